This design comes from an exercise in tuning for small area on the open sky130 flow, not from production work.
Only simulation tests tie the RTL to the original design; equivalence was not proved.
The runs stand in the order in which they began. Some may have run side by side, so a run need not build on the results above it, and the first need not be the original design.
Not every run is shown, and edits may drop behaviour that the tests do not exercise.
No activity file was given, so power comes from the tool's default toggle rates.

**design.v**
```verilog
module endian_flip #(
	parameter B = 8 
)(
	input logic  [8*B-1:0] d_i,
	output logic [8*B-1:0] d_o
);
genvar i;
generate
	for( i=0; i < B; i++) begin
		assign d_o[8*i+7:8*i] = d_i[8*(B-i-1)+7:8*(B-i-1)];
	end
endgenerate
endmodule
module header(
	input [63:0]    data_i,
	input           h0_v_i,  
	input           h1_v_i,  
	input           h2_v_i,  
	output logic        sid_p0_v_o, 
	output logic [15:0] sid_p0_o,
	output logic        sid_p1_v_o,	 
	output logic [63:0] sid_p1_o,
	output logic        seq_p0_v_o,
	output logic [15:0] seq_p0_o,
	output logic        seq_p1_v_o,
	output logic [47:0] seq_p1_o,
	output logic        msg_cnt_v_o,
	output logic [15:0] msg_cnt_o 
);
assign sid_p0_v_o = h1_v_i;
endian_flip #(.B(2)) m_ef_sid_p0( 
	.d_i(data_i[15:0]),
	.d_o(sid_p0_o)
);
assign sid_p1_v_o = h0_v_i;
endian_flip #(.B(8)) m_ef_sid_p1( 
	.d_i(data_i),
	.d_o(sid_p1_o)
);
assign seq_p0_v_o = h2_v_i;
endian_flip #(.B(2)) m_ef_seq_p0(
	.d_i(data_i[15:0]),
	.d_o(seq_p0_o)
);
assign seq_p1_v_o = h1_v_i;
endian_flip #(.B(6)) m_ef_seq_p1(
	.d_i(data_i[63:16]),
	.d_o(seq_p1_o)
);
assign msg_cnt_v_o = h2_v_i;
endian_flip #(.B(2)) m_ef_msg_cnt(
	.d_i(data_i[31:16]),
	.d_o(msg_cnt_o)
);
endmodule
module countdown #(
	parameter CNT_W = 14,  
	parameter CNT_B = 14'b10011100010000  
)(
	input clk,
	input nreset,
	input        start_v_i,  
	output logic finished_o
);
reg   [CNT_W-1:0] cnt_q;
logic [CNT_W-1:0] cnt_next;
logic             zero;
assign zero     = ~|cnt_q; 
assign cnt_next = start_v_i ? CNT_B :
					zero ? '0 : cnt_q - {{CNT_W-1{1'b0}}, 1'd1};
always @(posedge clk)
begin
	if (~nreset ) begin
		cnt_q <= CNT_B;
	end else begin
		cnt_q <= cnt_next;
	end
end
assign finished_o = zero;
endmodule
module miss_msg_det #(
	parameter SEQ_NUM_W = 64,
	parameter SID_W     = 80,
	parameter ML_W      = 16,
	parameter SID_GAP_MAX_IDX = SEQ_NUM_W-1	
)(
	input clk,
	input nreset,
	input                 v_i,
	input [SID_W-1:0]     sid_i,
	input [SEQ_NUM_W-1:0] seq_num_i,
	input [ML_W-1:0]      msg_cnt_i,
	input                 eos_i,  
	output logic                 miss_seq_num_v_o,
	output logic [SID_W-1:0]     miss_seq_num_sid_o,
	output logic [SEQ_NUM_W-1:0] miss_seq_num_start_o,	
	output logic [SEQ_NUM_W-1:0] miss_seq_num_cnt_o,
	output logic                 miss_sid_v_o,
	output logic [SID_W-1:0]     miss_sid_start_o,
	output logic [SEQ_NUM_W-1:0] miss_sid_seq_num_start_o,
	output logic [SID_W-1:0]     miss_sid_cnt_o,
	output logic [SEQ_NUM_W-1:0] miss_sid_seq_num_end_o
);
reg   [SID_W-1:0] sid_q;
logic [SID_W-1:0] sid_next;
logic [SID_W-1:0] sid_add;
logic             sid_add_v;
logic             sid_add_overflow;
logic             sid_loop;
logic             sid_lt;
logic             sid_gap_v;
logic [SID_W-1:0] sid_gap;
logic             sid_match;
reg   [SEQ_NUM_W-1:0] seq_q;
logic [SEQ_NUM_W-1:0] seq_next;
logic [SEQ_NUM_W-1:0] seq_add;
logic                 seq_add_overflow;
logic                 seq_add_v;
logic                 seq_gap_v;
logic [SEQ_NUM_W-1:0] seq_gap;
logic [SEQ_NUM_W-1:0] seq_gap_add;
logic                 seq_gap_add_overflow;
logic                 seq_lt;  
logic [ML_W:0] msg_cnt_add_one;
assign { sid_add_overflow, sid_add } = sid_q + { {SID_W-1{1'b0}}, 1'b1};
assign sid_add_v = eos_i;
assign sid_gap   = sid_i - sid_q;
assign sid_gap_v = ~(|sid_gap[SID_W-1:SID_GAP_MAX_IDX]);  
assign sid_lt    = sid_gap_v & ( sid_q < sid_i );
assign sid_next  = sid_add_v ? sid_add : 
				   sid_lt ? sid_i : sid_q;
always @(posedge clk) begin
	if ( ~nreset ) begin
		sid_q <= {SID_W{1'b0}};
	end else if ( v_i ) begin
		sid_q <= sid_next;
	end
end
assign miss_sid_v_o     = sid_lt & v_i;
assign miss_sid_start_o = sid_q;
assign miss_sid_cnt_o   = sid_gap;
assign miss_sid_seq_num_start_o = seq_q;
assign miss_sid_seq_num_end_o   = seq_num_i;
assign msg_cnt_add_one = msg_cnt_i + {{ML_W-1{1'b0}}, 1'b1}; 
assign { seq_add_overflow,     seq_add     } = seq_q     + { {SEQ_NUM_W-ML_W-1{1'b0}}, msg_cnt_add_one };
assign { seq_gap_add_overflow, seq_gap_add } = seq_num_i + { {SEQ_NUM_W-ML_W-1{1'b0}}, msg_cnt_add_one }; 
assign sid_match = sid_q == sid_i;
assign seq_gap   = seq_num_i - seq_q;
assign seq_lt    = seq_q < seq_num_i;
assign seq_gap_v = seq_lt & v_i;  
assign seq_next = eos_i ? '0 : seq_gap_v ? seq_gap_add : seq_add;
always @(posedge clk) begin
	if ( ~nreset ) begin
		seq_q <= '0;
	end else if( v_i ) begin
		seq_q <= seq_next;
	end
end
assign miss_seq_num_v_o     = seq_gap_v & sid_match;
assign miss_seq_num_sid_o   = sid_q;
assign miss_seq_num_start_o = seq_q;
assign miss_seq_num_cnt_o   = seq_gap; 
endmodule
module dispatch #(
	parameter AXI_DATA_W = 64,
	parameter AXI_KEEP_W = (AXI_DATA_W/8),
	parameter KEEP_LW    = 3, 
	parameter LEN_W      = 16, 
	parameter OV_DATA_W  = 64-LEN_W, 
	parameter OV_KEEP_W  = (OV_DATA_W/8), 
	parameter OV_KEEP_LW = 3, 
	parameter HEADER_DATA_OFF = 6
)(
	input clk,
	input nreset,
	input                  valid_i,
	input [AXI_DATA_W-1:0] data_i,
	input [AXI_KEEP_W-1:0] keep_i,
	input                  init_v_i,
	input                  last_i,
	output                 msg_end_v_o,
	output                  valid_o,
	output                  start_o,
	output [AXI_DATA_W-1:0] data_o,
	output [KEEP_LW-1:0]    len_o,
	output                  ov_valid_o,
	output [OV_DATA_W-1:0]  ov_data_o,
	output [OV_KEEP_LW-1:0] ov_len_o
);
localparam SEL_DATA_SHIFT_MAX = LEN_W/8;
localparam HEADER_DATA_LEN    = AXI_KEEP_W - HEADER_DATA_OFF; 
logic fsm_invalid_next;
logic fsm_msg_next;
logic fsm_len_align_next;
logic fsm_len_split_next;
reg   fsm_invalid_q;
reg   fsm_msg_q;
reg   fsm_len_align_q;
reg   fsm_len_split_q;
logic               sel_msg_end;
logic [LEN_W-1:0]   sel_msg_len_q;
logic [LEN_W-1:0]   sel_msg_len_dec;
logic [LEN_W-1:0]   sel_msg_len_next;
logic [KEEP_LW-1:0] data_len;
assign data_len = sel_msg_end ? sel_msg_len_q : 
				( valid_i & init_v_i )? HEADER_DATA_LEN :  AXI_KEEP_W; 
assign sel_msg_end = ~|sel_msg_len_q[LEN_W-1:KEEP_LW] & ( sel_msg_len_q[KEEP_LW-1:0] <= AXI_KEEP_W ) & ~init_v_i;
assign sel_msg_len_dec = sel_msg_len_q - data_len;
logic               pload_overlap_v;
logic [KEEP_LW-1:0] pload_overlap_len;
logic [KEEP_LW-1:0] msg_overlap_len;
logic [KEEP_LW-1:0] sel_len_inc2;
logic               sel_len_inc2_overflow;
logic               msg_len_split;
logic               msg_len_align;
logic               msg_len_align_end;
logic               msg_len_inner;
assign pload_overlap_v   = valid_i & msg_len_inner & sel_msg_end & ~fsm_len_align_q & ~(msg_len_split|fsm_len_split_q);
assign pload_overlap_len = data_len - sel_msg_len_q[KEEP_LW-1:0];
assign { sel_len_inc2_overflow , sel_len_inc2 } = sel_msg_len_q[KEEP_LW-1:0] + 'd2;
assign msg_overlap_len   = AXI_KEEP_W - sel_len_inc2;
assign msg_len_split = sel_msg_len_q == 'd7;  
assign msg_len_align = sel_msg_len_q == 'd8;  
assign msg_len_inner =( AXI_KEEP_W > sel_msg_len_q[KEEP_LW-1:0] ) & ~msg_len_align_end;  
assign msg_len_align_end = ( AXI_KEEP_W == sel_len_inc2 ) & ~sel_len_inc2_overflow;  
logic               init_len_v;
logic [LEN_W-1:0]   init_len;
logic [LEN_W-1:0]   init_overlap_len;
logic [LEN_W-1:0]   header_msg_len;
logic [7:0]         init_len_p1;
logic [7:0]         init_len_split_half_next;
logic [7:0]         init_len_split_half_q;
logic [7:0]         init_len_p0;
assign init_len_v = valid_i & ( sel_msg_end | init_v_i | fsm_len_split_q );
assign init_len   = {LEN_W{init_v_i}}  & ( { data_i[39:32] , data_i[47:40] } - 'd2 )
				  | {LEN_W{fsm_msg_q & msg_len_align_end}} & { data_i[55:48], data_i[63:56] }
				  | {LEN_W{fsm_msg_q & pload_overlap_v  }} & init_overlap_len
				  | {LEN_W{fsm_len_align_q }} & ({ data_i[7:0], data_i[15:8] } -'d6)
				  | {LEN_W{fsm_len_split_q }} & ({ init_len_split_half_q, data_i[7:0]} - 'd7);
assign init_overlap_len = { init_len_p1, init_len_p0 } -{ {LEN_W-KEEP_LW{1'b0}} , {KEEP_LW{pload_overlap_v}} &  msg_overlap_len };
assign sel_msg_len_next = init_len_v ? init_len : 
						 sel_msg_end ? 'd0 : ( sel_msg_len_q - 'd8 );
always @(posedge clk) begin
	if ( ~nreset ) begin
		sel_msg_len_q <= '0;
	end else begin
		sel_msg_len_q <= sel_msg_len_next;
	end
end
logic [KEEP_LW-1:0] len_shift;
logic [LEN_W-1:0]  len_shifted_arr[AXI_KEEP_W-2:1];
logic [LEN_W-1:0]  len_shifted;
assign len_shift = sel_msg_len_q[KEEP_LW-1:0];
genvar s;
generate
for ( s = 1; s < AXI_KEEP_W-1; s++ ) begin
	assign len_shifted_arr[s] = data_i[s*8 + LEN_W-1: s*8];
end
endgenerate
always_comb begin
	len_shifted = '0;
	for(int i=1; i< AXI_KEEP_W-1; i++) begin
		if( len_shift == i ) len_shifted = len_shifted_arr[i]; 
	end
end
assign init_len_p0 = len_shifted[15:8];
assign init_len_p1 = len_shifted[7:0];
assign init_len_split_half_next = data_i[AXI_DATA_W-1:AXI_DATA_W-8];
always @(posedge clk) begin
	init_len_split_half_q <= init_len_split_half_next;
end
logic [KEEP_LW-1:0]    sel_data_len;
logic [KEEP_LW-1:0]    sel_data_len_start;
logic [KEEP_LW-1:0]    ov_data_len;
assign sel_data_len_start = {KEEP_LW{fsm_len_split_q}} & 'd7
					      | {KEEP_LW{fsm_len_align_q}} & 'd6
					      | {KEEP_LW{fsm_msg_q}} & AXI_KEEP_W
					      | {KEEP_LW{valid_i & init_v_i}} & 'd2;  
assign sel_data_len = ( fsm_msg_q & sel_msg_end) ? sel_msg_len_q : sel_data_len_start;
assign ov_data_len = msg_overlap_len;
logic [KEEP_LW-1:0]    sel_data_shift;
logic [KEEP_LW-1:0]    ov_data_shift;
logic [AXI_DATA_W-1:0] sel_data_shifted; 
logic [AXI_DATA_W-1:0] ov_data_shifted; 
logic [AXI_DATA_W-1:0] data_shifted_arr[AXI_KEEP_W-1:0]; 
assign sel_data_shift = {KEEP_LW{fsm_len_split_q}} & 'd1
					  | {KEEP_LW{fsm_len_align_q}} & 'd2
					  | {KEEP_LW{valid_i & init_v_i}} & HEADER_DATA_OFF; 
assign ov_data_shift = sel_len_inc2;
generate
for ( s = 0; s < AXI_KEEP_W; s++ ) begin
	assign data_shifted_arr[s] = data_i >> (8*s);
end
endgenerate
always_comb begin
	sel_data_shifted = '0;
	ov_data_shifted  = '0;
	for(int i=0; i<=SEL_DATA_SHIFT_MAX ; i++) begin
		if( sel_data_shift == i ) sel_data_shifted = data_shifted_arr[i];
	end 
	if ( sel_data_shift == HEADER_DATA_OFF ) sel_data_shifted = data_shifted_arr[HEADER_DATA_OFF];
	for(int i=0; i< AXI_KEEP_W; i++) begin
		if( ov_data_shift == i ) ov_data_shifted = data_shifted_arr[i]; 
	end
end
logic sel_valid;
logic ov_valid;
assign sel_valid = ( ~fsm_invalid_q | init_v_i ) & valid_i; 
assign ov_valid = ~fsm_invalid_q & pload_overlap_v & valid_i & ~last_i;
logic sel_data_start;
reg   msg_len_align_end_q;
logic msg_len_align_end_next;
assign msg_len_align_end_next = msg_len_align_end & sel_msg_end & fsm_msg_q;
always @(posedge clk) begin
	msg_len_align_end_q	 <= msg_len_align_end_next;
end
assign sel_data_start = (fsm_len_split_q | fsm_len_align_q | msg_len_align_end_q | init_v_i) & ~last_i;
assign valid_o    = sel_valid;
assign ov_valid_o = ov_valid;
assign start_o    = sel_data_start;
assign data_o     = sel_data_shifted;
assign ov_data_o  = ov_data_shifted;
assign len_o      = sel_data_len;
assign ov_len_o   = ov_data_len;
assign msg_end_v_o = ( sel_msg_end & ~(fsm_len_split_q|fsm_len_align_q) ) & valid_i;
assign fsm_invalid_next = fsm_invalid_q & ~(valid_i& init_v_i) 
						| valid_i & last_i;
assign fsm_msg_next = (( valid_i & init_v_i )  
				    | fsm_len_align_q 
					| fsm_len_split_q
					| fsm_msg_q & ~( fsm_len_split_next | fsm_len_align_next | last_i)
					) & ~( valid_i & last_i );
assign fsm_len_align_next = fsm_msg_q & sel_msg_end & msg_len_align; 
assign fsm_len_split_next = fsm_msg_q & sel_msg_end & msg_len_split; 
always @(posedge clk) begin
	if ( ~nreset ) begin
		fsm_invalid_q   <= 1'b1;
		fsm_msg_q       <= 1'b0;
		fsm_len_align_q <= 1'b0;
		fsm_len_split_q <= 1'b0;
	end else begin
		fsm_invalid_q   <= fsm_invalid_next;
		fsm_msg_q       <= fsm_msg_next;
		fsm_len_align_q <= fsm_len_align_next;
		fsm_len_split_q <= fsm_len_split_next;
	end
end
endmodule
module moldudp64 #(
	parameter AXI_DATA_W  = 64,
	parameter AXI_KEEP_W  = 8,
	parameter SID_W       = 80,
	parameter SEQ_NUM_W   = 64,
	parameter ML_W        = 16,  
	parameter EOS_MSG_CNT = {ML_W{1'b1}}, 
	parameter OV_DATA_W  = 64-ML_W, 
	parameter OV_KEEP_W  = (OV_DATA_W/8), 
	parameter OV_KEEP_LW = 3  
)(
	input clk,
	input nreset,
	input                  udp_axis_tvalid_i,
	input [AXI_KEEP_W-1:0] udp_axis_tkeep_i,
	input [AXI_DATA_W-1:0] udp_axis_tdata_i,
	input                  udp_axis_tlast_i,
	input                  udp_axis_tuser_i,
	output                 udp_axis_tready_o,
	output logic                 miss_seq_num_v_o,
	output logic [SID_W-1:0]     miss_seq_num_sid_o,
	output logic [SEQ_NUM_W-1:0] miss_seq_num_start_o,	
	output logic [SEQ_NUM_W-1:0] miss_seq_num_cnt_o,
	output logic                 miss_sid_v_o,
	output logic [SID_W-1:0]     miss_sid_start_o,
	output logic [SEQ_NUM_W-1:0] miss_sid_seq_num_start_o,
	output logic [SID_W-1:0]     miss_sid_cnt_o,
	output logic [SEQ_NUM_W-1:0] miss_sid_seq_num_end_o,	
	output logic            flatlined_v_o,
	output [SID_W-1:0]      mold_msg_sid_o,
	output [SEQ_NUM_W-1:0]  mold_msg_seq_num_o,
	output                   mold_msg_v_o,
	output                   mold_msg_start_o,  
	output [AXI_KEEP_LW-1:0] mold_msg_len_o,
	output [AXI_DATA_W-1:0]  mold_msg_data_o, 
	output                   mold_msg_ov_v_o,
	output [OV_KEEP_LW-1:0]  mold_msg_ov_len_o,
	output [OV_DATA_W-1:0]   mold_msg_ov_data_o
);
localparam AXI_MSG_L   = $clog2( AXI_DATA_W / 8 );
localparam AXI_KEEP_LW = $clog2( AXI_KEEP_W ) + 1;
localparam DFF_DATA_W  = AXI_DATA_W - 8;  
localparam DFF_DATA_LW = $clog2( DFF_DATA_W );  
localparam DATA_DIF_W  = AXI_DATA_W - DFF_DATA_W;  
reg   [SID_W-1:0]     sid_q;
logic [SID_W-1:0]     sid_next;
reg   [SEQ_NUM_W-1:0] seq;
reg   [SEQ_NUM_W-1:0] seq_q;
logic [SEQ_NUM_W-1:0] seq_next;
logic [SEQ_NUM_W-1:0] seq_add;
logic                 seq_add_overflow;
logic                 seq_msb_en;
logic                 seq_lsb_en;
logic                 seq_en;
logic        init_sid_p0_v; 
logic [15:0] init_sid_p0;
logic        init_sid_p1_v;
logic [63:0] init_sid_p1;
logic        init_seq_num_p0_v;
logic [15:0] init_seq_num_p0;
logic        init_seq_num_p1_v;
logic [47:0] init_seq_num_p1;
logic            msg_end_v;
logic            pkt_end_v;
reg   [ML_W-1:0] msg_cnt_q;
logic [ML_W-1:0] msg_cnt_next;
logic            msg_cnt_dec_v;
logic [ML_W-1:0] msg_cnt_dec;
logic            init_msg_cnt_v;
logic [ML_W-1:0] init_msg_cnt;
logic            init_eos; 
logic            cnt_en;
logic            cnt_end;
logic            cnt_end_next;
reg   fsm_invalid_q;
logic fsm_invalid_next;
logic h0_v;
reg   fsm_h1_q;
reg   fsm_h2_q;
logic fsm_h1_next;
logic fsm_h2_next;
reg   fsm_msg_q;
logic fsm_msg_next;
header m_header(
	.data_i(udp_axis_tdata_i),
	.h0_v_i(h0_v),
	.h1_v_i(fsm_h1_q),
	.h2_v_i(fsm_h2_q),
	.sid_p0_v_o(init_sid_p0_v), 
	.sid_p0_o  (init_sid_p0),
	.sid_p1_v_o(init_sid_p1_v),
	.sid_p1_o  (init_sid_p1),
	.seq_p0_v_o(init_seq_num_p0_v),
	.seq_p0_o  (init_seq_num_p0),
	.seq_p1_v_o(init_seq_num_p1_v),
	.seq_p1_o  (init_seq_num_p1),
	.msg_cnt_v_o(init_msg_cnt_v),
	.msg_cnt_o  (init_msg_cnt)
);
always @(posedge clk) begin
	if( init_sid_p0_v )
		sid_q[15:0] <= init_sid_p0;
	if( init_sid_p1_v ) 
		sid_q[79:16] <= init_sid_p1;
end
assign { seq_add_overflow, seq_add } = seq_q + {{SEQ_NUM_W-1{1'b0}}, 1'b1};
assign seq_next[15:0]  = init_seq_num_p0_v ? init_seq_num_p0 : seq_add[15:0];
assign seq_next[63:16] = init_seq_num_p1_v ? init_seq_num_p1 : seq_add[63:16];
assign seq = { seq_q[63:16] , init_seq_num_p0_v? init_seq_num_p0 : seq_q[15:0] }; 
assign seq_en     = msg_end_v;
assign seq_msb_en = seq_en | init_seq_num_p1_v;
assign seq_lsb_en = seq_en | init_seq_num_p0_v;
always @(posedge clk) begin
	if( seq_lsb_en )
		seq_q[15:0] <= seq_next[15:0];
	if( seq_msb_en ) 
		seq_q[63:16] <= seq_next[63:16];
end
assign msg_cnt_dec   = msg_cnt_q - { {ML_W-1{1'b0}}, 1'b1 };
assign msg_cnt_dec_v = msg_end_v & ~cnt_end;
assign msg_cnt_next = init_msg_cnt_v ? init_msg_cnt :
					  msg_cnt_dec_v  ? msg_cnt_dec : msg_cnt_q;
assign cnt_end_next = ~|msg_cnt_next;
assign cnt_end = ~|msg_cnt_q;
assign cnt_en = init_msg_cnt_v | msg_end_v;
always @(posedge clk) begin
	if ( ~nreset ) begin
		msg_cnt_q <= '0;
	end else if ( cnt_en ) begin
		msg_cnt_q <= msg_cnt_next;	
	end
end
assign init_eos = init_msg_cnt == EOS_MSG_CNT;
miss_msg_det #(
	.SEQ_NUM_W(SEQ_NUM_W),
	.SID_W(SID_W),
	.ML_W(ML_W)
) m_miss_det(
	.clk(clk),
	.nreset(nreset),
	.v_i      (fsm_h2_q                      ),
	.sid_i    (sid_q                         ),
	.seq_num_i({seq_q[63:16], init_seq_num_p0}),
	.msg_cnt_i(init_msg_cnt                  ),
	.eos_i    (init_eos                      ),  
	.miss_seq_num_v_o    (miss_seq_num_v_o    ),
	.miss_seq_num_sid_o  (miss_seq_num_sid_o  ),
	.miss_seq_num_start_o(miss_seq_num_start_o),	
	.miss_seq_num_cnt_o  (miss_seq_num_cnt_o  ),
	.miss_sid_v_o            (miss_sid_v_o            ),
	.miss_sid_start_o        (miss_sid_start_o        ),
	.miss_sid_seq_num_start_o(miss_sid_seq_num_start_o),
	.miss_sid_cnt_o          (miss_sid_cnt_o          ),
	.miss_sid_seq_num_end_o  (miss_sid_seq_num_end_o  )
);
	countdown #() m_cntdwn(
		.clk(clk),
		.nreset(nreset),
		.start_v_i (h0_v     ),
		.finished_o(flatlined_v_o)
	);
dispatch #(
	.AXI_DATA_W(AXI_DATA_W),
	.AXI_KEEP_W(AXI_KEEP_W),
	.KEEP_LW(AXI_KEEP_LW),
	.LEN_W(ML_W),
	.OV_DATA_W(OV_DATA_W), 
	.OV_KEEP_W(OV_KEEP_W),
	.OV_KEEP_LW(OV_KEEP_LW),
	.HEADER_DATA_OFF(6)
) m_mold_data_dispatch(
	.clk(clk),
	.nreset(nreset),
	.valid_i(udp_axis_tvalid_i),
	.data_i(udp_axis_tdata_i),
	.keep_i(udp_axis_tkeep_i),
	.init_v_i(fsm_h2_q),
	.last_i(udp_axis_tlast_i),
	.msg_end_v_o(msg_end_v),
	.valid_o(mold_msg_v_o),
	.start_o(mold_msg_start_o),
	.data_o(mold_msg_data_o),
	.len_o(mold_msg_len_o),
	.ov_valid_o(mold_msg_ov_v_o),
	.ov_data_o (mold_msg_ov_data_o),
	.ov_len_o  (mold_msg_ov_len_o)
);
logic tlast_q;
always @(posedge clk) begin
	if ( ~nreset ) begin
		tlast_q <= 1'b0;
	end else begin
		tlast_q <= udp_axis_tlast_i;
	end
end
assign fsm_invalid_next = udp_axis_tvalid_i
						& ( udp_axis_tlast_i | ( cnt_end & ~(h0_v | fsm_h1_q | fsm_h2_q) ))
						| ( fsm_invalid_q & ~udp_axis_tvalid_i);
assign h0_v            = udp_axis_tvalid_i & ( fsm_invalid_q | tlast_q ) ;
assign fsm_h1_next  = h0_v;
assign fsm_h2_next  = fsm_h1_q & udp_axis_tvalid_i;
assign fsm_msg_next = fsm_h2_q 
                    | fsm_msg_q & ~(cnt_end | udp_axis_tlast_i); 
always @(posedge clk) begin
	if ( ~nreset ) begin
		fsm_invalid_q <= 1'b1;
		fsm_h1_q      <= 1'b0;
		fsm_h2_q      <= 1'b0;
		fsm_msg_q     <= 1'b0;
	end else begin
		fsm_invalid_q <=fsm_invalid_next;
		fsm_h1_q      <=fsm_h1_next;
		fsm_h2_q      <=fsm_h2_next;
		fsm_msg_q     <=fsm_msg_next;
	end
end
assign udp_axis_tready_o  = 1'b1;  
assign mold_msg_sid_o     = sid_q;
assign mold_msg_seq_num_o = seq;
endmodule
```
**run.sh**
```bash
#!/bin/bash
# synth_recipe.tcl (not shown) runs the flow's synth.tcl, then flattens the netlist and writes it again
# the make line also repeats each setting of config.mk as NAME=value (left out here)
make -C /OpenROAD-flow-scripts/flow DESIGN_CONFIG=/design/flow/config.mk WORK_HOME=/design/flow/orfs CLKGATE_MAP_FILE= SYNTH_SCRIPT=/design/flow/synth_recipe.tcl finish
```
**config.mk**
```make
export PLATFORM = sky130hd
export DESIGN_NAME = moldudp64
export DESIGN_NICKNAME = moldudp64
export VERILOG_FILES = /design/flow/design.v
export SDC_FILE = /design/flow/constraint.sdc
export NUM_CORES = 4
export LEC_CHECK = 0
export CAP_MARGIN = 20
export CORE_MARGIN = 2
export CORE_UTILIZATION = 40
export SLEW_MARGIN = 20
```
**constraint.sdc**
```tcl
create_clock -name core_clock -period 8.0 [get_ports {clk}]
set_input_delay 1.6000 -clock core_clock [delete_from_list [all_inputs] [get_ports {clk}]]
set_output_delay 1.6000 -clock core_clock [all_outputs]
set_load 0.01 [all_outputs]
```
==> flow_metrics.env, run 1 <==
export IMPL_status="no timing/DRC/antenna violations"
export IMPL_min_path_type="flop to flop"
export IMPL_fin_crit_sh_pct=96.47
export IMPL_pin_count=843
export IMPL_core_sq_mm=0.09347
export IMPL_crit_type="input port to output pin"
export IMPL_numPortBuffers=832
export IMPL_fp_dieH_um=311.2
export IMPL_arrival_ns=6.12
export IMPL_synth_area_leaders="edfxtp_1 11%, dfxtp_1 11%, ha_1 6.0%"
export IMPL_drt_total_wl_um=201400
export IMPL_ys_ff_latch=351
export IMPL_synth_warnings=7
export IMPL_row_count=112
export IMPL_switchingPower_mw=3.801
export IMPL_finalCriticalPeriod_ns=7.718
export IMPL_area_growth_syn_to_layout_pct=26.65
export IMPL_rr_worst_depth=31
export IMPL_netlist_instances=5204
export IMPL_cts_root_buf="clkbuf_16"
export IMPL_post_synth_mux_area_share_pct=1.074
export IMPL_synth_xor_area_share_pct=7.496
export IMPL_ir_worst_vdd_v=0.0001779
export IMPL_fin_nets=5957
export IMPL_seqPwrFrac_pct=25.2
export IMPL_swShare_pct=40.59
export IMPL_first_iter_violations=4845
export IMPL_drcViolationCount=0
export IMPL_via_per_inst=6.353
export IMPL_worstPathRequired_ns=6.40
export IMPL_dp_hpwl_um=152500
export IMPL_start_util_pct=40.37
export IMPL_grt_pass1_vias=41120
export IMPL_synth_simple_area_share_pct=23.51
export IMPL_numCtsBuffers=46
export IMPL_h_tree_depth=2
export IMPL_p_int_mw=5.562
export IMPL_critPathCapture="miss_seq_num_cnt_o[57]"
export IMPL_start_kind="input port"
export IMPL_rr_endpoint="m_miss_det.seq_q[58]"
export IMPL_power_mw=9.363
export IMPL_vias=44410
export IMPL_grt_antenna_before_repair=11
export IMPL_crit_path_end_kind="output pin"
export IMPL_grt_max_degree=97
export IMPL_insertion_delay_ns=0.62
export IMPL_drtPass1Iterations=11
export IMPL_ys_types=96
export IMPL_crit_path_max_fanout=6
export IMPL_r2r_slack_ns=1.19
export IMPL_layout_commonest_cell="clkdlybuf4s50_1"
export IMPL_synth_avg_cell_area_sq_um=7.252
export IMPL_synth_seq_area_share_pct=22.44
export IMPL_p_per_area_mw_per_mm2=195.9
export IMPL_gr_total_overflow=0
export IMPL_r2r_start="m_miss_det.seq_q[0]"
export IMPL_wire_per_inst_um=28.81
export IMPL_ant_nets=0
export IMPL_grt_pass1_wl_um=288400
export IMPL_max_freq_mhz=129.6
export IMPL_final_core_util_pct=51.13
export IMPL_setup_tns_ns=0
export IMPL_tightestPinTransition_ns=1.135
export IMPL_p_clk_share_pct=24.4
export IMPL_drv_slew=0
export IMPL_synth_adder_area_share_pct=6.246
export IMPL_clock_sinks=351
export IMPL_drive_above_1_share_pct=7.294
export IMPL_synth_edff_count=144
export IMPL_slew_headroom_pct=23.73
export IMPL_synth_top_cell_by_area="edfxtp_1"
export IMPL_grt_use_total_pct=39.47
export IMPL_synth_top_family_by_area="compound AO/OA/AOI/OAI gates"
export IMPL_crit_start="udp_axis_tdata_i[0]"
export IMPL_die_area_sq_mm=0.09682
export IMPL_fp_dieW_um=311.2
export IMPL_async_flop_share_pct=0
export IMPL_combPwrFrac_pct=50.4
export IMPL_layout_common_cells="827 x clkdlybuf4s50_1, 539 x nand2_1, 419 x a21oi_1"
export IMPL_setup_viol=0
export IMPL_drv_cap=0
export IMPL_syn_cell_area_sq_mm=0.03774
export IMPL_p_leak_nw=16.72
export IMPL_clk_path_buf_depth=3
export IMPL_synth_compound_area_share_pct=27.92
export IMPL_cts_clk_slew_worst_paths_ns=0.06
export IMPL_synth_top_area_share_pct=11.46
export IMPL_synthFlopType="dfxtp_1"
export IMPL_finalHoldViolations=0
export IMPL_clock_skew_ns=0.03043
export IMPL_place_congestion=1.037
export IMPL_cts_tree="built"
-- flip-flops by register name, summed over array words and instances (netlist names), 8 cells and up, named ones only --
| name | flops |
|---|---|
| m_cntdwn.cnt_q | 14 |
| m_miss_det.seq_q | 64 |
| m_miss_det.sid_q | 80 |
| m_mold_data_dispatch.init_len_split_half_q | 8 |
| m_mold_data_dispatch.sel_msg_len_q | 16 |
| msg_cnt_q | 16 |
| seq_q | 64 |
| sid_q | 80 |
-- cell families after synthesis --
group | Yosys count
buffers and inverters | 864
XOR/XNOR | 323
other | 1
adder cells (fa/ha/maj) | 186
AND/OR/NAND/NOR | 1826
flip-flops | 351
multiplexers | 40
AO/OA/AOI/OAI | 1613
-- power groups by stage --
stage               Clock, mW  Sequential [mW]  Combinational (mW)
finish                   2.29             2.36                4.72
global route             2.37             2.37                5.02
CTS                      2.30             2.35                4.66
detailed placement          0             2.38                4.62
global placement            0             2.38                4.62
floorplan                   0             2.32                2.61
-- worst min path at each step --
| stage | startpoint | to | slack, ns | depth (start not counted) |
|---|---|---|---|---|
| final | m_cntdwn.cnt_q[0] | m_cntdwn.cnt_q[0] | 0.46 | 1 |
| after global routing | m_cntdwn.cnt_q[0] | m_cntdwn.cnt_q[0] | 0.48 | 1 |
| after CTS | m_cntdwn.cnt_q[0] | m_cntdwn.cnt_q[0] | 0.46 | 1 |
| after detailed placement | m_cntdwn.cnt_q[0] | m_cntdwn.cnt_q[0] | 0.45 | 1 |
| after global placement | m_cntdwn.cnt_q[0] | m_cntdwn.cnt_q[0] | 0.44 | 1 |
| after floorplan | flop | flop | 0.43 | 2 |
-- metrics by stage --
| step | setup WS, ns | hold slack, ns | instances | instance area (sq um) |
|---|---|---|---|---|
| floorplan | 0.02911 | 0.4263 | 5204 | 37740 |
| finish | 0.2824 | 0.4625 | 6990 | 47790 |
| global route | -0.04851 | 0.4772 | 6985 | 47780 |
| global placement | -0.3589 | 0.4435 | 6897 | 46120 |
| detailed placement | -0.3842 | 0.4536 | 6898 | 46140 |
| CTS | 0.002014 | 0.4648 | 6983 | 47730 |
-- synthesized netlist by cell type, types with 48 or more instances --
library cell / count
o211ai_1: 59
nor2b_1: 54
a21o_1: 80
clkbuf_1: 302
nand4_1: 126
nand3_1: 196
buf_4: 261
a31oi_1: 48
inv_1: 237
o21ai_0: 389
a211oi_1: 91
dfxtp_1: 207
nor4_1: 59
xor2_1: 140
xnor2_1: 183
a221oi_1: 50
nor3_1: 161
and3_1: 66
edfxtp_1: 144
a21oi_1: 422
o22ai_1: 52
ha_1: 182
nand2_1: 540
a22oi_1: 49
nor2_1: 379
-- per-layer routing --
layer | vias up | wire (um) | global-route usage, %
met1 | 21280 | 78620 | 49.94
met3 | 584 | 20740 | 8.358
met4 | 8 | 11940 | 20.30
li1 | 19810 | - | -
met5 | - | 48 | 0
met2 | 2727 | 90010 | 63.20
-- critical path: stages --
cell and delay [ns]:
clkdlybuf4s50_1 0.46, buf_4 0.21, ha_1 0.34, a211oi_1 0.29, nor2_1 0.10, nor4_1 0.35
o31ai_1 0.13, a21oi_1 0.28, o22ai_2 0.20, a211oi_1 0.38, o31ai_1 0.18, o21ai_0 0.21
buf_4 0.16, a21oi_1 0.13, or4_1 0.43, nand4_1 0.10, clkdlybuf4s50_1 0.54
-- area by class of cell --
type | count | area [sq um]
fillers | 9306 | 45680
inverters | 238 | 894.6
clock buffers | 58 | 1247
multi-input cells | 3989 | 25110
well taps | 1254 | 1569
repair buffers | 1068 | 10130
clock inverters | 27 | 350.3
diodes | 5 | 12.51
flip-flops and latches | 351 | 8481
-- timing repair --
| action | 4_1_cts | 5_1_grt |
|---|---|---|
| setup endpoints to repair | 0 | 33 |
| gates resized for setup | 0 | 10 |
| hold buffers | 0 | 0 |
| setup buffers | 0 | 2 |
==> inputs of run 2 (changes only) <==
--- a/design.v
+++ b/design.v
@@ -12,4 +12,62 @@
 endgenerate
 endmodule
+module pfx_carry #(
+	parameter W = 8
+)(
+	input  [W-1:0] p,
+	input  [W-1:0] g,
+	input          ci,
+	output [W-1:0] co
+);
+integer i, j;
+reg [W-1:0] pp, gg;
+always @(*) begin
+	pp = p;
+	gg = g;
+	gg[0] = g[0] | (p[0] & ci);
+	for (i = 1; i <= $clog2(W); i = i+1) begin
+		for (j = 2**i - 1; j < W; j = j + 2**i) begin
+			gg[j] = gg[j] | pp[j] & gg[j - 2**(i-1)];
+			pp[j] = pp[j] & pp[j - 2**(i-1)];
+		end
+	end
+	for (i = $clog2(W); i > 0; i = i-1) begin
+		for (j = 2**i + 2**(i-1) - 1; j < W; j = j + 2**i) begin
+			gg[j] = gg[j] | pp[j] & gg[j - 2**(i-1)];
+			pp[j] = pp[j] & pp[j - 2**(i-1)];
+		end
+	end
+end
+assign co = gg;
+endmodule
+module add_bk #(
+	parameter W = 8
+)(
+	input  [W-1:0] a,
+	input  [W-1:0] b,
+	input          ci,
+	output [W-1:0] s,
+	output         co
+);
+wire [W-1:0] p, g, c;
+assign p = a ^ b;
+assign g = a & b;
+pfx_carry #(.W(W)) m_pfx(.p(p), .g(g), .ci(ci), .co(c));
+assign s  = p ^ {c[W-2:0], ci};
+assign co = c[W-1];
+endmodule
+module inc_bk #(
+	parameter W = 8
+)(
+	input  [W-1:0] a,
+	input          ci,
+	output [W-1:0] s,
+	output         co
+);
+wire [W-1:0] c;
+pfx_carry #(.W(W)) m_pfx(.p(a), .g({W{1'b0}}), .ci(ci), .co(c));
+assign s  = a ^ {c[W-2:0], ci};
+assign co = c[W-1];
+endmodule
 module header(
 	input [63:0]    data_i,
@@ -67,6 +125,8 @@
 logic             zero;
 assign zero     = ~|cnt_q; 
+logic [CNT_W-1:0] cnt_dec_n;
+inc_bk #(.W(CNT_W)) m_dec(.a(~cnt_q), .ci(1'b1), .s(cnt_dec_n), .co());
 assign cnt_next = start_v_i ? CNT_B :
-					zero ? '0 : cnt_q - {{CNT_W-1{1'b0}}, 1'd1};
+					zero ? '0 : ~cnt_dec_n;
 always @(posedge clk)
 begin
@@ -102,37 +162,22 @@
 	output logic [SEQ_NUM_W-1:0] miss_sid_seq_num_end_o
 );
-reg   [SID_W-1:0] sid_q;
-logic [SID_W-1:0] sid_next;
-logic [SID_W-1:0] sid_add;
-logic             sid_add_v;
-logic             sid_add_overflow;
-logic             sid_loop;
-logic             sid_lt;
-logic             sid_gap_v;
+reg   [SID_W-1:0]     sid_q;
+reg   [SEQ_NUM_W-1:0] seq_q;
 logic [SID_W-1:0] sid_gap;
+logic             sid_ge;
 logic             sid_match;
-reg   [SEQ_NUM_W-1:0] seq_q;
-logic [SEQ_NUM_W-1:0] seq_next;
-logic [SEQ_NUM_W-1:0] seq_add;
-logic                 seq_add_overflow;
-logic                 seq_add_v;
-logic                 seq_gap_v;
-logic [SEQ_NUM_W-1:0] seq_gap;
-logic [SEQ_NUM_W-1:0] seq_gap_add;
-logic                 seq_gap_add_overflow;
-logic                 seq_lt;  
-logic [ML_W:0] msg_cnt_add_one;
-assign { sid_add_overflow, sid_add } = sid_q + { {SID_W-1{1'b0}}, 1'b1};
-assign sid_add_v = eos_i;
-assign sid_gap   = sid_i - sid_q;
-assign sid_gap_v = ~(|sid_gap[SID_W-1:SID_GAP_MAX_IDX]);  
-assign sid_lt    = sid_gap_v & ( sid_q < sid_i );
-assign sid_next  = sid_add_v ? sid_add : 
-				   sid_lt ? sid_i : sid_q;
+logic             sid_lt;
+logic [SID_W-1:0] sid_add;
+add_bk #(.W(SID_W)) m_sid_sub(.a(sid_i), .b(~sid_q), .ci(1'b1), .s(sid_gap), .co(sid_ge));
+assign sid_match = sid_i == sid_q;
+assign sid_lt    = sid_ge & ~sid_match & ~(|sid_gap[SID_W-1:SID_GAP_MAX_IDX]);
+inc_bk #(.W(SID_W)) m_sid_inc(.a(sid_q), .ci(1'b1), .s(sid_add), .co());
 always @(posedge clk) begin
 	if ( ~nreset ) begin
 		sid_q <= {SID_W{1'b0}};
-	end else if ( v_i ) begin
-		sid_q <= sid_next;
+	end else if ( v_i & eos_i ) begin
+		sid_q <= sid_add;
+	end else if ( v_i & sid_lt ) begin
+		sid_q <= sid_i;
 	end
 end
@@ -142,23 +187,28 @@
 assign miss_sid_seq_num_start_o = seq_q;
 assign miss_sid_seq_num_end_o   = seq_num_i;
-assign msg_cnt_add_one = msg_cnt_i + {{ML_W-1{1'b0}}, 1'b1}; 
-assign { seq_add_overflow,     seq_add     } = seq_q     + { {SEQ_NUM_W-ML_W-1{1'b0}}, msg_cnt_add_one };
-assign { seq_gap_add_overflow, seq_gap_add } = seq_num_i + { {SEQ_NUM_W-ML_W-1{1'b0}}, msg_cnt_add_one }; 
-assign sid_match = sid_q == sid_i;
-assign seq_gap   = seq_num_i - seq_q;
-assign seq_lt    = seq_q < seq_num_i;
-assign seq_gap_v = seq_lt & v_i;  
-assign seq_next = eos_i ? '0 : seq_gap_v ? seq_gap_add : seq_add;
+logic [SEQ_NUM_W-1:0] seq_gap;
+logic                 seq_ge;
+logic                 seq_lt;
+logic [SEQ_NUM_W-1:0] seq_base;
+logic [SEQ_NUM_W-1:0] seq_next;
+logic                 seq_lo_co;
+add_bk #(.W(SEQ_NUM_W)) m_seq_sub(.a(seq_num_i), .b(~seq_q), .ci(1'b1), .s(seq_gap), .co(seq_ge));
+assign seq_lt   = seq_ge & ~(seq_num_i == seq_q);
+assign seq_base = seq_lt ? seq_num_i : seq_q;
+add_bk #(.W(ML_W)) m_seq_add_lo(.a(seq_base[ML_W-1:0]), .b(msg_cnt_i), .ci(1'b1),
+	.s(seq_next[ML_W-1:0]), .co(seq_lo_co));
+inc_bk #(.W(SEQ_NUM_W-ML_W)) m_seq_add_hi(.a(seq_base[SEQ_NUM_W-1:ML_W]), .ci(seq_lo_co),
+	.s(seq_next[SEQ_NUM_W-1:ML_W]), .co());
 always @(posedge clk) begin
 	if ( ~nreset ) begin
 		seq_q <= '0;
 	end else if( v_i ) begin
-		seq_q <= seq_next;
+		seq_q <= eos_i ? '0 : seq_next;
 	end
 end
-assign miss_seq_num_v_o     = seq_gap_v & sid_match;
+assign miss_seq_num_v_o     = seq_lt & v_i & sid_match;
 assign miss_seq_num_sid_o   = sid_q;
 assign miss_seq_num_start_o = seq_q;
-assign miss_seq_num_cnt_o   = seq_gap; 
+assign miss_seq_num_cnt_o   = seq_gap;
 endmodule
 module dispatch #(
@@ -188,6 +238,11 @@
 	output [OV_KEEP_LW-1:0] ov_len_o
 );
-localparam SEL_DATA_SHIFT_MAX = LEN_W/8;
-localparam HEADER_DATA_LEN    = AXI_KEEP_W - HEADER_DATA_OFF; 
+logic [7:0] b [0:7];
+genvar s;
+generate
+for ( s = 0; s < 8; s++ ) begin : g_b
+	assign b[s] = data_i[8*s+7:8*s];
+end
+endgenerate
 logic fsm_invalid_next;
 logic fsm_msg_next;
@@ -198,47 +253,64 @@
 reg   fsm_len_align_q;
 reg   fsm_len_split_q;
-logic               sel_msg_end;
-logic [LEN_W-1:0]   sel_msg_len_q;
-logic [LEN_W-1:0]   sel_msg_len_dec;
-logic [LEN_W-1:0]   sel_msg_len_next;
-logic [KEEP_LW-1:0] data_len;
-assign data_len = sel_msg_end ? sel_msg_len_q : 
-				( valid_i & init_v_i )? HEADER_DATA_LEN :  AXI_KEEP_W; 
-assign sel_msg_end = ~|sel_msg_len_q[LEN_W-1:KEEP_LW] & ( sel_msg_len_q[KEEP_LW-1:0] <= AXI_KEEP_W ) & ~init_v_i;
-assign sel_msg_len_dec = sel_msg_len_q - data_len;
-logic               pload_overlap_v;
-logic [KEEP_LW-1:0] pload_overlap_len;
-logic [KEEP_LW-1:0] msg_overlap_len;
-logic [KEEP_LW-1:0] sel_len_inc2;
-logic               sel_len_inc2_overflow;
-logic               msg_len_split;
-logic               msg_len_align;
-logic               msg_len_align_end;
-logic               msg_len_inner;
+logic [LEN_W-1:0] sel_msg_len_q;
+logic [LEN_W-1:0] sel_msg_len_next;
+logic [3:0]       l4;
+logic             len_hi_zero;
+logic             sel_msg_end;
+logic             msg_len_split;
+logic             msg_len_align;
+logic             msg_len_align_end;
+logic             msg_len_inner;
+logic             pload_overlap_v;
+assign l4                = sel_msg_len_q[3:0];
+assign len_hi_zero       = ~|sel_msg_len_q[LEN_W-1:4];
+assign sel_msg_end       = len_hi_zero & ( ~l4[3] | ~|l4[2:0] ) & ~init_v_i;
+assign msg_len_split     = len_hi_zero & ( l4 == 4'd7 );
+assign msg_len_align     = len_hi_zero & ( l4 == 4'd8 );
+assign msg_len_align_end = l4 == 4'd6;
+assign msg_len_inner     = ~l4[3] & ~msg_len_align_end;
 assign pload_overlap_v   = valid_i & msg_len_inner & sel_msg_end & ~fsm_len_align_q & ~(msg_len_split|fsm_len_split_q);
-assign pload_overlap_len = data_len - sel_msg_len_q[KEEP_LW-1:0];
-assign { sel_len_inc2_overflow , sel_len_inc2 } = sel_msg_len_q[KEEP_LW-1:0] + 'd2;
-assign msg_overlap_len   = AXI_KEEP_W - sel_len_inc2;
-assign msg_len_split = sel_msg_len_q == 'd7;  
-assign msg_len_align = sel_msg_len_q == 'd8;  
-assign msg_len_inner =( AXI_KEEP_W > sel_msg_len_q[KEEP_LW-1:0] ) & ~msg_len_align_end;  
-assign msg_len_align_end = ( AXI_KEEP_W == sel_len_inc2 ) & ~sel_len_inc2_overflow;  
-logic               init_len_v;
-logic [LEN_W-1:0]   init_len;
-logic [LEN_W-1:0]   init_overlap_len;
-logic [LEN_W-1:0]   header_msg_len;
-logic [7:0]         init_len_p1;
-logic [7:0]         init_len_split_half_next;
-logic [7:0]         init_len_split_half_q;
-logic [7:0]         init_len_p0;
+logic [7:0] sh1 [0:7];
+logic [7:0] sh2 [0:7];
+logic [7:0] sh4 [0:7];
+generate
+for ( s = 0; s < 8; s++ ) begin : g_sh
+	assign sh1[s] = ( l4[0] & s < 7 ) ? b[s+1 < 8 ? s+1 : 7] : b[s];
+	assign sh2[s] = ( l4[1] & s < 6 ) ? sh1[s+2 < 8 ? s+2 : 7] : sh1[s];
+	assign sh4[s] = ( l4[2] & s < 4 ) ? sh2[s+4 < 8 ? s+4 : 7] : sh2[s];
+end
+endgenerate
+logic             init_len_v;
+logic [LEN_W-1:0] init_hdr_len;
+logic [LEN_W-2:0] init_hdr_len_n;
+logic [7:0]       init_len_split_half_q;
+logic             c_align_end, c_overlap, c_align, c_split, c_cont;
+logic [LEN_W-1:0] len_y;
+logic [3:0]       len_k;
+logic [3:0]       len_lo;
+logic             len_lo_co;
+logic [LEN_W-5:0] len_hi_n;
+logic [LEN_W-1:0] len_sub;
 assign init_len_v = valid_i & ( sel_msg_end | init_v_i | fsm_len_split_q );
-assign init_len   = {LEN_W{init_v_i}}  & ( { data_i[39:32] , data_i[47:40] } - 'd2 )
-				  | {LEN_W{fsm_msg_q & msg_len_align_end}} & { data_i[55:48], data_i[63:56] }
-				  | {LEN_W{fsm_msg_q & pload_overlap_v  }} & init_overlap_len
-				  | {LEN_W{fsm_len_align_q }} & ({ data_i[7:0], data_i[15:8] } -'d6)
-				  | {LEN_W{fsm_len_split_q }} & ({ init_len_split_half_q, data_i[7:0]} - 'd7);
-assign init_overlap_len = { init_len_p1, init_len_p0 } -{ {LEN_W-KEEP_LW{1'b0}} , {KEEP_LW{pload_overlap_v}} &  msg_overlap_len };
-assign sel_msg_len_next = init_len_v ? init_len : 
-						 sel_msg_end ? 'd0 : ( sel_msg_len_q - 'd8 );
+inc_bk #(.W(LEN_W-1)) m_hdr_dec(.a(~{b[4], b[5][7:1]}), .ci(1'b1), .s(init_hdr_len_n), .co());
+assign init_hdr_len = { ~init_hdr_len_n, b[5][0] };
+assign c_align_end = init_len_v & fsm_msg_q & msg_len_align_end;
+assign c_overlap   = init_len_v & fsm_msg_q & pload_overlap_v;
+assign c_align     = init_len_v & fsm_len_align_q;
+assign c_split     = init_len_v & fsm_len_split_q;
+assign c_cont      = ~init_len_v & ~sel_msg_end;
+assign len_y = {LEN_W{c_align_end}} & { b[6], b[7] }
+             | {LEN_W{c_overlap & |l4}} & { sh4[0], sh4[1] }
+             | {LEN_W{c_align}} & { b[0], b[1] }
+             | {LEN_W{c_split}} & { init_len_split_half_q, b[0] }
+             | {LEN_W{c_cont}} & sel_msg_len_q;
+assign len_k = {4{c_overlap}} & ( 4'd6 - l4 )
+             | {4{c_align}} & 4'd6
+             | {4{c_split}} & 4'd7
+             | {4{c_cont}} & 4'd8;
+add_bk #(.W(4)) m_len_lo(.a(len_y[3:0]), .b(~len_k), .ci(1'b1), .s(len_lo), .co(len_lo_co));
+inc_bk #(.W(LEN_W-4)) m_len_hi(.a(~len_y[LEN_W-1:4]), .ci(~len_lo_co), .s(len_hi_n), .co());
+assign len_sub = { ~len_hi_n, len_lo };
+assign sel_msg_len_next = ( {LEN_W{init_len_v & init_v_i}} & init_hdr_len ) | len_sub;
 always @(posedge clk) begin
 	if ( ~nreset ) begin
@@ -248,60 +320,28 @@
 	end
 end
-logic [KEEP_LW-1:0] len_shift;
-logic [LEN_W-1:0]  len_shifted_arr[AXI_KEEP_W-2:1];
-logic [LEN_W-1:0]  len_shifted;
-assign len_shift = sel_msg_len_q[KEEP_LW-1:0];
-genvar s;
-generate
-for ( s = 1; s < AXI_KEEP_W-1; s++ ) begin
-	assign len_shifted_arr[s] = data_i[s*8 + LEN_W-1: s*8];
-end
-endgenerate
-always_comb begin
-	len_shifted = '0;
-	for(int i=1; i< AXI_KEEP_W-1; i++) begin
-		if( len_shift == i ) len_shifted = len_shifted_arr[i]; 
-	end
-end
-assign init_len_p0 = len_shifted[15:8];
-assign init_len_p1 = len_shifted[7:0];
-assign init_len_split_half_next = data_i[AXI_DATA_W-1:AXI_DATA_W-8];
 always @(posedge clk) begin
-	init_len_split_half_q <= init_len_split_half_next;
+	init_len_split_half_q <= b[7];
 end
-logic [KEEP_LW-1:0]    sel_data_len;
-logic [KEEP_LW-1:0]    sel_data_len_start;
-logic [KEEP_LW-1:0]    ov_data_len;
+logic [KEEP_LW-1:0] sel_data_len_start;
+logic [KEEP_LW-1:0] sel_data_len;
 assign sel_data_len_start = {KEEP_LW{fsm_len_split_q}} & 'd7
 					      | {KEEP_LW{fsm_len_align_q}} & 'd6
 					      | {KEEP_LW{fsm_msg_q}} & AXI_KEEP_W
 					      | {KEEP_LW{valid_i & init_v_i}} & 'd2;  
-assign sel_data_len = ( fsm_msg_q & sel_msg_end) ? sel_msg_len_q : sel_data_len_start;
-assign ov_data_len = msg_overlap_len;
-logic [KEEP_LW-1:0]    sel_data_shift;
-logic [KEEP_LW-1:0]    ov_data_shift;
-logic [AXI_DATA_W-1:0] sel_data_shifted; 
-logic [AXI_DATA_W-1:0] ov_data_shifted; 
-logic [AXI_DATA_W-1:0] data_shifted_arr[AXI_KEEP_W-1:0]; 
-assign sel_data_shift = {KEEP_LW{fsm_len_split_q}} & 'd1
-					  | {KEEP_LW{fsm_len_align_q}} & 'd2
-					  | {KEEP_LW{valid_i & init_v_i}} & HEADER_DATA_OFF; 
-assign ov_data_shift = sel_len_inc2;
+assign sel_data_len = ( fsm_msg_q & sel_msg_end) ? sel_msg_len_q[KEEP_LW-1:0] : sel_data_len_start;
+logic init_sel;
+logic [7:0] d [0:7];
+assign init_sel = valid_i & init_v_i;
+assign d[0] = init_sel ? ( fsm_len_split_q ? 8'd0 : b[6] ) :
+              fsm_len_split_q ? b[1] : fsm_len_align_q ? b[2] : b[0];
+assign d[1] = init_sel ? ( fsm_len_split_q ? 8'd0 : b[7] ) :
+              fsm_len_split_q ? b[2] : fsm_len_align_q ? b[3] : b[1];
 generate
-for ( s = 0; s < AXI_KEEP_W; s++ ) begin
-	assign data_shifted_arr[s] = data_i >> (8*s);
+for ( s = 2; s < 6; s++ ) begin : g_d
+	assign d[s] = {8{~init_sel}} & ( fsm_len_split_q ? b[s+1] : fsm_len_align_q ? b[s+2] : b[s] );
 end
 endgenerate
-always_comb begin
-	sel_data_shifted = '0;
-	ov_data_shifted  = '0;
-	for(int i=0; i<=SEL_DATA_SHIFT_MAX ; i++) begin
-		if( sel_data_shift == i ) sel_data_shifted = data_shifted_arr[i];
-	end 
-	if ( sel_data_shift == HEADER_DATA_OFF ) sel_data_shifted = data_shifted_arr[HEADER_DATA_OFF];
-	for(int i=0; i< AXI_KEEP_W; i++) begin
-		if( ov_data_shift == i ) ov_data_shifted = data_shifted_arr[i]; 
-	end
-end
+assign d[6] = {8{~init_sel}} & ( fsm_len_split_q ? b[7] : b[6] );
+assign d[7] = {8{~init_sel}} & b[7];
 logic sel_valid;
 logic ov_valid;
@@ -319,8 +359,8 @@
 assign ov_valid_o = ov_valid;
 assign start_o    = sel_data_start;
-assign data_o     = sel_data_shifted;
-assign ov_data_o  = ov_data_shifted;
+assign data_o     = { d[7], d[6], d[5], d[4], d[3], d[2], d[1], d[0] };
+assign ov_data_o  = { sh4[7], sh4[6], sh4[5], sh4[4], sh4[3], sh4[2] };
 assign len_o      = sel_data_len;
-assign ov_len_o   = ov_data_len;
+assign ov_len_o   = 3'd6 - l4[2:0];
 assign msg_end_v_o = ( sel_msg_end & ~(fsm_len_split_q|fsm_len_align_q) ) & valid_i;
 assign fsm_invalid_next = fsm_invalid_q & ~(valid_i& init_v_i) 
@@ -452,5 +492,5 @@
 		sid_q[79:16] <= init_sid_p1;
 end
-assign { seq_add_overflow, seq_add } = seq_q + {{SEQ_NUM_W-1{1'b0}}, 1'b1};
+inc_bk #(.W(SEQ_NUM_W)) m_seq_inc(.a(seq_q), .ci(1'b1), .s(seq_add), .co(seq_add_overflow));
 assign seq_next[15:0]  = init_seq_num_p0_v ? init_seq_num_p0 : seq_add[15:0];
 assign seq_next[63:16] = init_seq_num_p1_v ? init_seq_num_p1 : seq_add[63:16];
@@ -465,5 +505,7 @@
 		seq_q[63:16] <= seq_next[63:16];
 end
-assign msg_cnt_dec   = msg_cnt_q - { {ML_W-1{1'b0}}, 1'b1 };
+logic [ML_W-1:0] msg_cnt_dec_n;
+inc_bk #(.W(ML_W)) m_msg_cnt_dec(.a(~msg_cnt_q), .ci(1'b1), .s(msg_cnt_dec_n), .co());
+assign msg_cnt_dec   = ~msg_cnt_dec_n;
 assign msg_cnt_dec_v = msg_end_v & ~cnt_end;
 assign msg_cnt_next = init_msg_cnt_v ? init_msg_cnt :
--- a/config.mk
+++ b/config.mk
@@ -6,6 +6,8 @@
 export NUM_CORES = 4
 export LEC_CHECK = 0
+export ABC_AREA = 1
 export CAP_MARGIN = 20
 export CORE_MARGIN = 2
-export CORE_UTILIZATION = 40
+export CORE_UTILIZATION = 55
+export CTS_BUF_LIST = sky130_fd_sc_hd__clkbuf_2 sky130_fd_sc_hd__clkbuf_4
 export SLEW_MARGIN = 20
==> run 2 against run 1 <==
Net effect:
- largest power group unchanged
- core utilization is 19 points higher
- count of clock-buffer cells in the layout grew 87
- flip-flop and latch count unchanged
- maximum frequency is 0.18% lower
- via count shrank 28%
==> flow_metrics.env, run 2 <==
export IMPL_area_growth_syn_to_layout_pct=27.23
export IMPL_fp_dieH_um=241.6
export IMPL_cts_hold_buf=0
export IMPL_synth_top_area_share_pct=13.92
export IMPL_fin_nets=5286
export IMPL_cpMostUsedCell="nand2_1"
export IMPL_critPathCapture="miss_sid_v_o"
export IMPL_start_util_pct=55.41
export IMPL_clock_sinks=351
export IMPL_start_kind="flop"
export IMPL_drtPass1Iterations=10
export IMPL_max_freq_mhz=129.3
export IMPL_drive_above_1_share_pct=6.378
export IMPL_synth_simple_area_share_pct=20.25
export IMPL_via_per_inst=5.647
export IMPL_numPortBuffers=832
export IMPL_critPathSlowestCell="clkdlybuf4s50_1"
export IMPL_max_stage_delay_ns=0.55
export IMPL_setup_viol=0
export IMPL_min_path_type="flop to flop"
export IMPL_h_tree_depth=3
export IMPL_finalHoldViolations=0
export IMPL_async_flop_share_pct=0
export IMPL_synth_adder_area_share_pct=17.05
export IMPL_cts_tree="built"
export IMPL_r2r_slack_ns=1.09
export IMPL_synth_edff_count=144
export IMPL_ys_top_cells_by_count="871 x nand2_1, 570 x inv_1, 403 x o21ai_0"
export IMPL_drv_slew=0
export IMPL_ys_types=60
export IMPL_synth_area_leaders="edfxtp_1 14%, dfxtp_1 13%, ha_1 12%"
export IMPL_syn_cell_area_sq_mm=0.03106
export IMPL_drv_cap=0
export IMPL_die_area_sq_mm=0.05839
export IMPL_tightestPinTransition_ns=1.052
export IMPL_grt_use_total_pct=43.41
export IMPL_layout_commonest_cell="nand2_1"
export IMPL_row_count=87
export IMPL_setup_slack_ns=0.2688
export IMPL_yosysMostFrequentCell="nand2_1"
export IMPL_gr_total_overflow=0
export IMPL_synth_avg_cell_area_sq_um=7.267
export IMPL_drt_total_wl_um=131800
export IMPL_first_iter_violations=3982
export IMPL_cts_clk_slew_worst_paths_ns=0.07
export IMPL_wire_per_inst_um=23.14
export IMPL_setup_tns_ns=0
export IMPL_synthFlopType="dfxtp_1"
export IMPL_fin_crit_sh_pct=96.64
export IMPL_crit_type="flop to output pin"
export IMPL_place_congestion=1.048
export IMPL_crit_path_end_kind="output pin"
export IMPL_ir_worst_vdd_v=0.0001319
export IMPL_cp_cell_sequence="ha_1, fa_1, nand3b_1, nand2_1, inv_1, o211ai_1, buf_4, nand2_1, nand2_1, nand2_1, nand2_1, inv_1, o21bai_1, a21o_1, nand2_1, nand2_1, a21oi_1, fa_1, xnor2_1, nor4_1, o2111a_1, nand2_1, inv_1, clkdlybuf4s50_1"
export IMPL_vias=32170
export IMPL_netlist_instances=4274
export IMPL_grt_pass1_wl_um=190700
export IMPL_rr_endpoint="m_miss_det.seq_q[63]"
export IMPL_grt_pass1_vias=29700
export IMPL_synth_top_family_by_area="simple AND/OR/NAND/NOR gates"
export IMPL_grt_max_degree=109
export IMPL_p_leak_nw=17.06
export IMPL_ys_ff_latch=351
export IMPL_synth_xor_area_share_pct=4.483
export IMPL_p_per_area_mw_per_mm2=184.4
export IMPL_slew_headroom_pct=29.84
export IMPL_clk_path_buf_depth=3
export IMPL_numCtsBuffers=100
export IMPL_fp_dieW_um=241.6
export IMPL_arrival_ns=6.13
export IMPL_core_sq_mm=0.05606
export IMPL_insertion_delay_ns=0.93
export IMPL_rr_worst_depth=40
export IMPL_cts_root_buf="clkbuf_4"
export IMPL_worstPathRequired_ns=6.40
export IMPL_ant_nets=0
export IMPL_status="no timing/DRC/antenna violations"
export IMPL_place_ws_ns=-0.05339
export IMPL_finalCriticalPeriod_ns=7.731
export IMPL_r2r_start="seq_q[29]"
export IMPL_dp_hpwl_um=100800
export IMPL_grt_antenna_before_repair=11
export IMPL_crit_path_max_fanout=6
export IMPL_crit_start="m_miss_det.sid_q[0]"
export IMPL_top_regs="m_miss_det.sid_q: 80 flops, sid_q: 80 flops"
export IMPL_drcViolationCount=0
export IMPL_clock_skew_ns=0.05729
export IMPL_layout_common_cells="870 x nand2_1, 831 x clkdlybuf4s50_1, 568 x inv_1"
export IMPL_pin_count=843
export IMPL_synth_compound_area_share_pct=15.25
export IMPL_synth_seq_area_share_pct=27.26
export IMPL_synth_warnings=18
export IMPL_synth_top_cell_by_area="edfxtp_1"
export IMPL_post_synth_mux_area_share_pct=0
-- run 2: report_power, final --
group | switching (mW) | leakage, nW | total, mW | internal (mW)
clock network | 0.895 | 0.768 | 1.77 | 0.873
registers | 0.211 | 3.05 | 2.28 | 2.07
logic | 1.82 | 13.2 | 3.23 | 1.42
-- run 2: kinds of logic after synthesis --
group           Yosys count
xor+xnor                159
buf+inv                1017
fa+ha+maj               374
compound gates          860
other cells               1
flops                   351
simple gates           1512
-- run 2: repair_timing --
action	CTS	global route
gates resized for setup	0	1
hold endpoints to repair	0	0
setup endpoints to repair	0	1
buffers inserted	0	2
-- run 2: critical path, delay by kind of cell, from the launching register on --
kind,cells,cell delay [ns]
AND/OR/NAND/NOR,10,1.41
XOR/XNOR,1,0.22
flip-flops,1,0.37
buffers and inverters,5,1.08
AO/OA/AOI/OAI,5,1.11
adder cells (fa/ha/maj),3,1.03
-- run 2: layout make-up --
cell class                      count  area, sq um
Multi-Input combinational cell   2906        17750
Timing Repair Buffer              897         8811
Sequential cell                   351         8477
Clock buffer                      145         1089
Antenna cell                       17        42.54
Inverter                          579         2177
Tap cell                          756        945.9
Clock inverter                     45        222.7
Fill cell                        4848        16540
-- run 2: how the worst min path moves through the flow --
stage	from	to	slack, ns	cells past startpoint
after detailed placement	m_cntdwn.cnt_q[0]	m_cntdwn.cnt_q[0]	0.43	1
after global routing	m_cntdwn.cnt_q[0]	m_cntdwn.cnt_q[0]	0.46	1
after CTS	m_cntdwn.cnt_q[0]	m_cntdwn.cnt_q[0]	0.44	1
final	m_cntdwn.cnt_q[0]	m_cntdwn.cnt_q[0]	0.44	1
after global placement	m_cntdwn.cnt_q[0]	m_cntdwn.cnt_q[0]	0.40	1
after floorplan	m_cntdwn.cnt_q[0]	m_cntdwn.cnt_q[0]	0.39	1
-- run 2: layer usage --
metal / vias to the layer above / wire length [um] / global-route usage (%) / share of wire (%)
met5: - / 25 / 0 / 0.019
met3: 485 / 16490 / 13.93 / 13
met1: 14810 / 47680 / 51.67 / 36
li1: 14850 / - / - / -
met4: 4 / 9700 / 28.11 / 7.4
met2: 2014 / 57880 / 67.51 / 44
-- run 2: through the flow --
| stage | power (mW) | util (%) | cells | hold WS [ns] | cell area [sq um] |
|---|---|---|---|---|---|
| 6_report | 7.286 | 70.49 | 5696 | 0.4402 | 39520 |
| 5_1_grt | 7.668 | 70.47 | 5691 | 0.4568 | 39510 |
| 3_3_place_gp | 5.424 | 68.03 | 5487 | 0.4027 | 38140 |
| 4_1_cts | 7.230 | 70.38 | 5677 | 0.4404 | 39460 |
| 2_1_floorplan | 4.195 | - | 4274 | 0.3925 | 31060 |
| 3_5_place_dp | 5.473 | 68.05 | 5487 | 0.4313 | 38150 |
==> inputs of run 3 (changes only) <==
--- a/design.v
+++ b/design.v
@@ -48,7 +48,9 @@
 	input          ci,
 	output [W-1:0] s,
-	output         co
+	output         co,
+	output         eq
 );
 wire [W-1:0] p, g, c;
+assign eq = &p;
 assign p = a ^ b;
 assign g = a & b;
@@ -70,4 +72,75 @@
 assign co = c[W-1];
 endmodule
+module inc_blk #(
+	parameter W = 8,
+	parameter K = 8
+)(
+	input  [W-1:0] a,
+	input          ci,
+	output [W-1:0] s,
+	output         co
+);
+localparam NB = (W+K-1)/K;
+wire [NB:0] bc;
+wire [W:0]  c;
+assign bc[0] = ci;
+genvar i, j;
+generate
+for (i = 0; i < NB; i = i+1) begin : g_blk
+	localparam LO = i*K;
+	localparam HI = (i*K+K > W) ? W : i*K+K;
+	assign c[LO] = bc[i];
+	for (j = LO+1; j < HI; j = j+1) begin : g_bt
+		assign c[j] = c[j-1] & a[j-1];
+	end
+	assign bc[i+1] = bc[i] & (&a[HI-1:LO]);
+end
+endgenerate
+assign s  = a ^ c[W-1:0];
+assign co = bc[NB];
+endmodule
+module add_ci #(
+	parameter W = 8,
+	parameter K = 8
+)(
+	input  [W-1:0] a,
+	input  [W-1:0] b,
+	input          ci,
+	output [W-1:0] s,
+	output         co,
+	output         eq,   
+	output [(W+K-1)/K-1:0] bco  
+);
+localparam NB = (W+K-1)/K;
+wire [W-1:0]  s0;
+wire [W:0]    t;
+wire [NB-1:0] bg, bp, bc;
+genvar i, j;
+generate
+for (i = 0; i < NB; i = i+1) begin : g_blk
+	localparam LO = i*K;
+	localparam HI = (i*K+K > W) ? W : i*K+K;
+	wire [HI-LO:0] cc;
+	assign cc[0] = 1'b0;
+	for (j = LO; j < HI; j = j+1) begin : g_bt
+		assign s0[j]      = a[j] ^ b[j] ^ cc[j-LO];
+		assign cc[j-LO+1] = a[j] & b[j] | cc[j-LO] & (a[j] ^ b[j]);
+	end
+	assign bg[i] = cc[HI-LO];
+	assign bp[i] = &s0[HI-1:LO];
+	assign t[LO] = (i == 0) ? ci : bc[i-1];
+	for (j = LO; j < HI; j = j+1) begin : g_inc
+		assign s[j]   = s0[j] ^ t[j];
+		if (j+1 < HI) begin : g_t
+			assign t[j+1] = s0[j] & t[j];
+		end
+	end
+end
+endgenerate
+pfx_carry #(.W(NB)) m_pfx(.p(bp), .g(bg), .ci(ci), .co(bc));
+assign co  = bc[NB-1];
+assign eq  = &bp;
+assign bco = bc;
+endmodule
 module header(
 	input [63:0]    data_i,
@@ -126,5 +199,5 @@
 assign zero     = ~|cnt_q; 
 logic [CNT_W-1:0] cnt_dec_n;
-inc_bk #(.W(CNT_W)) m_dec(.a(~cnt_q), .ci(1'b1), .s(cnt_dec_n), .co());
+inc_blk #(.W(CNT_W),.K(7)) m_dec(.a(~cnt_q), .ci(1'b1), .s(cnt_dec_n), .co());
 assign cnt_next = start_v_i ? CNT_B :
 					zero ? '0 : ~cnt_dec_n;
@@ -164,13 +237,23 @@
 reg   [SID_W-1:0]     sid_q;
 reg   [SEQ_NUM_W-1:0] seq_q;
-logic [SID_W-1:0] sid_gap;
-logic             sid_ge;
-logic             sid_match;
-logic             sid_lt;
-logic [SID_W-1:0] sid_add;
-add_bk #(.W(SID_W)) m_sid_sub(.a(sid_i), .b(~sid_q), .ci(1'b1), .s(sid_gap), .co(sid_ge));
-assign sid_match = sid_i == sid_q;
-assign sid_lt    = sid_ge & ~sid_match & ~(|sid_gap[SID_W-1:SID_GAP_MAX_IDX]);
-inc_bk #(.W(SID_W)) m_sid_inc(.a(sid_q), .ci(1'b1), .s(sid_add), .co());
+localparam SID_K  = 7;
+localparam SID_NB = (SID_W+SID_K-1)/SID_K;
+logic [SID_W-1:0]  sid_gap;
+logic              sid_ge;
+logic              sid_match;
+logic              sid_lt;
+logic [SID_W-1:0]  sid_add;
+logic [SID_NB-1:0] sid_bco;
+add_ci #(.W(SID_W), .K(SID_K)) m_sid_sub(.a(sid_i), .b(~sid_q), .ci(1'b1), .s(sid_gap), .co(sid_ge),
+	.eq(sid_match), .bco(sid_bco));
+localparam HZ_W = SID_W - SID_GAP_MAX_IDX;
+logic [HZ_W-1:0] hz_x, hz_y, hz_c;
+logic            sid_hi_zero;
+assign hz_x = sid_i[SID_W-1:SID_GAP_MAX_IDX];
+assign hz_y = ~sid_q[SID_W-1:SID_GAP_MAX_IDX];
+assign hz_c = { hz_x[HZ_W-2:0] | hz_y[HZ_W-2:0], sid_bco[SID_GAP_MAX_IDX/SID_K-1] };
+assign sid_hi_zero = &( ~( hz_x ^ hz_y ^ hz_c ) );
+assign sid_lt    = sid_ge & ~sid_match & sid_hi_zero;
+inc_blk #(.W(SID_W)) m_sid_inc(.a(sid_q), .ci(1'b1), .s(sid_add), .co());
 always @(posedge clk) begin
 	if ( ~nreset ) begin
@@ -193,9 +276,10 @@
 logic [SEQ_NUM_W-1:0] seq_next;
 logic                 seq_lo_co;
-add_bk #(.W(SEQ_NUM_W)) m_seq_sub(.a(seq_num_i), .b(~seq_q), .ci(1'b1), .s(seq_gap), .co(seq_ge));
-assign seq_lt   = seq_ge & ~(seq_num_i == seq_q);
+logic                 seq_eq;
+add_bk #(.W(SEQ_NUM_W)) m_seq_sub(.a(seq_num_i), .b(~seq_q), .ci(1'b1), .s(seq_gap), .co(seq_ge), .eq(seq_eq));
+assign seq_lt   = seq_ge & ~seq_eq;
 assign seq_base = seq_lt ? seq_num_i : seq_q;
 add_bk #(.W(ML_W)) m_seq_add_lo(.a(seq_base[ML_W-1:0]), .b(msg_cnt_i), .ci(1'b1),
-	.s(seq_next[ML_W-1:0]), .co(seq_lo_co));
+	.s(seq_next[ML_W-1:0]), .co(seq_lo_co), .eq());
 inc_bk #(.W(SEQ_NUM_W-ML_W)) m_seq_add_hi(.a(seq_base[SEQ_NUM_W-1:ML_W]), .ci(seq_lo_co),
 	.s(seq_next[SEQ_NUM_W-1:ML_W]), .co());
@@ -271,12 +355,22 @@
 assign msg_len_inner     = ~l4[3] & ~msg_len_align_end;
 assign pload_overlap_v   = valid_i & msg_len_inner & sel_msg_end & ~fsm_len_align_q & ~(msg_len_split|fsm_len_split_q);
-logic [7:0] sh1 [0:7];
-logic [7:0] sh2 [0:7];
 logic [7:0] sh4 [0:7];
+logic [6:0] l4_dec;
+genvar m;
 generate
+for ( m = 0; m < 7; m++ ) begin : g_dec
+	assign l4_dec[m] = l4[2:0] == m;
+end
 for ( s = 0; s < 8; s++ ) begin : g_sh
-	assign sh1[s] = ( l4[0] & s < 7 ) ? b[s+1 < 8 ? s+1 : 7] : b[s];
-	assign sh2[s] = ( l4[1] & s < 6 ) ? sh1[s+2 < 8 ? s+2 : 7] : sh1[s];
-	assign sh4[s] = ( l4[2] & s < 4 ) ? sh2[s+4 < 8 ? s+4 : 7] : sh2[s];
+	logic [7:0] sh_or [0:7];
+	assign sh_or[0] = {8{l4_dec[0]}} & b[s];
+	for ( m = 1; m < 8; m++ ) begin : g_m
+		if ( s + m < 8 && m < 7 && ( s < 2 || s + m < 8 ) ) begin : g_t
+			assign sh_or[m] = sh_or[m-1] | {8{l4_dec[m]}} & b[s+m];
+		end else begin : g_n
+			assign sh_or[m] = sh_or[m-1];
+		end
+	end
+	assign sh4[s] = sh_or[7];
 end
 endgenerate
@@ -295,4 +389,5 @@
 inc_bk #(.W(LEN_W-1)) m_hdr_dec(.a(~{b[4], b[5][7:1]}), .ci(1'b1), .s(init_hdr_len_n), .co());
 assign init_hdr_len = { ~init_hdr_len_n, b[5][0] };
+logic c_field;
 assign c_align_end = init_len_v & fsm_msg_q & msg_len_align_end;
 assign c_overlap   = init_len_v & fsm_msg_q & pload_overlap_v;
@@ -300,14 +395,12 @@
 assign c_split     = init_len_v & fsm_len_split_q;
 assign c_cont      = ~init_len_v & ~sel_msg_end;
-assign len_y = {LEN_W{c_align_end}} & { b[6], b[7] }
-             | {LEN_W{c_overlap & |l4}} & { sh4[0], sh4[1] }
-             | {LEN_W{c_align}} & { b[0], b[1] }
+assign c_field     = c_align_end | c_overlap & |l4 | c_align;
+assign len_y = {LEN_W{c_field}} & { sh4[0], sh4[1] }
              | {LEN_W{c_split}} & { init_len_split_half_q, b[0] }
              | {LEN_W{c_cont}} & sel_msg_len_q;
-assign len_k = {4{c_overlap}} & ( 4'd6 - l4 )
-             | {4{c_align}} & 4'd6
+assign len_k = {4{c_align_end | c_overlap | c_align}} & ( 4'd6 - l4 )
              | {4{c_split}} & 4'd7
              | {4{c_cont}} & 4'd8;
-add_bk #(.W(4)) m_len_lo(.a(len_y[3:0]), .b(~len_k), .ci(1'b1), .s(len_lo), .co(len_lo_co));
+add_bk #(.W(4)) m_len_lo(.a(len_y[3:0]), .b(~len_k), .ci(1'b1), .s(len_lo), .co(len_lo_co), .eq());
 inc_bk #(.W(LEN_W-4)) m_len_hi(.a(~len_y[LEN_W-1:4]), .ci(~len_lo_co), .s(len_hi_n), .co());
 assign len_sub = { ~len_hi_n, len_lo };
@@ -333,14 +426,17 @@
 logic [7:0] d [0:7];
 assign init_sel = valid_i & init_v_i;
-assign d[0] = init_sel ? ( fsm_len_split_q ? 8'd0 : b[6] ) :
-              fsm_len_split_q ? b[1] : fsm_len_align_q ? b[2] : b[0];
-assign d[1] = init_sel ? ( fsm_len_split_q ? 8'd0 : b[7] ) :
-              fsm_len_split_q ? b[2] : fsm_len_align_q ? b[3] : b[1];
+logic d_hdr, d_split, d_align, d_msg;
+assign d_hdr   = init_sel & ~fsm_len_split_q;
+assign d_split = ~init_sel & fsm_len_split_q;
+assign d_align = ~init_sel & ~fsm_len_split_q & fsm_len_align_q;
+assign d_msg   = ~init_sel & ~fsm_len_split_q & ~fsm_len_align_q;
+assign d[0] = {8{d_hdr}} & b[6] | {8{d_split}} & b[1] | {8{d_align}} & b[2] | {8{d_msg}} & b[0];
+assign d[1] = {8{d_hdr}} & b[7] | {8{d_split}} & b[2] | {8{d_align}} & b[3] | {8{d_msg}} & b[1];
 generate
 for ( s = 2; s < 6; s++ ) begin : g_d
-	assign d[s] = {8{~init_sel}} & ( fsm_len_split_q ? b[s+1] : fsm_len_align_q ? b[s+2] : b[s] );
+	assign d[s] = {8{d_split}} & b[s+1] | {8{d_align}} & b[s+2] | {8{d_msg}} & b[s];
 end
 endgenerate
-assign d[6] = {8{~init_sel}} & ( fsm_len_split_q ? b[7] : b[6] );
+assign d[6] = {8{d_split}} & b[7] | {8{d_msg}} & b[6];
 assign d[7] = {8{~init_sel}} & b[7];
 logic sel_valid;
@@ -492,5 +588,5 @@
 		sid_q[79:16] <= init_sid_p1;
 end
-inc_bk #(.W(SEQ_NUM_W)) m_seq_inc(.a(seq_q), .ci(1'b1), .s(seq_add), .co(seq_add_overflow));
+inc_blk #(.W(SEQ_NUM_W)) m_seq_inc(.a(seq_q), .ci(1'b1), .s(seq_add), .co(seq_add_overflow));
 assign seq_next[15:0]  = init_seq_num_p0_v ? init_seq_num_p0 : seq_add[15:0];
 assign seq_next[63:16] = init_seq_num_p1_v ? init_seq_num_p1 : seq_add[63:16];
@@ -506,5 +602,5 @@
 end
 logic [ML_W-1:0] msg_cnt_dec_n;
-inc_bk #(.W(ML_W)) m_msg_cnt_dec(.a(~msg_cnt_q), .ci(1'b1), .s(msg_cnt_dec_n), .co());
+inc_blk #(.W(ML_W)) m_msg_cnt_dec(.a(~msg_cnt_q), .ci(1'b1), .s(msg_cnt_dec_n), .co());
 assign msg_cnt_dec   = ~msg_cnt_dec_n;
 assign msg_cnt_dec_v = msg_end_v & ~cnt_end;
==> flow/run.sh (new file) <==
#!/bin/bash
set -euo pipefail
export BUFFER_PORTS_ARGS="-buffer_cell sky130_fd_sc_hd__buf_1"
bash standard.sh > standard.log 2>&1
==> standard.sh (new file) <==
#!/bin/bash
# synth_recipe.tcl (not shown) runs the flow's synth.tcl, then flattens the netlist and writes it again
# the make line also repeats each setting of config.mk as NAME=value (left out here)
make -C /OpenROAD-flow-scripts/flow DESIGN_CONFIG=/design/flow/config.mk WORK_HOME=/design/flow/orfs CLKGATE_MAP_FILE= SYNTH_SCRIPT=/design/flow/synth_recipe.tcl "${@:-finish}"
--- a/config.mk
+++ b/config.mk
@@ -9,5 +9,7 @@
 export CAP_MARGIN = 20
 export CORE_MARGIN = 2
-export CORE_UTILIZATION = 55
-export CTS_BUF_LIST = sky130_fd_sc_hd__clkbuf_2 sky130_fd_sc_hd__clkbuf_4
+export CORE_UTILIZATION = 40
+export CTS_BUF_LIST = sky130_fd_sc_hd__clkbuf_8
+export CTS_CLUSTER_DIAMETER = 60
+export CTS_CLUSTER_SIZE = 16
 export SLEW_MARGIN = 20
removed: run.sh
==> run 3 against run 2 <==
Net effect:
- synthesized area shrank 2.9%
- global-route usage shrank 11 points
- power shrank 12%
- synthesized cell count shrank 11%
- clock power shrank 15%
- maximum frequency shrank 2.1%
- critical path type unchanged
- critical endpoint is now miss_sid_cnt_o[76]
==> flow_metrics.env, run 3 <==
export IMPL_row_count=100
export IMPL_numPortBuffers=832
export IMPL_first_iter_violations=3053
export IMPL_synth_top_family_by_area="adder cells"
export IMPL_insertion_delay_ns=0.68
export IMPL_drtPass1Iterations=8
export IMPL_yosysMostFrequentCell="nand2_1"
export IMPL_synth_area_leaders="ha_1 16%, edfxtp_1 14%, dfxtp_1 14%"
export IMPL_finalHoldViolations=0
export IMPL_crit_path_end_kind="output pin"
export IMPL_via_per_inst=5.517
export IMPL_cts_hold_buf=0
export IMPL_synth_adder_area_share_pct=23.19
export IMPL_finalCriticalPeriod_ns=7.899
export IMPL_start_util_pct=40.44
export IMPL_layout_common_cells="830 x buf_1, 735 x nand2_1, 438 x inv_1"
export IMPL_clock_skew_ns=0.06120
export IMPL_synthFlopType="dfxtp_1"
export IMPL_crit_path_max_fanout=3
export IMPL_ys_ff_latch=351
export IMPL_power_mw=6.432
export IMPL_clk_path_buf_depth=3
export IMPL_h_tree_depth=2
export IMPL_core_sq_mm=0.07457
export IMPL_fp_dieH_um=278.6
export IMPL_synth_compound_area_share_pct=13.56
export IMPL_crit_type="flop to output pin"
export IMPL_post_synth_mux_area_share_pct=0
export IMPL_wire_per_inst_um=24.71
export IMPL_synth_simple_area_share_pct=18.61
export IMPL_drv_cap=0
export IMPL_synth_top_area_share_pct=15.89
export IMPL_grt_pass1_wl_um=186900
export IMPL_drv_slew=0
export IMPL_grt_max_degree=91
export IMPL_synth_xor_area_share_pct=2.294
export IMPL_numCtsBuffers=41
export IMPL_grt_use_total_pct=32.78
export IMPL_area_growth_syn_to_layout_pct=12.26
export IMPL_dp_hpwl_um=101500
export IMPL_top_regs="m_miss_det.sid_q: 80 flops, sid_q: 80 flops"
export IMPL_fin_nets=4935
export IMPL_place_congestion=0.9671
export IMPL_fin_crit_sh_pct=98.74
export IMPL_start_kind="flop"
export IMPL_gr_total_overflow=0
export IMPL_ant_nets=0
export IMPL_pin_count=843
export IMPL_die_area_sq_mm=0.07761
export IMPL_ys_top_cells_by_count="745 x nand2_1, 438 x inv_1, 383 x ha_1"
export IMPL_synth_edff_count=144
export IMPL_netlist_instances=3796
export IMPL_p_leak_nw=14.32
export IMPL_vias=29630
export IMPL_slew_headroom_pct=19.47
export IMPL_drt_total_wl_um=132700
export IMPL_worstPathRequired_ns=6.40
export IMPL_fillers=7616
export IMPL_setup_viol=0
export IMPL_cts_tree="built"
export IMPL_setup_tns_ns=0
export IMPL_grt_antenna_before_repair=5
export IMPL_drcViolationCount=0
export IMPL_synth_seq_area_share_pct=28.08
export IMPL_p_per_area_mw_per_mm2=190.0
export IMPL_grt_pass1_vias=26830
export IMPL_layout_commonest_cell="buf_1"
export IMPL_clock_sinks=351
export IMPL_r2r_slack_ns=0.81
export IMPL_synth_top_cell_by_area="ha_1"
export IMPL_min_path_type="flop to flop"
export IMPL_syn_cell_area_sq_mm=0.03016
export IMPL_ys_types=54
export IMPL_async_flop_share_pct=0
export IMPL_arrival_ns=6.30
export IMPL_synth_avg_cell_area_sq_um=7.945
export IMPL_ir_worst_vdd_v=0.00009937
export IMPL_cts_root_buf="clkbuf_8"
export IMPL_cts_clk_slew_worst_paths_ns=0.10
export IMPL_tightestPinTransition_ns=1.197
export IMPL_synth_warnings=22
export IMPL_max_freq_mhz=126.6
export IMPL_fp_dieW_um=278.6
export IMPL_drive_above_1_share_pct=7.071
export IMPL_status="no timing/DRC/antenna violations"
## run 3: cell count changes after synthesis, sizes merged, moves of 28 or more
cell	delta
fa	+28
clkbuf	-30
ha	+91
a21oi	-52
o221ai	+65
o22ai	+48
nor2	-95
xnor2	-88
o21ai	-184
nand2	-122
nand3	-47
inv	-133
## run 3: final timing paths
check,end,from,cells past startpoint
min reg2reg,m_cntdwn.cnt_q[0],m_cntdwn.cnt_q[0],1
max reg2reg,m_miss_det.sid_q[18],m_miss_det.sid_q[7],34
max,miss_sid_cnt_o[76],sid_q[56],19
min,m_cntdwn.cnt_q[0],m_cntdwn.cnt_q[0],1
## run 3: timing repair
item,CTS,global route
setup buffers,18,2
pin swaps,8,13
setup endpoints to repair,8,12
gates resized for setup,17,25
## run 3: critical path, cell delays in order (launching register included)
cell and delay [ns]:
edfxtp_1 0.56, ha_1 0.27, fa_1 0.39, fa_1 0.39, fa_1 0.39, fa_1 0.39, fa_1 0.36, inv_1 0.08
fa_1 0.44, or3_1 0.49, or2_2 0.35, o21ai_4 0.21, ha_2 0.20, ha_1 0.14, ha_1 0.14, ha_1 0.14
ha_1 0.15, ha_2 0.20, xnor2_2 0.15, buf_2 0.18
## run 3: stage by stage
stage	cells	instance area, sq um	hold slack (ns)	util [%]	setup slack (ns)
floorplan	3796	30160	0.3925	-	0.9884
finish	5371	33860	0.4133	45.40	0.1007
global placement	5270	32590	0.4026	43.71	0.3462
CTS	5364	33720	0.4143	45.22	0.004875
global route	5370	33860	0.4203	45.40	-0.03325
detailed placement	5270	32590	0.4013	43.71	0.2633
## run 3: cell type report
cell class | count | area (sq um) | share of cell area (%)
clock buffer | 44 | 605.6 | 1.789
clock inverter | 32 | 341.6 | 1.009
antenna | 4 | 10.01 | 0.02956
sequential | 351 | 8479 | 25.04
tap | 969 | 1212 | 3.581
inverter | 461 | 1734 | 5.122
timing repair buffer | 934 | 3924 | 11.59
multi-input combinational | 2576 | 17550 | 51.84
## run 3: per-layer routing
metal  GRT usage (%)  part of all wire, %
met1           42.68                   41
met2           51.85                   45
met3           6.573                  8.8
met4           16.14                  5.6
met5               0                    0
## run 3: kinds of logic (layout without fill, tap and decap cells)
logic type / count (synthesis) / count (layout)
AOI/OAI and AO/OA: 686 / 686
xor gates and xnor gates: 79 / 79
adders and majority gates: 493 / 493
buffers and inverters: 869 / 1471
DFF: 351 / 351
other: 1 / 5
and+or+nand+nor: 1317 / 1317
## run 3: power breakdown
part | internal [mW] | leakage [nW] | total [mW] | switching, mW
combinational | 0.944 | 10.8 | 2.63 | 1.68
clock | 0.631 | 0.480 | 1.50 | 0.871
sequential | 2.07 | 3.05 | 2.30 | 0.233
total | 3.64 | 14.3 | 6.43 | 2.79
==> inputs of run 4 (changes only) <==
--- a/config.mk
+++ b/config.mk
@@ -10,6 +10,4 @@
 export CORE_MARGIN = 2
 export CORE_UTILIZATION = 40
-export CTS_BUF_LIST = sky130_fd_sc_hd__clkbuf_8
-export CTS_CLUSTER_DIAMETER = 60
-export CTS_CLUSTER_SIZE = 16
+export CTS_BUF_LIST = sky130_fd_sc_hd__clkbuf_4 sky130_fd_sc_hd__clkbuf_8
 export SLEW_MARGIN = 20
==> run 4 against run 3 <==
Net effect:
- still clean on timing, DRC and antenna
- worst setup slack better by 0.032 ns
- sequential share of layout area shrank 0.37 points
- critical path depth stayed put
- combinational power barely moved
- sequential power about the same
- highest routed layer unchanged
==> flow_metrics.env, run 4 <==
export IMPL_gr_total_overflow=0
export IMPL_synthFlopType="dfxtp_1"
export IMPL_finalHoldViolations=0
export IMPL_synth_edff_count=144
export IMPL_area_growth_syn_to_layout_pct=13.92
export IMPL_grt_pass1_vias=27030
export IMPL_core_sq_mm=0.07457
export IMPL_fin_nets=4956
export IMPL_synth_avg_cell_area_sq_um=7.945
export IMPL_synth_top_cell_by_area="ha_1"
export IMPL_place_congestion=0.9671
export IMPL_status="no timing/DRC/antenna violations"
export IMPL_worstPathRequired_ns=6.40
export IMPL_first_iter_violations=3183
export IMPL_min_path_type="flop to flop"
export IMPL_place_area_sq_mm=0.03259
export IMPL_slew_headroom_pct=23.89
export IMPL_clock_skew_ns=0.05688
export IMPL_layout_commonest_cell="buf_1"
export IMPL_synth_warnings=22
export IMPL_rr_worst_depth=34
export IMPL_rr_endpoint="m_miss_det.sid_q[9]"
export IMPL_met2_usage_pct=52.12
export IMPL_async_flop_share_pct=0
export IMPL_yosysMostFrequentCell="nand2_1"
export IMPL_crit_type="flop to output pin"
export IMPL_ir_worst_vdd_v=0.00009996
export IMPL_drtPass1Iterations=7
export IMPL_drv_cap=0
export IMPL_tightestPinTransition_ns=1.138
export IMPL_r2r_slack_ns=1.26
export IMPL_arrival_ns=6.27
export IMPL_synth_top_area_share_pct=15.89
export IMPL_p_leak_nw=14.60
export IMPL_cts_clk_slew_worst_paths_ns=0.06
export IMPL_setup_viol=0
export IMPL_drv_slew=0
export IMPL_clk_path_buf_depth=3
export IMPL_crit_path_max_fanout=3
export IMPL_ys_types=54
export IMPL_insertion_delay_ns=0.69
export IMPL_start_util_pct=40.44
export IMPL_grt_use_total_pct=32.92
export IMPL_ys_top_cells_by_count="745 x nand2_1, 438 x inv_1, 383 x ha_1"
export IMPL_finish_instance_area_sq_mm=0.03436
export IMPL_r2r_start="m_miss_det.sid_q[7]"
export IMPL_layout_common_cells="830 x buf_1, 735 x nand2_1, 434 x inv_1"
export IMPL_synth_area_leaders="ha_1 16%, edfxtp_1 14%, dfxtp_1 14%"
export IMPL_p_per_area_mw_per_mm2=202.8
export IMPL_max_freq_mhz=127.1
export IMPL_netlist_instances=3796
export IMPL_power_mw=6.968
export IMPL_h_tree_depth=3
export IMPL_die_area_sq_mm=0.07761
export IMPL_drcViolationCount=0
export IMPL_grt_pass1_wl_um=187300
export IMPL_synth_seq_area_share_pct=28.08
export IMPL_grt_util_met3_pct=7.438
export IMPL_critPathCapture="miss_sid_cnt_o[76]"
export IMPL_drive_above_1_share_pct=7.992
export IMPL_ant_nets=0
export IMPL_grt_max_degree=91
export IMPL_numCtsBuffers=72
export IMPL_ys_ff_latch=351
export IMPL_crit_path_end_kind="output pin"
export IMPL_numPortBuffers=832
export IMPL_top_regs="m_miss_det.sid_q: 80 flops, sid_q: 80 flops"
export IMPL_grt_antenna_before_repair=8
export IMPL_grtUsageMet1_pct=42.32
export IMPL_syn_cell_area_sq_mm=0.03016
export IMPL_via_per_inst=5.490
export IMPL_fp_dieW_um=278.6
export IMPL_pin_count=843
export IMPL_dp_hpwl_um=101500
export IMPL_drt_total_wl_um=133000
export IMPL_vias=29730
export IMPL_row_count=100
export IMPL_fillers=7611
export IMPL_fin_crit_sh_pct=98.35
export IMPL_busiest_layer="met2"
export IMPL_cts_tree="built"
export IMPL_wire_per_inst_um=24.55
export IMPL_finalCriticalPeriod_ns=7.868
export IMPL_crit_start="sid_q[56]"
export IMPL_cts_root_buf="clkbuf_8"
export IMPL_start_kind="flop"
export IMPL_clock_sinks=351
export IMPL_cts_hold_buf=0
export IMPL_fp_dieH_um=278.6
[run 4: cell count changes in the layout (fill, tap and decap cells not counted), moves of 5 or more]
cell and change:
buf_4 -10, clkbuf_4 +26, clkbuf_8 +40, clkinv_2 +8
clkinv_4 -5, clkinv_8 -5, inv_6 -6
[run 4: kinds of logic (layout without fill, tap and decap cells)]
logic type               after synthesis  after routing  share of synthesized area, %
XOR/XNOR                              79             79                         2.294
AND/OR/NAND/NOR                     1317           1317                         18.61
flip-flops                           351            351                         28.08
AO/OA/AOI/OAI                        686            686                         13.56
adder cells (fa/ha/maj)              493            493                         23.19
buffers and inverters                869           1515                         14.25
other                                  1              6                       0.01243
[run 4: through the flow]
stage | utilization [%] | TNS (ns) | hold slack [ns] | instances | worst slack, ns
2_1_floorplan | - | 0 | 0.3925 | 3796 | 0.9884
6_report | 46.08 | 0 | 0.4084 | 5416 | 0.1324
3_3_place_gp | 43.71 | 0 | 0.4026 | 5270 | 0.3462
3_5_place_dp | 43.71 | 0 | 0.4013 | 5270 | 0.2633
4_1_cts | 45.84 | 0 | 0.4092 | 5405 | 0.0006199
5_1_grt | 46.07 | -0.04043 | 0.4149 | 5415 | -0.04043
[run 4: what timing repair did]
action / 4_1_cts / 5_1_grt
endpoints found under the setup margin: 8 / 12
gates resized for setup: 12 / 29
pin swaps: 4 / 16
setup buffers: 5 / 5
[run 4: report_power, final]
| group | switching (mW) | internal, mW |
|---|---|---|
| clock network | 0.889 | 1.15 |
| logic | 1.68 | 0.943 |
| registers | 0.233 | 2.07 |
| total | 2.80 | 4.16 |
[run 4: per-layer routing]
metal,routed length [um],share of wire (%),vias up
met5,0,0,-
met4,7360,5.5,0
met3,12550,9.4,347
met2,59600,45,1692
met1,53440,40,14040
li1,-,-,13650
[run 4: worst max-delay path, stage by stage, from the launching register on]
cell and delay (ns):
edfxtp_1 0.54, ha_1 0.26, fa_1 0.39, fa_1 0.39
fa_1 0.39, fa_1 0.39, fa_1 0.36, inv_1 0.08
fa_1 0.44, or3_1 0.49, or2_2 0.35, o21ai_4 0.21
ha_2 0.20, ha_1 0.14, ha_1 0.14, ha_1 0.14
ha_1 0.15, ha_2 0.20, xnor2_2 0.15, buf_2 0.18
[run 4: area by class of cell]
| class | count | area (sq um) | area share (%) |
|---|---|---|---|
| Sequential cell | 351 | 8478 | 24.67 |
| Antenna cell | 5 | 12.51 | 0.03642 |
| Timing Repair Buffer | 924 | 3849 | 11.20 |
| Multi-Input combinational cell | 2576 | 17550 | 51.09 |
| Inverter | 461 | 1734 | 5.047 |
| Clock inverter | 20 | 168.9 | 0.4916 |
| Clock buffer | 110 | 1351 | 3.933 |
| Tap cell | 969 | 1212 | 3.529 |
[run 4: worst min path at each step]
stage | to | start | cells after the start | slack (ns)
after global routing | m_cntdwn.cnt_q[0] | m_cntdwn.cnt_q[0] | 1 | 0.41
after floorplan | m_cntdwn.cnt_q[0] | m_cntdwn.cnt_q[0] | 1 | 0.39
after CTS | m_cntdwn.cnt_q[0] | m_cntdwn.cnt_q[0] | 1 | 0.41
after detailed placement | m_cntdwn.cnt_q[0] | m_cntdwn.cnt_q[0] | 1 | 0.40
final | m_cntdwn.cnt_q[0] | m_cntdwn.cnt_q[0] | 1 | 0.41
after global placement | m_cntdwn.cnt_q[0] | m_cntdwn.cnt_q[0] | 1 | 0.40
==> inputs of run 5 (changes only) <==
--- a/design.v
+++ b/design.v
@@ -223,4 +223,6 @@
 	input [SID_W-1:0]     sid_i,
 	input [SEQ_NUM_W-1:0] seq_num_i,
+	input [SEQ_NUM_W-1:0] cur_seq_i,
+	output [SEQ_NUM_W-1:0] cur_seq_inc_o,
 	input [ML_W-1:0]      msg_cnt_i,
 	input                 eos_i,  
@@ -279,6 +281,8 @@
 add_bk #(.W(SEQ_NUM_W)) m_seq_sub(.a(seq_num_i), .b(~seq_q), .ci(1'b1), .s(seq_gap), .co(seq_ge), .eq(seq_eq));
 assign seq_lt   = seq_ge & ~seq_eq;
-assign seq_base = seq_lt ? seq_num_i : seq_q;
-add_bk #(.W(ML_W)) m_seq_add_lo(.a(seq_base[ML_W-1:0]), .b(msg_cnt_i), .ci(1'b1),
+assign seq_base[SEQ_NUM_W-1:ML_W] = ( v_i & ~seq_lt ) ? seq_q[SEQ_NUM_W-1:ML_W] : cur_seq_i[SEQ_NUM_W-1:ML_W];
+assign seq_base[ML_W-1:0] = ~v_i ? cur_seq_i[ML_W-1:0] :
+                            seq_lt ? seq_num_i[ML_W-1:0] : seq_q[ML_W-1:0];
+add_bk #(.W(ML_W)) m_seq_add_lo(.a(seq_base[ML_W-1:0]), .b(msg_cnt_i & {ML_W{v_i}}), .ci(1'b1),
 	.s(seq_next[ML_W-1:0]), .co(seq_lo_co), .eq());
 inc_bk #(.W(SEQ_NUM_W-ML_W)) m_seq_add_hi(.a(seq_base[SEQ_NUM_W-1:ML_W]), .ci(seq_lo_co),
@@ -291,4 +295,5 @@
 	end
 end
+assign cur_seq_inc_o = seq_next;
 assign miss_seq_num_v_o     = seq_lt & v_i & sid_match;
 assign miss_seq_num_sid_o   = sid_q;
@@ -588,5 +593,4 @@
 		sid_q[79:16] <= init_sid_p1;
 end
-inc_blk #(.W(SEQ_NUM_W)) m_seq_inc(.a(seq_q), .ci(1'b1), .s(seq_add), .co(seq_add_overflow));
 assign seq_next[15:0]  = init_seq_num_p0_v ? init_seq_num_p0 : seq_add[15:0];
 assign seq_next[63:16] = init_seq_num_p1_v ? init_seq_num_p1 : seq_add[63:16];
@@ -628,4 +632,6 @@
 	.sid_i    (sid_q                         ),
 	.seq_num_i({seq_q[63:16], init_seq_num_p0}),
+	.cur_seq_i(seq_q                         ),
+	.cur_seq_inc_o(seq_add                   ),
 	.msg_cnt_i(init_msg_cnt                  ),
 	.eos_i    (init_eos                      ),  
--- a/config.mk
+++ b/config.mk
@@ -10,4 +10,6 @@
 export CORE_MARGIN = 2
 export CORE_UTILIZATION = 40
-export CTS_BUF_LIST = sky130_fd_sc_hd__clkbuf_4 sky130_fd_sc_hd__clkbuf_8
+export CTS_BUF_LIST = sky130_fd_sc_hd__clkbuf_8
+export CTS_CLUSTER_DIAMETER = 60
+export CTS_CLUSTER_SIZE = 16
 export SLEW_MARGIN = 20
==> run 5 against run 4 <==
Net effect:
- synthesized cell count up 0.53%
- critical path depth up 7
- sequential power about the same
- flip-flop and latch count unchanged
- clock power down 26%
- worst setup slack better by 0.019 ns
- final cell count down 0.30%
- clock skew down 0.018 ns
- global-route usage up 2.1 points
- non-clock buffer count up 25
- routed wire length up 5.0%
- combinational power up 6%
- largest cell class unchanged
- highest routed layer is now met5
==> flow_metrics.env, run 5 <==
export IMPL_p_per_area_mw_per_mm2=196.5
export IMPL_yosysMostFrequentCell="nand2_1"
export IMPL_grt_max_degree=84
export IMPL_grt_pass1_vias=27560
export IMPL_netlist_instances=3816
export IMPL_cts_root_buf="clkbuf_8"
export IMPL_place_congestion=0.9784
export IMPL_layout_commonest_cell="nand2_1"
export IMPL_cts_clk_slew_worst_paths_ns=0.10
export IMPL_drv_cap=0
export IMPL_clock_sinks=351
export IMPL_fin_crit_sh_pct=98.11
export IMPL_drive_above_1_share_pct=7.101
export IMPL_synthFlopType="dfxtp_1"
export IMPL_p_int_mw=3.684
export IMPL_swShare_pct=44.15
export IMPL_cts_hold_buf=0
export IMPL_grt_pass1_wl_um=197100
export IMPL_synth_top_area_share_pct=14.56
export IMPL_seqCellArea_sq_mm=0.008489
export IMPL_clock_skew_ns=0.03863
export IMPL_combPwrFrac_pct=42.2
export IMPL_clk_path_buf_depth=3
export IMPL_cpMostUsedCell="fa_1"
export IMPL_drtPass1Iterations=6
export IMPL_ys_types=60
export IMPL_switchingPower_mw=2.912
export IMPL_synth_top_cell_by_area="edfxtp_1"
export IMPL_place_area_sq_mm=0.03219
export IMPL_synth_avg_cell_area_sq_um=7.780
export IMPL_fin_nets=4917
export IMPL_rsz0062_at_grt="true"
export IMPL_vias=30050
export IMPL_p_leak_nw=14.41
export IMPL_die_area_sq_mm=0.07642
export IMPL_multiInputGateArea_sq_mm=0.01698
export IMPL_insertion_delay_ns=0.67
export IMPL_fillers=7595
export IMPL_pin_count=843
export IMPL_crit_buf_inv=5
export IMPL_h_tree_depth=2
export IMPL_via_per_inst=5.565
export IMPL_layout_common_cells="840 x nand2_1, 828 x buf_1, 469 x inv_1"
export IMPL_synth_area_leaders="edfxtp_1 15%, dfxtp_1 14%, ha_1 14%"
export IMPL_finalHoldViolations=0
export IMPL_status="no timing/DRC/antenna violations"
export IMPL_area_growth_syn_to_layout_pct=13.05
export IMPL_async_flop_share_pct=0
export IMPL_slew_headroom_pct=23.14
export IMPL_tightestPinTransition_ns=1.145
export IMPL_ir_worst_vdd_v=0.0001056
export IMPL_synth_warnings=22
export IMPL_finalCriticalPeriod_ns=7.849
export IMPL_drv_slew=0
export IMPL_crit_type="flop to output pin"
export IMPL_row_count=99
export IMPL_drcViolationCount=0
export IMPL_grt_use_total_pct=35.00
export IMPL_fp_dieH_um=276.4
export IMPL_gr_total_overflow=0
export IMPL_max_stage_delay_ns=0.51
export IMPL_core_sq_mm=0.07321
export IMPL_min_path_type="flop to flop"
export IMPL_top_regs="m_miss_det.sid_q: 80 flops, sid_q: 80 flops"
export IMPL_drt_total_wl_um=139600
export IMPL_fp_dieW_um=276.4
export IMPL_grt_antenna_before_repair=11
export IMPL_cts_tree="built"
export IMPL_synth_edff_count=144
export IMPL_start_util_pct=40.56
export IMPL_setup_tns_ns=0
export IMPL_cp_top_family="adder cells"
export IMPL_synth_seq_area_share_pct=28.52
export IMPL_wire_per_inst_um=25.86
export IMPL_first_iter_violations=3220
export IMPL_numPortBuffers=832
export IMPL_start_kind="flop"
export IMPL_max_freq_mhz=127.4
export IMPL_dp_hpwl_um=107000
export IMPL_numCtsBuffers=43
export IMPL_p_clk_share_pct=22.8
export IMPL_seqPwrFrac_pct=35.0
export IMPL_crit_path_max_fanout=3
export IMPL_crit_path_end_kind="output pin"
export IMPL_ys_ff_latch=351
export IMPL_ys_top_cells_by_count="851 x nand2_1, 475 x inv_1, 328 x ha_1"
export IMPL_ant_nets=0
export IMPL_finish_instance_area_sq_mm=0.03356
export IMPL_worstPathRequired_ns=6.40
export IMPL_setup_viol=0
export IMPL_arrival_ns=6.25
export IMPL_critPathSlowestCell="fa_2"
export IMPL_syn_cell_area_sq_mm=0.02969
==> run 5: cell count changes after synthesis, sizes merged, moves of 9 or more <==
cell,delta
or2,-22
nand4,-13
xnor2,+14
inv,+38
ha,-55
nand2,+101
nand3,-26
nor4,+9
a21oi,-74
o21ai,+32
nor2,+14
o22ai,+10
nor3,-33
==> run 5: cell type report <==
type                    instances  area share, %
clock inverters                32         0.9096
diodes                          5        0.03728
multi-input cells            2552          50.58
flip-flops and latches        351          25.29
inverters                     505          5.663
well taps                     959          3.575
clock buffers                  47          1.927
repair buffers                949          12.01
==> run 5: metal layers <==
metal	share of wire (%)	routed length, um	track usage, %	up-vias
met1	40	55380	45.02	14370
met5	0.042	58	0	-
met4	4.9	6826	15.64	8
li1	-	-	-	13550
met2	45	63300	56.04	1784
met3	10	14070	7.926	346
==> run 5: timing repair <==
action | CTS | global route
pin swaps | 7 | 18
buffers inserted | 8 | 17
resized for setup | 20 | 56
setup endpoints to repair | 11 | 15
==> run 5: through the flow <==
step / util [%] / instances / hold WS (ns) / total power, mW / worst slack, ns
after floorplan: - / 3816 / 0.3925 / 4.145 / 0.8578
after global placement: 43.97 / 5291 / 0.4010 / 5.030 / 0.06221
after detailed placement: 43.97 / 5291 / 0.4061 / 5.069 / -0.09426
after CTS: 45.44 / 5378 / 0.4182 / 6.584 / 0.006090
after global routing: 45.83 / 5396 / 0.4323 / 7.014 / -0.06569
final: 45.85 / 5400 / 0.4134 / 6.595 / 0.1514
==> run 5: worst paths after layout <==
kind,from,end,slack [ns],depth (start not counted)
max,sid_q[14],miss_sid_cnt_o[76],0.15,26
min reg2reg,m_cntdwn.cnt_q[0],m_cntdwn.cnt_q[0],0.41,1
min,m_cntdwn.cnt_q[0],m_cntdwn.cnt_q[0],0.41,1
max reg2reg,sid_q[14],m_miss_det.sid_q[71],1.00,30
==> run 5: cells by family (layout without fill, tap and decap cells) <==
family / Yosys count / in the layout / share of synthesized area [%]
flops: 351 / 351 / 28.52
simple gates: 1343 / 1343 / 18.54
compound gates: 676 / 676 / 13.86
buf+inv: 913 / 1533 / 15.05
xor+xnor: 94 / 94 / 2.773
fa+ha+maj: 438 / 438 / 21.24
other cells: 1 / 6 / 0.01263
==> run 5: power groups by stage <==
| stage | Sequential [mW] | Combinational, mW | Clock, mW |
|---|---|---|---|
| floorplan | 2.28 | 1.87 | 0 |
| finish | 2.31 | 2.78 | 1.50 |
| global route | 2.33 | 3.08 | 1.60 |
| global placement | 2.35 | 2.68 | 0 |
| detailed placement | 2.35 | 2.72 | 0 |
| CTS | 2.31 | 2.74 | 1.53 |
==> inputs of run 6 (changes only) <==
==> flow/run.sh (replaced) <==
#!/bin/bash
set -euo pipefail
export BUFFER_PORTS_ARGS="-buffer_cell sky130_fd_sc_hd__buf_1"
export RECOVER_POWER=100
bash standard.sh > standard.log 2>&1
--- a/config.mk
+++ b/config.mk
@@ -7,5 +7,5 @@
 export LEC_CHECK = 0
 export ABC_AREA = 1
-export CAP_MARGIN = 20
+export CAP_MARGIN = 0
 export CORE_MARGIN = 2
 export CORE_UTILIZATION = 40
@@ -13,3 +13,3 @@
 export CTS_CLUSTER_DIAMETER = 60
 export CTS_CLUSTER_SIZE = 16
-export SLEW_MARGIN = 20
+export SLEW_MARGIN = 0
==> run 6 against run 5 <==
Net effect:
- the layout now fails its checks (max-capacitance violations, max-slew violations)
- routed wire length about the same
- maximum frequency down 0.17%
- sequential share of layout area up 0.14 points
- count of clock-buffer cells in the layout unchanged
- final cell count about the same
- critical endpoint unchanged
==> flow_metrics.env, run 6 <==
export IMPL_status="complete, but fails checks"
export IMPL_check_failures="max-capacitance violations, max-slew violations"
export IMPL_r2r_start="sid_q[14]"
export IMPL_clk_path_buf_depth=3
export IMPL_finalCriticalPeriod_ns=7.862
export IMPL_cts_hold_buf=0
export IMPL_synth_top_family_by_area="adder cells"
export IMPL_whs_endpoint="m_cntdwn.cnt_q[0]"
export IMPL_tightestPinTransition_ns=4.139
export IMPL_layout_commonest_cell="nand2_1"
export IMPL_drcViolationCount=0
export IMPL_synth_adder_area_share_pct=21.24
export IMPL_max_freq_mhz=127.2
export IMPL_cts_tree="built"
export IMPL_insertion_delay_ns=0.66
export IMPL_drive_above_1_share_pct=5.794
export IMPL_fin_crit_sh_pct=98.28
export IMPL_start_kind="flop"
export IMPL_start_util_pct=40.56
export IMPL_row_count=99
export IMPL_post_synth_mux_area_share_pct=0
export IMPL_drv_slew=218
export IMPL_drv_cap=4
export IMPL_layout_common_cells="840 x nand2_1, 798 x buf_1, 470 x inv_1"
export IMPL_rsz0062_at_grt="true"
export IMPL_multiInputGateArea_sq_mm=0.01698
export IMPL_rr_worst_depth=30
export IMPL_swShare_pct=44.13
export IMPL_fillers=7648
export IMPL_place_congestion=0.9784
export IMPL_seqPwrFrac_pct=35.1
export IMPL_setup_viol=0
export IMPL_clock_skew_ns=0.03301
export IMPL_syn_cell_area_sq_mm=0.02969
export IMPL_die_area_sq_mm=0.07642
export IMPL_met2_usage_pct=56.04
export IMPL_numCtsBuffers=43
export IMPL_grt_util_met3_pct=7.926
export IMPL_synth_xor_area_share_pct=2.773
export IMPL_slew_headroom_pct=-175.9
export IMPL_drtPass1Iterations=7
export IMPL_grt_pass1_wl_um=197100
export IMPL_area_growth_syn_to_layout_pct=12.37
export IMPL_pin_count=843
export IMPL_grt_pass1_vias=27560
export IMPL_crit_type="flop to output pin"
export IMPL_clock_sinks=351
export IMPL_final_cells=5401
export IMPL_p_leak_nw=14.20
export IMPL_core_sq_mm=0.07321
export IMPL_hold_start="m_cntdwn.cnt_q[0]"
export IMPL_ys_types=60
export IMPL_vias=30080
export IMPL_r2r_slack_ns=0.98
export IMPL_combPwrFrac_pct=42.1
export IMPL_wire_per_inst_um=25.86
export IMPL_fin_hold_ws_ns=0.4135
export IMPL_final_core_util_pct=45.57
export IMPL_synth_area_leaders="edfxtp_1 15%, dfxtp_1 14%, ha_1 14%"
export IMPL_synth_edff_count=144
export IMPL_numPortBuffers=832
export IMPL_gr_total_overflow=0
export IMPL_ys_ff_latch=351
export IMPL_top_regs="m_miss_det.sid_q: 80 flops, sid_q: 80 flops"
export IMPL_worstPathRequired_ns=6.40
export IMPL_synth_simple_area_share_pct=18.54
export IMPL_fp_dieH_um=276.4
export IMPL_grt_antenna_before_repair=12
export IMPL_min_path_type="flop to flop"
export IMPL_whs_path_depth=1
export IMPL_synth_seq_area_share_pct=28.52
export IMPL_yosysMostFrequentCell="nand2_1"
export IMPL_dp_hpwl_um=107000
export IMPL_placed_cells=5291
export IMPL_grtUsageMet1_pct=45.02
export IMPL_synth_compound_area_share_pct=13.86
export IMPL_netlist_instances=3816
export IMPL_grt_max_degree=84
export IMPL_synth_warnings=22
export IMPL_arrival_ns=6.26
export IMPL_ir_worst_vdd_v=0.0001054
export IMPL_crit_path_end_kind="output pin"
export IMPL_ys_top_cells_by_count="851 x nand2_1, 475 x inv_1, 328 x ha_1"
export IMPL_ant_nets=0
export IMPL_setup_tns_ns=0
export IMPL_cts_root_buf="clkbuf_8"
export IMPL_cts_clk_slew_worst_paths_ns=0.10
export IMPL_crit_path_max_fanout=3
export IMPL_rr_endpoint="m_miss_det.sid_q[71]"
export IMPL_synthFlopType="dfxtp_1"
export IMPL_fp_dieW_um=276.4
export IMPL_seqCellArea_sq_mm=0.008486
export IMPL_synth_top_cell_by_area="edfxtp_1"
export IMPL_async_flop_share_pct=0
export IMPL_synth_top_area_share_pct=14.56
export IMPL_drt_total_wl_um=139600
export IMPL_busiest_layer="met2"
export IMPL_p_per_area_mw_per_mm2=197.4
export IMPL_fin_nets=4917
export IMPL_switchingPower_mw=2.907
export IMPL_setup_slack_ns=0.1379
export IMPL_p_clk_share_pct=22.8
export IMPL_h_tree_depth=2
export IMPL_synth_avg_cell_area_sq_um=7.780
export IMPL_first_iter_violations=3373
export IMPL_finalHoldViolations=0
export IMPL_p_int_mw=3.680
export IMPL_grt_use_total_pct=35.00
export IMPL_via_per_inst=5.570
export IMPL_place_ws_ns=-0.09426
-- run 6: how the worst max path moves through the flow --
stage	endpoint	cells after the start	slack, ns	start
2_1_floorplan	miss_sid_v_o	33	0.86	m_miss_det.sid_q[7]
3_3_place_gp	seq_q[59]	44	0.06	udp_axis_tdata_i[8]
3_5_place_dp	seq_q[59]	44	-0.09	udp_axis_tdata_i[8]
4_1_cts	miss_sid_cnt_o[76]	30	0.006	sid_q[0]
5_1_grt	miss_sid_v_o	27	-0.07	sid_q[49]
6_report	miss_sid_cnt_o[76]	26	0.14	sid_q[14]
-- run 6: power groups by stage --
| stage | logic, mW | clock network, mW | registers, mW |
|---|---|---|---|
| floorplan | 1.87 | 0 | 2.28 |
| global placement | 2.68 | 0 | 2.35 |
| detailed placement | 2.72 | 0 | 2.35 |
| CTS | 2.74 | 1.53 | 2.31 |
| global route | 3.07 | 1.60 | 2.33 |
| finish | 2.77 | 1.50 | 2.32 |
-- run 6: area by class of cell --
class / instances / share of cell area (%)
multi-input cells: 2552 / 50.89
flip-flops and latches: 351 / 25.43
repair buffers: 949 / 11.49
inverters: 505 / 5.689
well taps: 959 / 3.596
clock buffers: 47 / 1.939
clock inverters: 32 / 0.9151
diodes: 6 / 0.04500
-- run 6: critical path, cell delays in order (launching register included) --
cell and delay (ns):
edfxtp_1 0.42, ha_1 0.21, fa_1 0.38, fa_1 0.41, fa_1 0.42, fa_2 0.37, fa_1 0.38, inv_1 0.09
fa_2 0.51, nor4_4 0.24, nand2_2 0.12, nand2_4 0.11, nand2_4 0.07, nand2_4 0.09, inv_2 0.04, o21ai_4 0.19
buf_6 0.12, buf_4 0.12, a21o_1 0.13, ha_2 0.16, ha_1 0.13, ha_1 0.14, ha_2 0.18, ha_4 0.12
ha_2 0.16, xnor2_1 0.11, buf_2 0.16
-- run 6: layer usage --
layer / vias up / share of wire (%)
met5: - / 0.029
met4: 6 / 4.8
met3: 345 / 9.5
met2: 1741 / 45
met1: 14430 / 40
li1: 13560 / -
-- run 6: through the flow --
step	area, sq um	power, mW
final	33360	6.587
after global routing	33350	7.010
after CTS	33270	6.584
after detailed placement	32190	5.069
after global placement	32190	5.030
after floorplan	29690	4.145
-- run 6: logic make-up (layout without fill, tap and decap cells) --
family	Yosys count	in the layout
other	1	7
flip-flops	351	351
adder cells (fa/ha/maj)	438	438
XOR/XNOR	94	94
AO/OA/AOI/OAI	676	676
buffers and inverters	913	1533
AND/OR/NAND/NOR	1343	1343
-- run 6: timing repair --
item	in CTS	in global routing
resized for setup	20	56
endpoints found under the setup margin	11	15
pin swaps	7	18
buffers inserted	8	17
==> inputs of run 7 (changes only) <==
--- a/design.v
+++ b/design.v
@@ -257,11 +257,14 @@
 assign sid_hi_zero = &( ~( hz_x ^ hz_y ^ hz_c ) );
 assign sid_lt    = sid_ge & ~sid_match & sid_hi_zero;
-inc_blk #(.W(SID_W)) m_sid_inc(.a(sid_q), .ci(1'b1), .s(sid_add), .co());
+reg eos_pend_q;
+always @(posedge clk) begin
+	eos_pend_q <= nreset & v_i & eos_i;
+end
 always @(posedge clk) begin
 	if ( ~nreset ) begin
 		sid_q <= {SID_W{1'b0}};
-	end else if ( v_i & eos_i ) begin
+	end else if ( eos_pend_q ) begin
 		sid_q <= sid_add;
-	end else if ( v_i & sid_lt ) begin
+	end else if ( v_i & ~eos_i & sid_lt ) begin
 		sid_q <= sid_i;
 	end
@@ -281,6 +284,8 @@
 add_bk #(.W(SEQ_NUM_W)) m_seq_sub(.a(seq_num_i), .b(~seq_q), .ci(1'b1), .s(seq_gap), .co(seq_ge), .eq(seq_eq));
 assign seq_lt   = seq_ge & ~seq_eq;
-assign seq_base[SEQ_NUM_W-1:ML_W] = ( v_i & ~seq_lt ) ? seq_q[SEQ_NUM_W-1:ML_W] : cur_seq_i[SEQ_NUM_W-1:ML_W];
-assign seq_base[ML_W-1:0] = ~v_i ? cur_seq_i[ML_W-1:0] :
+assign seq_base[SEQ_NUM_W-1:ML_W] = eos_pend_q ? sid_q[SEQ_NUM_W-1:ML_W] :
+                                    ( v_i & ~seq_lt ) ? seq_q[SEQ_NUM_W-1:ML_W] : cur_seq_i[SEQ_NUM_W-1:ML_W];
+assign seq_base[ML_W-1:0] = eos_pend_q ? sid_q[ML_W-1:0] :
+                            ~v_i ? cur_seq_i[ML_W-1:0] :
                             seq_lt ? seq_num_i[ML_W-1:0] : seq_q[ML_W-1:0];
 add_bk #(.W(ML_W)) m_seq_add_lo(.a(seq_base[ML_W-1:0]), .b(msg_cnt_i & {ML_W{v_i}}), .ci(1'b1),
@@ -288,4 +293,7 @@
 inc_bk #(.W(SEQ_NUM_W-ML_W)) m_seq_add_hi(.a(seq_base[SEQ_NUM_W-1:ML_W]), .ci(seq_lo_co),
 	.s(seq_next[SEQ_NUM_W-1:ML_W]), .co());
+inc_blk #(.W(SID_W-SEQ_NUM_W)) m_sid_inc_hi(.a(sid_q[SID_W-1:SEQ_NUM_W]), .ci(&sid_q[SEQ_NUM_W-1:0]),
+	.s(sid_add[SID_W-1:SEQ_NUM_W]), .co());
+assign sid_add[SEQ_NUM_W-1:0] = seq_next;
 always @(posedge clk) begin
 	if ( ~nreset ) begin
==> flow/run.sh (replaced) <==
#!/bin/bash
set -euo pipefail
export BUFFER_PORTS_ARGS="-buffer_cell sky130_fd_sc_hd__buf_1"
bash standard.sh > standard.log 2>&1
--- a/config.mk
+++ b/config.mk
@@ -7,5 +7,5 @@
 export LEC_CHECK = 0
 export ABC_AREA = 1
-export CAP_MARGIN = 0
+export CAP_MARGIN = 20
 export CORE_MARGIN = 2
 export CORE_UTILIZATION = 40
@@ -13,3 +13,3 @@
 export CTS_CLUSTER_DIAMETER = 60
 export CTS_CLUSTER_SIZE = 16
-export SLEW_MARGIN = 0
+export SLEW_MARGIN = 20
==> run 7 against run 6 <==
Net effect:
- now clean on timing, DRC and antenna
- flip-flop and latch count is 1 higher
- combinational power is 6% higher
- die area fell by 1.4%
- global-route usage rose by 0.49 points
- critical path depth fell by 4
- worst setup slack lost 0.0047 ns
- critical path type unchanged
- critical endpoint unchanged
==> flow_metrics.env, run 7 <==
export IMPL_status="no timing/DRC/antenna violations"
export IMPL_clk_path_buf_depth=3
export IMPL_rr_worst_depth=40
export IMPL_drtPass1Iterations=7
export IMPL_dp_hpwl_um=107100
export IMPL_synth_area_leaders="edfxtp_1 15%, dfxtp_1 14%, ha_1 12%"
export IMPL_synth_top_cell_by_area="edfxtp_1"
export IMPL_layout_commonest_cell="buf_1"
export IMPL_max_stage_delay_ns=0.59
export IMPL_placed_cells=5246
export IMPL_drive_above_1_share_pct=8.257
export IMPL_drv_cap=0
export IMPL_fin_crit_sh_pct=98.34
export IMPL_grt_max_degree=74
export IMPL_whs_path_depth=1
export IMPL_crit_type="flop to output pin"
export IMPL_critPathSlowestCell="or4_4"
export IMPL_ys_top_cells_by_count="730 x nand2_1, 502 x inv_1, 275 x o21ai_0"
export IMPL_synth_top_area_share_pct=14.78
export IMPL_fp_dieH_um=274.5
export IMPL_finalHoldViolations=0
export IMPL_top_regs="m_miss_det.sid_q: 80 flops, sid_q: 80 flops"
export IMPL_grt_pass1_wl_um=193500
export IMPL_synth_avg_cell_area_sq_um=7.801
export IMPL_ys_ff_latch=352
export IMPL_first_iter_violations=3684
export IMPL_ys_types=55
export IMPL_start_kind="flop"
export IMPL_min_path_type="flop to flop"
export IMPL_die_area_sq_mm=0.07533
export IMPL_cp_cell_sequence="ha_1, fa_1, fa_2, fa_1, fa_2, fa_1, inv_1, fa_2, or4_4, o21ai_2, a21oi_1, nand2_4, buf_6, a21o_1, ha_2, ha_4, ha_4, ha_4, ha_4, ha_4, xnor2_2, buf_2"
export IMPL_core_sq_mm=0.07271
export IMPL_p_leak_nw=13.78
export IMPL_gr_total_overflow=0
export IMPL_p_per_area_mw_per_mm2=203.0
export IMPL_finalCriticalPeriod_ns=7.867
export IMPL_arrival_ns=6.27
export IMPL_crit_path_end_kind="output pin"
export IMPL_worstPathRequired_ns=6.40
export IMPL_grt_antenna_before_repair=15
export IMPL_row_count=99
export IMPL_numPortBuffers=832
export IMPL_via_per_inst=5.662
export IMPL_cpMostUsedCell="ha_4"
export IMPL_swShare_pct=43.23
export IMPL_grt_use_total_pct=35.48
export IMPL_synth_warnings=22
export IMPL_fp_dieW_um=274.5
export IMPL_area_growth_syn_to_layout_pct=14.45
export IMPL_start_util_pct=40.24
export IMPL_hold_start="m_cntdwn.cnt_q[0]"
export IMPL_rr_endpoint="m_miss_det.sid_q[42]"
export IMPL_p_clk_share_pct=22.8
export IMPL_slew_headroom_pct=29.44
export IMPL_place_area_sq_mm=0.03201
export IMPL_p_int_mw=3.859
export IMPL_wire_per_inst_um=26.25
export IMPL_clock_sinks=352
export IMPL_crit_buf_inv=3
export IMPL_insertion_delay_ns=0.66
export IMPL_ant_nets=0
export IMPL_max_freq_mhz=127.1
export IMPL_seqPwrFrac_pct=34.1
export IMPL_grt_pass1_vias=27490
export IMPL_pin_count=843
export IMPL_synth_seq_area_share_pct=29.01
export IMPL_crit_path_max_fanout=3
export IMPL_h_tree_depth=2
export IMPL_setup_viol=0
export IMPL_drt_total_wl_um=140100
export IMPL_synthFlopType="dfxtp_1"
export IMPL_ir_worst_vdd_v=0.0001405
export IMPL_tightestPinTransition_ns=1.055
export IMPL_r2r_start="m_miss_det.seq_q[37]"
export IMPL_layout_common_cells="826 x buf_1, 720 x nand2_1, 502 x inv_1"
export IMPL_numCtsBuffers=42
export IMPL_vias=30220
export IMPL_netlist_instances=3751
export IMPL_fin_nets=4803
export IMPL_final_cells=5338
export IMPL_syn_cell_area_sq_mm=0.02926
export IMPL_drcViolationCount=0
export IMPL_cp_top_family="adder cells"
export IMPL_drv_slew=0
export IMPL_cts_hold_buf=0
export IMPL_finish_instance_area_sq_mm=0.03349
export IMPL_fin_hold_ws_ns=0.4120
export IMPL_r2r_slack_ns=0.67
export IMPL_cts_tree="built"
export IMPL_combPwrFrac_pct=43.1
export IMPL_synth_edff_count=144
export IMPL_cts_clk_slew_worst_paths_ns=0.09
export IMPL_switchingPower_mw=2.938
export IMPL_async_flop_share_pct=0
export IMPL_whs_endpoint="m_cntdwn.cnt_q[0]"
export IMPL_cts_root_buf="clkbuf_8"
export IMPL_clock_skew_ns=0.06978
export IMPL_yosysMostFrequentCell="nand2_1"
export IMPL_place_congestion=0.9993
run 7: cell types whose count changed after synthesis, sizes merged, moves of 21 or more:
cell / before / now
o22ai: 81 / 102
ha: 328 / 273
a21oi: 149 / 191
o21ai: 263 / 296
nand3: 69 / 136
nor2: 291 / 195
inv: 481 / 513
clkbuf: 114 / 135
nand2: 866 / 748
run 7: worst max-delay path by stage:
stage                         startpoint                   end  slack, ns  depth (start not counted)
global placement     udp_axis_tdata_i[3]  m_miss_det.sid_q[46]      -0.04                         44
CTS                 m_miss_det.sid_q[49]          miss_sid_v_o      0.002                         25
floorplan            udp_axis_tdata_i[8]  m_miss_det.sid_q[46]       0.56                         50
detailed placement   udp_axis_tdata_i[8]  m_miss_det.sid_q[42]      -0.18                         49
global route                    sid_q[7]    miss_sid_cnt_o[76]      -0.07                         29
finish                         sid_q[35]    miss_sid_cnt_o[76]       0.13                         22
run 7: cell type report:
cell class              instances  area, sq um
clock inverters                30        379.1
diodes                          7        17.52
well taps                     959         1200
fillers                      7583        39220
repair buffers                974         4248
clock buffers                  43        591.8
flip-flops and latches        352         8506
inverters                     530         1998
multi-input cells            2443        16550
run 7: worst reg2reg max path, delay by kind of cell, from the launching register on:
kind	cells	cell delay, ns
flip-flops	1	0.43
AO/OA/AOI/OAI	11	1.60
adder cells (fa/ha/maj)	5	1.49
AND/OR/NAND/NOR	17	2.86
buffers and inverters	7	0.78
run 7: what timing repair did:
action | 4_1_cts | 5_1_grt
setup buffers | 7 | 5
pin swaps | 8 | 24
cloned | 0 | 0
gates resized for setup | 31 | 71
endpoints found under the setup margin | 25 | 15
run 7: power by group through the flow:
stage                     clock (mW)  sequential, mW  combinational, mW
after floorplan                    0            2.29               1.93
after global placement             0            2.35               2.80
after detailed placement           0            2.35               2.84
after CTS                       1.57            2.31               2.86
after global routing            1.63            2.34               3.24
final                           1.55            2.32               2.93
run 7: per-layer routing:
| layer | share of wire, % | track usage, % |
|---|---|---|
| met5 | 0.031 | 0 |
| met4 | 5.5 | 17.52 |
| met3 | 11 | 8.188 |
| met2 | 44 | 54.86 |
| met1 | 40 | 46.45 |
run 7: through the flow:
step / setup TNS [ns] / util [%] / setup slack, ns / power [mW]
after floorplan: 0 / - / 0.5635 / 4.218
after global placement: -0.1660 / 44.00 / -0.04291 / 5.155
after detailed placement: -3.388 / 44.02 / -0.1788 / 5.195
after CTS: 0 / 45.54 / 0.002058 / 6.743
after global routing: -0.2343 / 46.04 / -0.06753 / 7.205
final: 0 / 46.06 / 0.1332 / 6.798
run 7: logic make-up (layout without fill, tap and decap cells):
family                     after synthesis  in the layout  share of synthesized area, %
other                                    1              8                       0.01282
adders and majority gates              383            383                         19.20
and+or+nand+nor                       1185           1185                         17.24
AOI/OAI and AO/OA                      784            784                         16.03
DFF                                    352            352                         29.01
xor gates and xnor gates                90             90                         2.694
buffers and inverters                  956           1577                         15.81
==> inputs of run 8 (changes only) <==
--- a/config.mk
+++ b/config.mk
@@ -10,6 +10,6 @@
 export CORE_MARGIN = 2
 export CORE_UTILIZATION = 40
-export CTS_BUF_LIST = sky130_fd_sc_hd__clkbuf_8
-export CTS_CLUSTER_DIAMETER = 60
-export CTS_CLUSTER_SIZE = 16
+export CTS_BUF_LIST = sky130_fd_sc_hd__clkbuf_16
+export CTS_CLUSTER_DIAMETER = 80
+export CTS_CLUSTER_SIZE = 30
 export SLEW_MARGIN = 20
==> run 8 against run 7 <==
Net effect:
- combinational power is essentially flat
- critical path depth is the same
- final area shrank 0.68%
- first-iteration DRC count shrank 0.65%
- synthesized cell count is the same
- synthesized area is the same
- sequential share of layout area grew 0.20 points
- core utilization shrank 0.31 points
- highest routed layer unchanged
==> flow_metrics.env, run 8 <==
export IMPL_status="no timing/DRC/antenna violations"
export IMPL_netlist_instances=3751
export IMPL_p_leak_nw=13.79
export IMPL_fp_dieW_um=274.5
export IMPL_via_per_inst=5.677
export IMPL_grt_antenna_before_repair=13
export IMPL_die_area_sq_mm=0.07533
export IMPL_grt_pass1_vias=27370
export IMPL_synth_warnings=22
export IMPL_tightestPinTransition_ns=1.070
export IMPL_ir_worst_vdd_v=0.0001543
export IMPL_place_ws_ns=-0.1788
export IMPL_place_congestion=0.9993
export IMPL_layout_commonest_cell="buf_1"
export IMPL_max_stage_delay_ns=0.58
export IMPL_crit_type="flop to output pin"
export IMPL_drtPass1Iterations=6
export IMPL_synth_edff_count=144
export IMPL_numCtsBuffers=29
export IMPL_fin_crit_sh_pct=98.29
export IMPL_setup_viol=0
export IMPL_numPortBuffers=832
export IMPL_r2r_slack_ns=0.58
export IMPL_syn_cell_area_sq_mm=0.02926
export IMPL_drv_slew=0
export IMPL_clock_sinks=352
export IMPL_grt_max_degree=74
export IMPL_cts_tree="built"
export IMPL_synth_xor_area_share_pct=2.694
export IMPL_wire_per_inst_um=26.26
export IMPL_start_util_pct=40.24
export IMPL_gr_total_overflow=0
export IMPL_cp_top_family="adder cells"
export IMPL_cpMostUsedCell="ha_1"
export IMPL_finish_instance_area_sq_mm=0.03326
export IMPL_finalHoldViolations=0
export IMPL_yosysMostFrequentCell="nand2_1"
export IMPL_area_growth_syn_to_layout_pct=13.67
export IMPL_met2_usage_pct=54.49
export IMPL_async_flop_share_pct=0
export IMPL_grtUsageMet1_pct=46.48
export IMPL_ys_ff_latch=352
export IMPL_drv_cap=0
export IMPL_insertion_delay_ns=0.62
export IMPL_fin_hold_ws_ns=0.4132
export IMPL_cts_clk_slew_worst_paths_ns=0.09
export IMPL_grt_pass1_wl_um=193200
export IMPL_final_cells=5315
export IMPL_row_count=99
export IMPL_cp_cell_sequence="ha_2, fa_1, fa_2, fa_1, fa_2, fa_1, inv_1, fa_2, or4_4, o21ai_2, a21oi_1, nand2_2, buf_6, a21o_1, ha_1, ha_1, ha_1, ha_1, ha_1, ha_2, xnor2_2, buf_2"
export IMPL_dp_hpwl_um=107100
export IMPL_slew_headroom_pct=28.42
export IMPL_cts_root_buf="clkbuf_16"
export IMPL_ys_types=55
export IMPL_arrival_ns=6.26
export IMPL_synth_top_cell_by_area="edfxtp_1"
export IMPL_synthFlopType="dfxtp_1"
export IMPL_drive_above_1_share_pct=7.464
export IMPL_start_kind="flop"
export IMPL_placed_cells=5246
export IMPL_h_tree_depth=1
export IMPL_final_core_util_pct=45.74
export IMPL_grt_use_total_pct=35.32
export IMPL_synth_avg_cell_area_sq_um=7.801
export IMPL_drt_total_wl_um=139600
export IMPL_vias=30170
export IMPL_max_freq_mhz=127.2
export IMPL_synth_area_leaders="edfxtp_1 15%, dfxtp_1 14%, ha_1 12%"
export IMPL_busiest_layer="met2"
export IMPL_grt_util_met3_pct=8.258
export IMPL_synth_compound_area_share_pct=16.03
export IMPL_min_path_type="flop to flop"
export IMPL_synth_simple_area_share_pct=17.24
export IMPL_finalCriticalPeriod_ns=7.863
export IMPL_p_per_area_mw_per_mm2=204.7
export IMPL_top_regs="m_miss_det.sid_q: 80 flops, sid_q: 80 flops"
export IMPL_synth_top_area_share_pct=14.78
export IMPL_ant_nets=0
export IMPL_crit_path_max_fanout=3
export IMPL_place_area_sq_mm=0.03201
export IMPL_synth_top_family_by_area="adder cells"
export IMPL_fp_dieH_um=274.5
export IMPL_pin_count=843
export IMPL_post_synth_mux_area_share_pct=0
export IMPL_fin_nets=4791
export IMPL_crit_path_end_kind="output pin"
export IMPL_worstPathRequired_ns=6.40
export IMPL_rsz0062_at_grt="true"
export IMPL_crit_buf_inv=3
export IMPL_setup_slack_ns=0.1370
export IMPL_synth_seq_area_share_pct=29.01
export IMPL_synth_adder_area_share_pct=19.20
export IMPL_layout_common_cells="828 x buf_1, 722 x nand2_1, 498 x inv_1"
export IMPL_clk_path_buf_depth=3
export IMPL_critPathSlowestCell="or4_4"
export IMPL_clock_skew_ns=0.03374
export IMPL_ys_top_cells_by_count="730 x nand2_1, 502 x inv_1, 275 x o21ai_0"
export IMPL_drcViolationCount=0
export IMPL_first_iter_violations=3660
export IMPL_core_sq_mm=0.07271
==> run 8: cell count changes in the layout (fill, tap and decap cells not counted), sizes merged <==
cell | before | now
bufinv | 6 | 0
clkbuf | 44 | 31
clkinv | 25 | 26
clkinvlp | 3 | 1
diode | 7 | 2
inv | 526 | 528
==> run 8: layout make-up <==
cell class / count / area, sq um
sequential: 352 / 8513
tap: 959 / 1200
antenna: 2 / 5.005
inverter: 530 / 1998
fill: 7591 / 39450
timing repair buffer: 975 / 4245
clock inverter: 25 / 285.3
multi-input combinational: 2443 / 16290
clock buffer: 29 / 725.7
==> run 8: what timing repair did <==
| action | in CTS | in global routing |
|---|---|---|
| pin swaps | 7 | 12 |
| setup buffers | 5 | 8 |
| gates cloned | 0 | 0 |
| endpoints found under the setup margin | 21 | 15 |
| hold buffers | 0 | 0 |
| resized for setup | 29 | 24 |
==> run 8: cells by family (layout without fill, tap and decap cells) <==
kind of cell               after synthesis  in the layout
and+or+nand+nor                       1185           1185
adders and majority gates              383            383
AOI/OAI and AO/OA                      784            784
other                                    1              3
DFF                                    352            352
xor gates and xnor gates                90             90
buffers and inverters                  956           1559
==> run 8: path summary, 6_finish.rpt <==
check             depth (start not counted)                  from                    to
setup reg to reg                         39  m_miss_det.seq_q[37]  m_miss_det.sid_q[34]
hold reg to reg                           1     m_cntdwn.cnt_q[0]     m_cntdwn.cnt_q[0]
setup / recovery                         22             sid_q[35]    miss_sid_cnt_o[76]
hold / removal                            1     m_cntdwn.cnt_q[0]     m_cntdwn.cnt_q[0]
==> run 8: power by group <==
part / leakage [nW] / total, mW / switching (mW) / internal (mW)
sequential: 3.06 / 2.32 / 0.209 / 2.11
combinational: 10.2 / 2.90 / 1.90 / 1.00
clock: 0.499 / 1.59 / 0.866 / 0.726
==> run 8: stage by stage <==
step	setup TNS (ns)	total power, mW
final	0	6.809
after global placement	-0.1660	5.155
after CTS	0	6.787
after global routing	-0.05291	7.223
after detailed placement	-3.388	5.195
after floorplan	0	4.218
==> run 8: worst register-to-register path, delay by kind of cell (launching register included) <==
family,cells,cell delay (ns)
simple gates,16,2.80
fa+ha+maj,5,1.49
compound gates,11,1.63
buf+inv,7,0.95
flops,1,0.42
==> run 8: metal layers <==
layer | routed length, um | up-vias
li1 | - | 13450
met1 | 55210 | 14310
met2 | 61280 | 2015
met3 | 15190 | 395
met4 | 7825 | 6
met5 | 40 | -
==> inputs of run 9 (changes only) <==
--- a/design.v
+++ b/design.v
@@ -239,22 +239,25 @@
 reg   [SID_W-1:0]     sid_q;
 reg   [SEQ_NUM_W-1:0] seq_q;
-localparam SID_K  = 7;
-localparam SID_NB = (SID_W+SID_K-1)/SID_K;
-logic [SID_W-1:0]  sid_gap;
-logic              sid_ge;
+localparam LO_W   = SID_GAP_MAX_IDX;
+localparam HZ_W   = SID_W - SID_GAP_MAX_IDX;
+localparam SID_K  = 4;
+logic [LO_W-1:0]   sid_gap_lo;
+logic              sid_lo_ge;
+logic              sid_lo_eq;
 logic              sid_match;
 logic              sid_lt;
 logic [SID_W-1:0]  sid_add;
-logic [SID_NB-1:0] sid_bco;
-add_ci #(.W(SID_W), .K(SID_K)) m_sid_sub(.a(sid_i), .b(~sid_q), .ci(1'b1), .s(sid_gap), .co(sid_ge),
-	.eq(sid_match), .bco(sid_bco));
-localparam HZ_W = SID_W - SID_GAP_MAX_IDX;
+add_ci #(.W(LO_W), .K(SID_K)) m_sid_sub(.a(sid_i[LO_W-1:0]), .b(~sid_q[LO_W-1:0]), .ci(1'b1),
+	.s(sid_gap_lo), .co(sid_lo_ge), .eq(sid_lo_eq), .bco());
 logic [HZ_W-1:0] hz_x, hz_y, hz_c;
 logic            sid_hi_zero;
-assign hz_x = sid_i[SID_W-1:SID_GAP_MAX_IDX];
-assign hz_y = ~sid_q[SID_W-1:SID_GAP_MAX_IDX];
-assign hz_c = { hz_x[HZ_W-2:0] | hz_y[HZ_W-2:0], sid_bco[SID_GAP_MAX_IDX/SID_K-1] };
+logic            sid_hi_eq;
+assign hz_x = sid_i[SID_W-1:LO_W];
+assign hz_y = ~sid_q[SID_W-1:LO_W];
+assign hz_c = { hz_x[HZ_W-2:0] | hz_y[HZ_W-2:0], sid_lo_ge };
 assign sid_hi_zero = &( ~( hz_x ^ hz_y ^ hz_c ) );
-assign sid_lt    = sid_ge & ~sid_match & sid_hi_zero;
+assign sid_hi_eq   = hz_x == ~hz_y;
+assign sid_match   = sid_lo_eq & sid_hi_eq;
+assign sid_lt      = sid_hi_zero & ( |hz_x | |hz_y | sid_lo_ge ) & ~sid_match;
 reg eos_pend_q;
 always @(posedge clk) begin
@@ -272,5 +275,5 @@
 assign miss_sid_v_o     = sid_lt & v_i;
 assign miss_sid_start_o = sid_q;
-assign miss_sid_cnt_o   = sid_gap;
+assign miss_sid_cnt_o   = { {HZ_W{1'b0}}, sid_gap_lo };
 assign miss_sid_seq_num_start_o = seq_q;
 assign miss_sid_seq_num_end_o   = seq_num_i;
@@ -368,10 +371,14 @@
 assign msg_len_inner     = ~l4[3] & ~msg_len_align_end;
 assign pload_overlap_v   = valid_i & msg_len_inner & sel_msg_end & ~fsm_len_align_q & ~(msg_len_split|fsm_len_split_q);
+logic       init_sel;
+logic [2:0] sh_amt;
 logic [7:0] sh4 [0:7];
 logic [6:0] l4_dec;
+assign init_sel = valid_i & init_v_i;
+assign sh_amt = init_sel ? 3'd6 : fsm_len_split_q ? 3'd1 : fsm_len_align_q ? 3'd2 : l4[2:0];
 genvar m;
 generate
 for ( m = 0; m < 7; m++ ) begin : g_dec
-	assign l4_dec[m] = l4[2:0] == m;
+	assign l4_dec[m] = sh_amt == m;
 end
 for ( s = 0; s < 8; s++ ) begin : g_sh
@@ -408,6 +415,7 @@
 assign c_split     = init_len_v & fsm_len_split_q;
 assign c_cont      = ~init_len_v & ~sel_msg_end;
-assign c_field     = c_align_end | c_overlap & |l4 | c_align;
+assign c_field     = c_align_end | c_overlap & |l4;
 assign len_y = {LEN_W{c_field}} & { sh4[0], sh4[1] }
+             | {LEN_W{c_align}} & { b[0], b[1] }
              | {LEN_W{c_split}} & { init_len_split_half_q, b[0] }
              | {LEN_W{c_cont}} & sel_msg_len_q;
@@ -436,21 +444,18 @@
 					      | {KEEP_LW{valid_i & init_v_i}} & 'd2;  
 assign sel_data_len = ( fsm_msg_q & sel_msg_end) ? sel_msg_len_q[KEEP_LW-1:0] : sel_data_len_start;
-logic init_sel;
 logic [7:0] d [0:7];
-assign init_sel = valid_i & init_v_i;
-logic d_hdr, d_split, d_align, d_msg;
-assign d_hdr   = init_sel & ~fsm_len_split_q;
-assign d_split = ~init_sel & fsm_len_split_q;
-assign d_align = ~init_sel & ~fsm_len_split_q & fsm_len_align_q;
-assign d_msg   = ~init_sel & ~fsm_len_split_q & ~fsm_len_align_q;
-assign d[0] = {8{d_hdr}} & b[6] | {8{d_split}} & b[1] | {8{d_align}} & b[2] | {8{d_msg}} & b[0];
-assign d[1] = {8{d_hdr}} & b[7] | {8{d_split}} & b[2] | {8{d_align}} & b[3] | {8{d_msg}} & b[1];
+logic d_hdr, d_sh, d_msg;
+assign d_hdr = init_sel & ~fsm_len_split_q;
+assign d_sh  = ~init_sel & ( fsm_len_split_q | fsm_len_align_q );
+assign d_msg = ~init_sel & ~fsm_len_split_q & ~fsm_len_align_q;
 generate
-for ( s = 2; s < 6; s++ ) begin : g_d
-	assign d[s] = {8{d_split}} & b[s+1] | {8{d_align}} & b[s+2] | {8{d_msg}} & b[s];
+for ( s = 0; s < 8; s++ ) begin : g_d
+	if ( s < 2 ) begin : g_lo
+		assign d[s] = {8{d_hdr | d_sh}} & sh4[s] | {8{d_msg}} & b[s];
+	end else begin : g_hi
+		assign d[s] = {8{d_sh}} & sh4[s] | {8{d_msg}} & b[s];
+	end
 end
 endgenerate
-assign d[6] = {8{d_split}} & b[7] | {8{d_msg}} & b[6];
-assign d[7] = {8{~init_sel}} & b[7];
 logic sel_valid;
 logic ov_valid;
@@ -686,16 +691,8 @@
 	.ov_len_o  (mold_msg_ov_len_o)
 );
-logic tlast_q;
-always @(posedge clk) begin
-	if ( ~nreset ) begin
-		tlast_q <= 1'b0;
-	end else begin
-		tlast_q <= udp_axis_tlast_i;
-	end
-end
 assign fsm_invalid_next = udp_axis_tvalid_i
 						& ( udp_axis_tlast_i | ( cnt_end & ~(h0_v | fsm_h1_q | fsm_h2_q) ))
 						| ( fsm_invalid_q & ~udp_axis_tvalid_i);
-assign h0_v            = udp_axis_tvalid_i & ( fsm_invalid_q | tlast_q ) ;
+assign h0_v            = udp_axis_tvalid_i & fsm_invalid_q;
 assign fsm_h1_next  = h0_v;
 assign fsm_h2_next  = fsm_h1_q & udp_axis_tvalid_i;
==> run 9 against run 8 <==
Net effect:
- final cell count down 2.6%
- core utilization is 0.41 points lower
- flip-flop and latch count down 1
- critical path depth increased by 26
- first-iteration DRC count is 20% lower
- clock power rose by 4%
- non-clock buffer count decreased by 64
- synthesized cell count decreased by 2.0%
- routed wire length shrank 4.5%
- count of clock-buffer cells in the layout unchanged
- die area down 3.1%
- power is 3.5% lower
- highest routed layer unchanged
==> flow_metrics.env, run 9 <==
export IMPL_status="no timing/DRC/antenna violations"
export IMPL_cts_root_buf="clkbuf_16"
export IMPL_max_freq_mhz=132.4
export IMPL_seqPwrFrac_pct=34.5
export IMPL_numPortBuffers=815
export IMPL_drive_above_1_share_pct=6.052
export IMPL_cts_tree="built"
export IMPL_drtPass1Iterations=6
export IMPL_pin_count=843
export IMPL_rr_worst_depth=48
export IMPL_r2r_slack_ns=0.61
export IMPL_ys_types=64
export IMPL_h_tree_depth=1
export IMPL_finalCriticalPeriod_ns=7.553
export IMPL_max_stage_delay_ns=0.45
export IMPL_start_kind="input port"
export IMPL_drv_slew=0
export IMPL_first_iter_violations=2945
export IMPL_fp_dieH_um=270.2
export IMPL_whs_path_depth=1
export IMPL_numCtsBuffers=29
export IMPL_clock_skew_ns=0.02693
export IMPL_core_sq_mm=0.07003
export IMPL_grt_antenna_before_repair=13
export IMPL_p_clk_share_pct=25.1
export IMPL_insertion_delay_ns=0.63
export IMPL_combPwrFrac_pct=40.3
export IMPL_syn_cell_area_sq_mm=0.02834
export IMPL_yosysMostFrequentCell="nand2_1"
export IMPL_gr_total_overflow=0
export IMPL_synth_top_cell_by_area="edfxtp_1"
export IMPL_async_flop_share_pct=0
export IMPL_setup_viol=0
export IMPL_slew_headroom_pct=22.41
export IMPL_ir_worst_vdd_v=0.0002129
export IMPL_fin_nets=4614
export IMPL_r2r_start="m_miss_det.seq_q[33]"
export IMPL_layout_commonest_cell="nand2_1"
export IMPL_synthFlopType="dfxtp_1"
export IMPL_vias=28570
export IMPL_row_count=97
export IMPL_cts_clk_slew_worst_paths_ns=0.11
export IMPL_synth_area_leaders="edfxtp_1 15%, dfxtp_1 15%, nand2_1 11%"
export IMPL_setup_tns_ns=0
export IMPL_final_cells=5176
export IMPL_synth_top_area_share_pct=15.26
export IMPL_fp_dieW_um=270.2
export IMPL_p_leak_nw=12.83
export IMPL_dp_hpwl_um=103500
export IMPL_start_util_pct=40.47
export IMPL_grt_max_degree=105
export IMPL_swShare_pct=42.92
export IMPL_area_growth_syn_to_layout_pct=12.02
export IMPL_place_area_sq_mm=0.03064
export IMPL_via_per_inst=5.520
export IMPL_grt_pass1_vias=26310
export IMPL_ys_top_cells_by_count="827 x nand2_1, 471 x inv_1, 282 x buf_4"
export IMPL_synth_avg_cell_area_sq_um=7.707
export IMPL_critPathSlowestCell="fa_1"
export IMPL_switchingPower_mw=2.819
export IMPL_drv_cap=0
export IMPL_clock_sinks=351
export IMPL_top_regs="m_miss_det.sid_q: 80 flops, sid_q: 80 flops"
export IMPL_layout_common_cells="824 x nand2_1, 815 x buf_1, 468 x inv_1"
export IMPL_drcViolationCount=0
export IMPL_place_congestion=1.008
export IMPL_place_ws_ns=-0.2732
export IMPL_finalHoldViolations=0
export IMPL_ant_nets=0
export IMPL_finish_instance_area_sq_mm=0.03174
export IMPL_crit_path_end_kind="flop"
export IMPL_tightestPinTransition_ns=1.135
export IMPL_arrival_ns=8.00
export IMPL_crit_path_max_fanout=5
export IMPL_setup_slack_ns=0.4474
export IMPL_fin_crit_sh_pct=94.41
export IMPL_whs_endpoint="m_cntdwn.cnt_q[0]"
export IMPL_placed_cells=5114
export IMPL_rsz0062_at_grt="false"
export IMPL_min_path_type="flop to flop"
export IMPL_grt_pass1_wl_um=187100
export IMPL_clk_path_buf_depth=3
export IMPL_synth_edff_count=144
export IMPL_netlist_instances=3677
export IMPL_worstPathRequired_ns=8.45
export IMPL_hold_start="m_cntdwn.cnt_q[0]"
export IMPL_grt_use_total_pct=34.84
export IMPL_drt_total_wl_um=133300
export IMPL_synth_warnings=22
export IMPL_p_int_mw=3.749
export IMPL_die_area_sq_mm=0.07299
export IMPL_p_per_area_mw_per_mm2=206.9
export IMPL_crit_type="input port to flop"
export IMPL_ys_ff_latch=351
export IMPL_synth_seq_area_share_pct=29.88
export IMPL_rr_endpoint="seq_q[63]"
export IMPL_wire_per_inst_um=25.75
-- run 9: changes by cell type in the layout (fill, tap and decap cells not counted), sizes merged, moves of 17 or more --
cell,delta
ha,-32
conb,+17
o21ai,-58
nand3,-23
nor2,-25
buf,-62
inv,-27
o221ai,-34
nand2,+103
fa,-21
a31oi,+43
-- run 9: per-layer routing --
metal	share of wire [%]	wire, um	GRT usage (%)	up-vias
met2	46	61080	56.45	1618
li1	-	-	-	13030
met4	5.0	6728	15.83	14
met1	40	53160	44.67	13610
met3	9.2	12210	7.023	301
met5	0.069	92	0	-
-- run 9: worst max-delay path, delay by kind of cell --
family | cells | cell delay, ns
buffers and inverters | 7 | 0.80
adder cells (fa/ha/maj) | 6 | 1.58
XOR/XNOR | 1 | 0.25
AO/OA/AOI/OAI | 8 | 1.13
AND/OR/NAND/NOR | 26 | 2.64
-- run 9: how the worst max path moves through the flow --
stage | startpoint | depth (start not counted) | end | slack, ns
detailed placement | udp_axis_tdata_i[8] | 50 | seq_q[55] | -0.27
floorplan | udp_axis_tdata_i[8] | 50 | seq_q[46] | 0.85
global placement | udp_axis_tdata_i[8] | 48 | seq_q[55] | -0.14
finish | udp_axis_tdata_i[8] | 48 | seq_q[63] | 0.45
global route | udp_axis_tdata_i[8] | 48 | seq_q[63] | 0.01
CTS | udp_axis_tdata_i[8] | 50 | seq_q[55] | 0.38
-- run 9: what timing repair did --
item | 4_1_cts | 5_1_grt
buffers inserted | 0 | 2
endpoints found under the hold margin | 0 | 0
endpoints found under the setup margin | 0 | 48
hold buffers | 0 | 0
gates resized for setup | 0 | 3
-- run 9: power groups by stage --
stage / Combinational [mW] / Sequential, mW / Clock [mW]
floorplan: 1.83 / 2.24 / 0
global placement: 2.58 / 2.30 / 0
detailed placement: 2.61 / 2.31 / 0
CTS: 2.62 / 2.27 / 1.67
global route: 2.94 / 2.28 / 1.73
finish: 2.65 / 2.27 / 1.65
-- run 9: layout make-up --
cell class	instances	area (sq um)
Fill cell	7263	38280
Multi-Input combinational cell	2425	15370
Sequential cell	351	8476
Timing Repair Buffer	911	3792
Inverter	489	1847
Tap cell	940	1176
Clock buffer	29	725.7
Clock inverter	25	340.3
Antenna cell	6	15.01
-- run 9: cell families (layout without fill, tap and decap cells) --
kind of cell	after synthesis	in the layout	share of synthesized area, %
xor+xnor	94	94	2.905
other cells	2	24	0.02650
compound gates	711	711	14.91
buf+inv	917	1454	16.22
flops	351	351	29.88
simple gates	1272	1272	19.13
fa+ha+maj	330	330	16.93
-- run 9: stage by stage --
step	hold slack [ns]	power [mW]	utilization [%]
after floorplan	0.3925	4.076	-
after global placement	0.4015	4.883	43.72
after detailed placement	0.4069	4.914	43.75
after CTS	0.4222	6.555	45.27
after global routing	0.4629	6.952	45.33
final	0.4210	6.569	45.33
==> inputs of run 10 (changes only) <==
--- a/config.mk
+++ b/config.mk
@@ -13,3 +13,4 @@
 export CTS_CLUSTER_DIAMETER = 80
 export CTS_CLUSTER_SIZE = 30
+export SETUP_SLACK_MARGIN = 0.1
 export SLEW_MARGIN = 20
==> run 10 against run 9 <==
Net effect:
- still clean on timing, DRC and antenna
- sequential power barely moved
- largest cell class unchanged
- routed wire length about the same
- clock power is essentially flat
- largest power group unchanged
==> flow_metrics.env, run 10 <==
export IMPL_status="no timing/DRC/antenna violations"
export IMPL_synth_top_cell_by_area="edfxtp_1"
export IMPL_numCtsBuffers=29
export IMPL_rr_worst_depth=48
export IMPL_synth_xor_area_share_pct=2.905
export IMPL_synthFlopType="dfxtp_1"
export IMPL_start_kind="input port"
export IMPL_synth_seq_area_share_pct=29.88
export IMPL_slew_headroom_pct=20.09
export IMPL_drt_total_wl_um=133300
export IMPL_start_util_pct=40.47
export IMPL_die_area_sq_mm=0.07299
export IMPL_cts_root_buf="clkbuf_16"
export IMPL_synth_avg_cell_area_sq_um=7.707
export IMPL_synth_adder_area_share_pct=16.93
export IMPL_clock_sinks=351
export IMPL_tightestPinTransition_ns=1.168
export IMPL_synth_edff_count=144
export IMPL_grt_pass1_wl_um=187100
export IMPL_drv_slew=0
export IMPL_setup_viol=0
export IMPL_whs_path_depth=1
export IMPL_worstPathRequired_ns=8.34
export IMPL_yosysMostFrequentCell="nand2_1"
export IMPL_crit_path_max_fanout=5
export IMPL_rsz0062_at_grt="false"
export IMPL_place_congestion=1.008
export IMPL_critPathSlowestCell="fa_1"
export IMPL_grt_pass1_vias=26310
export IMPL_row_count=97
export IMPL_pin_count=843
export IMPL_vias=28660
export IMPL_fp_dieW_um=270.2
export IMPL_cts_clk_slew_worst_paths_ns=0.10
export IMPL_cp_top_family="simple AND/OR/NAND/NOR gates"
export IMPL_ys_ff_latch=351
export IMPL_finalCriticalPeriod_ns=7.418
export IMPL_finalHoldViolations=0
export IMPL_seqCellArea_sq_mm=0.008476
export IMPL_synth_compound_area_share_pct=14.91
export IMPL_critical_path_depth=48
export IMPL_p_leak_nw=12.83
export IMPL_area_growth_syn_to_layout_pct=12.07
export IMPL_grt_use_total_pct=34.84
export IMPL_placed_cells=5114
export IMPL_numPortBuffers=815
export IMPL_async_flop_share_pct=0
export IMPL_insertion_delay_ns=0.63
export IMPL_drtPass1Iterations=7
export IMPL_synth_simple_area_share_pct=19.13
export IMPL_clock_skew_ns=0.02760
export IMPL_fin_nets=4614
export IMPL_drcViolationCount=0
export IMPL_h_tree_depth=1
export IMPL_cts_tree="built"
export IMPL_arrival_ns=7.76
export IMPL_r2r_slack_ns=0.75
export IMPL_wire_per_inst_um=25.75
export IMPL_netlist_instances=3677
export IMPL_clk_path_buf_depth=3
export IMPL_p_per_area_mw_per_mm2=206.8
export IMPL_max_freq_mhz=134.8
export IMPL_max_stage_delay_ns=0.45
export IMPL_synth_top_area_share_pct=15.26
export IMPL_synth_area_leaders="edfxtp_1 15%, dfxtp_1 15%, nand2_1 11%"
export IMPL_crit_type="input port to flop"
export IMPL_fillers=7262
export IMPL_ant_nets=0
export IMPL_ys_types=64
export IMPL_crit_buf_inv=7
export IMPL_grt_antenna_before_repair=13
export IMPL_drv_cap=0
export IMPL_fin_crit_sh_pct=92.72
export IMPL_setup_tns_ns=0
export IMPL_ys_top_cells_by_count="827 x nand2_1, 471 x inv_1, 282 x buf_4"
export IMPL_synth_warnings=22
export IMPL_cts_hold_buf=0
export IMPL_top_regs="m_miss_det.sid_q: 80 flops, sid_q: 80 flops"
export IMPL_via_per_inst=5.538
export IMPL_grt_max_degree=105
export IMPL_final_cells=5175
export IMPL_first_iter_violations=2852
export IMPL_dp_hpwl_um=103500
export IMPL_ir_worst_vdd_v=0.0002123
export IMPL_layout_common_cells="824 x nand2_1, 815 x buf_1, 468 x inv_1"
export IMPL_layout_commonest_cell="nand2_1"
export IMPL_crit_path_end_kind="flop"
export IMPL_core_sq_mm=0.07003
export IMPL_min_path_type="flop to flop"
export IMPL_multiInputGateArea_sq_mm=0.01539
export IMPL_fp_dieH_um=270.2
export IMPL_final_core_util_pct=45.35
export IMPL_gr_total_overflow=0
export IMPL_syn_cell_area_sq_mm=0.02834
export IMPL_synth_top_family_by_area="simple AND/OR/NAND/NOR gates"
export IMPL_post_synth_mux_area_share_pct=0
export IMPL_drive_above_1_share_pct=6.099
==> run 10: cell count changes in the layout (fill, tap and decap cells not counted) <==
| cell | delta |
|---|---|
| o21ai_0 | -1 |
| o21ai_1 | +1 |
| xor2_2 | +2 |
| xor2_1 | -2 |
| diode_2 | -1 |
==> run 10: per-stage QoR <==
stage,setup slack [ns],power [mW],instance area (sq um),hold WS (ns)
3_5_place_dp,-0.2732,4.914,30640,0.4069
2_1_floorplan,0.8509,4.076,28400,0.3925
4_1_cts,0.3769,6.555,31700,0.4222
5_1_grt,0.1251,6.954,31760,0.4629
3_3_place_gp,-0.1446,4.883,30620,0.4015
6_report,0.5823,6.567,31760,0.4203
==> run 10: repair_timing <==
action | CTS | global route
setup endpoints to repair | 0 | 79
buffers inserted | 0 | 2
gates resized for setup | 0 | 6
==> run 10: kinds of logic (layout without fill, tap and decap cells) <==
family | after synthesis | in the layout
XOR/XNOR | 94 | 94
buffers and inverters | 917 | 1454
flip-flops | 351 | 351
AND/OR/NAND/NOR | 1272 | 1272
adder cells (fa/ha/maj) | 330 | 330
AO/OA/AOI/OAI | 711 | 711
other | 2 | 23
==> run 10: worst register-to-register path: cells and delay by family, from the launching register on <==
family | cells | cell delay (ns)
simple gates | 26 | 2.79
fa+ha+maj | 6 | 1.55
compound gates | 10 | 1.54
flops | 1 | 0.49
buf+inv | 5 | 0.48
xor+xnor | 1 | 0.10
==> run 10: final timing paths <==
| kind | from | end |
|---|---|---|
| min | m_cntdwn.cnt_q[0] | m_cntdwn.cnt_q[0] |
| max | udp_axis_tdata_i[8] | seq_q[63] |
| min reg2reg | m_cntdwn.cnt_q[0] | m_cntdwn.cnt_q[0] |
| max reg2reg | m_miss_det.seq_q[33] | seq_q[63] |
==> run 10: where the power goes <==
part / total [mW] / switching, mW / internal (mW)
Clock: 1.65 / 0.903 / 0.749
Sequential: 2.27 / 0.187 / 2.08
Combinational: 2.65 / 1.73 / 0.919
Total: 6.57 / 2.82 / 3.75
==> run 10: area by class of cell <==
type                    count  area share (%)
flip-flops and latches    351           26.69
inverters                 489           5.815
repair buffers            911           11.94
clock inverters            25           1.072
clock buffers              29           2.285
multi-input cells        2425           48.45
diodes                      5         0.03940
well taps                 940           3.704
==> run 10: per-layer routing <==
layer	wire length [um]	up-vias	track usage, %
met3	12130	321	7.023
met5	83	-	0
met1	52980	13700	44.67
met4	7012	12	15.83
li1	-	13020	-
met2	61050	1609	56.45
==> inputs of run 11 (changes only) <==
--- a/config.mk
+++ b/config.mk
@@ -9,5 +9,5 @@
 export CAP_MARGIN = 20
 export CORE_MARGIN = 2
-export CORE_UTILIZATION = 40
+export CORE_UTILIZATION = 55
 export CTS_BUF_LIST = sky130_fd_sc_hd__clkbuf_16
 export CTS_CLUSTER_DIAMETER = 80
==> run 11 against run 10 <==
Net effect:
- the flow now stops in 3_2_place_iop
- synthesized cell count stayed put
- synthesized area stayed put
==> flow_metrics.env, run 11 <==
export IMPL_status="aborted with a tool error"
export IMPL_stop_stage="3_2_place_iop"
export IMPL_tool_error="[ERROR PPL-0024] Number of IO pins (843) exceeds maximum number of available positions (830). Increase the die perimeter from 923.94um to 1146.48um."
export IMPL_synth_edff_count=144
export IMPL_synth_warnings=22
export IMPL_fp_dieW_um=231.0
export IMPL_synth_avg_cell_area_sq_um=7.707
export IMPL_row_count=83
export IMPL_start_util_pct=55.46
export IMPL_ys_top_cells_by_count="827 x nand2_1, 471 x inv_1, 282 x buf_4"
export IMPL_synth_seq_area_share_pct=29.88
export IMPL_fp_dieH_um=231.0
export IMPL_netlist_instances=3677
export IMPL_yosysMostFrequentCell="nand2_1"
export IMPL_synth_top_cell_by_area="edfxtp_1"
export IMPL_synth_top_area_share_pct=15.26
export IMPL_syn_cell_area_sq_mm=0.02834
export IMPL_async_flop_share_pct=0
export IMPL_ys_types=64
export IMPL_ys_ff_latch=351
export IMPL_synth_area_leaders="edfxtp_1 15%, dfxtp_1 15%, nand2_1 11%"
export IMPL_synthFlopType="dfxtp_1"
[run 11: logic make-up after synthesis]
family,after synthesis,synth area share [%]
AO/OA/AOI/OAI,711,14.91
other,2,0.02650
flip-flops,351,29.88
adder cells (fa/ha/maj),330,16.93
AND/OR/NAND/NOR,1272,19.13
buffers and inverters,917,16.22
XOR/XNOR,94,2.905
==> inputs of run 12 (changes only) <==
--- a/design.v
+++ b/design.v
@@ -194,16 +194,19 @@
 	output logic finished_o
 );
+localparam [CNT_W-1:0] LFSR_MASK  = 14'h2015;
+localparam [CNT_W-1:0] LFSR_START = 14'h0001;
+localparam [CNT_W-1:0] LFSR_END   = 14'h2a11;
 reg   [CNT_W-1:0] cnt_q;
 logic [CNT_W-1:0] cnt_next;
+logic [CNT_W-1:0] cnt_step;
 logic             zero;
-assign zero     = ~|cnt_q; 
-logic [CNT_W-1:0] cnt_dec_n;
-inc_blk #(.W(CNT_W),.K(7)) m_dec(.a(~cnt_q), .ci(1'b1), .s(cnt_dec_n), .co());
-assign cnt_next = start_v_i ? CNT_B :
-					zero ? '0 : ~cnt_dec_n;
+assign zero     = cnt_q == LFSR_END;
+assign cnt_step = { 1'b0, cnt_q[CNT_W-1:1] } ^ ( LFSR_MASK & {CNT_W{cnt_q[0]}} );
+assign cnt_next = start_v_i ? LFSR_START :
+					zero ? cnt_q : cnt_step;
 always @(posedge clk)
 begin
 	if (~nreset ) begin
-		cnt_q <= CNT_B;
+		cnt_q <= LFSR_START;
 	end else begin
 		cnt_q <= cnt_next;
@@ -384,5 +387,5 @@
 for ( s = 0; s < 8; s++ ) begin : g_sh
 	logic [7:0] sh_or [0:7];
-	assign sh_or[0] = {8{l4_dec[0]}} & b[s];
+	assign sh_or[0] = {8{l4_dec[0] & ( s >= 2 )}} & b[s];
 	for ( m = 1; m < 8; m++ ) begin : g_m
 		if ( s + m < 8 && m < 7 && ( s < 2 || s + m < 8 ) ) begin : g_t
--- a/config.mk
+++ b/config.mk
@@ -9,5 +9,5 @@
 export CAP_MARGIN = 20
 export CORE_MARGIN = 2
-export CORE_UTILIZATION = 55
+export CORE_UTILIZATION = 40
 export CTS_BUF_LIST = sky130_fd_sc_hd__clkbuf_16
 export CTS_CLUSTER_DIAMETER = 80
==> run 12 against run 11 <==
Net effect:
- the run now finishes clean
- synthesized cell count up 2.7%
- synthesized area is 1.1% higher
==> flow_metrics.env, run 12 <==
export IMPL_status="no timing/DRC/antenna violations"
export IMPL_ys_top_cells_by_count="801 x nand2_1, 522 x inv_1, 279 x buf_4, 279 x o21ai_0, 231 x ha_1"
export IMPL_layout_commonest_cell="buf_1"
export IMPL_pin_count=843
export IMPL_synth_area_leaders="edfxtp_1 15%, dfxtp_1 14%, nand2_1 10%"
export IMPL_cts_tree="built"
export IMPL_crit_path_max_fanout=6
export IMPL_layout_common_cells="814 x buf_1, 798 x nand2_1, 516 x inv_1"
export IMPL_synthFlopType="dfxtp_1"
export IMPL_drcViolationCount=0
export IMPL_synth_seq_area_share_pct=29.57
export IMPL_ys_ff_latch=351
export IMPL_grt_max_degree=92
export IMPL_wl_met1_um=57750
export IMPL_first_iter_violations=3539
export IMPL_crit_type="input port to flop"
export IMPL_finalHoldViolations=0
export IMPL_grt_antenna_before_repair=14
export IMPL_clock_skew_ns=0.03220
export IMPL_max_stage_delay_ns=0.38
export IMPL_clk_path_buf_depth=3
export IMPL_via_per_inst=5.592
export IMPL_p_per_area_mw_per_mm2=206.5
export IMPL_cts_hold_buf=0
export IMPL_setup_viol=0
export IMPL_fp_dieH_um=271.6
export IMPL_setup_tns_ns=0
export IMPL_drtPass1Iterations=9
export IMPL_cts_clk_slew_worst_paths_ns=0.11
export IMPL_grt_pass1_wl_um=196400
export IMPL_clock_sinks=351
export IMPL_cts_root_buf="clkbuf_16"
export IMPL_rsz0062_at_grt="false"
export IMPL_synth_top_area_share_pct=15.10
export IMPL_fin_nets=4712
export IMPL_synth_edff_count=144
export IMPL_p_leak_nw=13.49
export IMPL_syn_cell_area_sq_mm=0.02863
export IMPL_tightestPinTransition_ns=1.184
export IMPL_start_util_pct=40.19
export IMPL_arrival_ns=8.19
export IMPL_async_flop_share_pct=0
export IMPL_worstPathRequired_ns=8.60
export IMPL_wl_met3_um=15150
export IMPL_drt_total_wl_um=141500
export IMPL_place_area_sq_mm=0.03106
export IMPL_yosysMostFrequentCell="nand2_1"
export IMPL_synth_warnings=22
export IMPL_place_congestion=0.9889
export IMPL_seqCellArea_sq_mm=0.008479
export IMPL_ant_nets=0
export IMPL_maxUsedRoutingLayer="met5"
export IMPL_slew_headroom_pct=21.08
export IMPL_min_path_type="flop to flop"
export IMPL_multiInputGateArea_sq_mm=0.01545
export IMPL_synth_top_cell_by_area="edfxtp_1"
export IMPL_start_kind="input port"
export IMPL_numPortBuffers=815
export IMPL_ir_worst_vdd_v=0.0001442
export IMPL_dp_hpwl_um=109300
export IMPL_finalCriticalPeriod_ns=7.592
export IMPL_wire_per_inst_um=26.74
export IMPL_area_growth_syn_to_layout_pct=12.48
export IMPL_finish_instance_area_sq_mm=0.03221
export IMPL_fillers=7494
export IMPL_wl_met2_um=60900
export IMPL_max_freq_mhz=131.7
export IMPL_die_area_sq_mm=0.07374
export IMPL_cts_setup_buffers=0
export IMPL_row_count=98
export IMPL_drive_above_1_share_pct=6.178
export IMPL_power_mw=6.650
export IMPL_netlist_instances=3777
export IMPL_numCtsBuffers=29
export IMPL_fin_crit_sh_pct=94.90
export IMPL_h_tree_depth=1
export IMPL_top_regs="m_miss_det.sid_q: 80 flops, sid_q: 80 flops"
export IMPL_grt_use_total_pct=36.63
export IMPL_core_sq_mm=0.07124
export IMPL_place_ws_ns=-0.1511
export IMPL_vias=29610
export IMPL_insertion_delay_ns=0.65
export IMPL_synth_avg_cell_area_sq_um=7.581
export IMPL_gr_total_overflow=0
export IMPL_drv_cap=0
export IMPL_drv_slew=0
export IMPL_fp_dieW_um=271.6
export IMPL_grt_pass1_vias=26690
export IMPL_final_core_util_pct=45.21
export IMPL_setup_slack_ns=0.4078
export IMPL_crit_path_end_kind="flop"
export IMPL_critPathSlowestCell="fa_1"
export IMPL_ys_types=63
export IMPL_cts_resized=0
## run 12: changes by cell type after synthesis, moves of 21 or more
| cell | before | now |
|---|---|---|
| nor2_1 | 155 | 198 |
| nand4_1 | 38 | 66 |
| a31oi_1 | 63 | 37 |
| nand3_1 | 109 | 137 |
| inv_1 | 471 | 522 |
| o21ai_0 | 220 | 279 |
| clkbuf_1 | 90 | 111 |
| nand2_1 | 827 | 801 |
## run 12: cell families after synthesis
family / Yosys count / synth area share, %
flops: 351 / 29.57
xor+xnor: 94 / 2.875
fa+ha+maj: 320 / 16.32
simple gates: 1324 / 19.79
other cells: 2 / 0.02623
buf+inv: 977 / 16.85
compound gates: 709 / 14.56
## run 12: path summary, 6_finish.rpt
kind                              from              endpoint  slack (ns)  cells after the start
setup / recovery   udp_axis_tdata_i[8]  m_miss_det.sid_q[45]        0.41                     52
hold / removal       m_cntdwn.cnt_q[6]     m_cntdwn.cnt_q[5]        0.43                      2
setup reg to reg  m_miss_det.seq_q[33]  m_miss_det.sid_q[45]        0.71                     50
hold reg to reg      m_cntdwn.cnt_q[6]     m_cntdwn.cnt_q[5]        0.43                      2
## run 12: routing by layer
metal | global-route usage, % | vias up
li1 | - | 13280
met1 | 50.02 | 14100
met2 | 55.30 | 1869
met3 | 8.005 | 343
met4 | 16.54 | 14
met5 | 0 | -
## run 12: through the flow
step / hold WS [ns] / std cells
2_1_floorplan: 0.4027 / 3793
3_3_place_gp: 0.4176 / 5234
3_5_place_dp: 0.4213 / 5234
4_1_cts: 0.4388 / 5288
5_1_grt: 0.4669 / 5291
6_report: 0.4347 / 5294
## run 12: where the power goes
group,total (mW),leakage (nW),switching [mW],internal [mW]
combinational,2.69,9.92,1.76,0.923
sequential,2.27,3.04,0.188,2.08
clock,1.70,0.518,0.941,0.755
total,6.65,13.5,2.89,3.76
## run 12: area by class of cell
type	instances	area share, %
well taps	950	3.690
flip-flops and latches	351	26.33
clock buffers	29	2.253
diodes	6	0.04662
multi-input cells	2465	47.98
repair buffers	928	12.18
clock inverters	25	1.196
inverters	540	6.324
## run 12: critical path: cells and delay by family
kind                       cells  cell delay, ns
xor gates and xnor gates       1            0.27
and+or+nand+nor               30            2.84
buffers and inverters          7            0.76
adders and majority gates      7            1.76
AOI/OAI and AO/OA              7            0.95
==> inputs of run 13 (changes only) <==
--- a/config.mk
+++ b/config.mk
@@ -13,4 +13,5 @@
 export CTS_CLUSTER_DIAMETER = 80
 export CTS_CLUSTER_SIZE = 30
+export PLACE_DENSITY = 0.75
 export SETUP_SLACK_MARGIN = 0.1
 export SLEW_MARGIN = 20
==> run 13 against run 12 <==
Net effect:
- largest power group unchanged
- register-to-register slack improved by 0.13 ns
- still clean on timing, DRC and antenna
- combinational power decreased by 1%
- maximum frequency rose by 2.9%
- non-clock buffer count is 20 lower
==> flow_metrics.env, run 13 <==
export IMPL_critPathSlowestCell="fa_1"
export IMPL_fillers=7298
export IMPL_setup_viol=0
export IMPL_grt_pass1_wl_um=192400
export IMPL_synth_edff_count=144
export IMPL_layout_commonest_cell="buf_1"
export IMPL_cts_root_buf="clkbuf_16"
export IMPL_clock_skew_ns=0.04654
export IMPL_numCtsBuffers=26
export IMPL_seqPwrFrac_pct=34.8
export IMPL_ys_types=63
export IMPL_p_per_area_mw_per_mm2=202.7
export IMPL_swShare_pct=43.41
export IMPL_synth_avg_cell_area_sq_um=7.581
export IMPL_fin_crit_sh_pct=92.26
export IMPL_finish_instance_area_sq_mm=0.03196
export IMPL_fin_hold_ws_ns=0.4272
export IMPL_yosysMostFrequentCell="nand2_1"
export IMPL_cts_hold_buf=0
export IMPL_seqCellArea_sq_mm=0.008479
export IMPL_wire_per_inst_um=26.41
export IMPL_dp_hpwl_um=106500
export IMPL_drv_slew=0
export IMPL_ir_worst_vdd_v=0.0002090
export IMPL_cts_resized=0
export IMPL_clock_sinks=351
export IMPL_ys_top_cells_by_count="801 x nand2_1, 522 x inv_1, 279 x buf_4, 279 x o21ai_0, 231 x ha_1"
export IMPL_crit_path_end_kind="flop"
export IMPL_crit_buf_inv=7
export IMPL_worstPathRequired_ns=8.33
export IMPL_drt_total_wl_um=139200
export IMPL_insertion_delay_ns=0.63
export IMPL_start_kind="input port"
export IMPL_crit_path_max_fanout=6
export IMPL_h_tree_depth=1
export IMPL_drv_cap=0
export IMPL_grt_antenna_before_repair=20
export IMPL_p_leak_nw=13.35
export IMPL_fin_nets=4689
export IMPL_synthFlopType="dfxtp_1"
export IMPL_tightestPinTransition_ns=1.081
export IMPL_grt_pass1_vias=27070
export IMPL_p_int_mw=3.667
export IMPL_rsz0062_at_grt="false"
export IMPL_syn_cell_area_sq_mm=0.02863
export IMPL_multiInputGateArea_sq_mm=0.01544
export IMPL_synth_area_leaders="edfxtp_1 15%, dfxtp_1 14%, nand2_1 10%"
export IMPL_cts_clk_slew_worst_paths_ns=0.10
export IMPL_vias=29980
export IMPL_drive_above_1_share_pct=5.566
export IMPL_clk_path_buf_depth=3
export IMPL_crit_type="input port to flop"
export IMPL_grt_max_degree=75
export IMPL_switchingPower_mw=2.814
export IMPL_cp_top_family="simple AND/OR/NAND/NOR gates"
export IMPL_numPortBuffers=815
export IMPL_fp_dieH_um=271.6
export IMPL_gr_total_overflow=0
export IMPL_start_util_pct=40.19
export IMPL_finalCriticalPeriod_ns=7.381
export IMPL_drtPass1Iterations=7
export IMPL_ant_nets=0
export IMPL_cpMostUsedCell="nand2_2"
export IMPL_area_growth_syn_to_layout_pct=11.63
export IMPL_core_sq_mm=0.07124
export IMPL_pin_count=843
export IMPL_via_per_inst=5.689
export IMPL_place_area_sq_mm=0.03090
export IMPL_cts_setup_buffers=0
export IMPL_cts_tree="built"
export IMPL_max_stage_delay_ns=0.35
export IMPL_finalHoldViolations=0
export IMPL_layout_common_cells="814 x buf_1, 797 x nand2_1, 516 x inv_1"
export IMPL_synth_top_cell_by_area="edfxtp_1"
export IMPL_grt_use_total_pct=35.81
export IMPL_async_flop_share_pct=0
export IMPL_max_freq_mhz=135.5
export IMPL_netlist_instances=3777
export IMPL_min_path_type="flop to flop"
export IMPL_status="no timing/DRC/antenna violations"
export IMPL_fp_dieW_um=271.6
export IMPL_p_clk_share_pct=24.2
export IMPL_slew_headroom_pct=27.92
export IMPL_synth_warnings=22
export IMPL_synth_seq_area_share_pct=29.57
export IMPL_row_count=98
export IMPL_first_iter_violations=4506
export IMPL_die_area_sq_mm=0.07374
export IMPL_drcViolationCount=0
export IMPL_arrival_ns=7.71
export IMPL_ys_ff_latch=351
export IMPL_synth_top_area_share_pct=15.10
export IMPL_combPwrFrac_pct=40.9
export IMPL_top_regs="m_miss_det.sid_q: 80 flops, sid_q: 80 flops"
export IMPL_place_congestion=1.004
-- run 13: cells by family (layout without fill, tap and decap cells) --
logic type | Yosys count | in the layout | share of synthesized area, %
fa+ha+maj | 320 | 320 | 16.32
buf+inv | 977 | 1496 | 16.85
compound gates | 709 | 709 | 14.56
xor+xnor | 94 | 94 | 2.875
flops | 351 | 351 | 29.57
other cells | 2 | 25 | 0.02623
simple gates | 1324 | 1324 | 19.79
-- run 13: layout make-up --
| cell class | instances | area share, % |
|---|---|---|
| clock buffers | 26 | 2.035 |
| clock inverters | 22 | 1.139 |
| flip-flops and latches | 351 | 26.53 |
| well taps | 950 | 3.719 |
| diodes | 7 | 0.05480 |
| repair buffers | 908 | 11.84 |
| multi-input cells | 2465 | 48.31 |
| inverters | 540 | 6.369 |
-- run 13: routing by layer --
layer / vias to the layer above / global-route usage [%] / routed length (um)
met5: - / 0 / 190
met4: 26 / 18.70 / 9019
met3: 459 / 12.79 / 18660
met2: 2161 / 54.75 / 59780
met1: 14090 / 44.25 / 51520
li1: 13240 / - / -
-- run 13: final timing paths --
| check | start | to | slack, ns | depth (start not counted) |
|---|---|---|---|---|
| worst max-delay path | udp_axis_tdata_i[8] | seq_q[43] | 0.62 | 51 |
| worst min register to register | m_cntdwn.cnt_q[6] | m_cntdwn.cnt_q[5] | 0.43 | 2 |
| worst min-delay path | m_cntdwn.cnt_q[6] | m_cntdwn.cnt_q[5] | 0.43 | 2 |
| worst max register to register | m_miss_det.seq_q[42] | seq_q[43] | 0.84 | 48 |
-- run 13: power by group through the flow --
stage | combinational (mW) | clock, mW | sequential [mW]
after floorplan | 1.82 | 0 | 2.24
after detailed placement | 2.60 | 0 | 2.29
after global placement | 2.54 | 0 | 2.29
after CTS | 2.61 | 1.58 | 2.25
final | 2.65 | 1.57 | 2.26
after global routing | 2.91 | 1.64 | 2.27
-- run 13: worst reg2reg max path: cells and delay by family (launching register included) --
kind                     cells  cell delay, ns
AND/OR/NAND/NOR             23            2.53
AO/OA/AOI/OAI               10            1.49
adder cells (fa/ha/maj)      6            1.47
buffers and inverters        8            0.79
flip-flops                   1            0.50
XOR/XNOR                     1            0.10
-- run 13: per-stage QoR --
stage / utilization, % / setup WS [ns] / setup TNS [ns] / instances / total power, mW
after floorplan: - / 0.7580 / 0 / 3793 / 4.061
after global placement: 43.37 / 0.04731 / 0 / 5213 / 4.828
after detailed placement: 43.37 / -0.1338 / -0.9902 / 5213 / 4.888
after CTS: 44.80 / 0.4828 / 0 / 5261 / 6.439
after global routing: 44.85 / 0.1429 / 0 / 5263 / 6.821
final: 44.87 / 0.6191 / 0 / 5269 / 6.481
==> inputs of run 14 (changes only) <==
--- a/design.v
+++ b/design.v
@@ -194,19 +194,16 @@
 	output logic finished_o
 );
-localparam [CNT_W-1:0] LFSR_MASK  = 14'h2015;
-localparam [CNT_W-1:0] LFSR_START = 14'h0001;
-localparam [CNT_W-1:0] LFSR_END   = 14'h2a11;
 reg   [CNT_W-1:0] cnt_q;
 logic [CNT_W-1:0] cnt_next;
-logic [CNT_W-1:0] cnt_step;
 logic             zero;
-assign zero     = cnt_q == LFSR_END;
-assign cnt_step = { 1'b0, cnt_q[CNT_W-1:1] } ^ ( LFSR_MASK & {CNT_W{cnt_q[0]}} );
-assign cnt_next = start_v_i ? LFSR_START :
-					zero ? cnt_q : cnt_step;
+assign zero     = ~|cnt_q; 
+logic [CNT_W-1:0] cnt_dec_n;
+inc_blk #(.W(CNT_W),.K(7)) m_dec(.a(~cnt_q), .ci(1'b1), .s(cnt_dec_n), .co());
+assign cnt_next = start_v_i ? CNT_B :
+					zero ? '0 : ~cnt_dec_n;
 always @(posedge clk)
 begin
 	if (~nreset ) begin
-		cnt_q <= LFSR_START;
+		cnt_q <= CNT_B;
 	end else begin
 		cnt_q <= cnt_next;
@@ -387,5 +384,5 @@
 for ( s = 0; s < 8; s++ ) begin : g_sh
 	logic [7:0] sh_or [0:7];
-	assign sh_or[0] = {8{l4_dec[0] & ( s >= 2 )}} & b[s];
+	assign sh_or[0] = {8{l4_dec[0]}} & b[s];
 	for ( m = 1; m < 8; m++ ) begin : g_m
 		if ( s + m < 8 && m < 7 && ( s < 2 || s + m < 8 ) ) begin : g_t
--- a/config.mk
+++ b/config.mk
@@ -7,5 +7,5 @@
 export LEC_CHECK = 0
 export ABC_AREA = 1
-export CAP_MARGIN = 20
+export CAP_MARGIN = 10
 export CORE_MARGIN = 2
 export CORE_UTILIZATION = 40
@@ -13,5 +13,4 @@
 export CTS_CLUSTER_DIAMETER = 80
 export CTS_CLUSTER_SIZE = 30
-export PLACE_DENSITY = 0.75
 export SETUP_SLACK_MARGIN = 0.1
-export SLEW_MARGIN = 20
+export SLEW_MARGIN = 10
==> run 14 against run 13 <==
Net effect:
- still clean
- global-route usage decreased by 0.97 points
- die area decreased by 1.0%
- sequential share of layout area increased by 0.063 points
- via count decreased by 4.4%
- clock power increased by 15%
- synthesized cell count decreased by 2.6%
- core utilization increased by 0.65 points
- synthesized area decreased by 1.0%
- register-to-register slack got worse by 0.04 ns
- critical path depth unchanged
- non-clock buffer count increased by 1
- critical path type unchanged
- critical endpoint is now seq_q[55]
- highest routed layer unchanged
==> flow_metrics.env, run 14 <==
export IMPL_critPathSlowestCell="fa_1"
export IMPL_gr_total_overflow=0
export IMPL_synth_top_cell_by_area="edfxtp_1"
export IMPL_finalHoldViolations=0
export IMPL_finalCriticalPeriod_ns=7.314
export IMPL_slew_headroom_pct=19.83
export IMPL_grt_max_degree=105
export IMPL_min_path_type="flop to flop"
export IMPL_cts_tree="built"
export IMPL_synth_top_area_share_pct=15.26
export IMPL_swShare_pct=43.08
export IMPL_insertion_delay_ns=0.65
export IMPL_synth_adder_area_share_pct=16.93
export IMPL_numPortBuffers=815
export IMPL_p_clk_share_pct=26.9
export IMPL_ys_types=64
export IMPL_row_count=97
export IMPL_vias=28660
export IMPL_fin_crit_sh_pct=91.43
export IMPL_fp_dieH_um=270.2
export IMPL_fp_dieW_um=270.2
export IMPL_synth_avg_cell_area_sq_um=7.707
export IMPL_start_util_pct=40.47
export IMPL_ir_worst_vdd_v=0.0001649
export IMPL_cts_clk_slew_worst_paths_ns=0.10
export IMPL_die_area_sq_mm=0.07299
export IMPL_synth_area_leaders="edfxtp_1 15%, dfxtp_1 15%, nand2_1 11%"
export IMPL_p_leak_nw=12.87
export IMPL_drv_cap=0
export IMPL_setup_viol=0
export IMPL_drcViolationCount=0
export IMPL_fillers=7204
export IMPL_p_int_mw=3.825
export IMPL_worstPathRequired_ns=8.37
export IMPL_top_regs="m_miss_det.sid_q: 80 flops, sid_q: 80 flops"
export IMPL_rsz0062_at_grt="false"
export IMPL_drive_above_1_share_pct=6.076
export IMPL_drt_total_wl_um=133600
export IMPL_clk_path_buf_depth=3
export IMPL_switchingPower_mw=2.895
export IMPL_arrival_ns=7.69
export IMPL_synth_top_family_by_area="simple AND/OR/NAND/NOR gates"
export IMPL_combPwrFrac_pct=39.4
export IMPL_tightestPinTransition_ns=1.203
export IMPL_core_sq_mm=0.07003
export IMPL_grt_antenna_before_repair=11
export IMPL_setup_slack_ns=0.6858
export IMPL_ys_ff_latch=351
export IMPL_start_kind="input port"
export IMPL_async_flop_share_pct=0
export IMPL_place_ws_ns=-0.2246
export IMPL_power_mw=6.720
export IMPL_synth_xor_area_share_pct=2.905
export IMPL_max_stage_delay_ns=0.37
export IMPL_cts_root_buf="clkbuf_16"
export IMPL_max_freq_mhz=136.7
export IMPL_pin_count=843
export IMPL_clock_skew_ns=0.02951
export IMPL_grt_use_total_pct=34.83
export IMPL_grt_pass1_wl_um=186600
export IMPL_h_tree_depth=1
export IMPL_dp_hpwl_um=103300
export IMPL_seqPwrFrac_pct=33.8
export IMPL_layout_commonest_cell="nand2_1"
export IMPL_status="no timing/DRC/antenna violations"
export IMPL_ant_nets=0
export IMPL_via_per_inst=5.536
export IMPL_first_iter_violations=2877
export IMPL_wire_per_inst_um=25.80
export IMPL_drv_slew=0
export IMPL_fin_nets=4613
export IMPL_cpMostUsedCell="nand2_1"
export IMPL_netlist_instances=3677
export IMPL_clock_sinks=351
export IMPL_yosysMostFrequentCell="nand2_1"
export IMPL_p_per_area_mw_per_mm2=210.8
export IMPL_final_core_util_pct=45.52
export IMPL_ys_top_cells_by_count="827 x nand2_1, 471 x inv_1, 282 x buf_4"
export IMPL_post_synth_mux_area_share_pct=0
export IMPL_area_growth_syn_to_layout_pct=12.48
export IMPL_synthFlopType="dfxtp_1"
export IMPL_numCtsBuffers=30
export IMPL_drtPass1Iterations=6
export IMPL_crit_type="input port to flop"
export IMPL_synth_compound_area_share_pct=14.91
export IMPL_layout_common_cells="824 x nand2_1, 815 x buf_1, 467 x inv_1"
export IMPL_synth_warnings=22
export IMPL_syn_cell_area_sq_mm=0.02834
export IMPL_synth_edff_count=144
export IMPL_cts_hold_buf=0
export IMPL_place_congestion=1.008
export IMPL_crit_path_end_kind="flop"
export IMPL_synth_seq_area_share_pct=29.88
export IMPL_crit_path_max_fanout=5
export IMPL_synth_simple_area_share_pct=19.13
export IMPL_grt_pass1_vias=26230
==> run 14: cell types whose count changed after synthesis, moves of 28 or more <==
cell	previous run	this run
inv_1	522	471
nand3_1	137	109
nand4_1	66	38
nor2_1	198	155
o21ai_0	279	220
==> run 14: metrics by stage <==
stage	TNS (ns)	cell area [sq um]	instances	hold WS, ns
6_report	0	31870	5176	0.4168
5_1_grt	0	31870	5174	0.4542
4_1_cts	0	31830	5169	0.4196
3_5_place_dp	-4.390	30620	5113	0.4056
3_3_place_gp	-0.9311	30620	5113	0.4015
2_1_floorplan	0	28400	3693	0.3925
==> run 14: what timing repair did <==
item / in CTS / in global routing
resized for setup: 0 / 3
setup buffers: 0 / 1
hold endpoints to repair: 0 / 0
endpoints found under the setup margin: 0 / 70
==> run 14: logic make-up after synthesis <==
group,count (synthesis)
and+or+nand+nor,1272
buffers and inverters,917
AOI/OAI and AO/OA,711
DFF,351
adders and majority gates,330
xor gates and xnor gates,94
other,2
==> run 14: cell type report <==
cell class	count	area (sq um)	area share (%)
multi-input cells	2425	15370	48.23
clock buffers	31	775.7	2.434
diodes	6	15.01	0.04711
clock inverters	25	435.4	1.366
well taps	940	1176	3.690
inverters	489	1847	5.794
repair buffers	909	3777	11.85
flip-flops and latches	351	8476	26.59
==> run 14: power by group through the flow <==
stage	registers, mW	logic, mW	clock network, mW
2_1_floorplan	2.24	1.83	0
3_3_place_gp	2.30	2.58	0
3_5_place_dp	2.31	2.61	0
4_1_cts	2.27	2.62	1.83
5_1_grt	2.28	2.94	1.89
6_report	2.27	2.64	1.81
==> run 14: layer usage <==
layer	wire length, um	global-route usage [%]
met3	12870	7.370
met4	6623	15.26
met1	52560	44.28
met2	61440	56.93
met5	57	0
==> run 14: worst paths after layout <==
kind	start	endpoint	slack, ns	depth (start not counted)
worst max-delay path	udp_axis_tdata_i[8]	seq_q[55]	0.69	51
worst max register to register	m_miss_det.seq_q[33]	seq_q[55]	0.80	49
worst min register to register	m_cntdwn.cnt_q[0]	m_cntdwn.cnt_q[0]	0.42	1
worst min-delay path	m_cntdwn.cnt_q[0]	m_cntdwn.cnt_q[0]	0.42	1
==> run 14: critical path: cells and delay by family <==
kind | cells | cell delay, ns
simple gates | 28 | 2.56
fa+ha+maj | 7 | 1.75
compound gates | 8 | 0.99
buf+inv | 7 | 0.67
xor+xnor | 1 | 0.11
==> inputs of run 15 (changes only) <==
--- a/design.v
+++ b/design.v
@@ -194,16 +194,19 @@
 	output logic finished_o
 );
+localparam [CNT_W-1:0] LFSR_MASK  = 14'h2015;
+localparam [CNT_W-1:0] LFSR_START = 14'h0001;
+localparam [CNT_W-1:0] LFSR_END   = 14'h2a11;
 reg   [CNT_W-1:0] cnt_q;
 logic [CNT_W-1:0] cnt_next;
+logic [CNT_W-1:0] cnt_step;
 logic             zero;
-assign zero     = ~|cnt_q; 
-logic [CNT_W-1:0] cnt_dec_n;
-inc_blk #(.W(CNT_W),.K(7)) m_dec(.a(~cnt_q), .ci(1'b1), .s(cnt_dec_n), .co());
-assign cnt_next = start_v_i ? CNT_B :
-					zero ? '0 : ~cnt_dec_n;
+assign zero     = cnt_q == LFSR_END;
+assign cnt_step = { 1'b0, cnt_q[CNT_W-1:1] } ^ ( LFSR_MASK & {CNT_W{cnt_q[0]}} );
+assign cnt_next = start_v_i ? LFSR_START :
+					zero ? cnt_q : cnt_step;
 always @(posedge clk)
 begin
 	if (~nreset ) begin
-		cnt_q <= CNT_B;
+		cnt_q <= LFSR_START;
 	end else begin
 		cnt_q <= cnt_next;
@@ -384,5 +387,5 @@
 for ( s = 0; s < 8; s++ ) begin : g_sh
 	logic [7:0] sh_or [0:7];
-	assign sh_or[0] = {8{l4_dec[0]}} & b[s];
+	assign sh_or[0] = {8{l4_dec[0] & ( s >= 2 )}} & b[s];
 	for ( m = 1; m < 8; m++ ) begin : g_m
 		if ( s + m < 8 && m < 7 && ( s < 2 || s + m < 8 ) ) begin : g_t
==> run 15 against run 14 <==
Net effect:
- via count increased by 3.3%
- flip-flop and latch count unchanged
- clock power decreased by 6%
- non-clock buffer count increased by 19
- power decreased by 1.0%
- critical path depth increased by 1
- maximum frequency decreased by 3.7%
- die area increased by 1.0%
- count of clock-buffer cells in the layout decreased by 2
- largest power group unchanged
- core utilization decreased by 0.31 points
- final area increased by 1.0%
- critical path type unchanged
==> flow_metrics.env, run 15 <==
export IMPL_status="no timing/DRC/antenna violations"
export IMPL_ir_worst_vdd_v=0.0001442
export IMPL_finalCriticalPeriod_ns=7.592
export IMPL_fp_dieW_um=271.6
export IMPL_clk_path_buf_depth=3
export IMPL_ant_nets=0
export IMPL_switchingPower_mw=2.892
export IMPL_seqPwrFrac_pct=34.1
export IMPL_clock_sinks=351
export IMPL_syn_cell_area_sq_mm=0.02863
export IMPL_setup_viol=0
export IMPL_crit_type="input port to flop"
export IMPL_drv_slew=0
export IMPL_combPwrFrac_pct=40.4
export IMPL_fin_crit_sh_pct=94.90
export IMPL_synth_edff_count=144
export IMPL_numCtsBuffers=29
export IMPL_setup_tns_ns=0
export IMPL_crit_path_max_fanout=6
export IMPL_async_flop_share_pct=0
export IMPL_r2r_start="m_miss_det.seq_q[33]"
export IMPL_critPathCapture="m_miss_det.sid_q[45]"
export IMPL_synthFlopType="dfxtp_1"
export IMPL_rsz0062_at_grt="false"
export IMPL_vias=29610
export IMPL_rr_worst_depth=50
export IMPL_top_regs="m_miss_det.sid_q: 80 flops, sid_q: 80 flops"
export IMPL_clock_skew_ns=0.03220
export IMPL_swShare_pct=43.49
export IMPL_insertion_delay_ns=0.65
export IMPL_fp_dieH_um=271.6
export IMPL_p_clk_share_pct=25.5
export IMPL_drt_total_wl_um=141500
export IMPL_place_congestion=0.9889
export IMPL_synth_top_cell_by_area="edfxtp_1"
export IMPL_core_sq_mm=0.07124
export IMPL_tightestPinTransition_ns=1.184
export IMPL_drive_above_1_share_pct=6.178
export IMPL_grt_antenna_before_repair=14
export IMPL_ys_types=63
export IMPL_numPortBuffers=815
export IMPL_via_per_inst=5.592
export IMPL_dp_hpwl_um=109300
export IMPL_min_path_type="flop to flop"
export IMPL_drcViolationCount=0
export IMPL_grt_pass1_vias=26690
export IMPL_cts_clk_slew_worst_paths_ns=0.11
export IMPL_grt_max_degree=92
export IMPL_max_stage_delay_ns=0.38
export IMPL_fillers=7494
export IMPL_drtPass1Iterations=9
export IMPL_max_freq_mhz=131.7
export IMPL_area_growth_syn_to_layout_pct=12.48
export IMPL_start_kind="input port"
export IMPL_cts_root_buf="clkbuf_16"
export IMPL_synth_seq_area_share_pct=29.57
export IMPL_cts_tree="built"
export IMPL_first_iter_violations=3539
export IMPL_start_util_pct=40.19
export IMPL_place_area_sq_mm=0.03106
export IMPL_layout_commonest_cell="buf_1"
export IMPL_gr_total_overflow=0
export IMPL_fin_nets=4712
export IMPL_finalHoldViolations=0
export IMPL_row_count=98
export IMPL_p_leak_nw=13.49
export IMPL_wire_per_inst_um=26.74
export IMPL_slew_headroom_pct=21.08
export IMPL_arrival_ns=8.19
export IMPL_synth_warnings=22
export IMPL_critPathSlowestCell="fa_1"
export IMPL_die_area_sq_mm=0.07374
export IMPL_p_per_area_mw_per_mm2=206.5
export IMPL_grt_pass1_wl_um=196400
export IMPL_final_core_util_pct=45.21
export IMPL_r2r_slack_ns=0.71
export IMPL_pin_count=843
export IMPL_h_tree_depth=1
export IMPL_finish_instance_area_sq_mm=0.03221
export IMPL_crit_path_end_kind="flop"
export IMPL_multiInputGateArea_sq_mm=0.01545
export IMPL_yosysMostFrequentCell="nand2_1"
export IMPL_p_int_mw=3.758
export IMPL_worstPathRequired_ns=8.60
export IMPL_grt_use_total_pct=36.63
export IMPL_cts_setup_buffers=0
export IMPL_netlist_instances=3777
export IMPL_ys_ff_latch=351
export IMPL_layout_common_cells="814 x buf_1, 798 x nand2_1, 516 x inv_1"
export IMPL_ys_top_cells_by_count="801 x nand2_1, 522 x inv_1, 279 x buf_4, 279 x o21ai_0, 231 x ha_1"
export IMPL_rr_endpoint="m_miss_det.sid_q[45]"
export IMPL_seqCellArea_sq_mm=0.008479
export IMPL_synth_top_area_share_pct=15.10
export IMPL_crit_start="udp_axis_tdata_i[8]"
export IMPL_synth_avg_cell_area_sq_um=7.581
export IMPL_drv_cap=0
export IMPL_synth_area_leaders="edfxtp_1 15%, dfxtp_1 14%, nand2_1 10%"
## run 15: cell count changes after synthesis, sizes merged, moves of 26 or more
cell	change
nand3	+26
nor2	+44
o21ai	+61
a31oi	-26
nand4	+29
inv	+44
nand2	-32
## run 15: worst min path at each step
stage / from / to / slack, ns / depth (start not counted)
detailed placement: m_cntdwn.cnt_q[6] / m_cntdwn.cnt_q[5] / 0.42 / 2
finish: m_cntdwn.cnt_q[6] / m_cntdwn.cnt_q[5] / 0.43 / 2
floorplan: m_cntdwn.cnt_q[7] / m_cntdwn.cnt_q[6] / 0.40 / 2
global route: m_cntdwn.cnt_q[6] / m_cntdwn.cnt_q[5] / 0.47 / 2
CTS: m_cntdwn.cnt_q[6] / m_cntdwn.cnt_q[5] / 0.44 / 2
global placement: m_cntdwn.cnt_q[6] / m_cntdwn.cnt_q[5] / 0.42 / 2
## run 15: layer usage
layer | part of all wire, % | wire [um] | vias up | track usage, %
met2 | 43 | 60900 | 1869 | 55.30
li1 | - | - | 13280 | -
met1 | 41 | 57750 | 14100 | 50.02
met3 | 11 | 15150 | 343 | 8.005
met5 | 0.064 | 90 | - | 0
met4 | 5.4 | 7640 | 14 | 16.54
## run 15: repair_timing
action,CTS,global route
endpoints found under the setup margin,0,30
hold buffers,0,0
gates resized for setup,0,4
## run 15: worst max-delay path, delay by kind of cell
kind / cells / cell delay, ns
xor+xnor: 1 / 0.27
fa+ha+maj: 7 / 1.76
compound gates: 7 / 0.95
simple gates: 30 / 2.84
buf+inv: 7 / 0.76
## run 15: final cells by class
cell class | instances | share of cell area [%]
clock inverter | 25 | 1.196
multi-input combinational | 2465 | 47.98
clock buffer | 29 | 2.253
sequential | 351 | 26.33
timing repair buffer | 928 | 12.18
tap | 950 | 3.690
inverter | 540 | 6.324
antenna | 6 | 0.04662
## run 15: logic make-up (layout without fill, tap and decap cells)
family,count (synthesis),after routing,share of synthesized area (%)
simple gates,1324,1324,19.79
buf+inv,977,1522,16.85
compound gates,709,709,14.56
flops,351,351,29.57
fa+ha+maj,320,320,16.32
xor+xnor,94,94,2.875
other cells,2,24,0.02623
## run 15: power by group through the flow
stage	registers [mW]	logic, mW	clock network, mW
2_1_floorplan	2.24	1.82	0
3_3_place_gp	2.30	2.61	0
3_5_place_dp	2.30	2.64	0
4_1_cts	2.26	2.65	1.70
5_1_grt	2.28	2.99	1.77
6_report	2.27	2.69	1.70
## run 15: metrics by stage
step	cells	power, mW	setup slack [ns]	hold WS [ns]
2_1_floorplan	3793	4.061	0.7580	0.4027
3_3_place_gp	5234	4.913	0.008484	0.4176
3_5_place_dp	5234	4.939	-0.1511	0.4213
4_1_cts	5288	6.613	0.4893	0.4388
5_1_grt	5291	7.047	0.1011	0.4669
6_report	5294	6.650	0.4078	0.4347
==> inputs of run 16 (changes only) <==
--- a/design.v
+++ b/design.v
@@ -194,19 +194,16 @@
 	output logic finished_o
 );
-localparam [CNT_W-1:0] LFSR_MASK  = 14'h2015;
-localparam [CNT_W-1:0] LFSR_START = 14'h0001;
-localparam [CNT_W-1:0] LFSR_END   = 14'h2a11;
 reg   [CNT_W-1:0] cnt_q;
 logic [CNT_W-1:0] cnt_next;
-logic [CNT_W-1:0] cnt_step;
 logic             zero;
-assign zero     = cnt_q == LFSR_END;
-assign cnt_step = { 1'b0, cnt_q[CNT_W-1:1] } ^ ( LFSR_MASK & {CNT_W{cnt_q[0]}} );
-assign cnt_next = start_v_i ? LFSR_START :
-					zero ? cnt_q : cnt_step;
+assign zero     = ~|cnt_q; 
+logic [CNT_W-1:0] cnt_dec_n;
+inc_blk #(.W(CNT_W),.K(7)) m_dec(.a(~cnt_q), .ci(1'b1), .s(cnt_dec_n), .co());
+assign cnt_next = start_v_i ? CNT_B :
+					zero ? '0 : ~cnt_dec_n;
 always @(posedge clk)
 begin
 	if (~nreset ) begin
-		cnt_q <= LFSR_START;
+		cnt_q <= CNT_B;
 	end else begin
 		cnt_q <= cnt_next;
@@ -387,5 +384,5 @@
 for ( s = 0; s < 8; s++ ) begin : g_sh
 	logic [7:0] sh_or [0:7];
-	assign sh_or[0] = {8{l4_dec[0] & ( s >= 2 )}} & b[s];
+	assign sh_or[0] = {8{l4_dec[0]}} & b[s];
 	for ( m = 1; m < 8; m++ ) begin : g_m
 		if ( s + m < 8 && m < 7 && ( s < 2 || s + m < 8 ) ) begin : g_t
--- a/config.mk
+++ b/config.mk
@@ -7,5 +7,5 @@
 export LEC_CHECK = 0
 export ABC_AREA = 1
-export CAP_MARGIN = 10
+export CAP_MARGIN = 20
 export CORE_MARGIN = 2
 export CORE_UTILIZATION = 40
@@ -13,4 +13,5 @@
 export CTS_CLUSTER_DIAMETER = 80
 export CTS_CLUSTER_SIZE = 30
+export PLACE_DENSITY = 0.75
 export SETUP_SLACK_MARGIN = 0.1
-export SLEW_MARGIN = 10
+export SLEW_MARGIN = 20
==> run 16 against run 15 <==
Net effect:
- worst setup slack improved by 0.16 ns
- die area fell by 1.0%
- final cell count fell by 2.4%
- critical endpoint is now seq_q[63]
- largest cell class unchanged
- critical path depth fell by 9
- clock power fell by 2%
- maximum frequency rose by 2.1%
- routed wire length fell by 4.0%
- count of clock-buffer cells in the layout did not move
- flip-flop and latch count did not move
- first-iteration DRC count rose by 0.79%
==> flow_metrics.env, run 16 <==
export IMPL_crit_type="input port to flop"
export IMPL_insertion_delay_ns=0.64
export IMPL_synthFlopType="dfxtp_1"
export IMPL_via_per_inst=5.672
export IMPL_setup_viol=0
export IMPL_clock_sinks=351
export IMPL_h_tree_depth=1
export IMPL_drv_slew=0
export IMPL_fin_hold_ws_ns=0.4248
export IMPL_grt_use_total_pct=35.51
export IMPL_gr_total_overflow=0
export IMPL_first_iter_violations=3567
export IMPL_start_util_pct=40.47
export IMPL_arrival_ns=7.77
export IMPL_synth_top_area_share_pct=15.26
export IMPL_layout_common_cells="824 x nand2_1, 815 x buf_1, 468 x inv_1"
export IMPL_die_area_sq_mm=0.07299
export IMPL_core_sq_mm=0.07003
export IMPL_yosysMostFrequentCell="nand2_1"
export IMPL_cpMostUsedCell="nand2_1"
export IMPL_crit_path_end_kind="flop"
export IMPL_ys_top_cells_by_count="827 x nand2_1, 471 x inv_1, 282 x buf_4"
export IMPL_p_per_area_mw_per_mm2=208.6
export IMPL_p_leak_nw=12.80
export IMPL_fin_nets=4607
export IMPL_max_freq_mhz=134.5
export IMPL_synth_top_cell_by_area="edfxtp_1"
export IMPL_status="no timing/DRC/antenna violations"
export IMPL_dp_hpwl_um=106000
export IMPL_area_growth_syn_to_layout_pct=12.06
export IMPL_synth_edff_count=144
export IMPL_drt_total_wl_um=135900
export IMPL_start_kind="input port"
export IMPL_fp_dieH_um=270.2
export IMPL_power_mw=6.624
export IMPL_finalCriticalPeriod_ns=7.436
export IMPL_fin_crit_sh_pct=92.95
export IMPL_drcViolationCount=0
export IMPL_finish_instance_area_sq_mm=0.03175
export IMPL_finalHoldViolations=0
export IMPL_cts_clk_slew_worst_paths_ns=0.09
export IMPL_synth_warnings=22
export IMPL_wire_per_inst_um=26.31
export IMPL_tightestPinTransition_ns=1.181
export IMPL_cts_root_buf="clkbuf_16"
export IMPL_crit_path_max_fanout=7
export IMPL_row_count=97
export IMPL_numPortBuffers=815
export IMPL_grt_max_degree=100
export IMPL_ant_nets=0
export IMPL_drive_above_1_share_pct=5.898
export IMPL_grt_antenna_before_repair=8
export IMPL_synth_avg_cell_area_sq_um=7.707
export IMPL_synth_seq_area_share_pct=29.88
export IMPL_top_regs="m_miss_det.sid_q: 80 flops, sid_q: 80 flops"
export IMPL_max_stage_delay_ns=0.42
export IMPL_async_flop_share_pct=0
export IMPL_placed_cells=5109
export IMPL_worstPathRequired_ns=8.34
export IMPL_grt_pass1_vias=26970
export IMPL_min_path_type="flop to flop"
export IMPL_ir_worst_vdd_v=0.0001507
export IMPL_layout_commonest_cell="nand2_1"
export IMPL_clock_skew_ns=0.04311
export IMPL_critPathSlowestCell="and3b_1"
export IMPL_netlist_instances=3677
export IMPL_cts_setup_buffers=0
export IMPL_clk_path_buf_depth=3
export IMPL_grt_pass1_wl_um=190600
export IMPL_place_congestion=0.9867
export IMPL_fp_dieW_um=270.2
export IMPL_place_area_sq_mm=0.03061
export IMPL_cp_top_family="simple AND/OR/NAND/NOR gates"
export IMPL_ys_types=64
export IMPL_drtPass1Iterations=8
export IMPL_final_cells=5166
export IMPL_drv_cap=0
export IMPL_vias=29300
export IMPL_pin_count=843
export IMPL_syn_cell_area_sq_mm=0.02834
export IMPL_slew_headroom_pct=19.20
export IMPL_cts_tree="built"
export IMPL_ys_ff_latch=351
export IMPL_crit_buf_inv=6
export IMPL_numCtsBuffers=28
export IMPL_synth_area_leaders="edfxtp_1 15%, dfxtp_1 15%, nand2_1 11%"
export IMPL_rsz0062_at_grt="false"
[run 16: changes by cell type after synthesis, moves of 8 or more]
cell | before | now
nor2_1 | 198 | 155
a221oi_1 | 22 | 12
nand3_1 | 137 | 109
inv_1 | 522 | 471
buf_1 | 14 | 26
o22ai_1 | 80 | 93
a22oi_1 | 0 | 8
ha_1 | 231 | 241
o21ai_0 | 279 | 220
nand2_1 | 801 | 827
a21oi_1 | 170 | 189
nand4_1 | 66 | 38
clkbuf_1 | 111 | 90
a31oi_1 | 37 | 63
[run 16: through the flow]
step / util (%) / TNS, ns / setup slack (ns)
after floorplan: - / 0 / 0.8509
after global placement: 43.71 / 0 / 0.008140
after detailed placement: 43.71 / -0.2787 / -0.08585
after CTS: 45.28 / 0 / 0.5304
after global routing: 45.34 / 0 / 0.1004
final: 45.34 / 0 / 0.5642
[run 16: final timing paths]
| kind | end | slack (ns) | start | depth (start not counted) |
|---|---|---|---|---|
| hold reg to reg | m_cntdwn.cnt_q[0] | 0.42 | m_cntdwn.cnt_q[0] | 1 |
| setup / recovery | seq_q[63] | 0.56 | udp_axis_tdata_i[7] | 43 |
| hold / removal | m_cntdwn.cnt_q[0] | 0.42 | m_cntdwn.cnt_q[0] | 1 |
| setup reg to reg | seq_q[63] | 0.84 | m_miss_det.seq_q[35] | 45 |
[run 16: cell families after synthesis]
group	count (synthesis)	synth area share, %
flops	351	29.88
simple gates	1272	19.13
buf+inv	917	16.22
xor+xnor	94	2.905
fa+ha+maj	330	16.93
compound gates	711	14.91
other cells	2	0.02650
[run 16: final cells by class]
cell class / instances / area [sq um]
timing repair buffer: 905 / 3772
sequential: 351 / 8476
tap: 940 / 1176
clock inverter: 23 / 367.9
fill: 7197 / 38270
multi-input combinational: 2425 / 15380
clock buffer: 29 / 725.7
inverter: 489 / 1847
antenna: 4 / 10.01
[run 16: timing repair]
item / 4_1_cts / 5_1_grt
resized for setup: 0 / 3
endpoints found under the setup margin: 0 / 32
hold buffers: 0 / 0
[run 16: report_power, final]
part           leakage, nW  switching [mW]  total, mW  internal [mW]
Sequential            3.04           0.177       2.26           2.08
Combinational         9.23            1.78       2.71          0.929
Clock                0.521           0.887       1.66          0.771
[run 16: metal layers]
metal / track usage, % / routed length, um / up-vias / part of all wire (%)
met1: 43.96 / 51160 / 13940 / 38
met5: 0 / 28 / - / 0.021
met2: 56.49 / 61050 / 1973 / 45
li1: - / - / 13010 / -
met3: 8.935 / 14720 / 378 / 11
met4: 19.66 / 8938 / 4 / 6.6
==> inputs of run 17 (changes only) <==
--- a/config.mk
+++ b/config.mk
@@ -11,5 +11,5 @@
 export CORE_UTILIZATION = 40
 export CTS_BUF_LIST = sky130_fd_sc_hd__clkbuf_16
-export CTS_CLUSTER_DIAMETER = 80
+export CTS_CLUSTER_DIAMETER = 90
 export CTS_CLUSTER_SIZE = 30
 export PLACE_DENSITY = 0.75
==> run 17 against run 16 <==
Net effect:
- still clean on timing, DRC and antenna
- synthesized cell count did not move
- core utilization fell by 0.20 points
- worst setup slack improved by 0.088 ns
- synthesized area did not move
- die area did not move
- register-to-register slack got worse by 0.09 ns
- critical path type is now flop to output pin
==> flow_metrics.env, run 17 <==
export IMPL_numPortBuffers=815
export IMPL_setup_viol=0
export IMPL_async_flop_share_pct=0
export IMPL_wire_per_inst_um=26.41
export IMPL_cts_clk_slew_worst_paths_ns=0.10
export IMPL_insertion_delay_ns=0.62
export IMPL_place_ws_ns=-0.08585
export IMPL_setup_tns_ns=0
export IMPL_cts_setup_buffers=0
export IMPL_worstPathRequired_ns=6.40
export IMPL_synth_top_area_share_pct=15.26
export IMPL_ys_ff_latch=351
export IMPL_tightestPinTransition_ns=1.119
export IMPL_synth_warnings=22
export IMPL_fin_crit_sh_pct=91.85
export IMPL_top_regs="m_miss_det.sid_q: 80 flops, sid_q: 80 flops"
export IMPL_layout_commonest_cell="nand2_1"
export IMPL_ant_nets=0
export IMPL_synth_area_leaders="edfxtp_1 15%, dfxtp_1 15%, nand2_1 11%"
export IMPL_yosysMostFrequentCell="nand2_1"
export IMPL_finalHoldViolations=0
export IMPL_grt_antenna_before_repair=9
export IMPL_cts_root_buf="clkbuf_16"
export IMPL_grt_max_degree=100
export IMPL_syn_cell_area_sq_mm=0.02834
export IMPL_die_area_sq_mm=0.07299
export IMPL_drcViolationCount=0
export IMPL_start_kind="flop"
export IMPL_clock_skew_ns=0.04165
export IMPL_pin_count=843
export IMPL_p_leak_nw=12.74
export IMPL_ir_worst_vdd_v=0.0001672
export IMPL_grt_pass1_wl_um=190500
export IMPL_synth_avg_cell_area_sq_um=7.707
export IMPL_crit_path_end_kind="output pin"
export IMPL_row_count=97
export IMPL_via_per_inst=5.664
export IMPL_fp_dieW_um=270.2
export IMPL_cts_tree="built"
export IMPL_grt_pass1_vias=26940
export IMPL_start_util_pct=40.47
export IMPL_p_per_area_mw_per_mm2=205.1
export IMPL_min_path_type="flop to flop"
export IMPL_crit_type="flop to output pin"
export IMPL_rsz0062_at_grt="false"
export IMPL_netlist_instances=3677
export IMPL_synth_top_cell_by_area="edfxtp_1"
export IMPL_ys_types=64
export IMPL_clk_path_buf_depth=3
export IMPL_finalCriticalPeriod_ns=7.348
export IMPL_drive_above_1_share_pct=5.787
export IMPL_numCtsBuffers=25
export IMPL_layout_common_cells="824 x nand2_1, 815 x buf_1, 469 x inv_1"
export IMPL_synth_edff_count=144
export IMPL_power_mw=6.485
export IMPL_setup_slack_ns=0.6518
export IMPL_slew_headroom_pct=23.49
export IMPL_gr_total_overflow=0
export IMPL_fin_nets=4604
export IMPL_max_freq_mhz=136.1
export IMPL_status="no timing/DRC/antenna violations"
export IMPL_fp_dieH_um=270.2
export IMPL_fillers=7213
export IMPL_clock_sinks=351
export IMPL_dp_hpwl_um=106000
export IMPL_drtPass1Iterations=6
export IMPL_crit_path_max_fanout=5
export IMPL_h_tree_depth=1
export IMPL_synthFlopType="dfxtp_1"
export IMPL_arrival_ns=5.75
export IMPL_place_congestion=0.9867
export IMPL_drv_cap=0
export IMPL_drt_total_wl_um=136300
export IMPL_area_growth_syn_to_layout_pct=11.57
export IMPL_first_iter_violations=3494
export IMPL_synth_seq_area_share_pct=29.88
export IMPL_grt_use_total_pct=35.52
export IMPL_vias=29240
export IMPL_drv_slew=0
export IMPL_core_sq_mm=0.07003
export IMPL_ys_top_cells_by_count="827 x nand2_1, 471 x inv_1, 282 x buf_4"
==> run 17: cell types whose count changed in the layout (fill, tap and decap cells not counted), moves of 2 or more <==
| cell | delta |
|---|---|
| clkinv_4 | -2 |
| diode_2 | +2 |
| clkbuf_16 | -3 |
| inv_16 | +2 |
| clkinv_8 | -3 |
| inv_6 | +4 |
| inv_12 | -4 |
==> run 17: kinds of logic (layout without fill, tap and decap cells) <==
kind of cell	after synthesis	count (layout)	synth area share (%)
AOI/OAI and AO/OA	711	711	14.91
xor gates and xnor gates	94	94	2.905
adders and majority gates	330	330	16.93
buffers and inverters	917	1440	16.22
DFF	351	351	29.88
other	2	24	0.02650
and+or+nand+nor	1272	1272	19.13
==> run 17: per-layer routing <==
metal / track usage [%] / vias to the layer above / wire, um
li1: - / 12980 / -
met1: 43.88 / 13890 / 51130
met2: 56.63 / 1977 / 61060
met3: 8.970 / 382 / 14910
met4: 19.59 / 6 / 9196
met5: 0 / - / 36
==> run 17: worst paths after layout <==
path                                            from            endpoint  slack [ns]  cells after the start
worst max-delay path            m_miss_det.sid_q[16]  miss_sid_cnt_o[59]        0.65                     20
worst min register to register     m_cntdwn.cnt_q[0]   m_cntdwn.cnt_q[0]        0.43                      1
worst min-delay path               m_cntdwn.cnt_q[0]   m_cntdwn.cnt_q[0]        0.43                      1
worst max register to register  m_miss_det.seq_q[35]           seq_q[63]        0.75                     45
==> run 17: critical path, stage by stage (launching register included) <==
cell     delay [ns]
dfxtp_1        0.44
inv_1          0.10
ha_1           0.22
fa_1           0.41
fa_1           0.40
inv_1          0.08
fa_1           0.45
nor3b_1        0.41
nand4_1        0.30
nor2_1         0.41
nand2_1        0.16
nand3_2        0.26
nand3_1        0.11
nand2_1        0.30
nand2_1        0.10
nand2_1        0.12
ha_1           0.16
ha_1           0.14
ha_1           0.15
xnor2_1        0.22
buf_1          0.19
==> run 17: layout make-up <==
type	count	area (sq um)	share of cell area [%]
Tap cell	940	1176	3.720
Clock inverter	20	289.0	0.9142
Antenna cell	6	15.01	0.04749
Multi-Input combinational cell	2425	15390	48.68
Inverter	489	1847	5.841
Sequential cell	351	8476	26.81
Timing Repair Buffer	905	3772	11.93
Clock buffer	26	650.6	2.058
==> run 17: through the flow <==
step / hold slack [ns] / cell area (sq um) / instances / util (%)
floorplan: 0.3925 / 28400 / 3693 / -
global placement: 0.4003 / 30610 / 5109 / 43.71
detailed placement: 0.4126 / 30610 / 5109 / 43.71
CTS: 0.4271 / 31550 / 5155 / 45.06
global route: 0.4691 / 31610 / 5159 / 45.14
finish: 0.4265 / 31620 / 5162 / 45.15
==> run 17: power breakdown <==
group	total [mW]	leakage [nW]	internal (mW)	switching, mW
registers	2.26	3.04	2.08	0.177
clock network	1.51	0.460	0.664	0.848
logic	2.71	9.23	0.929	1.78
total	6.48	12.7	3.68	2.81
==> run 17: what timing repair did <==
item                                    in CTS  in global routing
resized for setup                            0                  5
hold buffers                                 0                  0
endpoints found under the setup margin       0                 34

-- separate check: timing with driven ports --
How much do the figures lean on ideal ports? The routed layouts below were timed once more, with nothing changed but the port constraints.
Step 1: set_driving_cell puts a clkbuf_16 on clk and a buf_2 on each other input, an assumption about the parent block.
Step 2, shift: input delay + t, output delay - t, t = (earliest + latest rising clock arrival at the registers) / 2. This alone moves slack from input paths to output paths.
Three values: ideal, step 1, step 2; two values: the first two.
run | t, ns | slack for setup (ns) | hold slack, ns | worst register clock-pin slew, ns | worst slew at a driven data input, ns
run 1 | 0.682 | 0.282 / 0.254 / -0.163 | 0.462 / 0.462 / 0.462 | 0.07 / 0.07 | 0.14
run 2 | 0.968 | 0.269 / 0.203 / -0.181 | 0.440 / 0.440 / 0.440 | 0.08 / 0.08 | 0.17
run 3 | 0.719 | 0.101 / 0.028 / 0.327 | 0.413 / 0.413 / 0.413 | 0.11 / 0.11 | 0.12
run 4 | 0.729 | 0.132 / 0.062 / 0.291 | 0.408 / 0.408 / 0.408 | 0.06 / 0.06 | 0.11
run 5 | 0.706 | 0.151 / 0.092 / -0.228 | 0.413 / 0.413 / 0.413 | 0.10 / 0.10 | 0.13
run 6 | 0.707 | 0.138 / 0.079 / -0.273 | 0.413 / 0.413 / 0.413 | 0.10 / 0.10 | 0.13
run 7 | 0.684 | 0.133 / 0.070 / -0.153 | 0.412 / 0.412 / 0.412 | 0.11 / 0.11 | 0.06
run 8 | 0.673 | 0.137 / 0.070 / -0.233 | 0.413 / 0.413 / 0.413 | 0.10 / 0.10 | 0.06
run 9 | 0.683 | 0.447 / 0.492 / -0.191 | 0.421 / 0.421 / 0.421 | 0.11 / 0.11 | 0.15
run 10 | 0.684 | 0.582 / 0.628 / -0.057 | 0.420 / 0.420 / 0.420 | 0.11 / 0.11 | 0.16
run 12 | 0.696 | 0.408 / 0.448 / -0.248 | 0.435 / 0.435 / 0.435 | 0.11 / 0.11 | 0.14
run 13 | 0.675 | 0.619 / 0.600 / -0.007 | 0.427 / 0.427 / 0.427 | 0.11 / 0.11 | 0.19
run 14 | 0.701 | 0.686 / 0.726 / 0.025 | 0.417 / 0.417 / 0.417 | 0.11 / 0.11 | 0.18
run 15 | 0.696 | 0.408 / 0.448 / -0.248 | 0.435 / 0.435 / 0.435 | 0.11 / 0.11 | 0.14
run 16 | 0.679 | 0.564 / 0.535 / -0.076 | 0.425 / 0.425 / 0.425 | 0.11 / 0.11 | 0.16
run 17 | 0.664 | 0.652 / 0.587 / 0.031 | 0.426 / 0.426 / 0.426 | 0.11 / 0.11 | 0.15
The setup slack of run 14, which loses most, moves by +0.040 ns with the drivers and by -0.661 ns with both steps.
